What follows belongs to an exercise in optimizing a design on an open flow for small area; a production flow would make more cautious choices. RTL that was checked went through simulation tests only; none was proved equivalent to the original. The runs stand in the order in which they began. Some may have run side by side, so a run need not build on the results above it, and the first need not be the original design. Some runs may be left out. An edit can pass the tests and still lose a function that they never use. The RTL of runs 14 to 16 was laid out without a check of its function. The clock cells of runs 4 to 10, 12 to 21 and 23 come from the design's own scripts or RTL, not from TritonCTS. No driver is modelled on the clock port, so clock power and skew are understated where the tree is cut down; a real chip needs a root buffer or a tree. No activity file was given, so power comes from the tool's default toggle rates.

==> design/flow/config.mk <==
export PLATFORM = sky130hd
export DESIGN_NAME = seven_seg_disp
export DESIGN_NICKNAME = seven_seg_disp
export VERILOG_FILES = /design/flow/design.v
export SDC_FILE = /design/flow/constraint.sdc
export NUM_CORES = 4
export LEC_CHECK = 0
export CAP_MARGIN = 20
export CORE_MARGIN = 2
export CORE_UTILIZATION = 40
export SLEW_MARGIN = 20
==> design/flow/constraint.sdc <==
create_clock -name core_clock -period 10.0 [get_ports {i_clk}]
set_input_delay 2.0000 -clock core_clock [delete_from_list [all_inputs] [get_ports {i_clk}]]
set_output_delay 2.0000 -clock core_clock [all_outputs]
set_load 0.01 [all_outputs]
==> design/flow/design.v <==
module clockdiv #(
    parameter           I_CLK_FRQ = 100_000_000,
    parameter           FREQUENCY = 1  
) (
    input wire          i_rst,
    input wire          i_clk,
    output reg          o_clk
);
    localparam integer  divider = I_CLK_FRQ / FREQUENCY;
    localparam integer  width   = $clog2(divider);
    reg [width-1:0]     counter;
    always @( posedge i_clk ) begin
        if ( i_rst ) begin
            counter <= 0;
            o_clk <= 0;
        end else if ( counter == divider - 1 ) begin
            counter <= 0;
            o_clk <= 1;
        end else begin
            counter <= counter + 1;
            o_clk <= 0;
        end
    end
endmodule
module seven_seg_disp #(
    parameter           I_CLK_FRQ = 24_000,
    parameter           REFRESH = 60,
    parameter           DIGITS = 4
) (
    input               i_clk, 
    input               i_rst,
    input signed [10:0] i_data,
    input               i_en, 
    output  reg [3:0]   o_anodes,
    output wire [6:0]   o_segment
);
    reg                 sign;
    reg         [10:0]  num;
    reg         [1:0]   anode;
    reg         [3:0]   currentNum;
    reg         [10:0]  mod10, mod100, mod1000, pipe_num;
    reg         [3:0]   ones, tens, hundreds, thousands;
    localparam  [3:0]   an_en = {~(DIGITS == 4), ~(DIGITS >= 3), ~(DIGITS >= 2), ~(DIGITS >= 1)};
    wire                display_clk;
    clockdiv #(
        .I_CLK_FRQ(I_CLK_FRQ),
        .FREQUENCY(REFRESH*4)
    ) disp_clk_div (
        .i_clk(i_clk),
        .i_rst(i_rst),
        .o_clk(display_clk)
    );
    DecimalDecoder decode (currentNum, o_segment);
    always @ ( posedge i_clk ) begin
        if ( i_rst ) begin
            anode <= 0;
            num <= 0;
            sign <= 0;
        end else if ( display_clk ) begin 
            anode <= anode + 1;
            if ( i_en ) begin 
                if (i_data >= 0) begin
                    num <= i_data;
                    sign <= 0;
                end
                else begin
                    num <= ~i_data + 1;
                    sign <= 1;
                end
            end
            case ( anode )
                2'b00: begin
                    o_anodes <= {3'b111, an_en[0]};
                    currentNum <= ones;
                end
                2'b01: begin
                    o_anodes <= {2'b11, an_en[1], 1'b1};
                    currentNum <= (DIGITS == 1 && sign) ? 4'hf : tens;
                end
                2'b10: begin
                    o_anodes <= {1'b1, an_en[2], 2'b11};
                    currentNum <= (DIGITS == 2 && sign) ? 4'hf : hundreds;
                end
                2'b11: begin
                    o_anodes <= {an_en[3], 3'b111};
                    currentNum <= sign ? 4'hf : thousands;
                end
            endcase
        end else begin
            mod10 <= num % 10;
            mod100 <= num % 100;
            mod1000 <= num % 1000;
            pipe_num <= num;
            ones <= mod10;
            tens <= mod100 / 10;
            hundreds <= mod1000 / 100;
            thousands <= pipe_num / 1000;
        end
    end
endmodule
module DecimalDecoder(bin, cathodes);
    input       [3:0]   bin;
    output  reg [6:0]   cathodes;
    always @* begin
        case ( bin )
            4'd1:       cathodes = 7'b1111001;
            4'd2:       cathodes = 7'b0100100;
            4'd3:       cathodes = 7'b0110000;
            4'd4:       cathodes = 7'b0011001;
            4'd5:       cathodes = 7'b0010010;
            4'd6:       cathodes = 7'b0000010;
            4'd7:       cathodes = 7'b1111000;
            4'd8:       cathodes = 7'b0000000;
            4'd9:       cathodes = 7'b0011000;
            4'hf:       cathodes = 7'b0111111;  
            default:    cathodes = 7'b1000000;
        endcase
    end
endmodule 
==> design/flow/run.sh <==
#!/bin/bash
# synth_recipe.tcl (not shown) runs the flow's synth.tcl, then flattens the netlist and writes it again
# the make line also repeats each setting of config.mk as NAME=value (left out here)
make -C /OpenROAD-flow-scripts/flow DESIGN_CONFIG=/design/flow/config.mk WORK_HOME=/design/flow/orfs CLKGATE_MAP_FILE= SYNTH_SCRIPT=/design/flow/synth_recipe.tcl finish
==> results of run 1 <==
-- final cells by class --
type	count	area (sq um)
fill	1829	10400
multi-input combinational	718	4940
sequential	82	2170
timing repair buffer	33	308
tap	234	293
clock buffer	11	264
inverter	38	143
clock inverter	5	42.5
-- worst max-delay path, cell delays in order, from the launching register on --
cell and delay [ns]:
sky130_fd_sc_hd__dfxtp_1 0.30, sky130_fd_sc_hd__buf_4 0.22, sky130_fd_sc_hd__nor2_2 0.27, sky130_fd_sc_hd__inv_2 0.07
sky130_fd_sc_hd__ha_1 0.38, sky130_fd_sc_hd__or3b_4 0.42, sky130_fd_sc_hd__o22a_4 0.23, sky130_fd_sc_hd__o211a_1 0.24
sky130_fd_sc_hd__nand2_1 0.19, sky130_fd_sc_hd__o221ai_4 0.20, sky130_fd_sc_hd__nor3_2 0.32, sky130_fd_sc_hd__mux2i_1 0.29
sky130_fd_sc_hd__o2111ai_1 0.17, sky130_fd_sc_hd__a2111o_2 0.58, sky130_fd_sc_hd__or2_1 0.32, sky130_fd_sc_hd__xnor2_1 0.23
sky130_fd_sc_hd__a221o_1 0.41, sky130_fd_sc_hd__or2_0 0.24, sky130_fd_sc_hd__o31ai_1 0.23
-- sequential cells by signal, summed over array words and instances (netlist names), 7 cells and up --
register              cells
o_segment                 7
mod100                   10
pipe_num                  8
disp_clk_div.counter      7
mod1000                   9
num                      11
-- power groups by stage --
stage	clock [W]	sequential [W]	combinational, W
CTS	0.000340	0.000380	0.000102
global route	0.000355	0.000382	0.000116
finish	0.000332	0.000380	0.000103
detailed placement	0	0.000387	0.000102
floorplan	0	0.000381	0.0000827
global placement	0	0.000387	0.000101
-- how the worst max path moves through the flow --
| stage | from | end | slack, ns | cells past startpoint |
|---|---|---|---|---|
| 6_report | num[8] | mod10[1] | 4.50 | 18 |
| 5_1_grt | mod100[8] | tens[0] | 4.12 | 18 |
| 4_1_cts | num[8] | mod10[1] | 4.55 | 18 |
| 3_5_place_dp | num[8] | mod10[1] | 4.59 | 18 |
| 3_3_place_gp | num[8] | mod10[1] | 4.66 | 18 |
| 2_1_floorplan | num[9] | mod10[1] | 5.14 | 18 |
-- layout by cell type (no fill, tap or decap), drive strengths merged, types with 24 or more instances in the layout --
cell / synthesis / final
nor2: 84 / 84
nand2: 70 / 70
edfxtp: 53 / 53
o21ai: 49 / 49
a21oi: 47 / 47
inv: 37 / 39
xnor2: 30 / 30
dfxtp: 29 / 29
nor3: 26 / 26
nand3: 26 / 26
clkdlybuf4s50: 0 / 24
-- synthesized netlist by cell type, drive strengths merged, types with 15 or more instances --
| master | count |
|---|---|
| a211oi | 17 |
| a21oi | 47 |
| a31oi | 18 |
| and2 | 15 |
| buf | 18 |
| clkbuf | 31 |
| dfxtp | 29 |
| edfxtp | 53 |
| ha | 18 |
| inv | 37 |
| maj3 | 18 |
| mux2i | 15 |
| nand2 | 70 |
| nand2b | 22 |
| nand3 | 26 |
| nor2 | 84 |
| nor3 | 26 |
| o211ai | 16 |
| o21ai | 49 |
| o31ai | 16 |
| xnor2 | 30 |
-- per-stage QoR --
step / setup slack [ns] / instance area (sq um)
after floorplan: 5.14 / 7500
after global placement: 4.66 / 7860
after detailed placement: 4.59 / 7860
after CTS: 4.55 / 8160
after global routing: 4.12 / 8160
final: 4.50 / 8160
-- layer usage --
layer | share of wire | up-vias | global-route usage
li1 | - | 3361 | -
met3 | 0.032 | 11 | 0.0279
met1 | 0.49 | 3060 | 0.244
met5 | 0 | - | 0
met2 | 0.47 | 117 | 0.287
met4 | 0.0080 | 0 | 0.0300
-- kinds of logic (layout without fill, tap and decap cells) --
| family | count (synthesis) | count (layout) |
|---|---|---|
| AND/OR/NAND/NOR | 329 | 329 |
| AO/OA/AOI/OAI | 288 | 288 |
| buffers and inverters | 87 | 87 |
| flip-flops | 82 | 82 |
| XOR/XNOR | 44 | 44 |
| adder cells (fa/ha/maj) | 36 | 36 |
| multiplexers | 21 | 21 |
==> metrics list, run 1 <==
* Clock transition at the register clock pins on the worst setup and hold paths after CTS: 0.06 ns
* Root Buffer Master: sky130_fd_sc_hd__clkbuf_16
* Final hold violation count: 0
- Of the total synthesized cell area, the portion taken by XOR and XNOR cells is 0.0514.
- For this design the static power due to leakage is 2.93 nW.
- Worst-case register-to-register setup slack: 4.50 ns
- Entering global routing, the biggest net connects 46 pins.
- CTS built an H-tree with a depth of 3.
* Final layout net count: 914
- Number of buffers added on ports: 24
- The number of clock buffers added by TritonCTS is 9.
* Fmax: 0.182 GHz
- Number of synthesized flops with an enable pin: 53
- Count of maximum capacitance violations: 0
- Clock latency (worst-skew pair): 0.34 ns
- In the finished design, the share of the clock period the worst path needs comes to 0.550.
* Leading post-synthesis cells by cell area: sky130_fd_sc_hd__edfxtp_1 (21%), sky130_fd_sc_hd__dfxtp_1 (7.7%), sky130_fd_sc_hd__nor2_1 (4.1%), sky130_fd_sc_hd__xnor2_1 (3.5%), sky130_fd_sc_hd__nand2_1 (3.5%)
* Power density cells: 99.8 nW/um^2
- Depth of the most critical reg-to-reg path: 18
- Headroom to the max-slew limit came out at 0.345.
- Of all nets on the critical path, the largest fanout is 32.
* Num ports: 25
- Of the total synthesized cell area, the portion taken by full adders, half adders and majority gates is 0.0547.
- Share of synthesized cell area in and, or, nand and nor gates: 0.229
* Result of the run: no timing/DRC/antenna violations
- Utilization after layout: 0.441
- The worst setup path is captured at a flop.
- Maximum VDD drop: 0.0827 mV
- Wire length per cell after detailed routing: 15.3 microns
- Synthesized cell area: 7500 sq um
* Critical path start-end classification: reg -> reg
- Yosys cell types: 108
- Across all hold checks on the routed design, the worst slack comes to 0.417 ns.
* Complex-gate fraction of the synthesized area: 0.292
- Synthesis inferred 82 register bits.
- Clock Skew: 0.00670 ns
* Number of placed instances with taps included: 1105
- Startpoint types: flop
* Deepest clock path buffer count: 2
- Worst reg2reg path startpoint: num[8]
- Fraction of the yosys area taken by sequential cells: 0.290
- Cell count of the worst hold path: 0
- Resize count post-CTS: 0
- The startpoint identified for the worst hold timing path is mod10[0].
- Post-CTS repair timing setup buffer count: 0
* TritonCTS Sinks: 82
* Synthesized netlist net count: 919
* Final setup vio count: 0
- In the routed design, unresolved DRC markers number 0.
- In this run the core area contains 50 standard-cell rows.
- Fraction of final layout cells with drive strength greater than 1: 0.107
- The congestion estimate from routability-driven global placement came to 0.908.
* Share of Yosys cell area claimed by the top area cell type: 0.212
- The count of cells in the finished layout, fillers not included, comes to 1121.
- A synthesized cell averages 8.45 sq um.
* Area of the core: 18500 sq um
- Fraction of power consumed by the clock network: 0.408
* Number of search-and-repair iterations in the first detailed-routing pass: 4
* Yosys warning total: 3
- Min Tclk post-route: 5.50 ns
* Global-route congestion overflow total: 0
* Combined global-route utilization of all metal layers: 0.174
- The min-delay analysis places its worst path in the category reg -> reg.
* End of the worst register-to-register path: mod10[1]
- Internal Pwr Total: 0.000607 W
- Summing over every cut layer, the via total after detailed routing is 6549.
- Initial antenna violation count: 0
- Combinational fraction of design power: 0.126
- Overall Power: 0.000815 W
* Global-route wire length before repair: 29.0 mm
* Total routed wirelength: 17.1 mm
- Top_reg_cell synth: sky130_fd_sc_hd__edfxtp_1
* Setup repair after global routing missed its margin: no
- Fraction of registers with async set/reset: 0
- For this configuration, the core starts out at a cell density of 0.405.
- The max-slew violation count was 0.
* Die width: 141 microns
- In this run the vertical extent of the chip is 141 microns.
- Switching power: 0.000207 W
* Leading area contributor after synthesis: sky130_fd_sc_hd__edfxtp_1
- Largest family of logic cells by synthesized area: compound AO/OA/AOI/OAI gates
* Hold buffer count at cts: 0
- Adding up every negative setup slack in the final design gives 0 ns.
- The path with the worst hold slack has its endpoint at ones[0].
- Net switching fraction of the power: 0.254
* Sequential power share: 0.466
- The number of global-route vias before repair is 5858.
- Using the TritonRoute via totals, the vias-per-cell ratio works out to 5.84.
- For the pin with the worst max-slew slack, the measured transition is 0.969 ns.
* Fraction of synthesized area in multiplexers: 0.0305
- DR iter-0 viols: 487
- Number of antenna repair diodes: 0
* Die ar.: 19900 sq um
- Syn Inst Count: 887
* TritonCTS clock tree: done
- Data arrives at the worst endpoint at 5.66 ns.
* Req. time, crit path: 10.17 ns
* Estimated wirelength of the detail-placed design: 12.6 mm
- In this run the remaining antenna-violating nets after routing total 0.
- Relative to the synthesized area, the layout overhead comes to 8.90%.
==> run 2: changes to the inputs <==
==> design/flow/design.v (replaced) <==
module clockdiv #(
    parameter           I_CLK_FRQ = 100_000_000,
    parameter           FREQUENCY = 1  
) (
    input wire          i_rst,
    input wire          i_clk,
    output reg          o_clk
);
    localparam integer  divider = I_CLK_FRQ / FREQUENCY;
    localparam integer  width   = $clog2(divider);
    reg [width-1:0]     counter;
    always @( posedge i_clk ) begin
        if ( i_rst ) begin
            counter <= 0;
            o_clk <= 0;
        end else if ( counter == divider - 1 ) begin
            counter <= 0;
            o_clk <= 1;
        end else begin
            counter <= counter + 1;
            o_clk <= 0;
        end
    end
endmodule
module seven_seg_disp #(
    parameter           I_CLK_FRQ = 24_000,
    parameter           REFRESH = 60,
    parameter           DIGITS = 4
) (
    input               i_clk,
    input               i_rst,
    input signed [10:0] i_data,
    input               i_en,
    output wire [3:0]   o_anodes,
    output wire [6:0]   o_segment
);
    reg  [6:0]  cnt;
    wire        fire = cnt[6] & cnt[5] & cnt[2];
    always @(posedge i_clk)
        if (i_rst)      cnt <= 7'd0;
        else if (fire)  cnt <= 7'd1;
        else            cnt <= cnt + 7'd1;
    reg  [1:0]  pos;
    always @(posedge i_clk)
        if (i_rst)      pos <= 2'd3;
        else if (fire)  pos <= pos + 2'd1;
    assign o_anodes = ~(4'b0001 << pos);
    reg         s;
    reg  [12:0] P;
    reg         cv;      
    reg         z;       
    wire        ld   = i_rst | (fire & i_en);
    wire        win  = (cnt[6:4] == 3'd0) & (cnt[3] | (cnt[2] & cnt[1]));   
    wire        run  = cv & win;
    wire        e0   = run & cnt[3];                  
    wire        e1   = run & cnt[3] & cnt[2];         
    wire        e2   = run & (cnt[3:0] == 4'hf);      
    function [3:0] corr(input [3:0] d, input e);
        reg c;
        begin
            c = e & (d[3] | (d[2] & (d[1] | d[0])));
            corr[0] = d[0] ^ c;
            corr[1] = c ? ((d[1] & d[0]) | (d[3] & ~d[0])) : d[1];
            corr[2] = c ? (d[3] & d[0]) : d[2];
            corr[3] = d[3] | c;
        end
    endfunction
    wire [12:0] C = {P[12], corr(P[11:8], e2), corr(P[7:4], e1), corr(P[3:0], e0)};
    wire        fb = (P[12] ^ s) & z;
    always @(posedge i_clk) begin
        if (ld) begin
            P  <= {i_data[9:0], 3'b000};
            s  <= i_data[10] & ~i_rst;
            z  <= ~i_rst;
            cv <= 1'b1;
        end else begin
            if (fire) cv <= 1'b0;
            if (run)  P  <= {C[11:0], fb};
        end
    end
    wire [3:0]  d0 = P[3:0], d1 = P[7:4], d2 = P[11:8];
    wire        n0 = d0[3] & d0[0];
    wire        n1 = d1[3] & d1[0];
    reg  [3:0]  dsel;
    reg         cin;
    always @* begin
        case (pos)
            2'd3: begin dsel = d0; cin = s; end
            2'd0: begin dsel = d1; cin = s & n0; end
            2'd1: begin dsel = d2; cin = s & n0 & n1; end
            default: begin dsel = s ? 4'hf : {3'b000, P[12]}; cin = 1'b0; end
        endcase
    end
    wire [3:0]  dinc;
    assign dinc[0] = dsel[0] ^ cin;
    assign dinc[1] = dsel[1] ^ (cin & dsel[0] & ~dsel[3]);
    assign dinc[2] = dsel[2] ^ (cin & dsel[0] & dsel[1]);
    assign dinc[3] = cin ? ((dsel[3] & ~dsel[0]) | (dsel[2] & dsel[1] & dsel[0])) : dsel[3];
    reg  [3:0]  dig;
    always @(posedge i_clk)
        if (fire) dig <= dinc;
    reg  [6:0]  seg;
    always @* begin
        case (dig)
            4'd1:       seg = 7'b1111001;
            4'd2:       seg = 7'b0100100;
            4'd3:       seg = 7'b0110000;
            4'd4:       seg = 7'b0011001;
            4'd5:       seg = 7'b0010010;
            4'd6:       seg = 7'b0000010;
            4'd7:       seg = 7'b1111000;
            4'd8:       seg = 7'b0000000;
            4'd9:       seg = 7'b0011000;
            4'd0:       seg = 7'b1000000;
            default:    seg = 7'b0111111;
        endcase
    end
    assign o_segment = seg;
endmodule
==> run 2 against run 1 <==
Combinational power decreased by 81%. Worst setup slack improved by 1.8 ns. Via count fell by 77%. Sequential power shrank 57%. Clock power fell by 67%. Critical path type is now reg -> out. Critical endpoint is now o_anodes[0]. Highest routed layer unchanged. Total power down 64%. Maximum frequency grew 49%. Cell count decreased by 74%. Synthesized area shrank 74%. Synthesized cell count is 77% lower. Routed wire length down 77%. Critical path depth decreased by 14.
==> metrics list, run 2 <==
- The run finished with no timing, DRC or antenna violations.
- The count of cell types in the netlist was 42 (-61%).
* Via count of the first global-routing pass: 1290 (-78%)
- Fmax: 0.271 GHz (+49%)
- The worst register-to-register path begins at pos[0].
- The number of buffers inserted for hold repair after clock tree synthesis is 0 (unchanged).
- The final count of negative-setup-slack endpoints was 0 (unchanged).
* Post-detailed-route DRC marker count: 0 (unchanged)
* Deepest clock path buffer count: 2 (unchanged)
- Vertical die dimension: 74.2 microns (-47%)
* Maximum number of pins on one net before global-route repair: 20 (-57%)
* Critical path start-end classification: reg -> out
* Leading post-synthesis cells by cell area: sky130_fd_sc_hd__edfxtp_1 (24%), sky130_fd_sc_hd__dfxtp_1 (20%), sky130_fd_sc_hd__ha_1 (8.3%), sky130_fd_sc_hd__mux2i_1 (4.6%), sky130_fd_sc_hd__nand2_1 (4.4%)
- The power per standard cell area was 123 nW/um^2 (+23%).
* P_leak: 0.956 nW (-67%)
- Transition at the pin with the smallest max-transition slack: 0.705 ns (-0.264 ns)
* Fraction of the yosys area taken by sequential cells: 0.447 (+0.157)
* Global-route congestion overflow total: 0 (unchanged)
* Register with the most flip-flops: P
- The placed wire-length estimate is 2.87 mm (-77%).
- Fraction of registers with async set/reset: 0 (unchanged)
- The data arrival time of the critical path is 1.69 ns (-3.97 ns).
- #FFs+latches synth: 36 (-56%)
* Die ar.: 5500 sq um (-72%)
- Initial Util: 0.417 (+0.0124)
- Worst-case register-to-register setup slack: 7.03 ns (+2.53 ns)
- Clock tree synthesis selected as its root buffer the cell sky130_fd_sc_hd__clkbuf_8.
* Area growth from synthesis to layout: 20.4%
- The headroom to the max-slew limit came to 0.530 (+0.184).
* Cell count of the worst hold path: 2 (+2)
* Utilization after layout: 0.502 (+0.0614)
- The number of detailed-routing iterations run before antenna repair is 6 (+2).
- Initial antenna violation count: 0 (unchanged)
- Most repeated cell in the gate-level netlist after synthesis: sky130_fd_sc_hd__nand2_1
- The number of synthesized flops with an enable pin came to 16 (-70%).
* RePlAce Congestion: 0.846 (-6.8%)
- The number of fill cells came to 462 (-75%).
* Hold worst-path end: cv
- TritonCTS clock tree: done
- The number of warnings printed during yosys synthesis is 1 (-2).
* Leading area contributor after synthesis: sky130_fd_sc_hd__edfxtp_1
- The die span in x is 74.2 microns (-47%).
* Depth of the most critical reg-to-reg path: 11 (-7)
- Area of the multi-input gates: 1000 sq um (-80%)
- The final layout net count was 255 (-72%).
- The endpoint identified for the worst register-to-register timing path is o_segment[1].
- Max Slew Vio Count: 0 (unchanged)
- Post-route cell area: 2370 sq um (-71%)
- The H-tree depth reported by CTS came to 2 (-1).
- Std cell rows: 25 (-50%)
- Routed vias: 1501 (-77%)
- The worst setup path is launched from a flop.
- The post-synthesis average cell area was 9.85 sq um (+17%).
* Post-route antenna net violation count: 0 (unchanged)
- The number of buffers inserted during clock tree synthesis is 5 (-4).
- The number of primary I/O pins is 25 (unchanged).
- The share of the synthesized area in the top cell type was 0.244 (+0.0315).
* Synthesized netlist net count: 227 (-75%)
- Combined global-route utilization of all metal layers: 0.152 (-0.0220)
- Global-route wire length before repair: 6.19 mm (-79%)
- Area of the core: 4720 sq um (-74%)
- Fraction of final layout cells with drive strength greater than 1: 0.0742 (-0.0329)
* Hold/Removal Path Class: reg -> reg
- Syn Inst Count: 200 (-77%)
- The area used by sequential logic in the layout came to 881 sq um (-59%).
- The accumulated negative setup slack is 0 ns (unchanged).
- The aggregate routed wire length came to 3.87 mm (-77%).
* Post-CTS repair timing setup buffer count: 0 (unchanged)
- The required time of the critical path is 8.00 ns (-2.17 ns).
* Leading cell types in the layout, fill and taps excluded: sky130_fd_sc_hd__clkdlybuf4s50_1 (24), sky130_fd_sc_hd__nand2_1 (23), sky130_fd_sc_hd__dfxtp_1 (20)
- Mean number of vias per cell: 5.07 (-13%)
- The flip-flop count of the largest register, all copies and words added came to 13 (+2).
- The number of gates given a new drive strength after cts is 0 (unchanged).
* Leading cell type in the layout, fill and taps excluded: sky130_fd_sc_hd__clkdlybuf4s50_1
- Top_reg_cell synth: sky130_fd_sc_hd__dfxtp_1
- Final hold violation count: 0 (unchanged)
* Clock transition at the register clock pins on the worst setup and hold paths after CTS: 0.08 ns (+0.02 ns)
* TritonCTS Sinks: 36 (-56%)
- The number of input and output port buffers inserted is 24 (unchanged).
- The number of max-capacitance violations reported is 0 (unchanged).
- The placed standard-cell area came to 2280 sq um (-71%).
* Clock latency (worst-skew pair): 0.29 ns (-0.05 ns)
- Maximum VDD drop: 0.0687 mV (-17%)
* Top cells by count, synth: sky130_fd_sc_hd__nand2_1 (23), sky130_fd_sc_hd__dfxtp_1 (20), sky130_fd_sc_hd__edfxtp_1 (16)
- The number of diodes added for antenna fixing came to 0 (unchanged).
- The area of the mapped netlist was 1970 sq um (-74%).
- The final clock skew was 0.00617 ns (-0.000531 ns).
* Crit path capture type: output port
- The routed wirelength normalized by instance count was 13.1 microns (-14%).
- Fraction of the cycle the final worst path needs: 0.369 (-0.180)
- Min Tclk post-route: 3.69 ns (-1.80 ns)
- Overall Power: 0.000291 W (-64%)
- The maximum fanout encountered on the critical timing path came to 6 (-81%).
- Setup repair after global routing left no endpoint under its margin.
- DR iter-0 viols: 79 (-84%)
* Hold path start: cv
-- run 2: power breakdown --
group / internal (W) / switching [W] / leakage (nW)
Clock: 0.0000550 / 0.0000529 / 0.0510
Sequential: 0.000159 / 0.00000509 / 0.323
Combinational: 0.0000103 / 0.00000894 / 0.582
-- run 2: worst max path at each step --
stage / from / endpoint / slack [ns] / cells after the start
after floorplan: i_en / P[8] / 6.87 / 5
after global placement: i_rst / P[4] / 6.19 / 5
after detailed placement: i_rst / P[10] / 6.11 / 5
after CTS: pos[0] / o_anodes[0] / 6.31 / 4
after global routing: pos[0] / o_anodes[0] / 6.22 / 4
final: pos[0] / o_anodes[0] / 6.31 / 4
-- run 2: worst max-delay path: stages, from the launching register on --
cell	delay, ns
sky130_fd_sc_hd__dfxtp_1	0.38
sky130_fd_sc_hd__inv_1	0.11
sky130_fd_sc_hd__ha_1	0.29
sky130_fd_sc_hd__inv_1	0.09
sky130_fd_sc_hd__clkdlybuf4s50_1	0.53
-- run 2: area by class of cell --
type,count,area share
clock inverter,2,0.00422
inverter,17,0.0269
sequential,36,0.371
tap,67,0.0353
clock buffer,6,0.0348
multi-input combinational,143,0.423
timing repair buffer,25,0.104
-- run 2: per-stage QoR --
step                worst slack (ns)  cells  hold slack, ns
floorplan                       6.87    200           0.422
global placement                6.19    288           0.439
detailed placement              6.11    288           0.435
CTS                             6.31    296           0.446
global route                    6.22    296           0.452
finish                          6.31    296           0.444
-- run 2: routing by layer --
layer / up-vias / part of all wire / wire [microns] / track usage
li1: 779 / - / - / -
met1: 677 / 0.48 / 1860 / 0.204
met2: 39 / 0.46 / 1790 / 0.238
met3: 6 / 0.044 / 169 / 0.0407
met4: 0 / 0.014 / 55 / 0.0485
met5: - / 0 / 0 / 0
-- run 2: cell families after synthesis --
family | Yosys count | share of synthesized area
multiplexers | 13 | 0.0762
XOR/XNOR | 7 | 0.0311
buffers and inverters | 21 | 0.0438
AO/OA/AOI/OAI | 54 | 0.175
AND/OR/NAND/NOR | 56 | 0.145
adder cells (fa/ha/maj) | 13 | 0.0825
flip-flops | 36 | 0.447
==> run 3: changes to the inputs <==
--- a/design/flow/config.mk
+++ b/design/flow/config.mk
@@ -8,4 +8,7 @@
 export CAP_MARGIN = 20
 export CORE_MARGIN = 2
 export CORE_UTILIZATION = 40
+export CTS_BUF_LIST = sky130_fd_sc_hd__clkbuf_8
+export CTS_CLUSTER_DIAMETER = 200
+export CTS_CLUSTER_SIZE = 40
 export SLEW_MARGIN = 20
==> run 3 against run 2 <==
Flip-flop and latch count is the same. Worst setup slack stayed put. Sequential power hardly changed. Register-to-register slack is essentially flat. Still clean. Via count stayed put. Critical path type unchanged. Synthesized cell count unchanged. Sequential share of layout area did not move.
==> metrics list, run 3 <==
- Internal Pwr Total: 0.000224 W (unchanged)
- The mean number of vias per cell is 5.07 (unchanged).
- Post-route cell area: 2370 sq um (unchanged)
- Result of the run: no timing/DRC/antenna violations
- Leading cell type in the layout, fill and taps excluded: sky130_fd_sc_hd__clkdlybuf4s50_1
* Yosys cell types: 42 (unchanged)
* Post-detailed-route DRC marker count: 0 (unchanged)
- Total CTS buffers: 5 (unchanged)
- CP Cell Sequence: inv_1 -> ha_1 -> inv_1 -> clkdlybuf4s50_1
- The area growth from synthesis to layout came to 20.4% (unchanged).
- The number of post-CTS setup repair buffers is 0 (unchanged).
* Via count of the first global-routing pass: 1290 (unchanged)
* Gate family responsible for the most delay along the worst path: buffers and inverters
- Total routed wirelength: 3.87 mm (unchanged)
- The tightest min-delay check is of the reg -> reg type.
- End of the worst register-to-register path: o_segment[1]
- Hold worst-path end: cv
- Std cell rows: 25 (unchanged)
- Area of the core: 4720 sq um (unchanged)
- The core utilization of the finished layout came to 0.502 (unchanged).
- STA classifies the critical path endpoint as an output port.
- The number of max-capacitance violations reported is 0 (unchanged).
* Die width: 74.2 microns (unchanged)
- Sequential power share: 0.563 (about the same)
- Top cells by count, synth: sky130_fd_sc_hd__nand2_1 (23), sky130_fd_sc_hd__dfxtp_1 (20), sky130_fd_sc_hd__edfxtp_1 (16)
- Min Hold Slack: 0.444 ns (unchanged)
- Deepest clock path buffer count: 2 (unchanged)
* Switching power: 0.0000669 W (unchanged)
* Combined global-route utilization of all metal layers: 0.152 (unchanged)
* Leading cell types in the layout, fill and taps excluded: sky130_fd_sc_hd__clkdlybuf4s50_1 (24), sky130_fd_sc_hd__nand2_1 (23), sky130_fd_sc_hd__dfxtp_1 (20)
- Min Tclk post-route: 3.69 ns (unchanged)
- The area of the die came to 5500 sq um (unchanged).
- The clock latency on the worst-skew pair is 0.29 ns (about the same).
- Critical path start-end classification: reg -> out
- The fraction of layout cells with a size suffix above 1 came to 0.0742 (unchanged).
- Most repeated cell in the gate-level netlist after synthesis: sky130_fd_sc_hd__nand2_1
- The share of total power consumed by net switching was 0.230 (unchanged).
* P_leak: 0.956 nW (unchanged)
- Req. time, crit path: 8.00 ns (about the same)
- Global-route congestion overflow total: 0 (unchanged)
- Max reg flops: 13 (unchanged)
- Worst Path Max Fanout: 6 (unchanged)
- Mean area per synthesized cell: 9.85 sq um (unchanged)
- The starting utilization of the core area is 0.417 (unchanged).
- RePlAce Congestion: 0.846 (unchanged)
- The total number of vias is 1501 (unchanged).
- Synthesized cell area: 1970 sq um (unchanged)
- Setup_tns: 0 ns (unchanged)
* H-tree depth: 2 (unchanged)
- The number of gates given a new drive strength after cts came to 0 (unchanged).
- Fraction of the yosys area taken by sequential cells: 0.447 (unchanged)
- Worst-case register-to-register setup slack: 7.03 ns (about the same)
- The net count of the mapped netlist came to 227 (unchanged).
* Setup repair after global routing missed its margin: no
- Power density cells: 123 nW/um^2 (unchanged)
- Final setup vio count: 0 (unchanged)
- The number of hold-slack violations in the final timing report was 0 (unchanged).
- In the synthesized netlist the dominant register cell turns out to be sky130_fd_sc_hd__dfxtp_1.
* Root Buffer Master: sky130_fd_sc_hd__clkbuf_8
- The fraction of synthesis flops using an asynchronous set or reset pin was 0 (unchanged).
* CP peak stage delay: 0.53 ns (about the same)
* Hold path start: cv
* #FFs+latches synth: 36 (unchanged)
* Number of buffers and inverters on the critical path: 3 (unchanged)
* Transition at the pin with the smallest max-transition slack: 0.705 ns (unchanged)
* Clock Skew: 0.00617 ns (unchanged)
* Startpoint types: flop
- Fmax: 0.271 GHz (unchanged)
- Cell with the most instances on the worst path: sky130_fd_sc_hd__inv_1
* Depth of the most critical reg-to-reg path: 11 (unchanged)
- Fraction of the cycle the final worst path needs: 0.369 (unchanged)
* Hold buffer count at cts: 0 (unchanged)
* Post-route antenna net violation count: 0 (unchanged)
- The gate count after technology mapping was 200 (unchanged).
- The number of detailed-routing iterations run before antenna repair is 6 (unchanged).
- The final layout net count is 255 (unchanged).
- The number of cells traversed by the worst hold path was 2 (unchanged).
* Leading area contributor after synthesis: sky130_fd_sc_hd__edfxtp_1
- Fill count: 462 (unchanged)
- The slowest stage of the critical path is the sky130_fd_sc_hd__clkdlybuf4s50_1 cell.
- Num ports: 25 (unchanged)
- TritonCTS Sinks: 36 (unchanged)
- The share of the synthesized area in the top cell type came to 0.244 (unchanged).
* Maximum number of pins on one net before global-route repair: 20 (unchanged)
- Number of buffers added on ports: 24 (unchanged)
* Register with the most flip-flops: P
- The relative contribution of combinational cells to total power came to 0.066 (about the same).
* Overall Power: 0.000291 W (unchanged)
- The routed wirelength normalized by instance count was 13.1 microns (unchanged).
* Number of synthesized flops with an enable pin: 16 (unchanged)
* Data arrival time of the critical path: 1.69 ns (about the same)
* TritonCTS clock tree: done
- Initial antenna violation count: 0 (unchanged)
- DR iter-0 viols: 79 (unchanged)
- The headroom to the max-slew limit was 0.530 (unchanged).
* Cell area after placement: 2280 sq um (unchanged)
* Number of antenna repair diodes: 0 (unchanged)
- The clock input transition at the sequential cells of the worst setup and hold paths was 0.08 ns (about the same).
- Worst reg2reg path startpoint: pos[0]
- The max-slew violation count came to 0 (unchanged).
- The placed wire-length estimate was 2.87 mm (unchanged).
- The number of warnings printed during yosys synthesis came to 1 (unchanged).
* Leading post-synthesis cells by cell area: sky130_fd_sc_hd__edfxtp_1 (24%), sky130_fd_sc_hd__dfxtp_1 (20%), sky130_fd_sc_hd__ha_1 (8.3%), sky130_fd_sc_hd__mux2i_1 (4.6%), sky130_fd_sc_hd__nand2_1 (4.4%)
* Global-route wire length before repair: 6.19 mm (unchanged)
- The peak supply drop was 0.0687 mV (unchanged).
- The part of the power in the clock network came to 0.370 (about the same).
- Vertical die dimension: 74.2 microns (unchanged)
[run 3: cell counts after synthesis]
No cell type changed its count.
[run 3: worst max-delay path by stage]
stage,startpoint,endpoint,depth (start not counted)
2_1_floorplan,i_en,P[8],5
3_3_place_gp,i_rst,P[4],5
3_5_place_dp,i_rst,P[10],5
4_1_cts,pos[0],o_anodes[0],4
5_1_grt,pos[0],o_anodes[0],4
6_report,pos[0],o_anodes[0],4
[run 3: per-layer routing]
layer	GRT usage	vias to the layer above	wire, microns
li1	-	779	-
met1	0.204	677	1860
met2	0.238	39	1790
met3	0.0407	6	169
met4	0.0485	0	55
met5	0	-	0
[run 3: power by group through the flow]
stage / sequential, W / combinational [W] / clock, W
after global placement: 0.000167 / 0.0000191 / 0
after CTS: 0.000164 / 0.0000195 / 0.000111
after detailed placement: 0.000167 / 0.0000194 / 0
after global routing: 0.000165 / 0.0000215 / 0.000119
final: 0.000164 / 0.0000193 / 0.000108
after floorplan: 0.000165 / 0.0000117 / 0
[run 3: logic make-up after synthesis]
| kind of cell | after synthesis | share of synthesized area |
|---|---|---|
| AND/OR/NAND/NOR | 56 | 0.145 |
| AO/OA/AOI/OAI | 54 | 0.175 |
| buffers and inverters | 21 | 0.0438 |
| XOR/XNOR | 7 | 0.0311 |
| multiplexers | 13 | 0.0762 |
| adder cells (fa/ha/maj) | 13 | 0.0825 |
| flip-flops | 36 | 0.447 |
[run 3: through the flow]
| step | cells | setup slack [ns] |
|---|---|---|
| after floorplan | 200 | 6.87 |
| after global placement | 288 | 6.19 |
| after detailed placement | 288 | 6.11 |
| after CTS | 296 | 6.31 |
| after global routing | 296 | 6.22 |
| final | 296 | 6.31 |
[run 3: worst reg2reg max path: stages, from the launching register on]
cell                       delay [ns]
sky130_fd_sc_hd__dfxtp_1         0.38
sky130_fd_sc_hd__inv_1           0.11
sky130_fd_sc_hd__ha_1            0.29
sky130_fd_sc_hd__a222oi_1        0.64
sky130_fd_sc_hd__o211ai_1        0.18
sky130_fd_sc_hd__a31o_1          0.26
sky130_fd_sc_hd__mux2_4          0.30
sky130_fd_sc_hd__inv_1           0.14
sky130_fd_sc_hd__ha_1            0.25
sky130_fd_sc_hd__inv_1           0.06
sky130_fd_sc_hd__o21ai_0         0.08
sky130_fd_sc_hd__a21boi_1        0.14
[run 3: final cells by class]
type                    instances  area (sq um)  area share
flip-flops and latches         36           881       0.371
repair buffers                 25           248       0.104
multi-input cells             143          1000       0.423
clock buffers                   6          82.6      0.0348
well taps                      67          83.8      0.0353
clock inverters                 2          10.0     0.00422
inverters                      17          63.8      0.0269
==> run 4: changes to the inputs <==
==> design/flow/flow/run.sh (new file) <==
#!/bin/bash
# Layout: the standard flow (standard.sh) with two changes:
#  - port buffers are sky130_fd_sc_hd__buf_1 cells,
#  - the clock tree is a few clock buffers driven by the clock port (cts_pre.tcl),
#    in place of TritonCTS's H-tree.
# make's output goes to flow_make.log here; ORFS's per-step logs are under orfs/logs.
set -euo pipefail
W=$PWD
bash standard.sh \
  "BUFFER_PORTS_ARGS=-buffer_cell sky130_fd_sc_hd__buf_1" \
  "PRE_CTS_TCL=$W/flow/cts_pre.tcl" \
  finish > "$W/flow_make.log" 2>&1
==> design/flow/flow/cts_pre.tcl (new file) <==
# Sourced by ORFS's cts.tcl before clock tree synthesis. Builds the clock tree by hand:
# the clock port drives NBUF buffers of type CELL, each driving the clock pins of one group
# of registers (grouped by x position, equal sizes). TritonCTS is then skipped; the rest of
# cts.tcl (legalization, timing repair) runs as usual.
set my_cts_cell sky130_fd_sc_hd__clkbuf_8
set my_cts_nbuf 3

proc my_cts {cell nbuf} {
  set block [ord::get_db_block]
  set clk [$block findNet i_clk]
  set sinks {}
  foreach it [$clk getITerms] {
    set b [[$it getInst] getBBox]
    lappend sinks [list $it [expr {([$b xMin]+[$b xMax])/2}] [expr {([$b yMin]+[$b yMax])/2}]]
  }
  set sinks [lsort -integer -index 1 $sinks]
  set n [llength $sinks]
  set master [[ord::get_db] findMaster $cell]
  for {set g 0} {$g < $nbuf} {incr g} {
    set lo [expr {$g * $n / $nbuf}]
    set hi [expr {($g + 1) * $n / $nbuf - 1}]
    set buf [odb::dbInst_create $block $master clkbuf_root_$g]
    set net [odb::dbNet_create $block clknet_root_$g]
    $net setSigType CLOCK
    set sx 0
    set sy 0
    foreach s [lrange $sinks $lo $hi] {
      lassign $s it x y
      $it disconnect
      $it connect $net
      incr sx $x
      incr sy $y
    }
    set k [expr {$hi - $lo + 1}]
    [$buf findITerm A] connect $clk
    [$buf findITerm X] connect $net
    $buf setLocation [expr {$sx / $k}] [expr {$sy / $k}]
    $buf setPlacementStatus PLACED
    puts "my_cts: $cell clkbuf_root_$g drives $k clock pins"
  }
}

my_cts $my_cts_cell $my_cts_nbuf
set_propagated_clock [all_clocks]

rename clock_tree_synthesis tritoncts_unused
proc clock_tree_synthesis {args} {
  puts "my_cts: clock tree built by cts_pre.tcl; clock_tree_synthesis skipped"
}
==> design/flow/standard.sh (new file) <==
#!/bin/bash
# synth_recipe.tcl (not shown) runs the flow's synth.tcl, then flattens the netlist and writes it again
# the make line also repeats each setting of config.mk as NAME=value (left out here)
make -C /OpenROAD-flow-scripts/flow DESIGN_CONFIG=/design/flow/config.mk WORK_HOME=/design/flow/orfs CLKGATE_MAP_FILE= SYNTH_SCRIPT=/design/flow/synth_recipe.tcl "${@:-finish}"
--- a/design/flow/config.mk
+++ b/design/flow/config.mk
@@ -8,7 +8,4 @@
 export CAP_MARGIN = 20
 export CORE_MARGIN = 2
 export CORE_UTILIZATION = 40
-export CTS_BUF_LIST = sky130_fd_sc_hd__clkbuf_8
-export CTS_CLUSTER_DIAMETER = 200
-export CTS_CLUSTER_SIZE = 40
 export SLEW_MARGIN = 20
removed: design/flow/run.sh
==> run 4 against run 3 <==
Still clean. Routed wire length down 1.9%. Maximum frequency up 11%. Sequential share of layout area up 3.4 points. Sequential power about the same. Utilization down 4.3 points. Cell area down 8.5%. First-iteration DRC count down 14%. Critical path type is now in -> reg.
==> metrics list, run 4 <==
- The area of the die is 5500 sq um (unchanged).
* Die width: 74.2 microns (unchanged)
* Hold buffer count at cts: 0 (unchanged)
- Crit path capture type: flop
- P holds more flip-flops than any other register.
- The final critical delay including setup and external delays was 3.34 ns (-0.353 ns).
- Most repeated cell in the gate-level netlist after synthesis: sky130_fd_sc_hd__nand2_1
* Fraction of registers with async set/reset: 0 (unchanged)
* Cell count of the worst hold path: 2 (unchanged)
* Maximum number of pins on one net before global-route repair: 20 (unchanged)
- The total placed cells including tap cells was 288 (unchanged).
- Critical Path Slowest Stage Cell: sky130_fd_sc_hd__clkinv_1
* Wire length per cell after detailed routing: 13.1 microns (-0.20%)
- Ranked by total cell area, the synthesized netlist is headed by sky130_fd_sc_hd__edfxtp_1 (24%), sky130_fd_sc_hd__dfxtp_1 (20%), sky130_fd_sc_hd__ha_1 (8.3%), sky130_fd_sc_hd__mux2i_1 (4.6%), sky130_fd_sc_hd__nand2_1 (4.4%).
- The final clock skew came to 0.00563 ns (-0.000540 ns).
- Leading area contributor after synthesis: sky130_fd_sc_hd__edfxtp_1
- The worst reg-to-reg setup slack is 7.02 ns (about the same).
- The leakage power came to 0.860 nW (-10%).
* Vertical die dimension: 74.2 microns (unchanged)
- Count of maximum capacitance violations: 0 (unchanged)
- The area used by sequential logic in the layout came to 881 sq um (unchanged).
- The share of the synthesized area in the top cell type is 0.244 (unchanged).
- Synthesized cell area: 1970 sq um (unchanged)
- Non-filler cells, final: 291 (-1.7%)
* Startpoint types: input pin
- The sequential cell area fraction in the yosys report came to 0.447 (unchanged).
- The worst hold path begins at cv.
- Setup repair after global routing missed its margin: no
* Routed vias: 1480 (-1.4%)
- Setup_tns: 0 ns (unchanged)
- Top_reg_cell synth: sky130_fd_sc_hd__dfxtp_1
* Hold worst-path end: cv
- Final layout net count: 253 (-0.78%)
- Initial antenna violation count: 0 (unchanged)
- The detailed router used layers up to and including met4.
- The fraction of layout cells with a size suffix above 1 was 0.0536 (-0.0207).
* Leading cell type in the layout, fill and taps excluded: sky130_fd_sc_hd__buf_1
- The post-synthesis average cell area was 9.85 sq um (unchanged).
* Fmax: 0.299 GHz (+11%)
- The detailed route wirelength on metal2 came to 1.71 mm (-4.9%).
- RePlAce Congestion: 0.816 (-3.5%)
* Number of search-and-repair iterations in the first detailed-routing pass: 4 (-2)
- Transition at the pin with the smallest max-transition slack: 0.682 ns (-0.0231 ns)
- Worst reg2reg path startpoint: pos[0]
- The starting DRC count in detailed routing is 68 (-14%).
- The required time of the critical path came to 9.89 ns (+1.89 ns).
* Via count of the first global-routing pass: 1340 (+3.9%)
* Area of the multi-input gates: 1000 sq um (unchanged)
* Min Hold Slack: 0.445 ns (+0.000750 ns)
- The wire length on met3 came to 142 microns (-16%).
- The final count of negative-setup-slack endpoints is 0 (unchanged).
* Post-detailed-route DRC marker count: 0 (unchanged)
- Global-route wire length before repair: 6.34 mm (+2.5%)
- The number of nets with antenna violations after routing was 0 (unchanged).
- Combined global-route utilization of all metal layers: 0.143 (-0.00837)
- Data arrival time of the critical path: 3.23 ns (+1.54 ns)
- The placed wire-length estimate was 2.85 mm (-0.85%).
- The maximum fanout encountered on the critical timing path is 19 (+13).
* Yosys warning total: 1 (unchanged)
* Fill count: 458 (-0.87%)
* Area of the core: 4720 sq um (unchanged)
- The power consumption came to 0.000247 W (-15%).
* CP Cell Sequence: buf_1 -> a21oi_1 -> clkinv_1 -> nand2_1 -> o31ai_1
- Top cells by count, synth: sky130_fd_sc_hd__nand2_1 (23), sky130_fd_sc_hd__dfxtp_1 (20), sky130_fd_sc_hd__edfxtp_1 (16)
* Number of antenna repair diodes: 0 (unchanged)
- The worst hold path belongs to the class reg -> reg.
- Gate family responsible for the most delay along the worst path: buffers and inverters
* Resize count post-CTS: 0 (unchanged)
* Initial Util: 0.417 (unchanged)
- Final hold violation count: 0 (unchanged)
- The number of buffer and inverter stages on the critical path was 2 (-1).
* Critical path start-end classification: in -> reg
- The count of cell types in the netlist came to 42 (unchanged).
- Mean number of vias per cell: 5.09 (+0.30%)
- Num ports: 25 (unchanged)
- Synthesized netlist net count: 227 (unchanged)
- Clock transition at the register clock pins on the worst setup and hold paths after CTS: 0.08 ns (about the same)
- The total congestion overflow came to 0 (unchanged).
* Rel. slew slack: 0.545 (+0.0154)
* CP peak stage delay: 0.51 ns (-0.02 ns)
- The power per standard cell area was 114 nW/um^2 (-7.5%).
- The max-slew violation count was 0 (unchanged).
- The share of the clock period used by the worst path after layout is 0.334 (-0.0353).
- The count of cells along the worst register-to-register path is 13 (+2).
- Leaving out fill and tap cells, the most frequent cells in the layout are sky130_fd_sc_hd__buf_1 (24), sky130_fd_sc_hd__nand2_1 (23), sky130_fd_sc_hd__dfxtp_1 (20).
* Post-CTS repair timing setup buffer count: 0 (unchanged)
- The number of input and output port buffers inserted came to 24 (unchanged).
- The number of synthesized flops with an enable pin came to 16 (unchanged).
- The aggregate routed wire length was 3.80 mm (-1.9%).
- Syn Inst Count: 200 (unchanged)
- #FFs+latches synth: 36 (unchanged)
- Result of the run: no timing/DRC/antenna violations
* Area growth from synthesis to layout: 10.2%
- Max reg flops: 13 (unchanged)
- The met1 wire length came to 1.92 mm (+3.6%).
- In this run the critical register-to-register path is captured at o_segment[1].
- The row count is 25 (unchanged).
* Clock latency (worst-skew pair): 0.15 ns (-0.14 ns)
* Maximum VDD drop: 0.104 mV (+52%)
run 4: cell counts after synthesis:
No cell type changed its count.
run 4: where the power goes:
group	internal (W)	total [W]	switching, W
clock network	0.0000276	0.0000664	0.0000388
logic	0.00000715	0.0000162	0.00000905
registers	0.000159	0.000164	0.00000510
run 4: per-layer routing:
layer / global-route usage / vias to the layer above
met5: 0 / -
met4: 0.0101 / 0
met3: 0.0108 / 2
met2: 0.250 / 28
met1: 0.204 / 677
li1: - / 773
run 4: cell families after synthesis:
kind of cell,after synthesis,synth area share
multiplexers,13,0.0762
adder cells (fa/ha/maj),13,0.0825
AND/OR/NAND/NOR,56,0.145
flip-flops,36,0.447
XOR/XNOR,7,0.0311
buffers and inverters,21,0.0438
AO/OA/AOI/OAI,54,0.175
run 4: cell type report:
type	instances	area share
buffer	3	0.0190
sequential	36	0.406
inverter	17	0.0294
multi-input combinational	143	0.462
tap	67	0.0386
timing repair buffer	25	0.0450
run 4: worst max path at each step:
stage / from / endpoint / cells after the start
4_1_cts: i_rst / P[11] / 5
2_1_floorplan: i_en / P[8] / 5
6_report: i_rst / P[4] / 5
5_1_grt: i_rst / P[12] / 5
3_3_place_gp: i_rst / P[5] / 5
3_5_place_dp: i_rst / P[11] / 5
run 4: through the flow:
stage / utilization / worst slack (ns) / area, sq um
floorplan: - / 6.87 / 1970
global placement: 0.451 / 6.57 / 2130
detailed placement: 0.451 / 6.49 / 2130
CTS: 0.460 / 6.67 / 2170
global route: 0.460 / 6.39 / 2170
finish: 0.460 / 6.66 / 2170
run 4: worst min-delay path, stage by stage (launching register included):
cell	delay, ns
sky130_fd_sc_hd__dfxtp_1	0.31
sky130_fd_sc_hd__nand2_1	0.05
sky130_fd_sc_hd__nand2_1	0.04
==> run 5: changes to the inputs <==
==> design/flow/flow/run.sh (replaced) <==
#!/bin/bash
# Layout: the standard flow (standard.sh) with three changes:
#  - after synthesis every cell is swapped for the smallest of its family (downsize.tcl),
#  - port buffers are sky130_fd_sc_hd__buf_1 cells,
#  - the clock tree is a few clock buffers driven by the clock port (cts_pre.tcl),
#    in place of TritonCTS's H-tree.
# make's output goes to flow_make.log here; ORFS's per-step logs are under orfs/logs.
set -euo pipefail
W=$PWD
bash standard.sh \
  "PRE_FLOORPLAN_TCL=$W/flow/downsize.tcl" \
  "BUFFER_PORTS_ARGS=-buffer_cell sky130_fd_sc_hd__buf_1" \
  "PRE_CTS_TCL=$W/flow/cts_pre.tcl" \
  finish > "$W/flow_make.log" 2>&1
==> design/flow/flow/downsize.tcl (new file) <==
# Sourced by ORFS's floorplan.tcl (PRE_FLOORPLAN_TCL) right after the synthesized netlist is
# loaded. Swaps every cell for the smallest cell of the same family (same name up to the
# drive-strength suffix, so the same function and pins): synthesis sized cells for speed, and
# the clock period leaves ample slack. Registers keep their cell type; only drive strength can
# change. Later repair_design fixes any slew or capacitance violation this leaves.
proc downsize_all {} {
  set db [ord::get_db]
  set block [ord::get_db_block]
  set sizes {}
  foreach lib [$db getLibs] {
    foreach m [$lib getMasters] {
      set mn [$m getName]
      if {![regexp {^(sky130_fd_sc_hd__.+)_([0-9]+)$} $mn -> base drv]} continue
      if {[string match "*lpflow*" $mn] || [string match "*probe*" $mn]} continue
      dict lappend sizes $base $m
    }
  }
  set n 0
  foreach inst [$block getInsts] {
    set m [$inst getMaster]
    set mn [$m getName]
    if {![regexp {^(sky130_fd_sc_hd__.+)_([0-9]+)$} $mn -> base drv]} continue
    if {[string match "*tapvpwrvgnd*" $mn] || [string match "*clkbuf*" $mn]} continue
    if {![dict exists $sizes $base]} continue
    set best $m
    set besta [expr {[$m getWidth] * [$m getHeight]}]
    foreach c [dict get $sizes $base] {
      set a [expr {[$c getWidth] * [$c getHeight]}]
      if {$a < $besta} {
        set best $c
        set besta $a
      }
    }
    if {$best ne $m} {
      puts "downsize: [$inst getName] $mn -> [$best getName]"
      $inst swapMaster $best
      incr n
    }
  }
  puts "downsize: replaced $n cells"
}
downsize_all
==> run 5 against run 4 <==
Still clean. Via count fell by 0.74%. Sequential power is essentially flat. Combinational power decreased by 3%. First-iteration DRC count increased by 32%. Routed wire length grew 1.6%. Critical endpoint is now P[5]. Highest routed layer unchanged.
==> metrics list, run 5 <==
* Result of the run: no timing/DRC/antenna violations
- The power per standard cell area was 116 nW/um^2 (+2.2%).
- The part of the power in the clock network is 0.269 (about the same).
- The sequential group share of total power is 0.667 (+0.002).
- Critical Path Slowest Stage Cell: sky130_fd_sc_hd__clkinv_1
- Fmax: 0.299 GHz (-0.27%)
- The leakage power was 0.844 nW (-1.8%).
* CP peak stage delay: 0.52 ns (about the same)
* Final layout net count: 252 (-0.40%)
- The flip-flop count of the largest register, all copies and words added came to 13 (unchanged).
- In this run the top signal layer used is met4.
- Vertical die dimension: 73.5 microns (-0.90%)
* Rel. slew slack: 0.331 (-0.214)
* Transition at the pin with the smallest max-transition slack: 0.994 ns (+0.312 ns)
* Maximum VDD drop: 0.0890 mV (-15%)
* Number of buffers added on ports: 24 (unchanged)
- The detailed route wirelength on metal2 is 1.73 mm (+1.2%).
- The accumulated negative setup slack came to 0 ns (unchanged).
- Number of buffers and inverters on the critical path: 2 (unchanged)
- The aggregate routed wire length came to 3.86 mm (+1.6%).
- The startpoint identified for the worst hold timing path is cv.
- Depth of the most critical reg-to-reg path: 11 (-2)
- The placed wire-length estimate was 2.87 mm (+0.58%).
* Area of the core: 4690 sq um (-0.66%)
* DR iter-0 viols: 90 (+32%)
- In the layout the commonest cells are sky130_fd_sc_hd__buf_1 (24), sky130_fd_sc_hd__nand2_1 (23), sky130_fd_sc_hd__dfxtp_1 (20).
* Count of maximum capacitance violations: 0 (unchanged)
- The mean number of vias per cell is 5.30 (+4.3%).
* Internal Pwr Total: 0.000193 W (-0.16%)
* Fraction of final layout cells with drive strength greater than 1: 0.0269 (-0.0267)
- The placed standard-cell area came to 2080 sq um (-2.5%).
- Hold buffer count at cts: 0 (unchanged)
- Setup repair after global routing missed its margin: no
- The die span in x is 73.5 microns (-0.90%).
* Number of search-and-repair iterations in the first detailed-routing pass: 5 (+1)
- The number of global-route vias before repair came to 1329 (-0.82%).
- The number of fill cells came to 493 (+7.6%).
- The critical path is of the in -> reg type.
* Clock Skew: 0.00425 ns (-0.00138 ns)
- The clock latency on the worst-skew pair is 0.14 ns (about the same).
- The max-slew violation count is 0 (unchanged).
- In this run the worst hold path is classified as reg -> reg.
* Combined global-route utilization of all metal layers: 0.144 (+0.000781)
* Number of antenna repair diodes: 0 (unchanged)
- The met1 wire length came to 1.97 mm (+2.4%).
* Std cell rows: 25 (unchanged)
- End of the worst register-to-register path: o_segment[1]
- The number of cells traversed by the worst hold path came to 2 (unchanged).
- The cell family contributing the most delay on the critical path is compound AO/OA/AOI/OAI gates.
- The number of nets with antenna violations after routing came to 0 (unchanged).
- The net count of the mapped netlist came to 227 (unchanged).
- CP Cell Sequence: buf_1 -> a21oi_1 -> clkinv_1 -> o31ai_1
* Wire length on met3: 138 microns (-2.8%)
- Crit path capture type: flop
* Routed vias: 1469 (-0.74%)
- Worst reg2reg path startpoint: pos[0]
* Post-CTS repair timing setup buffer count: 0 (unchanged)
- Fraction of the cycle the final worst path needs: 0.335 (+0.000901)
- Req. time, crit path: 9.96 ns (+0.07 ns)
* Leading cell type in the layout, fill and taps excluded: sky130_fd_sc_hd__buf_1
- Register with the most flip-flops: P
- Final hold violation count: 0 (unchanged)
- The worst reg-to-reg setup slack is 6.87 ns (-0.15 ns).
* Num ports: 25 (unchanged)
* Startpoint types: input pin
* Yosys warning total: 1 (unchanged)
- Global-route congestion overflow total: 0 (unchanged)
- Maximum number of pins on one net before global-route repair: 20 (unchanged)
- The relative contribution of combinational cells to total power is 0.064 (-0.002).
- Switching power: 0.0000524 W (-1.1%)
- The data arrival time of the critical path was 3.31 ns (+0.08 ns).
- The gate count after technology mapping came to 200 (unchanged).
- The final critical delay including setup and external delays was 3.35 ns (+0.00901 ns).
- Die ar.: 5410 sq um (-1.8%)
- The residual DRC count was 0 (unchanged).
- Initial antenna violation count: 0 (unchanged)
- Net switching fraction of the power: 0.213 (-0.00157)
* Post-route cell area: 2120 sq um (-2.5%)
* Resize count post-CTS: 0 (unchanged)
- Hold worst-path end: cv
* RePlAce Congestion: 0.770 (-5.7%)
- Wire length per cell after detailed routing: 13.9 microns (+6.7%)
- Final setup vio count: 0 (unchanged)
* Worst Path Max Fanout: 19 (unchanged)
- Initial Util: 0.412 (-0.00522)
* Clock transition at the register clock pins on the worst setup and hold paths after CTS: 0.08 ns (about the same)
- Global-route wire length before repair: 6.34 mm (unchanged)
run 5: changes by cell type in the layout (fill, tap and decap cells not counted):
| cell | change |
|---|---|
| sky130_fd_sc_hd__buf_4 | -1 |
| sky130_fd_sc_hd__mux2_1 | +1 |
| sky130_fd_sc_hd__mux2i_1 | +1 |
| sky130_fd_sc_hd__mux2i_4 | -1 |
| sky130_fd_sc_hd__nor3b_1 | +1 |
| sky130_fd_sc_hd__or3_1 | +1 |
| sky130_fd_sc_hd__and2_0 | +1 |
| sky130_fd_sc_hd__nor3b_4 | -1 |
| sky130_fd_sc_hd__or3_2 | -1 |
| sky130_fd_sc_hd__and2_2 | -1 |
| sky130_fd_sc_hd__mux2_4 | -1 |
run 5: worst register-to-register path, stage by stage, from the launching register on:
cell and delay, ns:
sky130_fd_sc_hd__dfxtp_1 0.39, sky130_fd_sc_hd__inv_1 0.11, sky130_fd_sc_hd__ha_1 0.30, sky130_fd_sc_hd__a222oi_1 0.68, sky130_fd_sc_hd__o211ai_1 0.19, sky130_fd_sc_hd__a31o_1 0.27, sky130_fd_sc_hd__mux2_1 0.38, sky130_fd_sc_hd__inv_1 0.15
sky130_fd_sc_hd__ha_1 0.24, sky130_fd_sc_hd__inv_1 0.06, sky130_fd_sc_hd__o21ai_0 0.07, sky130_fd_sc_hd__a21boi_1 0.17
run 5: how the worst max path moves through the flow:
stage,from,endpoint,slack (ns),cells after the start
5_1_grt,i_rst,P[4],6.42,4
2_1_floorplan,i_en,P[8],6.87,5
4_1_cts,i_rst,P[5],6.64,4
3_3_place_gp,i_rst,P[5],6.55,5
6_report,i_rst,P[5],6.65,4
3_5_place_dp,i_rst,P[5],6.49,5
run 5: power groups by stage:
| stage | combinational (W) | clock (W) | sequential (W) |
|---|---|---|---|
| 3_3_place_gp | 0.0000154 | 0 | 0.000167 |
| 5_1_grt | 0.0000181 | 0.0000730 | 0.000165 |
| 4_1_cts | 0.0000159 | 0.0000688 | 0.000164 |
| 6_report | 0.0000157 | 0.0000660 | 0.000164 |
| 3_5_place_dp | 0.0000158 | 0 | 0.000167 |
| 2_1_floorplan | 0.0000114 | 0 | 0.000165 |
run 5: per-layer routing:
| layer | up-vias | global-route usage |
|---|---|---|
| met5 | - | 0 |
| met4 | 0 | 0.0101 |
| met3 | 2 | 0.0110 |
| met2 | 24 | 0.244 |
| met1 | 672 | 0.210 |
| li1 | 771 | - |
run 5: stage by stage:
stage,power (W),hold WS (ns),setup WS (ns),util,cells
final,0.000246,0.447,6.65,0.451,277
after global routing,0.000256,0.494,6.42,0.451,277
after CTS,0.000249,0.452,6.64,0.451,277
after detailed placement,0.000183,0.439,6.49,0.442,274
after global placement,0.000183,0.434,6.55,0.442,274
after floorplan,0.000177,0.422,6.87,-,200
run 5: final cells by class:
cell class | count | area (sq um) | share of cell area
multi-input cells | 143 | 973 | 0.460
plain buffers | 3 | 41.3 | 0.0195
well taps | 54 | 67.6 | 0.0319
repair buffers | 24 | 90.1 | 0.0426
flip-flops and latches | 36 | 881 | 0.416
inverters | 17 | 63.8 | 0.0301
==> run 6: changes to the inputs <==
--- a/design/flow/design.v
+++ b/design/flow/design.v
@@ -99,21 +99,12 @@
     reg  [3:0]  dig;
     always @(posedge i_clk)
         if (fire) dig <= dinc;
-    reg  [6:0]  seg;
-    always @* begin
-        case (dig)
-            4'd1:       seg = 7'b1111001;
-            4'd2:       seg = 7'b0100100;
-            4'd3:       seg = 7'b0110000;
-            4'd4:       seg = 7'b0011001;
-            4'd5:       seg = 7'b0010010;
-            4'd6:       seg = 7'b0000010;
-            4'd7:       seg = 7'b1111000;
-            4'd8:       seg = 7'b0000000;
-            4'd9:       seg = 7'b0011000;
-            4'd0:       seg = 7'b1000000;
-            default:    seg = 7'b0111111;
-        endcase
-    end
-    assign o_segment = seg;
+    wire [3:0]  d = dig;
+    assign o_segment[6] = (~d[3] & ~d[2] & ~d[1]) | (~d[3] & d[2] & d[1] & d[0]);
+    assign o_segment[5] = (~d[2] & d[1]) | (~d[3] & ~d[2] & d[0]) | (d[1] & d[0]);
+    assign o_segment[4] = (d[2] & ~d[1]) | d[0];
+    assign o_segment[3] = (d[2] & ~d[1] & ~d[0]) | (~d[2] & ~d[1] & d[0]) | (d[2] & d[1] & d[0]);
+    assign o_segment[2] = (d[3] & d[1]) | (~d[2] & d[1] & ~d[0]);
+    assign o_segment[1] = ~((~d[1] & ~d[0]) | (~d[3] & d[1] & d[0]) | ~d[2]);
+    assign o_segment[0] = (~d[3] & ~d[2] & ~d[1] & d[0]) | (d[3] & d[2]) | (d[2] & ~d[1] & ~d[0]);
 endmodule
==> run 6 against run 5 <==
Still clean. Maximum frequency is 2.6% lower. Flip-flop and latch count is 7 lower. Critical path depth is 1 higher. Total power is 15% lower. Die area is 11% lower. Routed wire length is 8.4% lower. Synthesized cell count is 6.0% lower. Combinational power is about 10% lower. Sequential share of layout area is 2.1 points lower. Cell area is 11% lower. Worst setup slack worse by 0.090 ns. Critical path type unchanged. Highest routed layer unchanged.
==> metrics list, run 6 <==
* P_leak: 0.725 nW (-14%)
- The stat command in Yosys gives a chip area of 1710 sq um.
- Final hold violation count: 0 (unchanged)
- Wire length per cell after detailed routing: 13.8 microns (-1.3%)
- The final clock skew was 0.0103 ns (+0.00610 ns).
* Fraction of the cycle the final worst path needs: 0.344 (+0.00899)
- The commonest cells after synthesis are sky130_fd_sc_hd__nand2_1 (20), sky130_fd_sc_hd__edfxtp_1 (16), sky130_fd_sc_hd__o21ai_0 (16).
* Setup repair after global routing missed its margin: no
- The sequential group share of total power was 0.654 (-0.013).
- The transition time at the pin with the least slew margin was 0.546 ns (-0.448 ns).
* Utilization after layout: 0.462 (+0.0110)
* Number of synthesized flops with an enable pin: 16
- The starting DRC count in detailed routing came to 44 (-51%).
* Num ports: 25 (unchanged)
* Final setup vio count: 0 (unchanged)
- The flow ran to the end and the layout has no timing, DRC or antenna violations.
- The data arrival time of the critical path was 3.34 ns (+0.03 ns).
- Power density cells: 111 nW/um^2 (-4.1%)
- Area of the core: 4060 sq um (-14%)
- Count of maximum capacitance violations: 0 (unchanged)
- The aggregate routed wire length is 3.54 mm (-8.4%).
* Post-route antenna net violation count: 0 (unchanged)
* Maximum VDD drop: 0.0664 mV (-25%)
- Yosys warning total: 1 (unchanged)
- The largest net degree at the start of global routing was 16 (-20%).
- Estimated wirelength of the detail-placed design: 2.64 mm (-7.8%)
- Global-route congestion overflow total: 0 (unchanged)
* Leading cell type in the layout, fill and taps excluded: sky130_fd_sc_hd__buf_1
* Post-CTS repair timing setup buffer count: 0 (unchanged)
- RePlAce Congestion: 0.781 (+1.5%)
* Leading area contributor after synthesis: sky130_fd_sc_hd__edfxtp_1
* Via count of the first global-routing pass: 1348 (+1.4%)
* Global-route wire length before repair: 6.09 mm (-3.9%)
- Register with the most flip-flops: P
- Mean area per synthesized cell: 9.08 sq um
* Number of search-and-repair iterations in the first detailed-routing pass: 4 (-1)
- Mean number of vias per cell: 5.51 (+3.8%)
- Clock latency (worst-skew pair): 0.14 ns (about the same)
- The clock input transition at the sequential cells of the worst setup and hold paths came to 0.07 ns (about the same).
- Crit path capture type: flop
- The height of the die was 69.3 microns (-5.7%).
- The number of input and output port buffers inserted was 24 (unchanged).
- Following the worst setup path forward leads to its endpoint at P[7].
* Min Tclk post-route: 3.44 ns (+0.0899 ns)
* #FFs+latches synth: 29
- The final layout net count was 231 (-8.3%).
- The net count of the mapped netlist is 210 (-7.5%).
- The fraction of layout cells with a size suffix above 1 was 0.0290 (+0.00208).
* Die width: 69.3 microns (-5.7%)
* Initial antenna violation count: 0 (unchanged)
- Crit path from: i_rst
- The starting utilization of the core area is 0.421 (+0.00891).
- Most repeated cell in the gate-level netlist after synthesis: sky130_fd_sc_hd__nand2_1
- In the layout the commonest cells are sky130_fd_sc_hd__buf_1 (24), sky130_fd_sc_hd__nand2_1 (20), sky130_fd_sc_hd__edfxtp_1 (16), sky130_fd_sc_hd__o21ai_0 (16), sky130_fd_sc_hd__inv_1 (15).
- Compared with the post-synthesis result, the final layout area differs by 9.82%.
- The number of buffers inserted for hold repair after clock tree synthesis was 0 (unchanged).
- The flip-flop count of the largest register, all copies and words added is 13 (unchanged).
* Synthesized cell area: 1710 sq um
- Worst Path Max Fanout: 15 (-4)
- Post-detailed-route DRC marker count: 0 (unchanged)
- Internal Pwr Total: 0.000164 W (-15%)
- The maximum operating frequency is 0.291 GHz (-2.6%).
- The number of fill cells was 417 (-15%).
- The accumulated negative setup slack is 0 ns (unchanged).
* Req. time, crit path: 9.90 ns (-0.06 ns)
- The count of cells along the worst register-to-register path is 4 (-7).
* Hold/Removal Path Class: reg -> reg
- The overall track demand over capacity in global routing was 0.147 (+0.00288).
* Net switching fraction of the power: 0.212 (-0.000875)
* Routed vias: 1415 (-3.7%)
- The total net switching power was 0.0000443 W (-15%).
* Rel. slew slack: 0.636 (+0.305)
- The relative contribution of combinational cells to total power is 0.067 (+0.003).
- The row count was 23 (-8.0%).
* Worst-case register-to-register setup slack: 7.96 ns (+1.09 ns)
- Fraction of power consumed by the clock network: 0.279 (+0.010)
- The number of diodes added for antenna fixing is 0 (unchanged).
- The area of the die was 4810 sq um (-11%).
- For this run, the leading register cell type out of synthesis is sky130_fd_sc_hd__edfxtp_1.
- The max-slew violation count was 0 (unchanged).
- The worst register-to-register path begins at cnt[6].
- Sorting the synthesized cells by area gives the leading types as sky130_fd_sc_hd__edfxtp_1 (28%), sky130_fd_sc_hd__dfxtp_1 (15%), sky130_fd_sc_hd__ha_1 (5.8%), sky130_fd_sc_hd__o21ai_0 (4.7%), sky130_fd_sc_hd__xnor2_1 (4.6%).
- Of all flip-flops after synthesis, the portion carrying an async set or reset was 0.
- The critical path is of the in -> reg type.
- Yosys cell types: 44
- Syn Inst Count: 188 (-6.0%)
- The worst setup path is launched from an input pin.
- The number of gates given a new drive strength after cts came to 0 (unchanged).
- The share of synthesized area in the top cell type comes to 0.281.
- In this run the critical register-to-register path is captured at P[10].
- Of the synthesized area, sequential elements account for 0.433.
-- run 6: worst min-delay path by stage --
stage                     startpoint     end  slack [ns]  cells past startpoint
final                         cnt[0]  cnt[0]        0.47                      1
after global routing              cv      cv        0.50                      1
after CTS                     cnt[0]  cnt[0]        0.47                      1
after detailed placement          cv      cv        0.46                      1
after global placement            cv      cv        0.45                      1
after floorplan               cnt[0]  cnt[0]        0.42                      1
-- run 6: metrics by stage --
stage               hold slack [ns]  worst slack (ns)  total power, W  instances  area (sq um)
global placement              0.451              6.48        0.000154        254          1830
global route                  0.498              6.40        0.000217        257          1880
detailed placement            0.455              6.39        0.000153        254          1830
finish                        0.468              6.56        0.000209        257          1880
floorplan                     0.423              6.83        0.000147        188          1710
CTS                           0.470              6.54        0.000210        257          1880
-- run 6: cell families (layout without fill, tap and decap cells) --
logic type	count (synthesis)	after routing	synth area share
buf+inv	24	43	0.0526
mux	4	4	0.0241
simple gates	55	55	0.161
xor+xnor	11	11	0.0563
fa+ha+maj	8	8	0.0585
flops	29	29	0.433
compound gates	57	57	0.215
-- run 6: power by group through the flow --
stage                      Clock, W  Sequential [W]  Combinational (W)
final                     0.0000582        0.000137          0.0000141
after CTS                 0.0000590        0.000137          0.0000143
after floorplan                   0        0.000136          0.0000110
after global placement            0        0.000139          0.0000141
after detailed placement          0        0.000139          0.0000142
after global routing      0.0000634        0.000137          0.0000162
-- run 6: cell type report --
| cell class | count | area [sq um] | share of cell area |
|---|---|---|---|
| plain buffers | 3 | 41.3 | 0.0220 |
| inverters | 15 | 56.3 | 0.0300 |
| multi-input cells | 135 | 877 | 0.468 |
| flip-flops and latches | 29 | 741 | 0.395 |
| well taps | 50 | 62.6 | 0.0334 |
| repair buffers | 25 | 97.6 | 0.0520 |
-- run 6: critical path, cell delays in order --
cell	delay, ns
sky130_fd_sc_hd__buf_1	0.14
sky130_fd_sc_hd__a41o_1	0.47
sky130_fd_sc_hd__nand3b_1	0.47
sky130_fd_sc_hd__a21oi_1	0.09
sky130_fd_sc_hd__a21o_1	0.17
-- run 6: metal layers --
layer | global-route usage | vias to the layer above | wire length (microns)
met4 | 0.0131 | 0 | 23
met1 | 0.186 | 671 | 1630
met2 | 0.279 | 23 | 1730
met3 | 0.0145 | 3 | 151
met5 | 0 | - | 0
li1 | - | 718 | -
==> run 7: changes to the inputs <==
--- a/design/flow/design.v
+++ b/design/flow/design.v
@@ -48,13 +48,11 @@
     reg         s;
     reg  [12:0] P;
     reg         cv;      
-    reg         z;       
     wire        ld   = i_rst | (fire & i_en);
     wire        win  = (cnt[6:4] == 3'd0) & (cnt[3] | (cnt[2] & cnt[1]));   
     wire        run  = cv & win;
     wire        e0   = run & cnt[3];                  
     wire        e1   = run & cnt[3] & cnt[2];         
-    wire        e2   = run & (cnt[3:0] == 4'hf);      
     function [3:0] corr(input [3:0] d, input e);
         reg c;
         begin
@@ -65,20 +63,20 @@
             corr[3] = d[3] | c;
         end
     endfunction
-    wire [12:0] C = {P[12], corr(P[11:8], e2), corr(P[7:4], e1), corr(P[3:0], e0)};
-    wire        fb = (P[12] ^ s) & z;
+    wire [12:0] C = {P[12:8], corr(P[7:4], e1), corr(P[3:0], e0)};
+    wire        take = fire & i_en & ~i_rst;
+    wire        keep = ~ld;
+    wire [12:0] R = {C[11:0], P[12] ^ s};
+    wire [12:0] L = {i_data[9:0], 3'b000};
     always @(posedge i_clk) begin
-        if (ld) begin
-            P  <= {i_data[9:0], 3'b000};
-            s  <= i_data[10] & ~i_rst;
-            z  <= ~i_rst;
-            cv <= 1'b1;
-        end else begin
-            if (fire) cv <= 1'b0;
-            if (run)  P  <= {C[11:0], fb};
-        end
+        if (i_rst | fire) cv <= take;
+        if (ld) s <= take & i_data[10];
+        if (ld | run) P <= ({13{take}} & L) | ({13{keep}} & R);
     end
-    wire [3:0]  d0 = P[3:0], d1 = P[7:4], d2 = P[11:8];
+    wire        h10 = P[11] & P[9];                        
+    wire [3:0]  d0 = P[3:0], d1 = P[7:4];
+    wire [3:0]  d2 = {P[11] & ~P[9], P[10], P[9] & ~P[11], P[8]};
+    wire        th = P[12] | h10;
     wire        n0 = d0[3] & d0[0];
     wire        n1 = d1[3] & d1[0];
     reg  [3:0]  dsel;
@@ -88,7 +86,7 @@
             2'd3: begin dsel = d0; cin = s; end
             2'd0: begin dsel = d1; cin = s & n0; end
             2'd1: begin dsel = d2; cin = s & n0 & n1; end
-            default: begin dsel = s ? 4'hf : {3'b000, P[12]}; cin = 1'b0; end
+            default: begin dsel = s ? 4'hf : {3'b000, th}; cin = 1'b0; end
         endcase
     end
     wire [3:0]  dinc;
==> run 7 against run 6 <==
Flip-flop and latch count shrank 1. Worst hold slack improved by 0.024 ns. First-iteration DRC count fell by 39%. Synthesized cell count fell by 16%. Die area decreased by 5.0%. Critical path depth down 1. Register-to-register slack lost 0.03 ns. Maximum frequency fell by 0.30%. Critical path type is now reg -> out.
==> metrics list, run 7 <==
- Critical Path Slowest Stage Cell: sky130_fd_sc_hd__edfxtp_1
- The data arrival time of the critical path is 1.45 ns (-1.89 ns).
- Min Tclk post-route: 3.45 ns (+0.0103 ns)
* CP Cell Sequence: inv_1 -> mux2_2 -> o21ai_0 -> buf_1
- Wire length on met3: 154 microns (+2.0%)
- The number of detailed-routing iterations run before antenna repair is 4 (unchanged).
* Maximum number of pins on one net before global-route repair: 14 (-2)
* Critical path start-end classification: reg -> out
- Rel. slew slack: 0.461 (-0.175)
- The number of buffer and inverter stages on the critical path was 2 (+1).
- Final setup vio count: 0 (unchanged)
* Hold buffer count at cts: 0 (unchanged)
- Setup repair after global routing missed its margin: no
* Global-route congestion overflow total: 0 (unchanged)
- The core utilization of the finished layout is 0.449 (-0.0132).
* Synthesized netlist net count: 179 (-15%)
* Hold/Removal Path Class: reg -> reg
- The placeable core region is 3940 sq um (-2.8%).
- Count of maximum capacitance violations: 0 (unchanged)
* Fraction of the cycle the final worst path needs: 0.345 (+0.00103)
- Std cell rows: 23 (unchanged)
- The number of input and output port buffers inserted was 24 (unchanged).
- Fill count: 395 (-5.3%)
- The peak supply drop came to 0.0941 mV (+42%).
- Max Slew Vio Count: 0 (unchanged)
- Post-CTS repair timing setup buffer count: 0 (unchanged)
- The power per standard cell area came to 117 nW/um^2 (+5.1%).
- Worst Path Max Fanout: 7 (-8)
- Leading cell type in the layout, fill and taps excluded: sky130_fd_sc_hd__buf_1
- Req. time, crit path: 8.00 ns (-1.90 ns)
- Syn Inst Count: 158 (-16%)
- Routed vias: 1256 (-11%)
- RePlAce Congestion: 0.814 (+4.2%)
- Final layout net count: 204 (-12%)
* Estimated wirelength of the detail-placed design: 2.39 mm (-9.6%)
- The number of diodes added for antenna fixing came to 0 (unchanged).
- Vertical die dimension: 67.6 microns (-2.5%)
* Leading cell types in the layout, fill and taps excluded: sky130_fd_sc_hd__buf_1 (24), sky130_fd_sc_hd__edfxtp_1 (19), sky130_fd_sc_hd__nand2_1 (12)
- The worst setup path is launched from a flop.
- Met2 wirelength from detailed routing: 1.58 mm (-8.7%)
- Setup_tns: 0 ns (unchanged)
- Counting flops per register, the top entry is P.
- The overall track demand over capacity in global routing is 0.149 (+0.00224).
* Fmax: 0.290 GHz (-0.30%)
- Transition at the pin with the smallest max-transition slack: 0.806 ns (+0.260 ns)
- The die span in x was 67.6 microns (-2.5%).
- DR iter-0 viols: 27 (-39%)
- The flow ran to the end and the layout has no timing, DRC or antenna violations.
- Clock latency (worst-skew pair): 0.14 ns (about the same)
* Global-route wire length before repair: 5.42 mm (-11%)
* Routed length on met1: 1.41 mm (-13%)
* Crit path capture type: output port
- P_leak: 0.644 nW (-11%)
- The number of gates given a new drive strength after cts was 0 (unchanged).
- The number of warnings printed during yosys synthesis was 1 (unchanged).
* Initial antenna violation count: 0 (unchanged)
* Post-detailed-route DRC marker count: 0 (unchanged)
- Max reg flops: 13 (unchanged)
* Wire length per cell after detailed routing: 13.8 microns (+0.27%)
- The number of primary I/O pins came to 25 (unchanged).
- The critical path's largest stage delay is 0.48 ns (about the same).
- Uppermost metal layer occupied by signal nets: met4
- The clock input transition at the sequential cells of the worst setup and hold paths is 0.08 ns (about the same).
- The number of nets with antenna violations after routing was 0 (unchanged).
- Worst-case register-to-register setup slack: 7.93 ns (-0.03 ns)
- The aggregate routed wire length came to 3.19 mm (-9.9%).
* Die ar.: 4570 sq um (-5.0%)
- The fraction of layout cells with a size suffix above 1 is 0.0331 (+0.00416).
- Initial Util: 0.410 (-0.0106)
- Mean number of vias per cell: 5.44 (-1.2%)
- Clock Skew: 0.0143 ns (+0.00398 ns)
- The cell family contributing the most delay on the critical path is flip-flops.
* Final hold violation count: 0 (unchanged)
* Via count of the first global-routing pass: 1187 (-12%)
==> run 7: final cells by class <==
class	count	area, sq um	share of cell area
Tap cell	50	62.6	0.0353
Multi-Input combinational cell	114	777	0.439
Inverter	11	41.3	0.0233
Timing Repair Buffer	25	97.6	0.0551
Sequential cell	28	751	0.424
Buffer	3	41.3	0.0233
==> run 7: final timing paths <==
path | cells past startpoint | end | startpoint
max | 4 | o_segment[0] | dig[2]
min | 1 | cnt[0] | cnt[0]
max reg2reg | 5 | P[8] | cnt[2]
min reg2reg | 1 | cnt[0] | cnt[0]
==> run 7: per-stage QoR <==
step / hold WS, ns / setup WS (ns) / total power [W] / std cells / instance area, sq um
2_1_floorplan: 0.431 / 6.71 / 0.000147 / 158 / 1620
3_3_place_gp: 0.464 / 6.60 / 0.000152 / 228 / 1730
3_5_place_dp: 0.464 / 6.50 / 0.000153 / 228 / 1730
4_1_cts: 0.485 / 6.56 / 0.000209 / 231 / 1770
5_1_grt: 0.514 / 6.43 / 0.000216 / 231 / 1770
6_report: 0.492 / 6.55 / 0.000207 / 231 / 1770
==> run 7: power breakdown <==
group	switching, W	internal, W	total (W)
sequential	0.00000510	0.000129	0.000134
clock	0.0000297	0.0000273	0.0000570
combinational	0.00000830	0.00000765	0.0000160
==> run 7: layer usage <==
metal  GRT usage  vias to the layer above
met2       0.276                       35
li1            -                      629
met1       0.194                      588
met4      0.0204                        0
met5           0                        -
met3      0.0100                        4
==> run 8: changes to the inputs <==
--- a/design/flow/design.v
+++ b/design/flow/design.v
@@ -46,7 +46,7 @@
         else if (fire)  pos <= pos + 2'd1;
     assign o_anodes = ~(4'b0001 << pos);
     reg         s;
-    reg  [12:0] P;
+    reg  [11:0] P;
     reg         cv;      
     wire        ld   = i_rst | (fire & i_en);
     wire        win  = (cnt[6:4] == 3'd0) & (cnt[3] | (cnt[2] & cnt[1]));   
@@ -63,20 +63,19 @@
             corr[3] = d[3] | c;
         end
     endfunction
-    wire [12:0] C = {P[12:8], corr(P[7:4], e1), corr(P[3:0], e0)};
+    wire [11:0] C = {P[11:8], corr(P[7:4], e1), corr(P[3:0], e0)};
     wire        take = fire & i_en & ~i_rst;
     wire        keep = ~ld;
-    wire [12:0] R = {C[11:0], P[12] ^ s};
-    wire [12:0] L = {i_data[9:0], 3'b000};
+    wire [11:0] R = {C[10:0], P[11] ^ s};
+    wire [11:0] L = {i_data[9:0], 2'b00};
     always @(posedge i_clk) begin
         if (i_rst | fire) cv <= take;
         if (ld) s <= take & i_data[10];
-        if (ld | run) P <= ({13{take}} & L) | ({13{keep}} & R);
+        if (ld | run) P <= ({12{take}} & L) | ({12{keep}} & R);
     end
     wire        h10 = P[11] & P[9];                        
     wire [3:0]  d0 = P[3:0], d1 = P[7:4];
     wire [3:0]  d2 = {P[11] & ~P[9], P[10], P[9] & ~P[11], P[8]};
-    wire        th = P[12] | h10;
     wire        n0 = d0[3] & d0[0];
     wire        n1 = d1[3] & d1[0];
     reg  [3:0]  dsel;
@@ -86,7 +85,7 @@
             2'd3: begin dsel = d0; cin = s; end
             2'd0: begin dsel = d1; cin = s & n0; end
             2'd1: begin dsel = d2; cin = s & n0 & n1; end
-            default: begin dsel = s ? 4'hf : {3'b000, th}; cin = 1'b0; end
+            default: begin dsel = s ? 4'hf : {3'b000, h10}; cin = 1'b0; end
         endcase
     end
     wire [3:0]  dinc;
==> run 8 against run 7 <==
Still clean. Cell count grew 1.7%. Die area is 3.8% lower. Via count grew 1.8%. Routed wire length shrank 0.91%. Cell area shrank 1.7%. Sequential share of layout area fell by 0.99 points.
==> metrics list, run 8 <==
- The flow ran to the end and the layout has no timing, DRC or antenna violations.
* Post-CTS repair timing setup buffer count: 0 (unchanged)
- Non-filler cells, final: 235 (+1.7%)
- Global-route wire length before repair: 5.18 mm (-4.3%)
* Setup repair after global routing missed its margin: no
* Clock transition at the register clock pins on the worst setup and hold paths after CTS: 0.06 ns (-0.02 ns)
- Hold/Removal Path Class: reg -> reg
- The die span in x is 66.3 microns (-1.9%).
- The number of global-route vias before repair came to 1170 (-1.4%).
- Combined global-route utilization of all metal layers: 0.146 (-0.00310)
- Clock latency (worst-skew pair): 0.13 ns (about the same)
- The final count of negative-setup-slack endpoints was 0 (unchanged).
- Critical Path Slowest Stage Cell: sky130_fd_sc_hd__edfxtp_1
* Fmax: 0.294 GHz (+1.3%)
- Setup_tns: 0 ns (unchanged)
- The number of cells traversed by the worst hold path was 1 (unchanged).
- Count of maximum capacitance violations: 0 (unchanged)
* Number of buffers added on ports: 24 (unchanged)
* Critical path start-end classification: reg -> out
- The max-slew violation count is 0 (unchanged).
- Yosys warning total: 1 (unchanged)
- The number of hold-slack violations in the final timing report came to 0 (unchanged).
- Internal Pwr Total: 0.000159 W (-3.1%)
- Combinational fraction of design power: 0.079 (+0.002)
- The number of nets with antenna violations after routing came to 0 (unchanged).
- Worst Path Max Fanout: 7 (unchanged)
- The starting DRC count in detailed routing is 58 (+110%).
* Hold worst-path end: cnt[0]
- The total net switching power came to 0.0000409 W (-5.2%).
- Number of buffers and inverters on the critical path: 2 (unchanged)
- The startpoint identified for the worst hold timing path is cnt[0].
- The transition time at the pin with the least slew margin came to 1.07 ns (+0.261 ns).
- In the layout the commonest cells are sky130_fd_sc_hd__buf_1 (24), sky130_fd_sc_hd__nand2_1 (21), sky130_fd_sc_hd__edfxtp_1 (18).
- Post-detailed-route DRC marker count: 0 (unchanged)
* Max reg flops: 12 (-1)
- Sequential power share: 0.648 (about the same)
- The signal on the critical path passes through inv_1 -> mux2_2 -> o21ai_0 -> buf_1.
* Final layout net count: 210 (+2.9%)
- The count of cells along the worst register-to-register path was 4 (-1).
- The required time of the critical path is 8.00 ns (about the same).
* Overall Power: 0.000200 W (-3.6%)
- The fraction of layout cells with a size suffix above 1 was 0.0481 (+0.0150).
- The weighted congestion reported at the end of routability-driven placement came to 0.850 (+4.4%).
* Crit path from: dig[2]
- Die ar.: 4400 sq um (-3.8%)
- The total congestion overflow was 0 (unchanged).
- The power per standard cell area is 115 nW/um^2 (-1.9%).
- The number of buffers inserted for hold repair after clock tree synthesis is 0 (unchanged).
- Rel. slew slack: 0.279 (-0.182)
- The share of total power consumed by net switching is 0.205 (-0.00358).
- The data arrival time of the critical path is 1.41 ns (-0.04 ns).
* Syn Inst Count: 163 (+3.2%)
- Register with the most flip-flops: P
* Clock Skew: 0.00542 ns (-0.00891 ns)
- Initial antenna violation count: 0 (unchanged)
- Fraction of power consumed by the clock network: 0.273 (-0.002)
- Vertical die dimension: 66.3 microns (-1.9%)
- The share of the clock period used by the worst path after layout is 0.341 (-0.00431).
- The net count of the mapped netlist is 184 (+2.8%).
* Startpoint types: flop
* Number of search-and-repair iterations in the first detailed-routing pass: 4 (unchanged)
- The worst setup path is captured at an output port.
- The routed wirelength normalized by instance count is 13.4 microns (-2.6%).
- Routed vias: 1279 (+1.8%)
- CP peak stage delay: 0.48 ns (about the same)
- Std cell rows: 22 (-4.3%)
* End of the worst register-to-register path: P[7]
* Leading cell type in the layout, fill and taps excluded: sky130_fd_sc_hd__buf_1
- Mean number of vias per cell: 5.44 (about the same)
- P_leak: 0.645 nW (+0.17%)
* Total routed wirelength: 3.16 mm (-0.91%)
* Num ports: 25 (unchanged)
- The total placed cells including tap cells was 232 (+1.8%).
* Area of the core: 3690 sq um (-6.4%)
* Estimated wirelength of the detail-placed design: 2.53 mm (+5.7%)
- The peak supply drop was 0.0808 mV (-14%).
* Resize count post-CTS: 0 (unchanged)
- The worst register-to-register path begins at cnt[6].
- Worst-case register-to-register setup slack: 7.78 ns (-0.15 ns)
* Gate family responsible for the most delay along the worst path: flip-flops
- Min Tclk post-route: 3.41 ns (-0.0431 ns)
* Number of antenna repair diodes: 0 (unchanged)
* Initial Util: 0.421 (+0.0106)
* Maximum number of pins on one net before global-route repair: 13 (-1)
-- run 8: stage by stage --
step	util	hold WS, ns	instance area, sq um	setup slack, ns
finish	0.472	0.484	1740	6.59
detailed placement	0.461	0.470	1700	6.59
global route	0.472	0.535	1740	6.49
CTS	0.472	0.494	1740	6.59
global placement	0.461	0.486	1700	6.68
floorplan	-	0.431	1550	6.72
-- run 8: worst register-to-register path: stages (launching register included) --
cell and delay [ns]:
sky130_fd_sc_hd__dfxtp_1 0.34, sky130_fd_sc_hd__nor4b_1 0.93, sky130_fd_sc_hd__o2111ai_1 0.34, sky130_fd_sc_hd__or3_1 0.38
sky130_fd_sc_hd__nand3_1 0.09
-- run 8: worst max path at each step --
stage,end,slack [ns],cells past startpoint
finish,o_segment[0],6.59,4
global route,o_segment[0],6.49,4
CTS,o_segment[0],6.59,4
detailed placement,P[7],6.59,5
global placement,P[7],6.68,5
floorplan,P[0],6.72,2
-- run 8: final cells by class --
type	count	area [sq um]
buffer	3	41.3
fill	375	1950
inverter	11	41.3
multi-input combinational	120	772
sequential	27	721
tap	48	60.1
timing repair buffer	26	105
-- run 8: power groups by stage --
| stage | logic (W) | registers (W) | clock network [W] |
|---|---|---|---|
| after CTS | 0.0000161 | 0.000129 | 0.0000561 |
| after detailed placement | 0.0000160 | 0.000132 | 0 |
| after global placement | 0.0000155 | 0.000132 | 0 |
| after floorplan | 0.0000117 | 0.000130 | 0 |
| after global routing | 0.0000184 | 0.000130 | 0.0000614 |
| final | 0.0000158 | 0.000129 | 0.0000545 |
-- run 8: layer usage --
layer | wire length [microns] | part of all wire | up-vias | global-route usage
li1 | - | - | 639 | -
met1 | 1340 | 0.42 | 611 | 0.177
met2 | 1690 | 0.53 | 27 | 0.288
met3 | 112 | 0.035 | 2 | 0.0136
met4 | 20 | 0.0063 | 0 | 0.0102
met5 | 0 | 0 | - | 0
==> run 9: changes to the inputs <==
--- a/design/flow/flow/cts_pre.tcl
+++ b/design/flow/flow/cts_pre.tcl
@@ -2,8 +2,8 @@
 # the clock port drives NBUF buffers of type CELL, each driving the clock pins of one group
 # of registers (grouped by x position, equal sizes). TritonCTS is then skipped; the rest of
 # cts.tcl (legalization, timing repair) runs as usual.
-set my_cts_cell sky130_fd_sc_hd__clkbuf_8
-set my_cts_nbuf 3
+set my_cts_cell sky130_fd_sc_hd__clkbuf_16
+set my_cts_nbuf 1
 
 proc my_cts {cell nbuf} {
   set block [ord::get_db_block]
==> run 9 against run 8 <==
Sequential share of layout area is 0.39 points higher. Total power is 4.9% lower. Combinational power is essentially flat. Die area unchanged. Synthesized cell count unchanged. Utilization is 0.44 points lower. Cell count shrank 0.85%. Routed wire length is 0.38% lower. Critical path depth stayed put. Largest cell class unchanged.
==> metrics list, run 9 <==
* Result of the run: no timing/DRC/antenna violations
- Hold buffer count at cts: 0 (unchanged)
* Total routed wirelength: 3.15 mm (-0.38%)
* Resize count post-CTS: 0 (unchanged)
* Combined global-route utilization of all metal layers: 0.144 (-0.00180)
- Final hold violation count: 0 (unchanged)
- The clock latency on the worst-skew pair was 0.16 ns (+0.03 ns).
- The starting utilization of the core area came to 0.421 (unchanged).
- The library cells used most frequently in the layout, excluding fill and tap cells, are sky130_fd_sc_hd__buf_1 (24), sky130_fd_sc_hd__nand2_1 (21), sky130_fd_sc_hd__edfxtp_1 (18).
* Setup repair after global routing missed its margin: no
* Power density cells: 110 nW/um^2 (-4.0%)
* Number of buffers and inverters on the critical path: 2 (unchanged)
- Max Slew Vio Count: 0 (unchanged)
- Req. time, crit path: 8.00 ns (about the same)
- The placed wire-length estimate came to 2.53 mm (unchanged).
- Num ports: 25 (unchanged)
- The number of input and output port buffers inserted came to 24 (unchanged).
- The clock input transition at the sequential cells of the worst setup and hold paths is 0.10 ns (+0.04 ns).
- Global-route congestion overflow total: 0 (unchanged)
- Initial antenna violation count: 0 (unchanged)
- The headroom to the max-slew limit was 0.279 (about the same).
- Post-CTS repair timing setup buffer count: 0 (unchanged)
- Data arrival time of the critical path: 1.44 ns (+0.03 ns)
- Number of search-and-repair iterations in the first detailed-routing pass: 4 (unchanged)
- The net count of the mapped netlist came to 184 (unchanged).
- Number of antenna repair diodes: 0 (unchanged)
- Leading cell type in the layout, fill and taps excluded: sky130_fd_sc_hd__buf_1
- The largest net degree at the start of global routing was 28 (+15).
- The maximum operating frequency came to 0.290 GHz (-1.1%).
- The maximum fanout encountered on the critical timing path was 7 (unchanged).
- Via count of the first global-routing pass: 1139 (-2.6%)
* Final setup vio count: 0 (unchanged)
* Gate family responsible for the most delay along the worst path: flip-flops
- CP Cell Sequence: inv_1 -> mux2_2 -> o21ai_0 -> buf_1
- The area used by sequential logic in the layout is 721 sq um (unchanged).
- Cell area after placement: 1700 sq um (unchanged)
- Setup_tns: 0 ns (unchanged)
- Count of maximum capacitance violations: 0 (unchanged)
* Critical path start-end classification: reg -> out
- The number of warnings printed during yosys synthesis came to 1 (unchanged).
- The fraction of layout cells with a size suffix above 1 came to 0.0378 (-0.0103).
- Routed vias: 1265 (-1.1%)
- STA classifies the critical path endpoint as an output port.
- The starting DRC count in detailed routing came to 58 (unchanged).
- Register with the most flip-flops: P
- P_leak: 0.635 nW (-1.4%)
- Wire length per cell after detailed routing: 13.5 microns (+0.47%)
- The residual DRC count was 0 (unchanged).
- Min Tclk post-route: 3.44 ns (+0.0390 ns)
* Hold/Removal Path Class: reg -> reg
- The flip-flop count of the largest register, all copies and words added is 12 (unchanged).
- The critical path's largest stage delay is 0.49 ns (about the same).
* Die ar.: 4400 sq um (unchanged)
- The row count is 22 (unchanged).
* RePlAce Congestion: 0.850 (unchanged)
- Utilization after layout: 0.467 (-0.00441)
* Clock Skew: 0.00848 ns (+0.00306 ns)
- Post-route cell area: 1720 sq um (-0.93%)
- The height of the die was 66.3 microns (unchanged).
- The die span in x came to 66.3 microns (unchanged).
* Mean number of vias per cell: 5.43 (-0.25%)
- The placeable core region was 3690 sq um (unchanged).
- The tightest hold margin was 0.493 ns (+0.00890 ns).
* Critical Path Slowest Stage Cell: sky130_fd_sc_hd__edfxtp_1
- Final layout net count: 208 (-0.95%)
* Fill count: 373 (-0.53%)
* Maximum VDD drop: 0.0605 mV (-25%)
- The worst setup path is launched from a flop.
- The share of the clock period used by the worst path after layout came to 0.344 (+0.00390).
- The transition time at the pin with the least slew margin is 1.07 ns (+0.0000623 ns).
- Area of the multi-input gates: 772 sq um (unchanged)
- Post-route antenna net violation count: 0 (unchanged)
* Global-route wire length before repair: 5.10 mm (-1.6%)
* Syn Inst Count: 163 (unchanged)
run 9: metal layers:
layer  track usage  part of all wire  vias to the layer above
met5             0                 0                        -
met4       0.00765            0.0064                        0
met3       0.00681             0.029                        2
met2         0.281              0.53                       22
met1         0.182              0.44                      607
li1              -                 -                      634
run 9: area by class of cell:
class	instances	area share
buffer	1	0.0145
tap	48	0.0348
timing repair buffer	26	0.0610
inverter	11	0.0239
sequential	27	0.418
multi-input combinational	120	0.448
run 9: path summary, 6_finish.rpt:
check	start	to	slack (ns)	cells past startpoint
worst max-delay path	dig[2]	o_segment[0]	6.56	4
worst min-delay path	cnt[0]	cnt[0]	0.49	1
worst max register to register	cnt[6]	P[7]	7.76	4
worst min register to register	cnt[0]	cnt[0]	0.49	1
run 9: metrics by stage:
stage | instances | power, W | setup slack (ns)
after floorplan | 163 | 0.000141 | 6.72
after global placement | 232 | 0.000147 | 6.68
after detailed placement | 232 | 0.000148 | 6.59
after CTS | 233 | 0.000191 | 6.54
after global routing | 233 | 0.000200 | 6.43
final | 233 | 0.000190 | 6.56
run 9: where the power goes:
part           switching [W]  internal [W]  total [W]
Combinational     0.00000842    0.00000751  0.0000159
Clock              0.0000264     0.0000185  0.0000449
Sequential        0.00000522      0.000124   0.000129
Total              0.0000401      0.000150   0.000190
==> run 10: changes to the inputs <==
--- a/design/flow/flow/cts_pre.tcl
+++ b/design/flow/flow/cts_pre.tcl
@@ -2,8 +2,8 @@
 # the clock port drives NBUF buffers of type CELL, each driving the clock pins of one group
 # of registers (grouped by x position, equal sizes). TritonCTS is then skipped; the rest of
 # cts.tcl (legalization, timing repair) runs as usual.
-set my_cts_cell sky130_fd_sc_hd__clkbuf_16
-set my_cts_nbuf 1
+set my_cts_cell sky130_fd_sc_hd__clkbuf_4
+set my_cts_nbuf 3
 
 proc my_cts {cell nbuf} {
   set block [ord::get_db_block]
==> run 10 against run 9 <==
First-iteration DRC count down 14%. Critical path depth is the same. Clock power down 8.7%. Synthesized cell count unchanged. Flip-flop and latch count unchanged. Highest routed layer unchanged. Largest power group unchanged. Combinational power about the same.
==> metrics list, run 10 <==
- The run finished with no timing, DRC or antenna violations.
* Post-route cell area: 1720 sq um (-0.14%)
- Std cell rows: 22 (unchanged)
- In the layout the commonest cells are sky130_fd_sc_hd__buf_1 (24), sky130_fd_sc_hd__nand2_1 (21), sky130_fd_sc_hd__edfxtp_1 (18).
- Initial Util: 0.421 (unchanged)
* Setup repair after global routing missed its margin: no
* Number of buffers and inverters on the critical path: 2 (unchanged)
* Die ar.: 4400 sq um (unchanged)
* Transition at the pin with the smallest max-transition slack: 1.03 ns (-0.0360 ns)
- The number of max-capacitance violations reported was 0 (unchanged).
* Fmax: 0.291 GHz (about the same)
- Die width: 66.3 microns (unchanged)
- The leakage power came to 0.637 nW (+0.23%).
* Fraction of the cycle the final worst path needs: 0.344 (about the same)
- The cell family contributing the most delay on the critical path is flip-flops.
- The number of post-CTS setup repair buffers was 0 (unchanged).
* CP Cell Sequence: inv_1 -> mux2_2 -> o21ai_0 -> buf_1
- Rel. slew slack: 0.304 (+0.0243)
* Global-route wire length before repair: 5.15 mm (+0.94%)
* Final layout net count: 210 (+0.96%)
- The placeable core region is 3690 sq um (unchanged).
- Yosys warning total: 1 (unchanged)
* Worst Path Max Fanout: 7 (unchanged)
- The height of the die is 66.3 microns (unchanged).
* Max Slew Vio Count: 0 (unchanged)
- The setup path with the least slack is of type reg -> out.
- The number of hold-slack violations in the final timing report is 0 (unchanged).
- The power per standard cell area is 108 nW/um^2 (-1.9%).
- The fraction of layout cells with a size suffix above 1 came to 0.0481 (+0.0103).
* Post-detailed-route DRC marker count: 0 (unchanged)
- The slowest stage of the critical path belongs to the cell sky130_fd_sc_hd__edfxtp_1.
* Final setup vio count: 0 (unchanged)
- Routed vias: 1268 (+0.24%)
- The clock input transition at the sequential cells of the worst setup and hold paths came to 0.09 ns (about the same).
- Maximum VDD drop: 0.0640 mV (+5.8%)
- The worst setup path is captured at an output port.
* Hold buffer count at cts: 0 (unchanged)
- Number of buffers added on ports: 24 (unchanged)
* Via count of the first global-routing pass: 1166 (+2.4%)
- Number of antenna repair diodes: 0 (unchanged)
- The placed wire-length estimate is 2.53 mm (unchanged).
- The number of nets with antenna violations after routing was 0 (unchanged).
- Register with the most flip-flops: P
- The number of detailed-routing iterations run before antenna repair came to 6 (+2).
- Startpoint types: flop
- DR iter-0 viols: 50 (-14%)
- Num ports: 25 (unchanged)
- The overall track demand over capacity in global routing came to 0.145 (+0.000666).
- The flip-flop count of the largest register, all copies and words added came to 12 (unchanged).
* Total routed wirelength: 3.14 mm (-0.29%)
* Min Tclk post-route: 3.44 ns (-0.00236 ns)
* Resize count post-CTS: 0 (unchanged)
- The core utilization of the finished layout is 0.467 (-0.000679).
- The final clock skew is 0.00850 ns (+0.0000242 ns).
- Req. time, crit path: 8.00 ns (about the same)
- Cell area after placement: 1700 sq um (unchanged)
- The library cell used most frequently in the layout, excluding fill and tap cells, is sky130_fd_sc_hd__buf_1.
- Syn Inst Count: 163 (unchanged)
- The clock latency on the worst-skew pair came to 0.16 ns (about the same).
- The accumulated negative setup slack is 0 ns (unchanged).
- The tightest hold margin is 0.491 ns (-0.00202 ns).
* Wire length per cell after detailed routing: 13.3 microns (-1.1%)
* Synthesized netlist net count: 184 (unchanged)
* Mean number of vias per cell: 5.40 (-0.62%)
- RePlAce Congestion: 0.850 (unchanged)
* CP peak stage delay: 0.49 ns (about the same)
* Initial antenna violation count: 0 (unchanged)
- Global-route congestion overflow total: 0 (unchanged)
* Data arrival time of the critical path: 1.44 ns (about the same)
* Maximum number of pins on one net before global-route repair: 13 (-54%)
- Hold/Removal Path Class: reg -> reg
run 10: cell count changes in the layout (fill, tap and decap cells not counted), sizes merged:
cell / change
clkbuf: +2
run 10: path summary, 6_finish.rpt:
kind                from      endpoint  slack [ns]  depth (start not counted)
setup reg to reg  cnt[6]          P[7]        7.80                          4
hold / removal    cnt[0]        cnt[0]        0.49                          1
setup / recovery  dig[2]  o_segment[0]        6.56                          4
hold reg to reg   cnt[0]        cnt[0]        0.49                          1
run 10: layout make-up:
class | instances | area, sq um
inverter | 11 | 41.3
fill | 371 | 1970
tap | 48 | 60.1
multi-input combinational | 120 | 772
sequential | 27 | 721
timing repair buffer | 26 | 105
buffer | 3 | 22.5
run 10: per-stage QoR:
stage | total power, W | cells | worst slack, ns
floorplan | 0.000141 | 163 | 6.72
global placement | 0.000147 | 232 | 6.68
detailed placement | 0.000148 | 232 | 6.59
CTS | 0.000188 | 235 | 6.55
global route | 0.000196 | 235 | 6.44
finish | 0.000186 | 235 | 6.56
run 10: report_power, final:
part           internal [W]  leakage [nW]  switching [W]   total, W
Clock             0.0000144        0.0138      0.0000266  0.0000410
Sequential         0.000124         0.253     0.00000525   0.000129
Combinational    0.00000751         0.370     0.00000831  0.0000158
run 10: routing by layer:
metal,track usage,up-vias,routed length [microns]
met2,0.288,21,1680
met3,0.0136,2,118
li1,-,641,-
met4,0.0102,0,20
met1,0.173,604,1320
met5,0,-,0
run 10: worst register-to-register path, cell delays in order (launching register included):
cell	delay, ns
sky130_fd_sc_hd__dfxtp_1	0.35
sky130_fd_sc_hd__nor4b_1	0.90
sky130_fd_sc_hd__o2111ai_1	0.34
sky130_fd_sc_hd__or3_1	0.38
sky130_fd_sc_hd__nand3_1	0.09
==> run 11: changes to the inputs <==
==> design/flow/flow/run.sh (replaced) <==
#!/bin/bash
# Layout: the standard flow (standard.sh), synthesis included, with three changes:
#  - after synthesis the logic between the registers is re-mapped for area with OpenROAD's
#    restructure, and each cell is swapped for the smallest of its family (resynth.tcl),
#  - port buffers are sky130_fd_sc_hd__buf_1 cells,
#  - the clock tree is a few clock buffers driven by the clock port (cts_pre.tcl),
#    in place of TritonCTS's H-tree.
# make's output goes to flow_make.log here; ORFS's per-step logs are under orfs/logs.
set -euo pipefail
W=$PWD
bash standard.sh \
  "PRE_FLOORPLAN_TCL=$W/flow/resynth.tcl" \
  "BUFFER_PORTS_ARGS=-buffer_cell sky130_fd_sc_hd__buf_1" \
  "PRE_CTS_TCL=$W/flow/cts_pre.tcl" \
  finish > "$W/flow_make.log" 2>&1
==> design/flow/flow/resynth.tcl (new file) <==
# Sourced by ORFS's floorplan.tcl (PRE_FLOORPLAN_TCL) right after the synthesized netlist is
# loaded: re-maps the logic between the registers for area with OpenROAD's restructure (ABC),
# then swaps each cell for the smallest of its family (downsize.tcl). Registers are untouched.
set_dont_use $::env(DONT_USE_CELLS)
file mkdir $::env(OBJECTS_DIR)/rmp
set tielo [split $::env(TIELO_CELL_AND_PORT)]
set tiehi [split $::env(TIEHI_CELL_AND_PORT)]
report_design_area
log_cmd restructure -target area -liberty_file [lindex $::env(LIB_FILES) 0] \
  -tielo_port [lindex $tielo 0]/[lindex $tielo 1] \
  -tiehi_port [lindex $tiehi 0]/[lindex $tiehi 1] \
  -work_dir $::env(OBJECTS_DIR)/rmp -abc_logfile $::env(LOG_DIR)/2_0_restructure_abc.log
report_design_area
source [file join [file dirname [info script]] downsize.tcl]
report_design_area
==> run 11 against run 10 <==
The run now fails in 2_1_floorplan. Synthesized cell count shrank 0.61%.
==> metrics list, run 11 <==
* Initial Util: 0.421 (about the same)
* Die width: 63.5 microns (-4.3%)
- The gate count after technology mapping is 162 (-0.61%).
* Std cell rows: 21 (-4.5%)
* Synthesized cell area: 1420 sq um
* Yosys warning total: 1 (unchanged)
- Vertical die dimension: 63.5 microns (-4.3%)
* Mean area per synthesized cell: 8.74 sq um
- The stage where the run came to a stop is 2_1_floorplan.
* Halt Reason: [ERROR EST-0104] inconsistent parasitics state
- The flow did not finish.
==> run 12: changes to the inputs <==
--- a/design/flow/design.v
+++ b/design/flow/design.v
@@ -40,10 +40,11 @@
         if (i_rst)      cnt <= 7'd0;
         else if (fire)  cnt <= 7'd1;
         else            cnt <= cnt + 7'd1;
-    reg  [1:0]  pos;
+    reg  [1:0]  gp;
     always @(posedge i_clk)
-        if (i_rst)      pos <= 2'd3;
-        else if (fire)  pos <= pos + 2'd1;
+        if (i_rst)      gp <= 2'b10;
+        else if (fire)  gp <= {gp[0], ~gp[1]};
+    wire [1:0]  pos = {gp[1], gp[1] ^ gp[0]};
     assign o_anodes = ~(4'b0001 << pos);
     reg         s;
     reg  [11:0] P;
--- a/design/flow/flow/run.sh
+++ b/design/flow/flow/run.sh
@@ -9,7 +9,7 @@
 set -euo pipefail
 W=$PWD
 bash standard.sh \
-  "PRE_FLOORPLAN_TCL=$W/flow/resynth.tcl" \
+  "POST_FLOORPLAN_TCL=$W/flow/resynth.tcl" \
   "BUFFER_PORTS_ARGS=-buffer_cell sky130_fd_sc_hd__buf_1" \
   "PRE_CTS_TCL=$W/flow/cts_pre.tcl" \
   finish > "$W/flow_make.log" 2>&1
==> design/flow/flow/filter_lib.py (new file) <==
#!/usr/bin/env python3
"""Copy a Liberty file without the cells named in DONT_USE_CELLS (glob patterns), so that a
tool reading the file directly (OpenROAD's restructure) cannot pick them.
usage: filter_lib.py IN OUT"""
import fnmatch, os, re, sys

src, dst = sys.argv[1], sys.argv[2]
pats = os.environ.get("DONT_USE_CELLS", "").split()
text = open(src).read()
out = []
pos = 0
dropped = 0
for m in re.finditer(r'\n(\s*)cell\s*\(\s*"?([\w$]+)"?\s*\)\s*\{', text):
    if m.start() < pos:
        continue
    name = m.group(2)
    if not any(fnmatch.fnmatchcase(name, p) for p in pats):
        continue
    # find the matching closing brace of this cell group
    depth = 0
    i = m.end() - 1
    while True:
        ch = text[i]
        if ch == "{":
            depth += 1
        elif ch == "}":
            depth -= 1
            if depth == 0:
                break
        i += 1
    out.append(text[pos:m.start()])
    pos = i + 1
    dropped += 1
out.append(text[pos:])
open(dst, "w").write("".join(out))
print(f"filter_lib: dropped {dropped} cells")
==> design/flow/flow/resynth.tcl (replaced) <==
# Sourced by ORFS's floorplan.tcl (POST_FLOORPLAN_TCL) once the floorplan is made: re-maps
# the logic between the registers for area with OpenROAD's restructure (ABC), then swaps each
# cell for the smallest of its family (downsize.tcl). Registers are untouched.
# restructure reads the Liberty file itself, so it gets a copy without the don't-use cells.
set_dont_use $::env(DONT_USE_CELLS)
set rmp_dir $::env(OBJECTS_DIR)/rmp
file mkdir $rmp_dir
set flow_dir [file dirname [info script]]
exec python3 $flow_dir/filter_lib.py [lindex $::env(LIB_FILES) 0] $rmp_dir/usable.lib \
  >@ stdout 2>@ stderr
set tielo [split $::env(TIELO_CELL_AND_PORT)]
set tiehi [split $::env(TIEHI_CELL_AND_PORT)]
report_design_area
log_cmd restructure -target area -liberty_file $rmp_dir/usable.lib \
  -tielo_port [lindex $tielo 0]/[lindex $tielo 1] \
  -tiehi_port [lindex $tiehi 0]/[lindex $tiehi 1] \
  -work_dir $rmp_dir -abc_logfile $::env(LOG_DIR)/2_0_restructure_abc.log
report_design_area
source $flow_dir/downsize.tcl
report_design_area
==> run 12 against run 11 <==
Synthesized area is 14% higher. Synthesized cell count grew 3.7%. Now clean on timing, DRC and antenna.
==> metrics list, run 12 <==
- The flow ran to the end and the layout has no timing, DRC or antenna violations.
- Adding up every negative setup slack in the final design gives 0 ns.
* Std cell rows: 23 (+9.5%)
- Data arrival time of the critical path: 3.59 ns
- Worst Path Max Fanout: 10
* Power density cells: 117 nW/um^2
- Leading cell type in the layout, fill and taps excluded: sky130_fd_sc_hd__clkinv_1
- For this block, the via count after detailed routing is 1244.
- In the synthesized netlist, the cells that appear most often are sky130_fd_sc_hd__edfxtp_1 (18), sky130_fd_sc_hd__nand2_1 (15), sky130_fd_sc_hd__nor2_1 (15).
* Cell with the most instances on the worst path: sky130_fd_sc_hd__clkinv_1
* Yosys warning total: 1 (unchanged)
- Setup violations remaining at the end of the flow were counted as 0.
- Syn Inst Count: 168 (+3.7%)
- Once detail routing completed, the nets flagged for antenna violations numbered 0.
- Critical Path Slowest Stage Cell: sky130_fd_sc_hd__o21ai_1
- For this run, the post-layout net count is 198.
- CP Cell Sequence: buf_1 -> clkinv_1 -> o21ai_1 -> clkinv_1 -> o21ai_0 -> buf_4
- Initial Util: 0.409 (-0.0120)
- The share of the Yosys chip area taken by registers is 0.447.
* Post-CTS repair timing setup buffer count: 0
- Depth of the most critical reg-to-reg path: 7
* Min Tclk post-route: 3.72 ns
- Crit path from: i_en
* Final hold violation count: 0
- At the end of routability-driven placement, the weighted congestion stood at 0.829.
* Global-route congestion overflow total: 0
- In this run, the number of DRC markers left after iteration 0 of detailed routing was 57.
- CP peak stage delay: 0.58 ns
* Max reg flops: 12
* Most repeated cell in the gate-level netlist after synthesis: sky130_fd_sc_hd__edfxtp_1
- Maximum number of pins on one net before global-route repair: 12
- The register with the most flip-flops in the final layout is P.
* Leading post-synthesis cells by cell area: sky130_fd_sc_hd__edfxtp_1 (34%), sky130_fd_sc_hd__dfxtp_1 (11%), sky130_fd_sc_hd__mux2i_1 (4.3%), sky130_fd_sc_hd__nand2_1 (3.5%), sky130_fd_sc_hd__nor2_1 (3.5%)
- Once layout is complete, the utilization of the core stands at 0.400.
* Count of maximum capacitance violations: 0
- Transition at the pin with the smallest max-transition slack: 0.877 ns
- The share of synthesized area in the top cell type comes to 0.335.
- The routed design has 3.13 mm of wire.
* Clock transition at the register clock pins on the worst setup and hold paths after CTS: 0.09 ns
- 0 antenna diodes ended up in the layout.
- Crit path capture type: flop
* Worst reg2reg path startpoint: cnt[2]
- Hold buffer count at cts: 0
- Req. time, crit path: 9.87 ns
- Clock Skew: 0.0103 ns
* Max Slew Vio Count: 0
- Via count of the first global-routing pass: 1172
* Global-route wire length before repair: 5.14 mm
- The critical path ends at P[4].
* Maximum VDD drop: 0.0673 mV
- Yosys mapped the design onto 45 distinct sky130hd cell types.
* Number of synthesized flops with an enable pin: 18
- Setup repair after global routing missed its margin: no
* #FFs+latches synth: 27
- Wire length per cell after detailed routing: 13.5 microns
- Startpoint types: input pin
* Number of buffers added on ports: 24
* Resize count post-CTS: 0
- sky130_fd_sc_hd__edfxtp_1 takes more of the synthesized area than any other cell.
- Synthesized cell area: 1610 sq um (+14%)
* Mean area per synthesized cell: 9.59 sq um (+9.8%)
* Area of the core: 3940 sq um
- Of the available clock period, the critical path in the final layout requires 0.372.
* Number of search-and-repair iterations in the first detailed-routing pass: 4
- Die ar.: 4550 sq um
* Num ports: 25
- In this run the static leakage power is 0.492 nW.
* End of the worst register-to-register path: P[4]
- Synthesis produced a netlist with a net count of 184.
- The height of the die came to 67.5 microns (+6.3%).
* Fraction of registers with async set/reset: 0
* Leading cell types in the layout, fill and taps excluded: sky130_fd_sc_hd__clkinv_1 (26), sky130_fd_sc_hd__buf_1 (24), sky130_fd_sc_hd__o21ai_0 (19)
- Headroom to the max-slew limit came out at 0.411.
- Mean number of vias per cell: 5.36
- Estimated wirelength of the detail-placed design: 2.44 mm
- The area growth from synthesis to layout is -2.17%.
* Top_reg_cell synth: sky130_fd_sc_hd__edfxtp_1
- Fmax: 0.269 GHz
- The initial antenna violation count is 0.
* Combined global-route utilization of all metal layers: 0.144
- Fraction of final layout cells with drive strength greater than 1: 0.0275
- The die span in x is 67.5 microns (+6.3%).
- The critical path in this run is classified as in -> reg.
- Worst-case register-to-register setup slack: 6.64 ns
- The path class of the tightest hold or removal check is reg -> reg.
- For this run, design rule violations remaining after detail routing come to 0.
* Clock latency (worst-skew pair): 0.16 ns
## run 12: cell type report
| type | count | area, sq um |
|---|---|---|
| inverter | 26 | 97.6 |
| multi-input combinational | 100 | 568 |
| tap | 50 | 62.6 |
| timing repair buffer | 26 | 105 |
| fill | 399 | 2370 |
| sequential | 27 | 721 |
| buffer | 3 | 22.5 |
## run 12: cell families (layout without fill, tap and decap cells)
kind of cell / Yosys count / count (layout) / share of synthesized area
AND/OR/NAND/NOR: 58 / 41 / 0.189
AO/OA/AOI/OAI: 44 / 58 / 0.182
buffers and inverters: 18 / 55 / 0.0474
adder cells (fa/ha/maj): 2 / 0 / 0.0155
XOR/XNOR: 8 / 1 / 0.0435
multiplexers: 11 / 0 / 0.0761
flip-flops: 27 / 27 / 0.447
## run 12: worst max-delay path, delay by kind of cell
family,cells,cell delay (ns)
compound gates,2,0.85
buf+inv,4,0.72
## run 12: worst min-delay path by stage
stage	startpoint	to	depth (start not counted)
after global routing	cnt[6]	cnt[6]	2
after floorplan	cnt[0]	cnt[0]	1
final	cnt[4]	cnt[4]	2
after detailed placement	cnt[6]	cnt[6]	2
after CTS	cnt[4]	cnt[4]	2
after global placement	cnt[6]	cnt[6]	2
## run 12: power breakdown
| group | switching, W | leakage, nW | internal, W |
|---|---|---|---|
| sequential | 0.00000471 | 0.253 | 0.000124 |
| clock | 0.0000282 | 0.0138 | 0.0000144 |
| combinational | 0.00000777 | 0.226 | 0.00000609 |
## run 12: per-layer routing
layer	vias up	global-route usage	part of all wire
met1	582	0.174	0.43
met5	-	0	0
met2	37	0.284	0.52
met3	2	0.0100	0.042
li1	623	-	-
met4	0	0.0153	0.0038
## run 12: through the flow
step | cell area (sq um) | instances | setup slack, ns | hold slack (ns) | total power [W]
floorplan | 1610 | 168 | 6.83 | 0.423 | 0.000142
global placement | 1550 | 229 | 5.79 | 0.464 | 0.000144
detailed placement | 1550 | 229 | 5.68 | 0.467 | 0.000145
CTS | 1580 | 232 | 5.85 | 0.484 | 0.000187
global route | 1580 | 232 | 6.05 | 0.504 | 0.000193
finish | 1580 | 232 | 6.28 | 0.478 | 0.000185
==> run 13: changes to the inputs <==
--- a/design/flow/config.mk
+++ b/design/flow/config.mk
@@ -8,4 +8,5 @@
 export CAP_MARGIN = 20
 export CORE_MARGIN = 2
 export CORE_UTILIZATION = 40
+export GPL_TIMING_DRIVEN = 0
 export SLEW_MARGIN = 20
==> run 13 against run 12 <==
Critical path depth stayed put. Die area stayed put. Global-route usage is 1.1 points lower. Maximum frequency is 4.9% lower. Utilization is 0.063 points lower. Worst hold slack better by 0.0099 ns. Clock power is 3% lower. Combinational power hardly changed. Worst setup slack worse by 0.19 ns. Flip-flop and latch count stayed put.
==> metrics list, run 13 <==
- The wire length of the first global-routing pass came to 4.83 mm (-6.0%).
- The area fraction in compound gates after synthesis came to 0.182 (unchanged).
- Fraction of final layout cells with drive strength greater than 1: 0.0276 (+0.000152)
- P_leak: 0.487 nW (-1.1%)
- The starting DRC count in detailed routing is 32 (-44%).
- The maximum fanout encountered on the critical timing path is 10 (unchanged).
* Fmax: 0.256 GHz (-4.9%)
* Fraction of the cycle the final worst path needs: 0.391 (+0.0191)
* Result of the run: no timing/DRC/antenna violations
- Crit path capture type: flop
- Std cell rows: 23 (unchanged)
* Worst reg2reg path startpoint: cnt[2]
* Hold/Removal Path Class: reg -> reg
- For this design, the slowest cell found on the critical path is sky130_fd_sc_hd__o21ai_1.
- Resize count post-CTS: 0 (unchanged)
- For this run, the leading register cell type out of synthesis is sky130_fd_sc_hd__edfxtp_1.
- Setup repair after global routing missed its margin: no
* Min Hold Slack: 0.488 ns (+0.00994 ns)
- By area the synthesized netlist is led by sky130_fd_sc_hd__edfxtp_1 (34%), sky130_fd_sc_hd__dfxtp_1 (11%), sky130_fd_sc_hd__mux2i_1 (4.3%), sky130_fd_sc_hd__nand2_1 (3.5%), sky130_fd_sc_hd__nor2_1 (3.5%).
* Max Slew Vio Count: 0 (unchanged)
- The final critical delay including setup and external delays was 3.91 ns (+0.191 ns).
- CP Cell Sequence: buf_1 -> clkinv_1 -> o21ai_1 -> clkinv_1 -> o21ai_1 -> buf_4
- The headroom to the max-slew limit was 0.398 (-0.0133).
- The area used by sequential logic in the layout is 721 sq um (unchanged).
- The number of hold-slack violations in the final timing report is 0 (unchanged).
* Initial Util: 0.409 (unchanged)
- The number of primary I/O pins is 25 (unchanged).
* Parity-gate share of the synthesized area counting xor and xnor cells: 0.0435 (unchanged)
- Area of the core: 3940 sq um (unchanged)
- The worst setup path is launched from an input pin.
- Synthesized cell area: 1610 sq um (unchanged)
* Total routed wirelength: 2.97 mm (-5.2%)
* Number of antenna repair diodes: 0 (unchanged)
* Leading cell types in the layout, fill and taps excluded: sky130_fd_sc_hd__clkinv_1 (26), sky130_fd_sc_hd__buf_1 (24), sky130_fd_sc_hd__edfxtp_1 (18), sky130_fd_sc_hd__o21ai_0 (18), sky130_fd_sc_hd__nor2_1 (17)
- Final setup vio count: 0 (unchanged)
* Wire length per cell after detailed routing: 12.8 microns (-4.8%)
- The peak supply drop is 0.0693 mV (+2.9%).
- The die span in x was 67.5 microns (unchanged).
* Clock transition at the register clock pins on the worst setup and hold paths after CTS: 0.09 ns (about the same)
- Req. time, crit path: 9.88 ns (about the same)
- By area, the combinational part of the netlist is dominated by simple AND/OR/NAND/NOR gates.
- Fraction of power consumed by the clock network: 0.225 (-0.005)
- Clock latency (worst-skew pair): 0.16 ns (about the same)
- Power density cells: 117 nW/um^2 (-0.58%)
- The number of buffers inserted for hold repair after clock tree synthesis was 0 (unchanged).
- Number of synthesized flops with an enable pin: 18 (unchanged)
- The relative contribution of combinational cells to total power was 0.076 (about the same).
- Hold path start: cnt[4]
- Net switching fraction of the power: 0.214 (-0.00579)
- #FFs+latches synth: 27 (unchanged)
* Worst-case setup margin in the final layout: 6.09 ns (-0.191 ns)
* Depth of the most critical reg-to-reg path: 7 (unchanged)
- CP endpoint: P[0]
* Area of the multi-input gates: 573 sq um (+0.88%)
- CP peak stage delay: 0.62 ns (+0.04 ns)
* Fraction of the yosys area taken by sequential cells: 0.447 (unchanged)
- Post-synthesis adder-cell area fraction: 0.0155 (unchanged)
- The net count of the mapped netlist came to 184 (unchanged).
* Cell count of the worst hold path: 2 (unchanged)
* Combined global-route utilization of all metal layers: 0.133 (-0.0112)
- Via count of the first global-routing pass: 1117 (-4.7%)
- Yosys cell types: 45 (unchanged)
- Share of Yosys cell area claimed by the top area cell type: 0.335 (unchanged)
- Worst Setup Slack post-DPL: 5.91 ns (+0.230 ns)
- Mean number of vias per cell: 5.32 (-0.70%)
- Summed over all instances, the cell type with the most area after synthesis is sky130_fd_sc_hd__edfxtp_1.
* Maximum number of pins on one net before global-route repair: 12 (unchanged)
- Routed vias: 1230 (-1.1%)
- Area growth from synthesis to layout: -2.33%
* Critical path start-end classification: in -> reg
- Fraction of registers with async set/reset: 0 (unchanged)
* Most repeated cell in the gate-level netlist after synthesis: sky130_fd_sc_hd__edfxtp_1
- The number of detailed-routing iterations run before antenna repair was 4 (unchanged).
* Number of buffers and inverters on the critical path: 4 (unchanged)
* Transition at the pin with the smallest max-transition slack: 0.896 ns (+0.0198 ns)
- Fraction of synthesized area in multiplexers: 0.0761 (unchanged)
- Vertical die dimension: 67.5 microns (unchanged)
- The total net switching power is 0.0000393 W (-3.4%).
- The final clock skew came to 0.00934 ns (-0.000986 ns).
* Yosys warning total: 1 (unchanged)
- The accumulated negative setup slack came to 0 ns (unchanged).
* Die ar.: 4550 sq um (unchanged)
- The number of input and output port buffers inserted came to 24 (unchanged).
- The number of max-capacitance violations reported came to 0 (unchanged).
- Post-detailed-route DRC marker count: 0 (unchanged)
- Register with the most flip-flops: P
* CP Depth: 6 (unchanged)
- The endpoint identified for the worst register-to-register timing path is P[0].
- The number of nets with antenna violations after routing is 0 (unchanged).
- The weighted congestion reported at the end of routability-driven placement came to 0.860 (+3.7%).
* Top cells by count, synth: sky130_fd_sc_hd__edfxtp_1 (18), sky130_fd_sc_hd__nand2_1 (15), sky130_fd_sc_hd__nor2_1 (15)
* Global-route congestion overflow total: 0 (unchanged)
- Initial antenna violation count: 0 (unchanged)
- Final layout net count: 197 (-0.51%)
- Leading cell type in the layout, fill and taps excluded: sky130_fd_sc_hd__clkinv_1
- Sequential power share: 0.700 (+0.005)
- Worst-case register-to-register setup slack: 6.38 ns (-0.26 ns)
- Fill count: 414 (+3.8%)
- The internal power of the cells is 0.000144 W (about the same).
* Data arrival time of the critical path: 3.79 ns (+0.20 ns)
- The gate count after technology mapping was 168 (unchanged).
* Crit path from: i_en
- The placed wire-length estimate came to 2.34 mm (-3.9%).
- Share of synthesized cell area in and, or, nand and nor gates: 0.189 (unchanged)
- Post-CTS repair timing setup buffer count: 0 (unchanged)
- Gate family responsible for the most delay along the worst path: compound AO/OA/AOI/OAI gates
- The post-synthesis average cell area is 9.59 sq um (unchanged).
- Max reg flops: 12 (unchanged)
[run 13: cell counts after synthesis]
Identical to the previous run, type by type.
[run 13: worst min path at each step]
| stage | end | slack (ns) |
|---|---|---|
| after floorplan | cnt[0] | 0.42 |
| after global placement | cnt[4] | 0.46 |
| after detailed placement | cnt[6] | 0.47 |
| after CTS | cnt[6] | 0.49 |
| after global routing | cnt[4] | 0.51 |
| final | cnt[4] | 0.49 |
[run 13: cell families (layout without fill, tap and decap cells)]
logic type / Yosys count / in the layout
muxes: 11 / 0
DFF: 27 / 27
buffers and inverters: 18 / 54
adders and majority gates: 2 / 0
and+or+nand+nor: 58 / 41
xor gates and xnor gates: 8 / 1
AOI/OAI and AO/OA: 44 / 58
[run 13: power by group through the flow]
stage	combinational, W	sequential, W	clock (W)
finish	0.0000139	0.000128	0.0000413
global route	0.0000159	0.000129	0.0000481
CTS	0.0000139	0.000128	0.0000429
detailed placement	0.0000139	0.000131	0
global placement	0.0000131	0.000131	0
floorplan	0.0000129	0.000129	0
[run 13: per-stage QoR]
| step | instances | utilization | area [sq um] | total power [W] |
|---|---|---|---|---|
| floorplan | 168 | - | 1610 | 0.000142 |
| global placement | 227 | 0.390 | 1540 | 0.000144 |
| detailed placement | 228 | 0.394 | 1550 | 0.000145 |
| CTS | 231 | 0.399 | 1570 | 0.000185 |
| global route | 231 | 0.399 | 1570 | 0.000193 |
| finish | 231 | 0.399 | 1570 | 0.000184 |
[run 13: metal layers]
layer / part of all wire / wire (microns) / vias to the layer above / global-route usage
met5: 0 / 0 / - / 0
met4: 0.0037 / 11 / 0 / 0.00765
met3: 0.054 / 161 / 2 / 0.0100
li1: - / - / 623 / -
met2: 0.50 / 1500 / 37 / 0.263
met1: 0.44 / 1300 / 568 / 0.161
[run 13: layout make-up]
class,count,area share
timing repair buffer,25,0.0620
sequential,27,0.458
tap,50,0.0397
multi-input combinational,100,0.364
buffer,3,0.0143
inverter,26,0.0620
[run 13: worst reg2reg max path, stage by stage (launching register included)]
cell and delay [ns]:
sky130_fd_sc_hd__dfxtp_1 0.41, sky130_fd_sc_hd__clkinv_1 0.11, sky130_fd_sc_hd__nor3_1 0.75, sky130_fd_sc_hd__clkinv_1 0.38
sky130_fd_sc_hd__o21ai_1 0.69, sky130_fd_sc_hd__clkinv_1 0.33, sky130_fd_sc_hd__o21ai_1 0.40, sky130_fd_sc_hd__buf_4 0.27
==> run 14: changes to the inputs <==
--- a/design/flow/design.v
+++ b/design/flow/design.v
@@ -69,10 +69,13 @@
     wire        keep = ~ld;
     wire [11:0] R = {C[10:0], P[11] ^ s};
     wire [11:0] L = {i_data[9:0], 2'b00};
+    wire        step = keep & run;
+    wire        hold = keep & ~run;
+    always @(posedge i_clk)
+        P <= ({12{take}} & L) | ({12{step}} & R) | ({12{hold}} & P);
     always @(posedge i_clk) begin
         if (i_rst | fire) cv <= take;
         if (ld) s <= take & i_data[10];
-        if (ld | run) P <= ({12{take}} & L) | ({12{keep}} & R);
     end
     wire        h10 = P[11] & P[9];                        
     wire [3:0]  d0 = P[3:0], d1 = P[7:4];
==> run 14 against run 13 <==
Cell count rose by 4.8%. Largest cell class is now multi-input combinational cells. Cell area fell by 1.4%. Still clean. Global-route usage rose by 1.1 points. Routed wire length rose by 1.7%. Critical endpoint is now P[10]. Sequential share of layout area fell by 7.1 points. First-iteration DRC count rose to 2.7 times the previous value.
==> metrics list, run 14 <==
* Result of the run: no timing/DRC/antenna violations
- DR iter-0 viols: 87 (+170%)
- In the layout the commonest cells are sky130_fd_sc_hd__clkinv_1 (37), sky130_fd_sc_hd__buf_1 (24), sky130_fd_sc_hd__dfxtp_1 (21).
* Clock transition at the register clock pins on the worst setup and hold paths after CTS: 0.09 ns (about the same)
- In this run the most used layer during global routing was met2.
- Mean number of vias per cell: 5.51 (+3.5%)
- Largest family of logic cells by synthesized area: compound AO/OA/AOI/OAI gates
- #FFs+latches synth: 27 (unchanged)
* Complex-gate fraction of the synthesized area: 0.257 (+0.0754)
* Num ports: 25 (unchanged)
- Data arrival time of the critical path: 3.44 ns (-0.35 ns)
* Maximum number of pins on one net before global-route repair: 13 (+1)
- Setup_tns: 0 ns (unchanged)
* Number of buffers added on ports: 24 (unchanged)
- The post-synthesis average cell area is 8.51 sq um (-11%).
- Critical path start-end classification: in -> reg
- Yosys cell types: 46 (+2.2%)
- Hold buffer count at cts: 0 (unchanged)
* Maximum VDD drop: 0.0764 mV (+10%)
- Fmax: 0.298 GHz (+16%)
- Die ar.: 4500 sq um (-1.2%)
- STA classifies the critical path endpoint as a flop.
* Met3 demand-to-capacity share in global routing: 0.0118 (+0.00182)
- The power per standard cell area came to 104 nW/um^2 (-11%).
- The die span in x is 67.1 microns (-0.59%).
* Register with the most flip-flops: P
- Number of synthesized flops with an enable pin: 6 (-12)
- The weighted congestion reported at the end of routability-driven placement came to 0.890 (+3.5%).
* Global-route wire length before repair: 5.24 mm (+8.4%)
- The number of global-route vias before repair is 1163 (+4.1%).
- Fraction of registers with async set/reset: 0 (unchanged)
- The overall track demand over capacity in global routing was 0.144 (+0.0115).
* Fraction of synthesized area in multiplexers: 0.0487 (-0.0273)
- sky130_fd_sc_hd__dfxtp_1 takes more of the synthesized area than any other cell.
- The share of the clock period used by the worst path after layout is 0.336 (-0.0551).
- The final layout net count came to 210 (+6.6%).
- The final critical delay including setup and external delays was 3.36 ns (-0.551 ns).
- Most repeated cell in the gate-level netlist after synthesis: sky130_fd_sc_hd__dfxtp_1
* Clock latency (worst-skew pair): 0.17 ns (about the same)
* Share of synthesized cell area in and, or, nand and nor gates: 0.211 (+0.0228)
* Final hold violation count: 0 (unchanged)
* Fraction of the yosys area taken by sequential cells: 0.377 (-0.0698)
- Initial Util: 0.425 (+0.0164)
- Setup repair after global routing missed its margin: no
* Number of antenna repair diodes: 0 (unchanged)
- Worst Path Max Fanout: 10 (unchanged)
- Max Slew Vio Count: 0 (unchanged)
- The row count is 22 (-4.3%).
* Transition at the pin with the smallest max-transition slack: 0.939 ns (+0.0431 ns)
* Post-route antenna net violation count: 0 (unchanged)
- Req. time, crit path: 10.09 ns (+0.21 ns)
- Post-CTS repair timing setup buffer count: 0 (unchanged)
* Area growth from synthesis to layout: -2.44%
- Parity-gate share of the synthesized area counting xor and xnor cells: 0.0330 (-0.0105)
- Top cells by count, synth: sky130_fd_sc_hd__dfxtp_1 (21), sky130_fd_sc_hd__nand2_1 (17), sky130_fd_sc_hd__o21ai_0 (16)
- Vertical die dimension: 67.1 microns (-0.59%)
* P_leak: 0.469 nW (-3.6%)
- The gate count after technology mapping came to 187 (+11%).
- In this run the worst hold path is classified as reg -> reg.
- The net count of the mapped netlist was 203 (+10%).
- The total number of vias is 1334 (+8.5%).
- The post-synthesis share of cell area spent on full adders, half adders and majority gates was 0.0157 (+0.000195).
* Synthesized cell area: 1590 sq um (-1.2%)
- Number of search-and-repair iterations in the first detailed-routing pass: 5 (+1)
- Startpoint types: input pin
- The headroom to the max-slew limit came to 0.369 (-0.0290).
- Post-detailed-route DRC marker count: 0 (unchanged)
- Global-route congestion overflow total: 0 (unchanged)
- Top_reg_cell synth: sky130_fd_sc_hd__dfxtp_1
- Leaving out fill and tap cells, the most frequent cell in the layout is sky130_fd_sc_hd__clkinv_1.
* Max reg flops: 12 (unchanged)
* Clock Skew: 0.0140 ns (+0.00462 ns)
- Met2 track demand over resource: 0.231 (-0.0320)
- The final count of negative-setup-slack endpoints is 0 (unchanged).
- Initial antenna violation count: 0 (unchanged)
- Area of the core: 3740 sq um (-5.0%)
- The post-placement worst setup slack was 6.48 ns (+0.571 ns).
* Resize count post-CTS: 0 (unchanged)
- The number of warnings printed during yosys synthesis is 1 (unchanged).
* Met1 track demand over resource in global routing: 0.215 (+0.0541)
- Total routed wirelength: 3.02 mm (+1.7%)
- The number of max-capacitance violations reported is 0 (unchanged).
* Share of Yosys cell area claimed by the top area cell type: 0.264 (-0.0713)
- Fraction of final layout cells with drive strength greater than 1: 0.0206 (-0.00701)
- Wire length per cell after detailed routing: 12.5 microns (-2.9%)
- Worst-case setup margin in the final layout: 6.64 ns (+0.551 ns)
- Leading post-synthesis cells by cell area: sky130_fd_sc_hd__dfxtp_1 (26%), sky130_fd_sc_hd__edfxtp_1 (11%), sky130_fd_sc_hd__a22oi_1 (5.7%), sky130_fd_sc_hd__o21ai_0 (5.0%), sky130_fd_sc_hd__nand2_1 (4.0%)
- The placed wire-length estimate came to 2.33 mm (-0.66%).
[run 14: changes by cell type after synthesis, sizes merged, moves of 2 or more]
cell and change:
buf +2, nand2 +2, mux2i -3, clkbuf +3, xnor2 -2, dfxtp +12, inv -2, a22o -3
a22oi +12, edfxtp -12, nand4 +3, a32oi +3
[run 14: final cells by class]
class                      count  area [sq um]
tap                           48          60.1
timing repair buffer          24          90.1
sequential                    27           601
multi-input combinational    103           641
fill                         397          2190
buffer                         3          22.5
inverter                      37           139
[run 14: kinds of logic after synthesis]
group / count (synthesis)
XOR/XNOR: 6
AND/OR/NAND/NOR: 63
buffers and inverters: 21
adder cells (fa/ha/maj): 2
AO/OA/AOI/OAI: 61
flip-flops: 27
multiplexers: 7
[run 14: path summary, 6_finish.rpt]
check / startpoint / endpoint / slack [ns] / cells after the start
min reg2reg: cnt[4] / cnt[4] / 0.47 / 2
max reg2reg: cnt[2] / P[3] / 6.96 / 7
max: i_rst / P[10] / 6.64 / 6
min: cnt[4] / cnt[4] / 0.47 / 2
[run 14: worst max-delay path, cell delays in order]
cell	delay, ns
sky130_fd_sc_hd__buf_1	0.14
sky130_fd_sc_hd__clkinv_1	0.08
sky130_fd_sc_hd__o21ai_0	0.18
sky130_fd_sc_hd__nor2_1	0.62
sky130_fd_sc_hd__clkinv_1	0.24
sky130_fd_sc_hd__o21ai_0	0.18
[run 14: metrics by stage]
| step | hold WS (ns) | util | total power, W | instance area [sq um] | std cells |
|---|---|---|---|---|---|
| finish | 0.473 | 0.415 | 0.000161 | 1550 | 242 |
| global route | 0.491 | 0.415 | 0.000168 | 1550 | 242 |
| CTS | 0.478 | 0.415 | 0.000163 | 1550 | 242 |
| detailed placement | 0.462 | 0.409 | 0.000122 | 1530 | 239 |
| global placement | 0.462 | 0.407 | 0.000122 | 1530 | 239 |
| floorplan | 0.451 | - | 0.000120 | 1590 | 187 |
[run 14: where the power goes]
group / total (W) / switching, W / internal (W)
registers: 0.000113 / 0.000000911 / 0.000112
logic: 0.00000665 / 0.00000414 / 0.00000251
clock network: 0.0000416 / 0.0000273 / 0.0000144
[run 14: per-layer routing]
layer,routed length [microns],share of wire,vias to the layer above
met5,0,0,-
met4,27,0.0089,0
met3,166,0.055,5
met2,1360,0.45,35
met1,1470,0.49,611
li1,-,-,683
==> run 15: changes to the inputs <==
--- a/design/flow/design.v
+++ b/design/flow/design.v
@@ -46,14 +46,22 @@
         else if (fire)  gp <= {gp[0], ~gp[1]};
     wire [1:0]  pos = {gp[1], gp[1] ^ gp[0]};
     assign o_anodes = ~(4'b0001 << pos);
+    wire        q0 = (pos == 2'd3);
+    wire        q1 = (pos == 2'd0);
+    wire        q2 = (pos == 2'd1);
+    wire        q3 = (pos == 2'd2);
     reg         s;
     reg  [11:0] P;
     reg         cv;      
     wire        ld   = i_rst | (fire & i_en);
     wire        win  = (cnt[6:4] == 3'd0) & (cnt[3] | (cnt[2] & cnt[1]));   
-    wire        run  = cv & win;
-    wire        e0   = run & cnt[3];                  
-    wire        e1   = run & cnt[3] & cnt[2];         
+    wire        conv = cv & win;
+    wire        e0   = conv & cnt[3];                 
+    wire        e1   = conv & cnt[3] & cnt[2];        
+    wire        r8   = cv ? q1 : ~q3;
+    wire        r16  = cv & (q2 | q3);
+    wire        rot  = ~cnt[6] & cnt[5] & ~cnt[4] & ((~cnt[3] & r8) | r16);
+    wire        run  = conv | rot;
     function [3:0] corr(input [3:0] d, input e);
         reg c;
         begin
@@ -67,7 +75,7 @@
     wire [11:0] C = {P[11:8], corr(P[7:4], e1), corr(P[3:0], e0)};
     wire        take = fire & i_en & ~i_rst;
     wire        keep = ~ld;
-    wire [11:0] R = {C[10:0], P[11] ^ s};
+    wire [11:0] R = {C[10:0], P[11] ^ (s & conv)};
     wire [11:0] L = {i_data[9:0], 2'b00};
     wire        step = keep & run;
     wire        hold = keep & ~run;
@@ -77,21 +85,8 @@
         if (i_rst | fire) cv <= take;
         if (ld) s <= take & i_data[10];
     end
-    wire        h10 = P[11] & P[9];                        
-    wire [3:0]  d0 = P[3:0], d1 = P[7:4];
-    wire [3:0]  d2 = {P[11] & ~P[9], P[10], P[9] & ~P[11], P[8]};
-    wire        n0 = d0[3] & d0[0];
-    wire        n1 = d1[3] & d1[0];
-    reg  [3:0]  dsel;
-    reg         cin;
-    always @* begin
-        case (pos)
-            2'd3: begin dsel = d0; cin = s; end
-            2'd0: begin dsel = d1; cin = s & n0; end
-            2'd1: begin dsel = d2; cin = s & n0 & n1; end
-            default: begin dsel = s ? 4'hf : {3'b000, h10}; cin = 1'b0; end
-        endcase
-    end
+    wire        cin  = s & (q0 | (P[11] & P[8] & (q1 | (q2 & P[7] & P[4]))));
+    wire [3:0]  dsel = q3 ? (s ? 4'hf : {3'b000, P[3] & P[1]}) : P[3:0];
     wire [3:0]  dinc;
     assign dinc[0] = dsel[0] ^ cin;
     assign dinc[1] = dsel[1] ^ (cin & dsel[0] & ~dsel[3]);
@@ -101,11 +96,11 @@
     always @(posedge i_clk)
         if (fire) dig <= dinc;
     wire [3:0]  d = dig;
-    assign o_segment[6] = (~d[3] & ~d[2] & ~d[1]) | (~d[3] & d[2] & d[1] & d[0]);
-    assign o_segment[5] = (~d[2] & d[1]) | (~d[3] & ~d[2] & d[0]) | (d[1] & d[0]);
+    assign o_segment[6] = (~d[3] & ~d[2] & ~d[1]) | (d[3] & d[1] & ~d[0]) | (~d[3] & d[2] & d[1] & d[0]);
+    assign o_segment[5] = (d[1] & d[0]) | (~d[3] & ~d[2] & d[0]) | (~d[3] & ~d[2] & d[1]);
     assign o_segment[4] = (d[2] & ~d[1]) | d[0];
     assign o_segment[3] = (d[2] & ~d[1] & ~d[0]) | (~d[2] & ~d[1] & d[0]) | (d[2] & d[1] & d[0]);
-    assign o_segment[2] = (d[3] & d[1]) | (~d[2] & d[1] & ~d[0]);
+    assign o_segment[2] = (~d[3] & ~d[2] & d[1] & ~d[0]) | (d[3] & d[2]);
     assign o_segment[1] = ~((~d[1] & ~d[0]) | (~d[3] & d[1] & d[0]) | ~d[2]);
     assign o_segment[0] = (~d[3] & ~d[2] & ~d[1] & d[0]) | (d[3] & d[2]) | (d[2] & ~d[1] & ~d[0]);
 endmodule
==> run 15 against run 14 <==
Combinational power up 5.1%. Cell area fell by 0.89%. Critical path depth shrank 2. Synthesized area shrank 2.2%. First-iteration DRC count decreased by 67%. Die area shrank 2.1%. Utilization rose by 0.25 points. Largest cell class unchanged.
==> metrics list, run 15 <==
- Final setup vio count: 0 (unchanged)
- DR iter-0 viols: 29 (-67%)
- Area of the multi-input gates: 649 sq um (+1.4%)
* Worst-case setup margin in the final layout: 6.57 ns (-0.0767 ns)
- The mean number of vias per cell was 5.60 (+1.5%).
* Synthesized cell area: 1560 sq um (-2.2%)
* Transition at the pin with the smallest max-transition slack: 0.766 ns (-0.173 ns)
- Crit path capture type: output port
- The placed standard-cell area is 1520 sq um (-0.90%).
- The number of synthesized flops with an enable pin came to 6 (unchanged).
- Leading cell types in the layout, fill and taps excluded: sky130_fd_sc_hd__clkinv_1 (31), sky130_fd_sc_hd__buf_1 (24), sky130_fd_sc_hd__dfxtp_1 (21)
* Clock transition at the register clock pins on the worst setup and hold paths after CTS: 0.10 ns (about the same)
* Initial Util: 0.422 (-0.00315)
- Synthesized netlist net count: 195 (-3.9%)
- The number of buffers inserted for hold repair after clock tree synthesis was 0 (unchanged).
* Via count of the first global-routing pass: 1254 (+7.8%)
- Count of maximum capacitance violations: 0 (unchanged)
- The flip-flop count of the largest register, all copies and words added was 12 (unchanged).
- Setup repair after global routing left no endpoint under its margin.
* Req. time, crit path: 8.00 ns (-2.09 ns)
- Number of antenna repair diodes: 0 (unchanged)
* Fmax: 0.291 GHz (-2.2%)
- Hold/Removal Path Class: reg -> reg
* Data arrival time of the critical path: 1.43 ns (-2.01 ns)
- Leading cell type in the layout, fill and taps excluded: sky130_fd_sc_hd__clkinv_1
* Die width: 66.4 microns (-1.0%)
* Area of the core: 3690 sq um (-1.5%)
* Final hold violation count: 0 (unchanged)
* Worst Path Max Fanout: 6 (-4)
- The share of the synthesized area in the top cell type was 0.270 (+0.00595).
* Resize count post-CTS: 0 (unchanged)
- P_leak: 0.447 nW (-4.8%)
* Post-detailed-route DRC marker count: 0 (unchanged)
- Power density cells: 105 nW/um^2 (+1.3%)
* Mean area per synthesized cell: 8.70 sq um (+2.2%)
- Yosys cell types: 45 (-2.2%)
- The number of primary I/O pins was 25 (unchanged).
- The final layout net count was 209 (-0.48%).
* Most repeated cell in the gate-level netlist after synthesis: sky130_fd_sc_hd__dfxtp_1
- Maximum VDD drop: 0.0735 mV (-3.8%)
* Post-CTS repair timing setup buffer count: 0 (unchanged)
* Number of buffers added on ports: 24 (unchanged)
* Post-route cell area: 1540 sq um (-0.89%)
- The area of the die came to 4410 sq um (-2.1%).
* Global-route wire length before repair: 5.63 mm (+7.5%)
* #FFs+latches synth: 27 (unchanged)
- Area growth from synthesis to layout: -1.13%
- The worst setup path is launched from a flop.
- The fraction of synthesis flops using an asynchronous set or reset pin was 0 (unchanged).
- Maximum number of pins on one net before global-route repair: 13 (unchanged)
- The height of the die came to 66.4 microns (-1.0%).
* Post-route antenna net violation count: 0 (unchanged)
- Leading post-synthesis cells by cell area: sky130_fd_sc_hd__dfxtp_1 (27%), sky130_fd_sc_hd__edfxtp_1 (12%), sky130_fd_sc_hd__a221o_1 (5.8%), sky130_fd_sc_hd__nand2_1 (3.4%), sky130_fd_sc_hd__clkbuf_1 (2.9%)
* Fraction of the yosys area taken by sequential cells: 0.386 (+0.00849)
* Worst Setup Slack post-DPL: 6.47 ns (-0.0164 ns)
- Clock latency (worst-skew pair): 0.16 ns (about the same)
* Fraction of the cycle the final worst path needs: 0.343 (+0.00767)
- By startpoint and endpoint, the worst setup path is classified as reg -> out.
- Min Tclk post-route: 3.43 ns (+0.0767 ns)
- Max Slew Vio Count: 0 (unchanged)
* Estimated wirelength of the detail-placed design: 2.54 mm (+9.2%)
- Register with the most flip-flops: P
* Result of the run: no timing/DRC/antenna violations
- The overall track demand over capacity in global routing was 0.157 (+0.0124).
- Setup_tns: 0 ns (unchanged)
* Rel. slew slack: 0.487 (+0.118)
- The total congestion overflow was 0 (unchanged).
- For this run, the leading register cell type out of synthesis is sky130_fd_sc_hd__dfxtp_1.
- Total routed wirelength: 3.27 mm (+8.4%)
* Yosys warning total: 1 (unchanged)
- Syn Inst Count: 179 (-4.3%)
* Clock Skew: 0.00834 ns (-0.00562 ns)
- Wire length per cell after detailed routing: 13.6 microns (+8.9%)
- The initial antenna violation count came to 0 (unchanged).
- Number of search-and-repair iterations in the first detailed-routing pass: 4 (-1)
- Routed vias: 1349 (+1.1%)
- The weighted congestion reported at the end of routability-driven placement came to 0.830 (-6.8%).
* Leading area contributor after synthesis: sky130_fd_sc_hd__dfxtp_1
* Fraction of final layout cells with drive strength greater than 1: 0.0207 (+0.000107)
- Std cell rows: 22 (unchanged)
* Seq. cell area: 601 sq um (unchanged)
* Top cells by count, synth: sky130_fd_sc_hd__dfxtp_1 (21), sky130_fd_sc_hd__nand2_1 (14), sky130_fd_sc_hd__clkbuf_1 (12)
- The number of fill cells was 402 (+1.3%).
-- run 15: cell families after synthesis --
| family | Yosys count | synth area share |
|---|---|---|
| flops | 27 | 0.386 |
| buf+inv | 24 | 0.0635 |
| compound gates | 55 | 0.269 |
| mux | 2 | 0.0137 |
| simple gates | 61 | 0.206 |
| fa+ha+maj | 3 | 0.0225 |
| xor+xnor | 7 | 0.0394 |
-- run 15: through the flow --
| step | total power, W | std cells | hold WS, ns | util |
|---|---|---|---|---|
| global placement | 0.000122 | 238 | 0.449 | 0.410 |
| CTS | 0.000164 | 241 | 0.485 | 0.417 |
| detailed placement | 0.000123 | 238 | 0.459 | 0.411 |
| global route | 0.000169 | 241 | 0.521 | 0.417 |
| finish | 0.000162 | 241 | 0.484 | 0.417 |
| floorplan | 0.000121 | 179 | 0.423 | - |
-- run 15: final timing paths --
path	startpoint	endpoint	slack, ns	cells past startpoint
min reg2reg	P[10]	P[10]	0.48	2
max reg2reg	cv	P[9]	7.30	7
max	gp[1]	o_anodes[2]	6.57	4
min	P[10]	P[10]	0.48	2
-- run 15: report_power, final --
part           switching, W  internal (W)
sequential       0.00000100      0.000112
combinational    0.00000448    0.00000251
clock             0.0000276     0.0000144
total             0.0000330      0.000129
-- run 15: layout make-up --
type,count,share of cell area
Buffer,3,0.0146
Inverter,31,0.0756
Multi-Input combinational cell,108,0.422
Sequential cell,27,0.390
Tap cell,48,0.0390
Timing Repair Buffer,24,0.0585
-- run 15: critical path, cell delays in order (launching register included) --
cell and delay [ns]:
sky130_fd_sc_hd__dfxtp_1 0.40, sky130_fd_sc_hd__clkinv_1 0.20, sky130_fd_sc_hd__nor2_1 0.30, sky130_fd_sc_hd__clkinv_1 0.21, sky130_fd_sc_hd__buf_1 0.17
-- run 15: routing by layer --
metal  global-route usage  part of all wire  vias up
met5                    0                 0        -
met4               0.0153            0.0089        0
met3               0.0119             0.042        5
met2                0.303              0.51       26
met1                0.194              0.44      635
li1                     -                 -      683
==> run 16: changes to the inputs <==
--- a/design/flow/design.v
+++ b/design/flow/design.v
@@ -86,21 +86,23 @@
         if (ld) s <= take & i_data[10];
     end
     wire        cin  = s & (q0 | (P[11] & P[8] & (q1 | (q2 & P[7] & P[4]))));
-    wire [3:0]  dsel = q3 ? (s ? 4'hf : {3'b000, P[3] & P[1]}) : P[3:0];
-    wire [3:0]  dinc;
-    assign dinc[0] = dsel[0] ^ cin;
-    assign dinc[1] = dsel[1] ^ (cin & dsel[0] & ~dsel[3]);
-    assign dinc[2] = dsel[2] ^ (cin & dsel[0] & dsel[1]);
-    assign dinc[3] = cin ? ((dsel[3] & ~dsel[0]) | (dsel[2] & dsel[1] & dsel[0])) : dsel[3];
+    wire [3:0]  t = P[3:0];
+    wire [3:0]  enc;
+    assign enc[3] = (cin ^ t[0]) & ~t[3];
+    assign enc[2] = (t[2] & ~t[1]) | (~cin & ~t[3] & t[1] & ~t[0]) | (cin & ~t[3] & ~t[2] & t[0]);
+    assign enc[1] = ~((~t[3] & ~t[2] & ~t[1]) | (~cin & ~t[2] & t[1] & ~t[0]) | (cin & t[3] & t[0]));
+    assign enc[0] = ~((t[2] & t[1]) | (~cin & ~t[2] & ~t[0]) | (cin & ~t[1] & t[0]));
+    wire        th   = s | (P[3] & P[1]);
+    wire [3:0]  dinc = q3 ? {th, s, 1'b0, th} : enc;
     reg  [3:0]  dig;
     always @(posedge i_clk)
         if (fire) dig <= dinc;
     wire [3:0]  d = dig;
-    assign o_segment[6] = (~d[3] & ~d[2] & ~d[1]) | (d[3] & d[1] & ~d[0]) | (~d[3] & d[2] & d[1] & d[0]);
-    assign o_segment[5] = (d[1] & d[0]) | (~d[3] & ~d[2] & d[0]) | (~d[3] & ~d[2] & d[1]);
-    assign o_segment[4] = (d[2] & ~d[1]) | d[0];
-    assign o_segment[3] = (d[2] & ~d[1] & ~d[0]) | (~d[2] & ~d[1] & d[0]) | (d[2] & d[1] & d[0]);
-    assign o_segment[2] = (~d[3] & ~d[2] & d[1] & ~d[0]) | (d[3] & d[2]);
-    assign o_segment[1] = ~((~d[1] & ~d[0]) | (~d[3] & d[1] & d[0]) | ~d[2]);
-    assign o_segment[0] = (~d[3] & ~d[2] & ~d[1] & d[0]) | (d[3] & d[2]) | (d[2] & ~d[1] & ~d[0]);
+    assign o_segment[6] = (~d[2] & ~d[1]) | (d[3] & ~d[0]);
+    assign o_segment[5] = (d[3] & ~d[2]) | (d[2] & ~d[1]);
+    assign o_segment[4] = d[0] | d[3];
+    assign o_segment[3] = ~((~d[3] & ~d[0]) | (d[3] & d[1] & d[0]));
+    assign o_segment[2] = d[2] & ~d[1];
+    assign o_segment[1] = (d[3] & d[2]) | (d[2] & d[1] & ~d[0]);
+    assign o_segment[0] = (d[3] & ~d[1]) | (~d[3] & d[2] & d[0]);
 endmodule
==> run 16 against run 15 <==
Still clean. Total power grew 0.48%. Worst hold slack better by 0.010 ns. Routed wire length down 2.8%. Clock skew rose by 0.00090 ns. Register-to-register slack better by 0.15 ns.
==> metrics list, run 16 <==
* CP peak stage delay: 0.57 ns (+0.17 ns)
- CP Cell Sequence: buf_1 -> clkinv_1 -> o41ai_1 -> o21bai_1 -> clkinv_1 -> a222oi_1 -> clkinv_1
* Min Hold Slack: 0.494 ns (+0.0101 ns)
* Final layout net count: 204 (-2.4%)
- The number of buffer and inverter stages on the critical path came to 4 (+1).
- The count of cells along the worst register-to-register path came to 6 (-1).
- The number of hold-slack violations in the final timing report was 0 (unchanged).
- Count of maximum capacitance violations: 0 (unchanged)
* Synthesized netlist net count: 189 (-3.1%)
- The worst reg-to-reg setup slack was 7.45 ns (+0.15 ns).
- Max Slew Vio Count: 0 (unchanged)
- #FFs+latches synth: 27 (unchanged)
- The overall track demand over capacity in global routing came to 0.147 (-0.0101).
- Data arrival time of the critical path: 3.78 ns (+2.35 ns)
* Estimated wirelength of the detail-placed design: 2.41 mm (-5.3%)
* Maximum VDD drop: 0.0702 mV (-4.5%)
- Top_reg_cell synth: sky130_fd_sc_hd__dfxtp_1
* Result of the run: no timing/DRC/antenna violations
- The clock input transition at the sequential cells of the worst setup and hold paths was 0.10 ns (about the same).
* Std cell rows: 22 (unchanged)
- In the layout the commonest cells are sky130_fd_sc_hd__clkinv_1 (34), sky130_fd_sc_hd__buf_1 (24), sky130_fd_sc_hd__dfxtp_1 (21).
* Hold buffer count at cts: 0 (unchanged)
- The transition time at the pin with the least slew margin is 0.843 ns (+0.0770 ns).
* Share of Yosys cell area claimed by the top area cell type: 0.272 (+0.00175)
- The share of the clock period used by the worst path after layout came to 0.373 (+0.0301).
- The mean number of vias per cell came to 5.54 (-0.99%).
* Clock Skew: 0.00924 ns (+0.000898 ns)
- The headroom to the max-slew limit came to 0.434 (-0.0529).
- Fraction of the yosys area taken by sequential cells: 0.388 (+0.00250)
- The total number of vias came to 1308 (-3.0%).
- Wire length per cell after detailed routing: 13.5 microns (-0.69%)
- The post-layout worst setup margin is 6.27 ns (-0.301 ns).
- Register with the most flip-flops: P
- Maximum number of pins on one net before global-route repair: 13 (unchanged)
* Post-CTS repair timing setup buffer count: 0 (unchanged)
* Num ports: 25 (unchanged)
* Final setup vio count: 0 (unchanged)
* Crit path capture type: flop
- Syn Inst Count: 174 (-2.8%)
- The number of nets with antenna violations after routing is 0 (unchanged).
- Utilization after layout: 0.410 (-0.00712)
- The number of cells traversed by the worst hold path is 2 (unchanged).
* Area growth from synthesis to layout: -2.18%
- The required time of the critical path was 10.05 ns (+2.05 ns).
* Leading post-synthesis cells by cell area: sky130_fd_sc_hd__dfxtp_1 (27%), sky130_fd_sc_hd__edfxtp_1 (12%), sky130_fd_sc_hd__a221o_1 (5.8%), sky130_fd_sc_hd__nand2_1 (3.2%), sky130_fd_sc_hd__nor2_1 (2.7%)
- The aggregate routed wire length was 3.18 mm (-2.8%).
- Global-route wire length before repair: 5.29 mm (-6.0%)
- The number of synthesized flops with an enable pin is 6 (unchanged).
- The maximum fanout encountered on the critical timing path is 10 (+4).
* CP Depth: 7 (+3)
- The area used by sequential logic in the layout is 601 sq um (unchanged).
* Critical Path Slowest Stage Cell: sky130_fd_sc_hd__o41ai_1
* Top cells by count, synth: sky130_fd_sc_hd__dfxtp_1 (21), sky130_fd_sc_hd__nand2_1 (13), sky130_fd_sc_hd__nor2_1 (11)
- Gate family responsible for the most delay along the worst path: compound AO/OA/AOI/OAI gates
- In this run the worst hold path is classified as reg -> reg.
* Fraction of registers with async set/reset: 0 (unchanged)
- Yosys cell types: 50 (+11%)
- Clock latency (worst-skew pair): 0.16 ns (about the same)
* Overall Power: 0.000163 W (+0.48%)
* Mean area per synthesized cell: 8.89 sq um (+2.2%)
- The area of the die was 4380 sq um (-0.60%).
- The starting DRC count in detailed routing was 48 (+66%).
* Most repeated cell in the gate-level netlist after synthesis: sky130_fd_sc_hd__dfxtp_1
- Summed over all instances, the cell type with the most area after synthesis is sky130_fd_sc_hd__dfxtp_1.
* Number of antenna repair diodes: 0 (unchanged)
- Power density cells: 108 nW/um^2 (+2.2%)
- Synthesized cell area: 1550 sq um (-0.64%)
* Critical path start-end classification: in -> reg
* Yosys warning total: 1 (unchanged)
- The flip-flop count of the largest register, all copies and words added was 12 (unchanged).
* Area of the multi-input gates: 612 sq um (-5.8%)
* P_leak: 0.450 nW (+0.64%)
- The number of detailed-routing iterations run before antenna repair came to 4 (unchanged).
- The height of the die is 66.2 microns (-0.30%).
- The die span in x is 66.2 microns (-0.30%).
* Post-detailed-route DRC marker count: 0 (unchanged)
- Area of the core: 3690 sq um (unchanged)
* Fill count: 406 (+1.0%)
* RePlAce Congestion: 0.844 (+1.7%)
* Initial Util: 0.419 (-0.00271)
- Cell with the most instances on the worst path: sky130_fd_sc_hd__clkinv_1
- Initial antenna violation count: 0 (unchanged)
- The number of global-route vias before repair is 1204 (-4.0%).
- The worst setup path is launched from an input pin.
- Resize count post-CTS: 0 (unchanged)
- The total congestion overflow came to 0 (unchanged).
* Worst Setup Slack post-DPL: 6.10 ns (-0.369 ns)
* Fmax: 0.268 GHz (-8.1%)
- Setup_tns: 0 ns (unchanged)
* Setup repair after global routing missed its margin: no
- Number of buffers added on ports: 24 (unchanged)
* Leading cell type in the layout, fill and taps excluded: sky130_fd_sc_hd__clkinv_1
- Min Tclk post-route: 3.73 ns (+0.301 ns)
- Fraction of final layout cells with drive strength greater than 1: 0.0213 (+0.000551)
run 16: changes by cell type in the layout (fill, tap and decap cells not counted), moves of 2 or more:
cell                       previous run  this run
sky130_fd_sc_hd__a21oi_1              9         6
sky130_fd_sc_hd__a222oi_1             1         5
sky130_fd_sc_hd__a22oi_1             10         6
sky130_fd_sc_hd__a31oi_1              1         4
sky130_fd_sc_hd__clkinv_1            31        34
sky130_fd_sc_hd__nand3_1              3         1
sky130_fd_sc_hd__nor2_1              17        14
sky130_fd_sc_hd__nor3_1               2         6
sky130_fd_sc_hd__o21ai_0             18        15
sky130_fd_sc_hd__o22a_1               4         1
run 16: final timing paths:
check / from / end
worst min register to register: P[9] / P[10]
worst max register to register: cnt[5] / P[8]
worst min-delay path: P[9] / P[10]
worst max-delay path: i_en / P[9]
run 16: kinds of logic (layout without fill, tap and decap cells):
group                    Yosys count  in the layout  synth area share
AND/OR/NAND/NOR                   66             37             0.234
AO/OA/AOI/OAI                     53             63             0.265
flip-flops                        27             27             0.388
buffers and inverters             21             61            0.0704
XOR/XNOR                           6              0            0.0340
adder cells (fa/ha/maj)            1              0           0.00809
run 16: area by class of cell:
| type | instances | area share |
|---|---|---|
| Multi-Input combinational cell | 100 | 0.404 |
| Timing Repair Buffer | 24 | 0.0596 |
| Inverter | 34 | 0.0844 |
| Buffer | 3 | 0.0149 |
| Tap cell | 48 | 0.0397 |
| Sequential cell | 27 | 0.397 |
run 16: where the power goes:
part           internal (W)  switching, W
Clock             0.0000144     0.0000284
Sequential         0.000112   0.000000917
Combinational    0.00000262    0.00000431
run 16: per-layer routing:
layer | vias up | wire length, microns | share of wire | GRT usage
li1 | 668 | - | - | -
met1 | 597 | 1460 | 0.46 | 0.185
met2 | 37 | 1520 | 0.48 | 0.273
met3 | 6 | 153 | 0.048 | 0.0153
met4 | 0 | 50 | 0.016 | 0.0204
met5 | - | 0 | 0 | 0
run 16: metrics by stage:
stage,cells,cell area (sq um)
final,236,1510
after global routing,236,1510
after CTS,236,1510
after detailed placement,233,1490
after global placement,233,1490
after floorplan,174,1550
run 16: worst reg2reg max path, stage by stage (launching register included):
cell	delay, ns
sky130_fd_sc_hd__dfxtp_1	0.36
sky130_fd_sc_hd__clkinv_1	0.14
sky130_fd_sc_hd__nor3_1	0.71
sky130_fd_sc_hd__clkinv_1	0.35
sky130_fd_sc_hd__nor3_2	0.62
sky130_fd_sc_hd__a222oi_1	0.25
sky130_fd_sc_hd__clkinv_1	0.07
==> run 17: changes to the inputs <==
--- a/design/flow/design.v
+++ b/design/flow/design.v
@@ -51,7 +51,8 @@
     wire        q2 = (pos == 2'd1);
     wire        q3 = (pos == 2'd2);
     reg         s;
-    reg  [11:0] P;
+    reg  [11:0] nP;      
+    wire [11:0] P = ~nP;
     reg         cv;      
     wire        ld   = i_rst | (fire & i_en);
     wire        win  = (cnt[6:4] == 3'd0) & (cnt[3] | (cnt[2] & cnt[1]));   
@@ -80,7 +81,7 @@
     wire        step = keep & run;
     wire        hold = keep & ~run;
     always @(posedge i_clk)
-        P <= ({12{take}} & L) | ({12{step}} & R) | ({12{hold}} & P);
+        nP <= ~(({12{take}} & L) | ({12{step}} & R) | ({12{hold}} & P));
     always @(posedge i_clk) begin
         if (i_rst | fire) cv <= take;
         if (ld) s <= take & i_data[10];
==> run 17 against run 16 <==
Critical path depth down 3. First-iteration DRC count up 83%. Maximum frequency up 9.2%. Die area up 1.4%. Utilization down 0.74 points. Still clean on timing, DRC and antenna. Cell area down 1.1%. Critical endpoint is now o_anodes[2]. Clock power down 2%. Routed wire length down 0.94%.
==> metrics list, run 17 <==
- The share of the synthesized area in the top cell type was 0.268 (-0.00412).
- Count of maximum capacitance violations: 0 (unchanged)
* Global-route congestion overflow total: 0 (unchanged)
- The initial antenna violation count came to 0 (unchanged).
* Sequential power share: 0.697 (+0.002)
- Synthesized cell area: 1570 sq um (+1.5%)
* Leading post-synthesis cells by cell area: sky130_fd_sc_hd__dfxtp_1 (27%), sky130_fd_sc_hd__edfxtp_1 (11%), sky130_fd_sc_hd__a221oi_2 (3.8%), sky130_fd_sc_hd__nand3_1 (3.5%), sky130_fd_sc_hd__nor2_1 (3.3%)
- The number of nets with antenna violations after routing came to 0 (unchanged).
- The aggregate routed wire length came to 3.15 mm (-0.94%).
- STA classifies the critical path startpoint as a flop.
- Internal Pwr Total: 0.000129 W (about the same)
* Utilization after layout: 0.403 (-0.00742)
- The final clock skew came to 0.00710 ns (-0.00213 ns).
- The area of the die was 4440 sq um (+1.4%).
* CP peak stage delay: 0.42 ns (-0.15 ns)
- The count of cell types in the netlist was 53 (+6.0%).
* Maximum number of pins on one net before global-route repair: 13 (unchanged)
* Synthesized netlist net count: 188 (-0.53%)
- The final critical delay including setup and external delays was 3.42 ns (-0.316 ns).
* Net switching fraction of the power: 0.205 (-0.00191)
- Final layout net count: 197 (-3.4%)
- The mean number of vias per cell is 5.62 (+1.4%).
- The flip-flop count of the largest register, all copies and words added came to 12 (unchanged).
- Transition at the pin with the smallest max-transition slack: 0.792 ns (-0.0508 ns)
- Clock transition at the register clock pins on the worst setup and hold paths after CTS: 0.10 ns (about the same)
* Leading cell types in the layout, fill and taps excluded: sky130_fd_sc_hd__clkinv_1 (30), sky130_fd_sc_hd__buf_1 (24), sky130_fd_sc_hd__dfxtp_1 (21)
- P_leak: 0.468 nW (+4.0%)
* Resize count post-CTS: 0 (unchanged)
- The number of primary I/O pins is 25 (unchanged).
* Result of the run: no timing/DRC/antenna violations
- The total net switching power was 0.0000332 W (-1.1%).
* Std cell rows: 22 (unchanged)
* Worst Path Max Fanout: 6 (-4)
- The worst hold path belongs to the class reg -> reg.
- Final hold violation count: 0 (unchanged)
* Post-CTS repair timing setup buffer count: 0 (unchanged)
* Vertical die dimension: 66.7 microns (+0.72%)
- Clock latency (worst-skew pair): 0.16 ns (about the same)
- Combined global-route utilization of all metal layers: 0.144 (-0.00277)
- Number of buffers added on ports: 24 (unchanged)
- Top_reg_cell synth: sky130_fd_sc_hd__dfxtp_1
* Initial Util: 0.423 (+0.00329)
- Fraction of the yosys area taken by sequential cells: 0.382 (-0.00588)
* Worst-case register-to-register setup slack: 7.62 ns (+0.17 ns)
- The number of storage elements in the synthesis netlist came to 27 (unchanged).
* Cell with the most instances on the worst path: sky130_fd_sc_hd__clkinv_1
- The peak supply drop was 0.0573 mV (-18%).
- Area of the core: 3720 sq um (+0.75%)
* Via count of the first global-routing pass: 1192 (-1.0%)
- Routed vias: 1287 (-1.6%)
- The power per standard cell area came to 109 nW/um^2 (+0.90%).
* Fraction of the cycle the final worst path needs: 0.342 (-0.0316)
* Yosys warning total: 1 (unchanged)
- Fraction of final layout cells with drive strength greater than 1: 0.0276 (+0.00635)
- By count the netlist is led by sky130_fd_sc_hd__dfxtp_1 (21), sky130_fd_sc_hd__nor2_1 (14), sky130_fd_sc_hd__nand2_1 (13).
* Seq. cell area: 601 sq um (unchanged)
- The number of diodes added for antenna fixing came to 0 (unchanged).
- Final setup vio count: 0 (unchanged)
- RePlAce Congestion: 0.834 (-1.1%)
- Syn Inst Count: 173 (-0.57%)
- Fraction of power consumed by the clock network: 0.258 (-0.005)
- Req. time, crit path: 8.00 ns (-2.05 ns)
* Fmax: 0.293 GHz (+9.2%)
- Mean area per synthesized cell: 9.08 sq um (+2.1%)
- Wire length per cell after detailed routing: 13.8 microns (+2.1%)
* Fraction of registers with async set/reset: 0 (unchanged)
- Most repeated cell in the gate-level netlist after synthesis: sky130_fd_sc_hd__dfxtp_1
- The residual DRC count is 0 (unchanged).
* Setup_tns: 0 ns (unchanged)
- Leading area contributor after synthesis: sky130_fd_sc_hd__dfxtp_1
* Critical Path Slowest Stage Cell: sky130_fd_sc_hd__dfxtp_1
- Fill count: 373 (-8.1%)
- The die span in x is 66.7 microns (+0.72%).
- The data arrival time of the critical path came to 1.42 ns (-2.36 ns).
- The wire length of the first global-routing pass was 5.24 mm (-1.0%).
- The worst setup path is captured at an output port.
- Area of the multi-input gates: 611 sq um (-0.20%)
- The relative contribution of combinational cells to total power was 0.045 (+0.002).
* Register with the most flip-flops: nP
- The number of synthesized flops with an enable pin came to 6 (unchanged).
- CP Cell Sequence: clkinv_1 -> nor2_1 -> clkinv_1 -> buf_1
- The number of buffers inserted for hold repair after clock tree synthesis was 0 (unchanged).
- The starting DRC count in detailed routing is 88 (+83%).
* Leading cell type in the layout, fill and taps excluded: sky130_fd_sc_hd__clkinv_1
- The placed wire-length estimate is 2.37 mm (-1.4%).
* Rel. slew slack: 0.470 (+0.0363)
- The max-slew violation count is 0 (unchanged).
- Compared with the post-synthesis result, the final layout area differs by -4.70%.
- The number of detailed-routing iterations run before antenna repair is 5 (+1).
* Setup repair after global routing missed its margin: no
- By startpoint and endpoint, the worst setup path is classified as reg -> out.
-- run 17: cell types whose count changed after synthesis, moves of 4 or more --
cell | previous run | this run
sky130_fd_sc_hd__a221oi_2 | 0 | 4
sky130_fd_sc_hd__o221a_1 | 0 | 4
sky130_fd_sc_hd__nand3_1 | 7 | 11
sky130_fd_sc_hd__a221o_1 | 9 | 0
-- run 17: kinds of logic (layout without fill, tap and decap cells) --
logic type / after synthesis / count (layout) / share of synthesized area
XOR/XNOR: 5 / 0 / 0.0279
buffers and inverters: 20 / 57 / 0.0606
flip-flops: 27 / 27 / 0.382
adder cells (fa/ha/maj): 1 / 0 / 0.00797
AO/OA/AOI/OAI: 57 / 56 / 0.293
AND/OR/NAND/NOR: 63 / 41 / 0.228
-- run 17: routing by layer --
layer / vias to the layer above / part of all wire / global-route usage / routed length [microns]
met3: 5 / 0.051 / 0.0135 / 161
met2: 44 / 0.47 / 0.263 / 1490
met5: - / 0 / 0 / 0
met1: 590 / 0.47 / 0.186 / 1480
li1: 648 / - / - / -
met4: 0 / 0.0076 / 0.0230 / 24
-- run 17: cell type report --
class	instances	share of cell area
Buffer	3	0.0151
Inverter	30	0.0753
Multi-Input combinational cell	97	0.408
Sequential cell	27	0.401
Tap cell	48	0.0401
Timing Repair Buffer	24	0.0602
-- run 17: worst max-delay path: cells and delay by family, from the launching register on --
| kind | cells | cell delay [ns] |
|---|---|---|
| simple gates | 1 | 0.26 |
| buf+inv | 3 | 0.57 |
| flops | 1 | 0.42 |
-- run 17: through the flow --
stage | area (sq um) | hold slack (ns) | instances | worst slack (ns) | power, W
final | 1500 | 0.456 | 229 | 6.58 | 0.000162
after global routing | 1500 | 0.485 | 229 | 6.43 | 0.000171
after CTS | 1490 | 0.462 | 229 | 6.32 | 0.000164
after detailed placement | 1470 | 0.448 | 226 | 6.13 | 0.000123
after global placement | 1460 | 0.436 | 226 | 6.16 | 0.000122
after floorplan | 1570 | 0.451 | 173 | 6.96 | 0.000123
-- run 17: power by group through the flow --
stage / Clock (W) / Combinational [W] / Sequential (W)
2_1_floorplan: 0 / 0.00000677 / 0.000116
3_3_place_gp: 0 / 0.00000675 / 0.000116
3_5_place_dp: 0 / 0.00000713 / 0.000116
4_1_cts: 0.0000437 / 0.00000716 / 0.000113
5_1_grt: 0.0000496 / 0.00000825 / 0.000114
6_report: 0.0000419 / 0.00000733 / 0.000113
-- run 17: worst paths after layout --
check	cells after the start	end	from
setup / recovery	4	o_anodes[2]	gp[1]
hold / removal	2	nP[11]	nP[10]
setup reg to reg	7	nP[1]	gp[0]
hold reg to reg	2	nP[11]	nP[10]
==> run 18: changes to the inputs <==
--- a/design/flow/design.v
+++ b/design/flow/design.v
@@ -34,12 +34,14 @@
     output wire [3:0]   o_anodes,
     output wire [6:0]   o_segment
 );
-    reg  [6:0]  cnt;
-    wire        fire = cnt[6] & cnt[5] & cnt[2];
-    always @(posedge i_clk)
-        if (i_rst)      cnt <= 7'd0;
-        else if (fire)  cnt <= 7'd1;
-        else            cnt <= cnt + 7'd1;
+    reg  [4:0]  hi;
+    reg  [1:0]  j;
+    wire        fire = hi[4] & hi[3] & hi[0] & ~j[1] & ~j[0];
+    always @(posedge i_clk) begin
+        j <= i_rst ? 2'b00 : {j[0], ~j[1]};
+        if (i_rst | fire)       hi <= 5'd0;
+        else if (j == 2'b10)    hi <= hi + 5'd1;
+    end
     reg  [1:0]  gp;
     always @(posedge i_clk)
         if (i_rst)      gp <= 2'b10;
@@ -55,13 +57,13 @@
     wire [11:0] P = ~nP;
     reg         cv;      
     wire        ld   = i_rst | (fire & i_en);
-    wire        win  = (cnt[6:4] == 3'd0) & (cnt[3] | (cnt[2] & cnt[1]));   
+    wire        win  = (hi[4:2] == 3'd0) & (hi[1] | (hi[0] & j[1]));
     wire        conv = cv & win;
-    wire        e0   = conv & cnt[3];                 
-    wire        e1   = conv & cnt[3] & cnt[2];        
+    wire        e0   = conv & hi[1];                  
+    wire        e1   = conv & hi[1] & hi[0];          
     wire        r8   = cv ? q1 : ~q3;
     wire        r16  = cv & (q2 | q3);
-    wire        rot  = ~cnt[6] & cnt[5] & ~cnt[4] & ((~cnt[3] & r8) | r16);
+    wire        rot  = (hi[4:2] == 3'b010) & ((~hi[1] & r8) | r16);    
     wire        run  = conv | rot;
     function [3:0] corr(input [3:0] d, input e);
         reg c;
==> run 18 against run 17 <==
Still clean. Flip-flop and latch count unchanged. Clock power fell by 3%. Die area shrank 2.3%. Via count is 1.9% lower. Critical path type unchanged. Critical endpoint unchanged. Highest routed layer unchanged.
==> metrics list, run 18 <==
* Result of the run: no timing/DRC/antenna violations
* Setup_tns: 0 ns (unchanged)
- The number of post-CTS setup repair buffers was 0 (unchanged).
- Leading area contributor after synthesis: sky130_fd_sc_hd__dfxtp_1
- Num ports: 25 (unchanged)
* Maximum VDD drop: 0.0542 mV (-5.5%)
- The area of the die was 4340 sq um (-2.3%).
- Maximum number of pins on one net before global-route repair: 13 (unchanged)
- Fmax: 0.293 GHz (about the same)
- The placed wire-length estimate was 2.31 mm (-2.7%).
- The count of cells along the worst register-to-register path was 5 (-2).
- Final layout net count: 198 (+0.51%)
* Crit path capture type: output port
- Number of search-and-repair iterations in the first detailed-routing pass: 5 (unchanged)
- Rel. slew slack: 0.303 (-0.167)
* Resize count post-CTS: 0 (unchanged)
- nP holds more flip-flops than any other register.
* Worst reg2reg path startpoint: hi[3]
* Number of buffers added on ports: 24 (unchanged)
* Critical path start-end classification: reg -> out
- The area of combinational cells with multiple inputs came to 596 sq um (-2.5%).
- Leading cell types in the layout, fill and taps excluded: sky130_fd_sc_hd__clkinv_1 (30), sky130_fd_sc_hd__buf_1 (24), sky130_fd_sc_hd__dfxtp_1 (21)
* RePlAce Congestion: 0.796 (-4.6%)
* Share of Yosys cell area claimed by the top area cell type: 0.275 (+0.00678)
- Post-detailed-route DRC marker count: 0 (unchanged)
- Number of synthesized flops with an enable pin: 6 (unchanged)
* Top cells by count, synth: sky130_fd_sc_hd__dfxtp_1 (21), sky130_fd_sc_hd__inv_1 (13), sky130_fd_sc_hd__nor2_1 (12)
- The share of the clock period used by the worst path after layout was 0.341 (about the same).
* Most repeated cell in the gate-level netlist after synthesis: sky130_fd_sc_hd__dfxtp_1
- Hold buffer count at cts: 0 (unchanged)
- The number of warnings printed during yosys synthesis is 1 (unchanged).
- The gate count after technology mapping is 162 (-6.4%).
- Fraction of registers with async set/reset: 0 (unchanged)
- Global-route congestion overflow total: 0 (unchanged)
- Leaving out fill and tap cells, the most frequent cell in the layout is sky130_fd_sc_hd__clkinv_1.
- The clock input transition at the sequential cells of the worst setup and hold paths came to 0.10 ns (about the same).
* Area of the core: 3660 sq um (-1.5%)
- Startpoint types: flop
- The initial antenna violation count was 0 (unchanged).
- The final critical delay including setup and external delays was 3.41 ns (-0.00331 ns).
- Area growth from synthesis to layout: -3.27%
- The routed wirelength normalized by instance count is 13.1 microns (-5.0%).
- In this run the critical register-to-register path is captured at nP[6].
* Fraction of final layout cells with drive strength greater than 1: 0.0165 (-0.0111)
- The required time of the critical path was 8.00 ns (about the same).
* Transition at the pin with the smallest max-transition slack: 1.04 ns (+0.245 ns)
* Mean area per synthesized cell: 9.45 sq um (+4.2%)
- DR iter-0 viols: 72 (-18%)
* Clock latency (worst-skew pair): 0.16 ns (about the same)
- The number of nets with antenna violations after routing came to 0 (unchanged).
- CP endpoint: o_anodes[2]
- Die width: 65.9 microns (-1.2%)
- Final setup vio count: 0 (unchanged)
- Yosys cell types: 52 (-1.9%)
* Seq. cell area: 601 sq um (unchanged)
* Clock Skew: 0.00713 ns (+0.0000249 ns)
- The net count of the mapped netlist is 177 (-5.9%).
* Worst Path Max Fanout: 5 (-1)
- Max Slew Vio Count: 0 (unchanged)
- Crit path from: gp[1]
- Setup repair after global routing left no endpoint under its margin.
- The placed standard-cell area was 1460 sq um (-0.68%).
* Fraction of the yosys area taken by sequential cells: 0.392 (+0.00969)
* Global-route wire length before repair: 5.24 mm (unchanged)
* Via count of the first global-routing pass: 1196 (+0.34%)
* Mean number of vias per cell: 5.49 (-2.3%)
* Routed vias: 1263 (-1.9%)
- P_leak: 0.467 nW (-0.19%)
* Count of maximum capacitance violations: 0 (unchanged)
- Final hold violation count: 0 (unchanged)
- Total routed wirelength: 3.01 mm (-4.6%)
* Top_reg_cell synth: sky130_fd_sc_hd__dfxtp_1
- Data arrival time of the critical path: 1.41 ns (about the same)
* Max reg flops: 12 (unchanged)
- Initial Util: 0.418 (-0.00424)
- Vertical die dimension: 65.9 microns (-1.2%)
* Std cell rows: 22 (unchanged)
- #FFs+latches synth: 27 (unchanged)
* Number of antenna repair diodes: 0 (unchanged)
- Leading post-synthesis cells by cell area: sky130_fd_sc_hd__dfxtp_1 (27%), sky130_fd_sc_hd__edfxtp_1 (12%), sky130_fd_sc_hd__a222oi_1 (6.5%), sky130_fd_sc_hd__inv_1 (3.2%), sky130_fd_sc_hd__o21ai_0 (2.9%)
- The overall track demand over capacity in global routing is 0.145 (+0.00109).
- The tightest min-delay check is of the reg -> reg type.
- The worst reg-to-reg setup slack is 7.40 ns (-0.22 ns).
- The number of fill cells came to 392 (+5.1%).
- The power per standard cell area was 108 nW/um^2 (-0.27%).
- The area of the mapped netlist was 1530 sq um (-2.5%).
- The summed area of non-filler cells in the final layout is 1480 sq um (-1.0%).
-- run 18: cell count changes in the layout (fill, tap and decap cells not counted), sizes merged, moves of 2 or more --
cell and change:
nand2 +3, a221oi -2, o21a -2, nor2 +4
-- run 18: metrics by stage --
| step | power [W] | setup WS (ns) | cells | utilization | hold slack, ns |
|---|---|---|---|---|---|
| after global routing | 0.000169 | 6.47 | 230 | 0.405 | 0.488 |
| final | 0.000160 | 6.59 | 230 | 0.405 | 0.457 |
| after floorplan | 0.000124 | 6.94 | 162 | - | 0.444 |
| after CTS | 0.000163 | 6.58 | 230 | 0.405 | 0.464 |
| after global placement | 0.000122 | 6.64 | 227 | 0.398 | 0.413 |
| after detailed placement | 0.000122 | 6.58 | 227 | 0.398 | 0.442 |
-- run 18: worst max-delay path: stages (launching register included) --
cell and delay, ns:
sky130_fd_sc_hd__dfxtp_1 0.44, sky130_fd_sc_hd__clkinv_1 0.19, sky130_fd_sc_hd__nor2_1 0.30, sky130_fd_sc_hd__clkinv_1 0.18, sky130_fd_sc_hd__buf_1 0.16
-- run 18: worst min-delay path by stage --
stage	cells past startpoint	endpoint	startpoint
after floorplan	1	j[0]	j[1]
after global routing	2	nP[10]	nP[10]
after CTS	1	j[0]	j[1]
after detailed placement	1	j[0]	j[1]
final	1	j[0]	j[1]
after global placement	1	j[0]	j[1]
-- run 18: final cells by class --
class | count | area share
timing repair buffer | 24 | 0.0608
buffer | 3 | 0.0152
multi-input combinational | 98 | 0.402
sequential | 27 | 0.405
inverter | 30 | 0.0760
tap | 48 | 0.0405
-- run 18: report_power, final --
group	internal, W	switching, W	total [W]
Combinational	0.00000245	0.00000439	0.00000684
Sequential	0.000112	0.000000780	0.000113
Clock	0.0000144	0.0000264	0.0000407
Total	0.000129	0.0000315	0.000160
-- run 18: layer usage --
metal | share of wire | track usage | wire, microns
met1 | 0.44 | 0.187 | 1340
met2 | 0.48 | 0.270 | 1450
met3 | 0.066 | 0.0136 | 199
met4 | 0.0063 | 0.0104 | 19
met5 | 0 | 0 | 0
-- run 18: kinds of logic after synthesis --
family | after synthesis | synth area share
mux | 1 | 0.00654
simple gates | 50 | 0.197
xor+xnor | 6 | 0.0343
compound gates | 52 | 0.264
flops | 27 | 0.392
fa+ha+maj | 1 | 0.00817
buf+inv | 25 | 0.0980
==> run 19: changes to the inputs <==
--- a/design/flow/config.mk
+++ b/design/flow/config.mk
@@ -5,8 +5,8 @@
 export SDC_FILE = /design/flow/constraint.sdc
 export NUM_CORES = 4
 export LEC_CHECK = 0
-export CAP_MARGIN = 20
+export CAP_MARGIN = 0
 export CORE_MARGIN = 2
 export CORE_UTILIZATION = 40
 export GPL_TIMING_DRIVEN = 0
-export SLEW_MARGIN = 20
+export SLEW_MARGIN = 0
==> run 19 against run 18 <==
Global-route usage did not move. Still clean. First-iteration DRC count did not move. Sequential share of layout area did not move. Flip-flop and latch count did not move. Die area did not move. Critical path depth did not move. Worst setup slack did not move.
==> metrics list, run 19 <==
* Num ports: 25 (unchanged)
- The number of max-capacitance violations reported is 0 (unchanged).
- The transition time at the pin with the least slew margin came to 1.04 ns (unchanged).
* Worst Setup Slack post-DPL: 6.58 ns (unchanged)
- Data arrival time of the critical path: 1.41 ns (about the same)
- Internal Pwr Total: 0.000129 W (unchanged)
- The leakage power is 0.467 nW (unchanged).
* Crit path capture type: output port
- The placed wire-length estimate was 2.31 mm (unchanged).
* Fraction of power consumed by the clock network: 0.254 (about the same)
* Post-CTS repair timing setup buffer count: 0 (unchanged)
* Maximum VDD drop: 0.0542 mV (unchanged)
* Fraction of registers with async set/reset: 0 (unchanged)
- Depth of the most critical reg-to-reg path: 5 (unchanged)
- The height of the die came to 65.9 microns (unchanged).
- Global-route congestion overflow total: 0 (unchanged)
* DR iter-0 viols: 72 (unchanged)
* Clock Skew: 0.00713 ns (unchanged)
* Area of the core: 3660 sq um (unchanged)
- Number of antenna repair diodes: 0 (unchanged)
* Min Tclk post-route: 3.41 ns (unchanged)
- The sequential group share of total power came to 0.703 (about the same).
- The summed area of non-filler cells in the final layout was 1480 sq um (unchanged).
- For this run, the leading register cell type out of synthesis is sky130_fd_sc_hd__dfxtp_1.
* Fraction of the cycle the final worst path needs: 0.341 (unchanged)
- The area growth from synthesis to layout was -3.27% (unchanged).
- Final setup vio count: 0 (unchanged)
- The share of total power consumed by net switching was 0.197 (unchanged).
* Hold/Removal Path Class: reg -> reg
* Register with the most flip-flops: nP
- The total number of vias came to 1263 (unchanged).
- Leading area contributor after synthesis: sky130_fd_sc_hd__dfxtp_1
* Yosys cell types: 52 (unchanged)
- Worst Path Max Fanout: 5 (unchanged)
- The clock latency on the worst-skew pair was 0.16 ns (about the same).
* Final layout net count: 198 (unchanged)
- Worst reg2reg path startpoint: hi[3]
- The flow ran to the end and the layout has no timing, DRC or antenna violations.
- Leading post-synthesis cells by cell area: sky130_fd_sc_hd__dfxtp_1 (27%), sky130_fd_sc_hd__edfxtp_1 (12%), sky130_fd_sc_hd__a222oi_1 (6.5%), sky130_fd_sc_hd__inv_1 (3.2%), sky130_fd_sc_hd__o21ai_0 (2.9%)
- The die span in x is 65.9 microns (unchanged).
* Global-route wire length before repair: 5.24 mm (unchanged)
* Max reg flops: 12 (unchanged)
- Std cell rows: 22 (unchanged)
- Mean number of vias per cell: 5.49 (unchanged)
- The post-synthesis average cell area came to 9.45 sq um (unchanged).
- Worst-case setup margin in the final layout: 6.59 ns (unchanged)
- Setup repair after global routing left no endpoint under its margin.
* Number of buffers added on ports: 24 (unchanged)
- Final hold violation count: 0 (unchanged)
* Power density cells: 108 nW/um^2 (unchanged)
- The residual DRC count was 0 (unchanged).
- The number of detailed-routing iterations run before antenna repair was 5 (unchanged).
- The number of global-route vias before repair is 1196 (unchanged).
- #FFs+latches synth: 27 (unchanged)
- The number of warnings printed during yosys synthesis came to 1 (unchanged).
- Hold worst-path end: j[0]
- The number of synthesized flops with an enable pin came to 6 (unchanged).
* Most repeated cell in the gate-level netlist after synthesis: sky130_fd_sc_hd__dfxtp_1
* Startpoint types: flop
- The required time of the critical path is 8.00 ns (about the same).
- The area of the mapped netlist is 1530 sq um (unchanged).
- The number of buffers inserted for hold repair after clock tree synthesis came to 0 (unchanged).
- The initial antenna violation count was 0 (unchanged).
- The gate count after technology mapping was 162 (unchanged).
- The largest net degree at the start of global routing came to 13 (unchanged).
- The sequential cell area fraction in the yosys report came to 0.392 (unchanged).
- Cell count of the worst hold path: 1 (unchanged)
- The number of gates given a new drive strength after cts was 0 (unchanged).
- Rel. slew slack: 0.303 (unchanged)
- Cell area after placement: 1460 sq um (unchanged)
- RePlAce Congestion: 0.796 (unchanged)
- Share of Yosys cell area claimed by the top area cell type: 0.275 (unchanged)
- The overall track demand over capacity in global routing was 0.145 (unchanged).
- Synthesized netlist net count: 177 (unchanged)
- Leading cell types in the layout, fill and taps excluded: sky130_fd_sc_hd__clkinv_1 (30), sky130_fd_sc_hd__buf_1 (24), sky130_fd_sc_hd__dfxtp_1 (21)
- Setup_tns: 0 ns (unchanged)
- The clock input transition at the sequential cells of the worst setup and hold paths was 0.10 ns (about the same).
- Critical path start-end classification: reg -> out
- The fraction of layout cells with a size suffix above 1 is 0.0165 (unchanged).
- The aggregate routed wire length was 3.01 mm (unchanged).
* Switching power: 0.0000315 W (unchanged)
* Die ar.: 4340 sq um (unchanged)
- End of the worst register-to-register path: nP[6]
* Worst-case register-to-register setup slack: 7.40 ns (about the same)
- Hold path start: j[1]
- The max-slew violation count is 0 (unchanged).
* Top cells by count, synth: sky130_fd_sc_hd__dfxtp_1 (21), sky130_fd_sc_hd__inv_1 (13), sky130_fd_sc_hd__nor2_1 (12)
* Initial Util: 0.418 (unchanged)
- The relative contribution of combinational cells to total power was 0.043 (about the same).
- Fmax: 0.293 GHz (unchanged)
* Wire length per cell after detailed routing: 13.1 microns (unchanged)
- The number of nets with antenna violations after routing is 0 (unchanged).
- Leading cell type in the layout, fill and taps excluded: sky130_fd_sc_hd__clkinv_1
run 19: power groups by stage:
stage	combinational [W]	clock [W]	sequential, W
floorplan	0.00000769	0	0.000116
global placement	0.00000657	0	0.000115
detailed placement	0.00000684	0	0.000115
CTS	0.00000690	0.0000433	0.000113
global route	0.00000798	0.0000478	0.000113
finish	0.00000684	0.0000407	0.000113
run 19: metal layers:
metal / up-vias / global-route usage / part of all wire
li1: 644 / - / -
met1: 577 / 0.187 / 0.44
met2: 40 / 0.270 / 0.48
met3: 2 / 0.0136 / 0.066
met4: 0 / 0.0104 / 0.0063
met5: - / 0 / 0
run 19: layout make-up:
cell class | count | area, sq um
Buffer | 3 | 22.5
Fill cell | 392 | 2180
Inverter | 30 | 113
Multi-Input combinational cell | 98 | 596
Sequential cell | 27 | 601
Tap cell | 48 | 60.1
Timing Repair Buffer | 24 | 90.1
run 19: metrics by stage:
| step | total power [W] | instances | util | hold WS [ns] |
|---|---|---|---|---|
| 2_1_floorplan | 0.000124 | 162 | - | 0.444 |
| 3_3_place_gp | 0.000122 | 227 | 0.398 | 0.413 |
| 3_5_place_dp | 0.000122 | 227 | 0.398 | 0.442 |
| 4_1_cts | 0.000163 | 230 | 0.405 | 0.464 |
| 5_1_grt | 0.000169 | 230 | 0.405 | 0.488 |
| 6_report | 0.000160 | 230 | 0.405 | 0.457 |
run 19: cells by family (layout without fill, tap and decap cells):
group | count (synthesis) | after routing | share of synthesized area
simple gates | 50 | 45 | 0.197
xor+xnor | 6 | 0 | 0.0343
compound gates | 52 | 53 | 0.264
mux | 1 | 0 | 0.00654
buf+inv | 25 | 57 | 0.0980
fa+ha+maj | 1 | 0 | 0.00817
flops | 27 | 27 | 0.392
run 19: worst max-delay path: stages (launching register included):
cell and delay (ns):
sky130_fd_sc_hd__dfxtp_1 0.44, sky130_fd_sc_hd__clkinv_1 0.19, sky130_fd_sc_hd__nor2_1 0.30, sky130_fd_sc_hd__clkinv_1 0.18, sky130_fd_sc_hd__buf_1 0.16
run 19: how the worst max path moves through the flow:
stage,start,to,cells after the start
CTS,gp[1],o_anodes[2],4
global route,gp[1],o_anodes[2],4
detailed placement,i_rst,nP[11],5
finish,gp[1],o_anodes[2],4
floorplan,i_en,nP[9],5
global placement,i_rst,nP[3],5
==> run 20: changes to the inputs <==
==> design/flow/flow/run.sh (replaced) <==
#!/bin/bash
# Layout: the standard flow (standard.sh) with these changes:
#  - synthesis is the standard synthesis with an area-oriented ABC script
#    (synth_area.tcl, area.abc); registers are mapped exactly as in the standard synthesis,
#  - after floorplanning the logic between the registers is re-mapped for area with
#    OpenROAD's restructure, and each cell is swapped for the smallest of its family
#    (resynth.tcl, downsize.tcl, filter_lib.py),
#  - port buffers are sky130_fd_sc_hd__buf_1 cells,
#  - the clock tree is three clock buffers driven by the clock port (cts_pre.tcl),
#    in place of TritonCTS's H-tree.
# make's output goes to flow_make.log here; ORFS's per-step logs are under orfs/logs.
set -euo pipefail
W=$PWD
bash standard.sh \
  "SYNTH_SCRIPT=$W/flow/synth_area.tcl" \
  "FLOW_SYNTH_TCL=$W/synth_recipe.tcl" \
  "AREA_ABC_SCRIPT=$W/flow/area.abc" \
  "POST_FLOORPLAN_TCL=$W/flow/resynth.tcl" \
  "BUFFER_PORTS_ARGS=-buffer_cell sky130_fd_sc_hd__buf_1" \
  "PRE_CTS_TCL=$W/flow/cts_pre.tcl" \
  finish > "$W/flow_make.log" 2>&1
==> design/flow/flow/area.abc (new file) <==
strash
balance
rewrite
refactor
balance
rewrite
rewrite -z
balance
refactor -z
rewrite -z
balance
balance
rewrite
refactor
balance
rewrite
rewrite -z
balance
refactor -z
rewrite -z
balance
dch -f
amap
topo
strash
balance
rewrite
refactor
balance
rewrite
rewrite -z
balance
refactor -z
rewrite -z
balance
dch -f
amap
topo
==> design/flow/flow/synth_area.tcl (new file) <==
# Synthesis script for ORFS (SYNTH_SCRIPT): the standard synthesis (synth_recipe.tcl in the
# work folder, sourced unchanged), except that ABC maps the logic with flow/area.abc, an
# area-oriented script, in place of ORFS's. Everything before ABC, flip-flop mapping included,
# is the standard synthesis, so the registers, their names and cell types are the same.
proc abc {args} {
  set i [lsearch -exact $args -script]
  if {$i >= 0} {
    lset args [expr {$i + 1}] $::env(AREA_ABC_SCRIPT)
  }
  puts "synth_area: abc $args"
  yosys abc {*}$args
}
source $::env(FLOW_SYNTH_TCL)
--- a/design/flow/config.mk
+++ b/design/flow/config.mk
@@ -5,8 +5,8 @@
 export SDC_FILE = /design/flow/constraint.sdc
 export NUM_CORES = 4
 export LEC_CHECK = 0
-export CAP_MARGIN = 0
+export CAP_MARGIN = 20
 export CORE_MARGIN = 2
 export CORE_UTILIZATION = 40
 export GPL_TIMING_DRIVEN = 0
-export SLEW_MARGIN = 0
+export SLEW_MARGIN = 20
==> run 20 against run 19 <==
Die area shrank 14%. Cell count fell by 2.6%. Utilization is 6.5 points higher. Clock skew fell by 0.0013 ns. Maximum frequency fell by 0.69%. Worst setup slack worse by 0.024 ns. Register-to-register slack got worse by 0.13 ns. Synthesized area shrank 15%. Clock power about the same. Via count shrank 5.1%. Routed wire length decreased by 6.1%. Largest power group unchanged.
==> metrics list, run 20 <==
* Via count of the first global-routing pass: 1164 (-2.7%)
- The height of the die was 60.9 microns (-7.5%).
* Leading cell type in the layout, fill and taps excluded: sky130_fd_sc_hd__clkinv_1
- Final layout net count: 196 (-1.0%)
* Number of buffers added on ports: 24 (unchanged)
- Fraction of power consumed by the clock network: 0.255 (about the same)
- Req. time, crit path: 8.00 ns (about the same)
- Post-detailed-route DRC marker count: 0 (unchanged)
* Crit path capture type: output port
- The share of the synthesized area in the top cell type is 0.324 (+0.0498).
- Initial Util: 0.421 (+0.00282)
- The critical path is of the reg -> out type.
- Rel. slew slack: 0.376 (+0.0732)
* Final hold violation count: 0 (unchanged)
* Leading cell types in the layout, fill and taps excluded: sky130_fd_sc_hd__clkinv_1 (34), sky130_fd_sc_hd__buf_1 (24), sky130_fd_sc_hd__dfxtp_1 (21)
* Setup_tns: 0 ns (unchanged)
- Yosys attributes the largest share of cell area to sky130_fd_sc_hd__dfxtp_1 (32%), sky130_fd_sc_hd__edfxtp_1 (14%), sky130_fd_sc_hd__clkinv_1 (7.2%), sky130_fd_sc_hd__nor2_1 (7.2%), sky130_fd_sc_hd__a21oi_1 (5.8%).
- The routed wirelength normalized by instance count was 12.6 microns (-3.6%).
* Yosys warning total: 1 (unchanged)
* Num ports: 25 (unchanged)
- Result of the run: no timing/DRC/antenna violations
- Synthesized cell area: 1300 sq um (-15%)
- Number of synthesized flops with an enable pin: 6 (unchanged)
- The max-slew violation count came to 0 (unchanged).
- The final clock skew is 0.00579 ns (-0.00134 ns).
- The number of gates given a new drive strength after cts was 0 (unchanged).
- The peak supply drop came to 0.0751 mV (+39%).
- Total routed wirelength: 2.83 mm (-6.1%)
* Switching power: 0.0000320 W (+1.5%)
- The count of cell types in the netlist is 32 (-38%).
- The largest total area in the synthesized netlist belongs to sky130_fd_sc_hd__dfxtp_1.
- The fraction of layout cells with a size suffix above 1 was 0.0222 (+0.00574).
- The wire length of the first global-routing pass is 4.96 mm (-5.3%).
- The clock input transition at the sequential cells of the worst setup and hold paths was 0.09 ns (about the same).
* Worst-case register-to-register setup slack: 7.27 ns (-0.13 ns)
- The fraction of synthesis flops using an asynchronous set or reset pin is 0 (unchanged).
- The total congestion overflow was 0 (unchanged).
* Syn Inst Count: 159 (-1.9%)
* Fraction of the yosys area taken by sequential cells: 0.463 (+0.0712)
* Transition at the pin with the smallest max-transition slack: 0.929 ns (-0.109 ns)
- The data arrival time of the critical path was 1.44 ns (+0.03 ns).
- The tightest hold margin was 0.456 ns (-0.00140 ns).
* Number of search-and-repair iterations in the first detailed-routing pass: 5 (unchanged)
- After synthesis, the most frequently instantiated cells are sky130_fd_sc_hd__clkinv_1 (25), sky130_fd_sc_hd__nor2_1 (25), sky130_fd_sc_hd__dfxtp_1 (21).
- #FFs+latches synth: 27 (unchanged)
- The initial antenna violation count is 0 (unchanged).
- The area growth from synthesis to layout is 11.5%.
- In the synthesized netlist the dominant register cell turns out to be sky130_fd_sc_hd__dfxtp_1.
* Fraction of the cycle the final worst path needs: 0.344 (+0.00238)
- Setup repair after global routing missed its margin: no
- The weighted congestion reported at the end of routability-driven placement was 0.870 (+9.3%).
* Sequential power share: 0.701 (-0.002)
* Min Tclk post-route: 3.44 ns (+0.0238 ns)
- In this run the worst setup path begins at gp[1].
- The number of nets with antenna violations after routing is 0 (unchanged).
- The starting DRC count in detailed routing is 42 (-42%).
* Max reg flops: 12 (unchanged)
- Net switching fraction of the power: 0.199 (+0.00221)
- P_leak: 0.480 nW (+2.7%)
- Routed vias: 1198 (-5.1%)
- STA classifies the critical path startpoint as a flop.
* Area of the core: 3080 sq um (-16%)
- Worst Path Max Fanout: 6 (+1)
* Count of maximum capacitance violations: 0 (unchanged)
- Hold/Removal Path Class: reg -> reg
- Internal Pwr Total: 0.000129 W (+0.11%)
* CP endpoint: o_anodes[2]
- The net count of the mapped netlist was 174 (-1.7%).
* Final setup vio count: 0 (unchanged)
* Hold buffer count at cts: 0 (unchanged)
- The die span in x came to 60.9 microns (-7.5%).
- The maximum operating frequency came to 0.291 GHz (-0.69%).
* Number of antenna repair diodes: 0 (unchanged)
- Mean number of vias per cell: 5.35 (-2.6%)
- Worst reg2reg path startpoint: hi[0]
* Mean area per synthesized cell: 8.15 sq um (-14%)
* Clock latency (worst-skew pair): 0.16 ns (about the same)
* Combined global-route utilization of all metal layers: 0.171 (+0.0261)
- The row count was 20 (-9.1%).
* Estimated wirelength of the detail-placed design: 2.22 mm (-3.8%)
* Register with the most flip-flops: nP
- The relative contribution of combinational cells to total power was 0.044 (about the same).
- The endpoint identified for the worst register-to-register timing path is nP[5].
- Maximum number of pins on one net before global-route repair: 13 (unchanged)
- Die ar.: 3710 sq um (-14%)
- The count of cells along the worst register-to-register path came to 8 (+3).
* Post-CTS repair timing setup buffer count: 0 (unchanged)
* Fill count: 331 (-16%)
- The power per standard cell area came to 111 nW/um^2 (+2.9%).
run 20: cell types whose count changed after synthesis, moves of 7 or more:
cell | before | now
sky130_fd_sc_hd__a21oi_1 | 3 | 15
sky130_fd_sc_hd__a222oi_1 | 10 | 0
sky130_fd_sc_hd__clkinv_1 | 0 | 25
sky130_fd_sc_hd__inv_1 | 13 | 0
sky130_fd_sc_hd__nor2_1 | 12 | 25
sky130_fd_sc_hd__o22ai_1 | 2 | 9
run 20: final cells by class:
cell class	count	area, sq um	share of cell area
Multi-Input combinational cell	92	549	0.380
Tap cell	44	55.1	0.0381
Inverter	34	128	0.0883
Timing Repair Buffer	24	90.1	0.0623
Buffer	3	22.5	0.0156
Sequential cell	27	601	0.416
run 20: cells by family after synthesis:
logic type,synth area share
AO/OA/AOI/OAI,0.290
adder cells (fa/ha/maj),0.00965
buffers and inverters,0.0724
flip-flops,0.463
AND/OR/NAND/NOR,0.165
run 20: per-layer routing:
layer | share of wire | track usage | wire length, microns
met5 | 0 | 0 | 0
met4 | 0.0060 | 0.0124 | 17
met3 | 0.038 | 0.0128 | 108
met2 | 0.49 | 0.329 | 1380
met1 | 0.47 | 0.217 | 1320
run 20: how the worst min path moves through the flow:
stage,from,end,slack [ns],cells after the start
6_report,nP[9],nP[10],0.46,2
5_1_grt,nP[9],nP[10],0.49,2
4_1_cts,nP[9],nP[10],0.46,2
3_5_place_dp,j[1],j[0],0.45,1
3_3_place_gp,nP[9],nP[10],0.43,2
2_1_floorplan,j[1],j[0],0.39,1
run 20: power by group through the flow:
stage                     clock [W]  sequential [W]  combinational [W]
after detailed placement          0        0.000115         0.00000708
after global routing      0.0000472        0.000113         0.00000815
final                     0.0000410        0.000113         0.00000705
after CTS                 0.0000435        0.000113         0.00000708
after global placement            0        0.000115         0.00000680
after floorplan                   0        0.000116         0.00000507
run 20: stage by stage:
step | utilization | instances | cell area, sq um | power [W] | setup WS [ns]
6_report | 0.470 | 224 | 1450 | 0.000161 | 6.56
3_5_place_dp | 0.462 | 221 | 1420 | 0.000123 | 6.37
2_1_floorplan | - | 159 | 1300 | 0.000121 | 6.93
5_1_grt | 0.470 | 224 | 1450 | 0.000169 | 6.37
3_3_place_gp | 0.461 | 221 | 1420 | 0.000122 | 6.42
4_1_cts | 0.470 | 224 | 1450 | 0.000164 | 6.56
run 20: critical path: stages, from the launching register on:
cell	delay, ns
sky130_fd_sc_hd__dfxtp_1	0.41
sky130_fd_sc_hd__clkinv_1	0.19
sky130_fd_sc_hd__nor2_1	0.33
sky130_fd_sc_hd__clkinv_1	0.19
sky130_fd_sc_hd__buf_1	0.16
==> run 21: changes to the inputs <==
--- a/design/flow/config.mk
+++ b/design/flow/config.mk
@@ -7,6 +7,6 @@
 export LEC_CHECK = 0
 export CAP_MARGIN = 20
 export CORE_MARGIN = 2
-export CORE_UTILIZATION = 40
+export CORE_UTILIZATION = 70
 export GPL_TIMING_DRIVEN = 0
 export SLEW_MARGIN = 20
==> run 21 against run 20 <==
Maximum frequency fell by 1.1%. Utilization rose by 35 points. Worst hold slack improved by 0.0042 ns. Critical path depth rose by 2. Routed wire length fell by 7.3%. First-iteration DRC count rose by 14%. Sequential power barely moved. Critical path type is now in -> reg. Highest routed layer unchanged.
==> metrics list, run 21 <==
* Combined global-route utilization of all metal layers: 0.250 (+0.0793)
* Post-route cell area: 1420 sq um (-1.6%)
- The number of gates given a new drive strength after cts was 0 (unchanged).
- The peak supply drop is 0.0916 mV (+22%).
* Number of antenna repair diodes: 0 (unchanged)
* Initial antenna violation count: 0 (unchanged)
* Max reg flops: 12 (unchanged)
* Setup repair after global routing missed its margin: no
* Register with the most flip-flops: nP
- Req. time, crit path: 10.06 ns (+2.06 ns)
- Worst Setup Slack post-DPL: 6.39 ns (+0.0214 ns)
- The headroom to the max-slew limit was 0.402 (+0.0262).
- STA classifies the critical path startpoint as an input pin.
- Leading cell types in the layout, fill and taps excluded: sky130_fd_sc_hd__clkinv_1 (34), sky130_fd_sc_hd__buf_1 (24), sky130_fd_sc_hd__dfxtp_1 (21)
- Final layout net count: 196 (unchanged)
* Die ar.: 2210 sq um (-40%)
* Clock Skew: 0.00507 ns (-0.000718 ns)
- Worst Path Max Fanout: 11 (+5)
- Std cell rows: 15 (-25%)
- The share of the synthesized area in the top cell type is 0.324 (unchanged).
- Power density cells: 112 nW/um^2 (+0.53%)
- The starting DRC count in detailed routing came to 48 (+14%).
- Mean number of vias per cell: 5.96 (+11%)
* Parity-gate share of the synthesized area counting xor and xnor cells: 0 (unchanged)
* Fraction of registers with async set/reset: 0 (unchanged)
- Complex-gate fraction of the synthesized area: 0.290 (unchanged)
- Number of search-and-repair iterations in the first detailed-routing pass: 5 (unchanged)
* Final hold violation count: 0 (unchanged)
* Wire length on met3: 140 microns (+30%)
- Vertical die dimension: 47.0 microns (-23%)
- Post-synthesis adder-cell area fraction: 0.00965 (unchanged)
- The post-layout worst setup margin came to 6.52 ns (-0.0370 ns).
* Uppermost metal layer occupied by signal nets: met4
* Yosys cell types: 32 (unchanged)
* Maximum number of pins on one net before global-route repair: 13 (unchanged)
- The number of primary I/O pins is 25 (unchanged).
- Max Slew Vio Count: 0 (unchanged)
* Routed vias: 1221 (+1.9%)
- The fraction of layout cells with a size suffix above 1 was 0.0222 (unchanged).
* Total routed wirelength: 2.62 mm (-7.3%)
- Wire length per cell after detailed routing: 12.8 microns (+1.3%)
- The share of the clock period used by the worst path after layout was 0.348 (+0.00370).
- Via count of the first global-routing pass: 1073 (-7.8%)
- Mean area per synthesized cell: 8.15 sq um (unchanged)
* Share of synthesized cell area in and, or, nand and nor gates: 0.165 (unchanged)
- Post-detailed-route DRC marker count: 0 (unchanged)
- The total congestion overflow was 0 (unchanged).
- The biggest area contributor in the post-synthesis netlist is sky130_fd_sc_hd__dfxtp_1.
- The number of max-capacitance violations reported came to 0 (unchanged).
- Area growth from synthesis to layout: 9.65%
- The number of post-CTS setup repair buffers was 0 (unchanged).
* Setup_tns: 0 ns (unchanged)
* #FFs+latches synth: 27 (unchanged)
* P_leak: 0.480 nW (unchanged)
* Global-route wire length before repair: 4.20 mm (-15%)
- Fraction of synthesized area in multiplexers: 0 (unchanged)
* Yosys warning total: 1 (unchanged)
- Synthesized cell area: 1300 sq um (unchanged)
* Number of buffers added on ports: 24 (unchanged)
* Transition at the pin with the smallest max-transition slack: 0.890 ns (-0.0390 ns)
* Largest family of logic cells by synthesized area: compound AO/OA/AOI/OAI gates
* Min Tclk post-route: 3.48 ns (+0.0370 ns)
- Utilization after layout: 0.823 (+0.354)
- The die span in x was 47.0 microns (-23%).
* Fmax: 0.288 GHz (-1.1%)
- The power consumption was 0.000159 W (-1.1%).
- Data arrival time of the critical path: 3.53 ns (+2.09 ns)
* Cell area after placement: 1400 sq um (-1.7%)
- Top cells by count, synth: sky130_fd_sc_hd__clkinv_1 (25), sky130_fd_sc_hd__nor2_1 (25), sky130_fd_sc_hd__dfxtp_1 (21)
- Area of the core: 1730 sq um (-44%)
* Clock latency (worst-skew pair): 0.15 ns (about the same)
- The number of fill cells was 133 (-60%).
- Number of synthesized flops with an enable pin: 6 (unchanged)
- In this run the worst hold path is classified as reg -> reg.
- RePlAce Congestion: 0.844 (-3.0%)
- The met1 wire length came to 1.13 mm (-14%).
- The number of nets with antenna violations after routing is 0 (unchanged).
- Fraction of the yosys area taken by sequential cells: 0.463 (unchanged)
- Met2 wirelength from detailed routing: 1.31 mm (-4.8%)
* Hold buffer count at cts: 0 (unchanged)
- Synthesized netlist net count: 174 (unchanged)
- Result of the run: no timing/DRC/antenna violations
- Clock transition at the register clock pins on the worst setup and hold paths after CTS: 0.09 ns (about the same)
* Syn Inst Count: 159 (unchanged)
- Crit path capture type: flop
- Final setup vio count: 0 (unchanged)
- Top_reg_cell synth: sky130_fd_sc_hd__dfxtp_1
* Critical path start-end classification: in -> reg
- The placed wire-length estimate came to 2.10 mm (-5.7%).
- The library cell used most frequently in the layout, excluding fill and tap cells, is sky130_fd_sc_hd__clkinv_1.
- Initial Util: 0.751 (+0.330)
- Leading post-synthesis cells by cell area: sky130_fd_sc_hd__dfxtp_1 (32%), sky130_fd_sc_hd__edfxtp_1 (14%), sky130_fd_sc_hd__clkinv_1 (7.2%), sky130_fd_sc_hd__nor2_1 (7.2%), sky130_fd_sc_hd__a21oi_1 (5.8%)
run 21: path summary, 6_finish.rpt:
path         startpoint  endpoint  slack [ns]  depth (start not counted)
max               i_rst     nP[1]        6.52                          6
min reg2reg      nP[10]    nP[11]        0.46                          2
max reg2reg       hi[0]    nP[10]        7.25                          6
min              nP[10]    nP[11]        0.46                          2
run 21: logic make-up after synthesis:
group                      Yosys count
adders and majority gates            1
and+or+nand+nor                     50
DFF                                 27
AOI/OAI and AO/OA                   56
buffers and inverters               25
run 21: through the flow:
stage / instances / hold WS [ns]
after floorplan: 159 / 0.389
after global placement: 202 / 0.430
after detailed placement: 202 / 0.450
after CTS: 205 / 0.464
after global routing: 205 / 0.492
final: 205 / 0.460
run 21: final cells by class:
cell class,instances,area [sq um],area share
sequential,27,601,0.423
multi-input combinational,92,549,0.386
inverter,34,128,0.0898
timing repair buffer,24,90.1,0.0634
tap,25,31.3,0.0220
buffer,3,22.5,0.0158
run 21: where the power goes:
part           internal, W  switching (W)
Clock            0.0000144      0.0000249
Sequential        0.000112    0.000000863
Combinational   0.00000259     0.00000449
run 21: per-layer routing:
layer | global-route usage | vias to the layer above
met5 | 0 | -
met4 | 0.0556 | 0
met3 | 0.0231 | 4
met2 | 0.482 | 39
met1 | 0.298 | 562
li1 | - | 616
run 21: critical path, stage by stage:
cell	delay (ns)
sky130_fd_sc_hd__buf_1	0.15
sky130_fd_sc_hd__clkinv_1	0.08
sky130_fd_sc_hd__o21ai_0	0.15
sky130_fd_sc_hd__nor2b_1	0.67
sky130_fd_sc_hd__clkinv_1	0.23
sky130_fd_sc_hd__o22a_1	0.25
==> run 22: changes to the inputs <==
--- a/design/flow/flow/cts_pre.tcl
+++ b/design/flow/flow/cts_pre.tcl
@@ -3,7 +3,7 @@
 # of registers (grouped by x position, equal sizes). TritonCTS is then skipped; the rest of
 # cts.tcl (legalization, timing repair) runs as usual.
 set my_cts_cell sky130_fd_sc_hd__clkbuf_4
-set my_cts_nbuf 3
+set my_cts_nbuf 2
 
 proc my_cts {cell nbuf} {
   set block [ord::get_db_block]
--- a/design/flow/config.mk
+++ b/design/flow/config.mk
@@ -7,6 +7,6 @@
 export LEC_CHECK = 0
 export CAP_MARGIN = 20
 export CORE_MARGIN = 2
-export CORE_UTILIZATION = 70
+export CORE_UTILIZATION = 85
 export GPL_TIMING_DRIVEN = 0
 export SLEW_MARGIN = 20
==> run 22 against run 21 <==
The flow now stops in 3_3_place_gp. Synthesized area unchanged. Synthesized cell count unchanged.
==> metrics list, run 22 <==
- The flow did not finish.
- Progress stopped at 3_3_place_gp.
* Halt Reason: [ERROR GPL-0301] Utilization 105.401 % exceeds 100%.
- The area of the mapped netlist came to 1300 sq um (unchanged).
- Leading area contributor after synthesis: sky130_fd_sc_hd__dfxtp_1
* Number of buffers added on ports: 24 (unchanged)
- The most used flip-flop cell after synthesis is sky130_fd_sc_hd__dfxtp_1.
* Syn Inst Count: 159 (unchanged)
- The starting utilization of the core area was 0.881 (+0.130).
- The sequential cell area fraction in the yosys report came to 0.463 (unchanged).
- Die width: 43.1 microns (-8.5%)
- In the post-synthesis netlist, the biggest area contributors are sky130_fd_sc_hd__dfxtp_1 (32%), sky130_fd_sc_hd__edfxtp_1 (14%), sky130_fd_sc_hd__clkinv_1 (7.2%), sky130_fd_sc_hd__nor2_1 (7.2%), sky130_fd_sc_hd__a21oi_1 (5.8%).
- The fraction of synthesis flops using an asynchronous set or reset pin was 0 (unchanged).
- Yosys warning total: 1 (unchanged)
* Yosys cell types: 32 (unchanged)
* Synthesized netlist net count: 174 (unchanged)
* #FFs+latches synth: 27 (unchanged)
* Share of Yosys cell area claimed by the top area cell type: 0.324 (unchanged)
* Num ports: 25 (unchanged)
- Vertical die dimension: 43.1 microns (-8.5%)
* Number of synthesized flops with an enable pin: 6 (unchanged)
* Top cells by count, synth: sky130_fd_sc_hd__clkinv_1 (25), sky130_fd_sc_hd__nor2_1 (25), sky130_fd_sc_hd__dfxtp_1 (21)
- The row count came to 14 (-1).
- Mean area per synthesized cell: 8.15 sq um (unchanged)
run 22: cell counts after synthesis:
Identical to the previous run, type by type.
run 22: cell families after synthesis:
kind of cell,synth area share
buffers and inverters,0.0724
adders and majority gates,0.00965
DFF,0.463
AOI/OAI and AO/OA,0.290
and+or+nand+nor,0.165
==> run 23: changes to the inputs <==
--- a/design/flow/design.v
+++ b/design/flow/design.v
@@ -85,8 +85,8 @@
     always @(posedge i_clk)
         nP <= ~(({12{take}} & L) | ({12{step}} & R) | ({12{hold}} & P));
     always @(posedge i_clk) begin
-        if (i_rst | fire) cv <= take;
-        if (ld) s <= take & i_data[10];
+        cv <= take | (~(i_rst | fire) & cv);
+        s  <= (take & i_data[10]) | (keep & s);
     end
     wire        cin  = s & (q0 | (P[11] & P[8] & (q1 | (q2 & P[7] & P[4]))));
     wire [3:0]  t = P[3:0];
--- a/design/flow/flow/cts_pre.tcl
+++ b/design/flow/flow/cts_pre.tcl
@@ -3,7 +3,7 @@
 # of registers (grouped by x position, equal sizes). TritonCTS is then skipped; the rest of
 # cts.tcl (legalization, timing repair) runs as usual.
 set my_cts_cell sky130_fd_sc_hd__clkbuf_4
-set my_cts_nbuf 2
+set my_cts_nbuf 3
 
 proc my_cts {cell nbuf} {
   set block [ord::get_db_block]
--- a/design/flow/config.mk
+++ b/design/flow/config.mk
@@ -7,6 +7,6 @@
 export LEC_CHECK = 0
 export CAP_MARGIN = 20
 export CORE_MARGIN = 2
-export CORE_UTILIZATION = 85
+export CORE_UTILIZATION = 40
 export GPL_TIMING_DRIVEN = 0
 export SLEW_MARGIN = 20
==> run 23 against run 22 <==
The run now finishes clean. Synthesized area shrank 1.4%. Synthesized cell count grew 3.8%.
==> metrics list, run 23 <==
* Resize count post-CTS: 0
- The detailed router put a total of 1.31 mm of wire on met1.
* Yosys warning total: 1 (unchanged)
- Estimated wirelength of the detail-placed design: 2.20 mm
- Data arrives at the worst endpoint at 3.45 ns.
* Routed vias: 1229
- The number of hold-slack violations in the final timing report was 0.
- At the pin with the least slew margin, the transition time is 0.946 ns.
- Leading cell type in the layout, fill and taps excluded: sky130_fd_sc_hd__clkinv_1
- Cell count of the worst hold path: 2
* Post-route antenna net violation count: 0
- Setup repair after global routing missed its margin: no
- Depth of the most critical reg-to-reg path: 8
* Min Tclk post-route: 3.45 ns
- The number of input and output port buffers inserted came to 24 (unchanged).
- The min-delay analysis places its worst path in the category reg -> reg.
* Worst Path Max Fanout: 9
* RePlAce Congestion: 0.807
- Yosys cell types: 27 (-16%)
- Register with the most flip-flops: nP
* End of the worst register-to-register path: nP[6]
- The starting utilization of the core area is 0.419 (-0.462).
* CP Cell Sequence: buf_1 -> clkinv_1 -> o21ai_0 -> nor2_1 -> clkinv_1 -> nor2_1 -> a221oi_1
- In the routed design, unresolved DRC markers number 0.
- Clock latency (worst-skew pair): 0.16 ns
* Num ports: 25 (unchanged)
- Wire segments on met2 add up to 1.35 mm in the final route.
- In the final layout, the multi-input gates occupy 558 sq um.
* Leading post-synthesis cells by cell area: sky130_fd_sc_hd__dfxtp_1 (36%), sky130_fd_sc_hd__edfxtp_1 (9.4%), sky130_fd_sc_hd__nor2_1 (9.1%), sky130_fd_sc_hd__clkinv_1 (6.8%), sky130_fd_sc_hd__a21oi_1 (6.7%)
- Uppermost metal layer occupied by signal nets: met4
- Wire length on met3: 195 microns
- Fraction of registers with async set/reset: 0 (unchanged)
* Post-CTS repair timing setup buffer count: 0
- Max reg flops: 12
* Gate family responsible for the most delay along the worst path: simple AND/OR/NAND/NOR gates
* Count of maximum capacitance violations: 0
* Hold path start: nP[10]
- Seq. cell area: 581 sq um
- The die covers 3670 sq um.
- Leading cell types in the layout, fill and taps excluded: sky130_fd_sc_hd__clkinv_1 (35), sky130_fd_sc_hd__buf_1 (24), sky130_fd_sc_hd__dfxtp_1 (23)
- For this design the static power due to leakage is 0.476 nW.
- For this run, the share of the core covered by cells in the final layout is 0.471.
* Number of antenna repair diodes: 0
* Initial antenna violation count: 0
* Number of buffers and inverters on the critical path: 3
- Fraction of the cycle the final worst path needs: 0.345
- Global-route congestion overflow total: 0
- CP peak stage delay: 0.55 ns
- In the final routed layout, each cell accounts on average for 12.8 microns.
- Leading area contributor after synthesis: sky130_fd_sc_hd__dfxtp_1
- Startpoint types: input pin
* Mean area per synthesized cell: 7.75 sq um (-4.9%)
- Critical Path Slowest Stage Cell: sky130_fd_sc_hd__nor2_1
- Clock-pin slew was measured on the worst setup and hold paths at 0.10 ns.
- Fraction of the yosys area taken by sequential cells: 0.454 (-0.00931)
- Max Slew Vio Count: 0
* Setup_tns: 0 ns
- Fraction of final layout cells with drive strength greater than 1: 0.0220
- From synthesis to final layout, the design area changed by 12.4%.
- In this run, post-CTS hold repair placed 0 buffers.
- For this run, the total global-route usage over all layers was measured as 0.166.
* Syn Inst Count: 165 (+3.8%)
- Result of the run: no timing/DRC/antenna violations
* Fill count: 326
- Clock Skew: 0.00716 ns
* Worst-case register-to-register setup slack: 7.25 ns
- Power density cells: 111 nW/um^2
- Share of Yosys cell area claimed by the top area cell type: 0.360 (+0.0358)
* Req. time, crit path: 10.00 ns
- VDD sags by at most 0.0647 mV.
- The total area inside the core boundary comes to 3050 sq um.
- Synthesized netlist net count: 180 (+3.4%)
* Most repeated cell in the gate-level netlist after synthesis: sky130_fd_sc_hd__nor2_1
* Top cells by count, synth: sky130_fd_sc_hd__nor2_1 (31), sky130_fd_sc_hd__clkinv_1 (23), sky130_fd_sc_hd__dfxtp_1 (23)
- Mean number of vias per cell: 5.44
* Maximum number of pins on one net before global-route repair: 13
* Global-route wire length before repair: 4.85 mm
- The number of storage elements in the synthesis netlist came to 27 (unchanged).
- For hold timing, the worst endpoint is nP[11].
- Number of synthesized flops with an enable pin: 4 (-2)
* Synthesized cell area: 1280 sq um (-1.4%)
- Setup violations remaining at the end of the flow were counted as 0.
- Fmax: 0.290 GHz
- In this run, the number of DRC markers left after iteration 0 of detailed routing was 65.
- Worst reg2reg path startpoint: hi[0]
- In this run the tightest slew margin relative to its limit is 0.365.
- Via count of the first global-routing pass: 1152
- The critical path is of the in -> reg type.
* Die width: 60.5 microns (+41%)
- Number of search-and-repair iterations in the first detailed-routing pass: 4
- Final layout net count: 198
- Std cell rows: 20 (+6)
* Crit path capture type: flop
* Vertical die dimension: 60.5 microns (+41%)
- Top_reg_cell synth: sky130_fd_sc_hd__dfxtp_1
- Total routed wirelength: 2.89 mm
[run 23: cell types whose count changed after synthesis, sizes merged, moves of 2 or more]
cell,previous run,this run
nor2,25,31
a21oi,15,17
nand2,12,15
edfxtp,6,4
dfxtp,21,23
clkinv,25,23
a32oi,2,0
[run 23: worst reg2reg max path: stages, from the launching register on]
cell,delay [ns]
sky130_fd_sc_hd__dfxtp_1,0.37
sky130_fd_sc_hd__clkinv_1,0.12
sky130_fd_sc_hd__nor3_1,0.79
sky130_fd_sc_hd__clkinv_1,0.31
sky130_fd_sc_hd__o21ai_0,0.38
sky130_fd_sc_hd__nor2_1,0.25
sky130_fd_sc_hd__clkinv_1,0.16
sky130_fd_sc_hd__nor2_1,0.05
sky130_fd_sc_hd__a221oi_1,0.20
[run 23: cell type report]
type / count / area share
sequential: 27 / 0.404
multi-input combinational: 93 / 0.388
tap: 44 / 0.0383
timing repair buffer: 24 / 0.0627
inverter: 35 / 0.0914
buffer: 3 / 0.0157
[run 23: metal layers]
metal | vias to the layer above | track usage
li1 | 624 | -
met2 | 42 | 0.295
met1 | 558 | 0.214
met5 | - | 0
met3 | 5 | 0.0192
met4 | 0 | 0.0435
[run 23: cells by family after synthesis]
group,after synthesis,synth area share
compound gates,54,0.271
fa+ha+maj,1,0.00978
buf+inv,23,0.0675
flops,27,0.454
simple gates,60,0.198
[run 23: per-stage QoR]
step	hold WS (ns)	cell area, sq um	setup slack [ns]	std cells	total power (W)
2_1_floorplan	0.389	1280	7.00	165	0.000117
3_3_place_gp	0.437	1410	6.39	223	0.000119
3_5_place_dp	0.446	1420	6.36	223	0.000119
4_1_cts	0.448	1440	6.56	226	0.000162
5_1_grt	0.482	1440	6.39	226	0.000167
6_report	0.444	1440	6.55	226	0.000159
[run 23: worst max-delay path by stage]
stage | from | end | slack (ns) | cells after the start
6_report | i_rst | nP[6] | 6.55 | 7
5_1_grt | i_rst | nP[1] | 6.39 | 6
4_1_cts | i_rst | nP[1] | 6.56 | 6
3_5_place_dp | i_rst | nP[1] | 6.36 | 6
3_3_place_gp | i_rst | nP[6] | 6.39 | 7
2_1_floorplan | i_en | nP[5] | 7.00 | 6
[run 23: power breakdown]
group | internal, W | switching [W]
sequential | 0.000110 | 0.000000721
clock | 0.0000144 | 0.0000276
combinational | 0.00000199 | 0.00000374

static timing again, ports no longer ideal:
The flow's constraints put no driver on any port. The routed layouts listed below were extracted and timed again, unchanged, in two steps. Step 1 (the two cells are an assumption about what drives the block):
set clk [get_ports {i_clk}]
set_driving_cell -lib_cell sky130_fd_sc_hd__clkbuf_16 $clk
set_driving_cell -lib_cell sky130_fd_sc_hd__buf_2 [delete_from_list [all_inputs] $clk]
Step 2, shift: input delay + t, output delay - t, t = (earliest + latest rising clock arrival at the registers) / 2. This alone moves slack from input paths to output paths. a / b / c = ideal ports / drivers / drivers and shift; a / b = the first two.
run	t, ns	slack for setup (ns)	worst slew at a driven data input, ns	cell pins on the clock port's net
run 1	0.368	4.504 / 4.504 / 4.504	0.03	1
run 2	0.312	6.308 / 6.281 / 6.136	0.03	1
run 3	0.312	6.308 / 6.281 / 6.136	0.03	1
run 4	0.185	6.661 / 6.684 / 6.499	0.03	3
run 5	0.184	6.652 / 6.675 / 6.491	0.03	3
run 6	0.173	6.562 / 6.545 / 6.409	0.03	3
run 7	0.170	6.552 / 6.512 / 6.511	0.03	3
run 8	0.167	6.595 / 6.554 / 6.600	0.03	3
run 9	0.190	6.556 / 6.526 / 6.595	0.03	1
run 10	0.187	6.558 / 6.526 / 6.605	0.03	3
run 12	0.189	6.285 / 6.293 / 6.104	0.03	3
run 13	0.188	6.094 / 6.101 / 5.914	0.03	3
run 14	0.193	6.645 / 6.639 / 6.468	0.03	3
run 15	0.192	6.568 / 6.533 / 6.472	0.03	3
run 16	0.193	6.267 / 6.271 / 6.078	0.03	3
run 17	0.193	6.582 / 6.547 / 6.500	0.03	3
run 18	0.189	6.586 / 6.551 / 6.589	0.03	3
run 19	0.189	6.586 / 6.551 / 6.589	0.03	3
run 20	0.190	6.562 / 6.528 / 6.398	0.03	3
run 21	0.184	6.525 / 6.539 / 6.355	0.03	3
run 23	0.193	6.550 / 6.561 / 6.369	0.03	3
After both steps every run listed still meets setup and hold. The setup slack of run 16, which loses most, moves by +0.004 ns with the drivers and by -0.189 ns with both steps.
